Context: an optimization exercise on an open-source flow, tuned for a short achievable clock period. The choices shown serve that exercise and are no tape-out recipe.
The RTL was checked by simulation tests, not by an equivalence proof against the original design.
The runs stand in the order in which they began. Some may have run side by side, so a run need not build on the results above it, and the first need not be the original design.
Not every run is shown, and edits may drop behaviour that the tests do not exercise.
No driver is modelled on the clock port, so clocking that relies on it looks cheaper here than on a real chip.
Power figures rest on the tool's default switching activity, not on a simulated workload.

**flow/run.sh**
```bash
#!/bin/bash
# synth_recipe.tcl (not shown) runs the flow's synth.tcl, then flattens the netlist and writes it again
# the make line also repeats each setting of config.mk as NAME=value (left out here)
make -C /OpenROAD-flow-scripts/flow DESIGN_CONFIG=/design/flow/config.mk WORK_HOME=/design/flow/orfs CLKGATE_MAP_FILE= SYNTH_SCRIPT=/design/flow/synth_recipe.tcl finish
```
**flow/config.mk**
```make
export PLATFORM = sky130hd
export DESIGN_NAME = Basic_ALU
export DESIGN_NICKNAME = Basic_ALU
export VERILOG_FILES = /design/flow/design.v
export SDC_FILE = /design/flow/constraint.sdc
export NUM_CORES = 4
export LEC_CHECK = 0
export CAP_MARGIN = 20
export CORE_MARGIN = 2
export CORE_UTILIZATION = 40
export SLEW_MARGIN = 20
```
**flow/constraint.sdc**
```tcl
create_clock -name core_clock -period 6.0 [get_ports {clock}]
set_input_delay 1.2000 -clock core_clock [delete_from_list [all_inputs] [get_ports {clock}]]
set_output_delay 1.2000 -clock core_clock [all_outputs]
set_load 0.01 [all_outputs]
```
**flow/design.v**
```verilog
module Basic_ALU 	( 
					clock, 
					reset, 
					enable, 
					aluin1, 
					aluin2, 
                    aluoperation, 
					aluopselect, 
					aluout  );
	parameter   reg_wd    	=  32;
	parameter	[0:3] 
				ADD	= 8'b001,
				SUB	= 8'b010,
				NOT	= 8'b011,
				AND	= 8'b100,
				OR	= 8'b101,
				XOR	= 8'b110;
	parameter   [0:3] ARITH_LOGIC = 3'b001;
    input                   			clock, reset, enable;
    input     		[reg_wd -1:0]   	aluin1, aluin2;
    input   		[2:0]           	aluoperation, aluopselect;
    output   reg   	[reg_wd:0]   		aluout;
	always @ (posedge clock)
    begin
        if (reset)
        begin
            aluout  <=  0;
        end    
        else if (enable)
        begin   
       			case(aluoperation)
       			ADD : 	begin	aluout <= aluin1 + aluin2;	    end
       			SUB: 	begin   aluout <= aluin1 - aluin2;    	end 
       			NOT: 	begin   aluout <= {1'b0, {~aluin2}};    	end 
       			AND: 	begin   aluout <= {1'b0,{aluin1 & aluin2}};    	end
       			OR: 	begin   aluout <= {1'b0,{aluin1 | aluin2}};    	end
       			XOR: 	begin   aluout <= {1'b0,{aluin1 ^ aluin2}};      end
       			endcase
        end   
    end
endmodule 
```
==> impl_results.md, run 1 <==
* Worst hold slack at 0.4872 ns
* GRT Total Usage at 24.61%
* Placeable core area at 13720 um2
* Htree depth at 2
* Actual transition at the worst max-transition pin at 0.9890 ns
* Number of buffers created by CTS at 5
* Clock transition time at the flip-flop clock pins of the worst setup and hold paths at 0.06 ns
* Worst Path Max Fanout at 7
* Busiest grt layer: met2
* Fmax at 0.1795 GHz
* Die footprint at 14830 um2
* Total I/O pin count at 106
* Buffers added on ports at 102
* Routability congestion estimate from global placement at 0.9700
* Die H at 121.8 um
* Die span in x at 121.8 um
* First-pass GRT wire length at 29100 um
* Total detailed-routing wirelength at 18110 um
* Largest registers in the final layout: aluout x33
* Core utilization of the finished layout at 50.22%
* TritonCTS clock tree: done
* First-iteration detailed-routing DRC count at 321
* Max Slew Vio Count at 0
* Met3 global-route usage at 3.418%
* Max FFs per register at 33
* Num Clock Sinks at 33
* Startpoint-to-endpoint class of the critical path: primary input to flop
* Post-synth EDFFs at 0
* Number of fill cells in the layout at 1417
* Avg Cell Area, Syn at 7.140 um2
* RSZ-0062 raised after global routing: false
* Area share of xor/xnor cells in the synthesized design at 8.367%
* Sequential cell area fraction in the yosys report at 11.91%
* Post-CTS Setup Inserts at 0
* Vias in the first global route at 5792
* Net switching power of the design at 0.4551 mW
* Remaining Overflow, GRT at 0
* Post-synthesis simple-gate area fraction at 20.59%
* Largest net degree at the start of global routing at 33
* Quantity of gates resized following cts at 0
* Setup Total Neg Slack at 0 ns
* Post-synthesis adder-cell area fraction at 22.24%
* Hold_buf cts at 0
* Combinational cell fraction of total power at 53.1%
* FF+latch count, synth at 33
* Number of search-and-repair iterations in the first detailed-routing pass at 5
* Relative area change from synthesis to final layout at 24.20%
* Max incr delay on CP at 0.60 ns
* Ant. Diodes at 0
* Clock skew at 0 ns
* Initial core utilization at 40.44%
* Data arrival time at the worst-slack endpoint at 5.75 ns
* Standby leakage power at 3.023 nW
* Number of vias after detailed routing at 6013
* Max-capacitance violation count at 0
* Clock insertion delay at the later pin of the skew report at 0.29 ns
* Summed instance area of the synthesized netlist at 5548 um2
* Clock root cell: sky130_fd_sc_hd__clkbuf_16
* Dominant register cell in the synthesized netlist: sky130_fd_sc_hd__dfxtp_1
* Critical-path cell list: clkdlybuf4s50_1 > or4_4 > or4_4 > nor2_1 > nand3_1 > o21ai_0 > xnor2_1 > ha_1 > a21oi_1 > o21ai_0 > a221o_1 > a21o_1 > a31o_2 > a221oi_4 > a2111oi_0 > a311o_1
* Antenna viol nets, final at 0
* Share of power burned in the clock network at 24.3%
* GR Layer Usage met1 at 32.03%
* Average vias per placed instance at 5.754
* Multiplexer share of the synthesized area at 0.9021%
* Seq pwr share at 22.7%
* Startpoint Class: primary input
* Worst slew margin relative to its limit at 33.88%
* Largest family of logic cells by synthesized area: compound AO/OA/AOI/OAI gates
* Result of the run: timing/DRC/antenna clean
* Total internal power at 0.6791 mW
* Synthesized instance count at 777
* Sum of net half-perimeters after detailed placement at 13470 um
* Category of the worst setup path capture point: flop
* Final period utilization at 92.86%
* FP Rows at 43
* Post-Synthesis Net Count at 948
* Largest reg by FF count: aluout
* Count of endpoints failing setup in the final report at 0
* Worst Path Required at 6.18 ns
* Switching portion of total power at 40.13%
* Endpoints failing hold at 0
* Worst path slowest cell: sky130_fd_sc_hd__or4_4
* Drt drc at 0
* Global-route met2 utilization at 41.72%
* Number of library cell types mapped by synthesis at 64
* Post-layout min period at 5.572 ns
* Fraction of final layout cells with drive strength greater than 1 at 4.971%
* Yosys warning count at 1
* Asr flop ratio synth at 0%
* Maximum buffer depth of the clock tree at 2
* Power density over the cells at 164.6 nW/um2
* Antenna violations before repair at 0
* Post-synthesis compound-gate area fraction at 27.54%
* Number of nets in the final layout at 1036
* Worst vdd rail ir drop at 105.2 uV
* Average routed wire per standard cell at 17.33 um
* Type of the most critical hold path: flop to flop
synthesized netlist by cell type, drive strengths merged (4+ instances only):
| library cell | number | area, um2 |
|---|---|---|
| ha | 97 | 1214 |
| clkbuf | 31 | 117.6 |
| nor2 | 82 | 310.3 |
| o31ai | 5 | 42.54 |
| dfxtp | 33 | 660.6 |
| and3 | 8 | 50.05 |
| nand2 | 59 | 221.5 |
| o22ai | 9 | 56.30 |
| o41ai | 4 | 50.05 |
| a221oi | 5 | 61.31 |
| a31oi | 9 | 56.30 |
| nor2b | 7 | 43.79 |
| xor2 | 5 | 43.79 |
| o2111ai | 13 | 113.9 |
| o21bai | 5 | 37.54 |
| nand2b | 6 | 37.54 |
| and2 | 5 | 31.28 |
| buf | 7 | 60.06 |
| mux2i | 5 | 50.05 |
| a22o | 4 | 35.03 |
| o21ai | 51 | 255.3 |
| xnor2 | 48 | 420.4 |
| a2111oi | 9 | 85.08 |
| nand3 | 17 | 85.08 |
| a21oi | 73 | 365.4 |
| a21o | 13 | 97.59 |
| nand4 | 8 | 56.30 |
| nor3 | 32 | 165.2 |
| a211oi | 4 | 30.03 |
| nand3b | 5 | 37.54 |
| inv | 75 | 281.5 |
through the flow:
| step | cell area [um2] | cells | setup WS (ns) | total power [mW] |
|---|---|---|---|---|
| after global routing | 6890 | 1045 | 0.1509 | 1.215 |
| final | 6890 | 1045 | 0.4282 | 1.134 |
| after global placement | 6748 | 1038 | 0.2254 | 0.8487 |
| after detailed placement | 6748 | 1038 | 0.1760 | 0.8559 |
| after floorplan | 5548 | 777 | 1.053 | 0.6398 |
| after CTS | 6890 | 1045 | 0.4721 | 1.143 |
power groups by stage:
stage / logic (mW) / clock network (mW) / registers [mW]
after floorplan: 0.369 / 0 / 0.271
after global placement: 0.588 / 0 / 0.261
after detailed placement: 0.594 / 0 / 0.262
after CTS: 0.599 / 0.287 / 0.257
after global routing: 0.666 / 0.290 / 0.259
final: 0.602 / 0.275 / 0.257
critical path, delay by kind of cell:
kind            cells  cell delay [ns]
compound gates      9             2.21
simple gates        4             1.41
buf+inv             1             0.46
fa+ha+maj           1             0.33
xor+xnor            1             0.15
cell type report:
type                       count  area (um2)  area share (%)
tap                          180       225.2           3.269
inverter                      75       281.5           4.086
multi-input combinational    630        4424           64.21
clock buffer                   7       142.6           2.070
sequential                    33       660.6           9.588
timing repair buffer         120        1156           16.78
logic make-up (layout without fill, tap and decap cells):
group           Yosys count  count (layout)
mux                       5               5
xor+xnor                 53              53
compound gates          231             231
simple gates            243             243
fa+ha+maj                98              98
buf+inv                 114             202
flops                    33              33
cell usage in the layout, fill, tap and decap left out, drive strengths merged, types with 5 or more instances in the layout:
master	n
o31ai	5
nand3b	5
a21o	13
xnor2	48
nand2b	6
mux2i	5
nor2	82
and2	5
xor2	5
nand4	8
dfxtp	33
nor2b	7
o21ai	51
a221oi	5
buf	18
and3	8
a2111oi	9
nand2	59
o21bai	5
nor3	32
ha	97
clkbuf	7
o22ai	9
inv	75
nand3	17
clkdlybuf4s50	102
a31oi	9
a21oi	73
o2111ai	13
per-layer routing:
metal / up-vias / share of wire, %
met2: 166 / 47
met3: 28 / 4.7
li1: 2946 / -
met5: - / 0
met1: 2873 / 46
met4: 0 / 2.1
final timing paths:
kind | from | endpoint | slack [ns] | cells after the start
worst max-delay path | aluin2[7] | aluout[29]$_SDFFE_PP0P_ | 0.43 | 16
worst min-delay path | aluout[18]$_SDFFE_PP0P_ | aluout[18]$_SDFFE_PP0P_ | 0.49 | 2
worst max register to register | aluout[29]$_SDFFE_PP0P_ | aluout[29]$_SDFFE_PP0P_ | 4.86 | 3
worst min register to register | aluout[18]$_SDFFE_PP0P_ | aluout[18]$_SDFFE_PP0P_ | 0.49 | 2
==> run 2, diff against run 1 <==
--- a/flow/config.mk
+++ b/flow/config.mk
@@ -7,2 +7,3 @@
 export LEC_CHECK = 0
+export ABC_CLOCK_PERIOD_IN_PS = 1000
 export CAP_MARGIN = 20
@@ -10,2 +11,3 @@
 export CORE_UTILIZATION = 40
+export SETUP_SLACK_MARGIN = 4
 export SLEW_MARGIN = 20
==> run 2 against run 1 <==
Compared with the run above:
- hold slack lost 0.00064 ns
- die area is the same
- clock skew is the same
==> impl_results.md, run 2 <==
* Fraction of final layout cells with drive strength greater than 1 at 28.97% (was 4.971%)
* Worst Path Required at 6.19 ns (was 6.18 ns)
* Type of the most critical hold path: flop to flop (unchanged)
* Sum of net half-perimeters after detailed placement at 13860 um (was 13470 um)
* Number of fill cells in the layout at 1259 (was 1417)
* Fmax at 0.2050 GHz (was 0.1795 GHz)
* Final Instance Area at 8053 um2 (was 6890 um2)
* Die footprint at 14830 um2 (unchanged)
* Category of the worst setup path capture point: flop (unchanged)
* Number of search-and-repair iterations in the first detailed-routing pass at 7 (was 5)
* Largest net degree at the start of global routing at 38 (was 33)
* Dominant register cell in the synthesized netlist: sky130_fd_sc_hd__dfxtp_1 (unchanged)
* Num Clock Sinks at 33 (unchanged)
* Max incr delay on CP at 0.55 ns (was 0.60 ns)
* Clock transition time at the flip-flop clock pins of the worst setup and hold paths at 0.06 ns (about the same)
* GRT Total Usage at 28.25% (was 24.61%)
* Most common library cell in the layout ignoring fill and taps: sky130_fd_sc_hd__ha_1 (was sky130_fd_sc_hd__clkdlybuf4s50_1)
* TritonCTS clock tree: done (unchanged)
* Worst vdd rail ir drop at 95.16 uV (was 105.2 uV)
* Worst slew margin relative to its limit at 49.82% (was 33.88%)
* Number of library cell types mapped by synthesis at 64 (unchanged)
* Clock root cell: sky130_fd_sc_hd__clkbuf_16 (unchanged)
* Number of vias after detailed routing at 6431 (was 6013)
* Maximum buffer depth of the clock tree at 2 (unchanged)
* Result of the run: timing/DRC/antenna clean (unchanged)
* Summed instance area of the synthesized netlist at 5548 um2 (unchanged)
* Synthesized instance count at 777 (unchanged)
* Count of endpoints failing setup in the final report at 0 (unchanged)
* Die H at 121.8 um (unchanged)
* Clock skew at 0 ns (unchanged)
* Cell types with the largest area share after synthesis: sky130_fd_sc_hd__ha_1 (22%), sky130_fd_sc_hd__dfxtp_1 (12%), sky130_fd_sc_hd__xnor2_1 (7.6%), sky130_fd_sc_hd__a21oi_1 (6.6%), sky130_fd_sc_hd__nor2_1 (5.5%) (unchanged)
* Power density over the cells at 161.6 nW/um2 (was 164.6 nW/um2)
* Antenna viol nets, final at 0 (unchanged)
* Placeable core area at 13720 um2 (unchanged)
* FF+latch count, synth at 33 (unchanged)
* Avg Cell Area, Syn at 7.140 um2 (unchanged)
* Critical-path cell list: buf_6 > or4_4 > or4_4 > nor2_4 > nand3_4 > o31ai_2 > xnor2_1 > ha_2 > a21oi_2 > o21ai_2 > a221o_1 > a21o_1 > a31o_4 > a221oi_4 > buf_6 > a2111oi_4 > a311o_1 (was clkdlybuf4s50_1 > or4_4 > or4_4 > nor2_1 > nand3_1 > o21ai_0 > xnor2_1 > ha_1 > a21oi_1 > o21ai_0 > a221o_1 > a21o_1 > a31o_2 > a221oi_4 > a2111oi_0 > a311o_1)
* Asr flop ratio synth at 0% (unchanged)
* Average routed wire per standard cell at 18.89 um (was 17.33 um)
* Relative area change from synthesis to final layout at 45.15% (was 24.20%)
* Final period utilization at 81.31% (was 92.86%)
* Vias in the first global route at 6375 (was 5792)
* Max Slew Vio Count at 0 (unchanged)
* Worst path slowest cell: sky130_fd_sc_hd__or4_4 (unchanged)
* Total detailed-routing wirelength at 21010 um (was 18110 um)
* Initial core utilization at 40.44% (unchanged)
* Endpoints failing hold at 0 (unchanged)
* Share of the synthesized area in the top cell type at 21.88% (unchanged)
* Largest area contributor in the netlist: sky130_fd_sc_hd__ha_1 (unchanged)
* Area after DPL at 6874 um2 (was 6748 um2)
* Post-layout min period at 4.879 ns (was 5.572 ns)
* First-iteration detailed-routing DRC count at 395 (was 321)
* Post-Synthesis Net Count at 948 (unchanged)
* Most instantiated library cell after synthesis: sky130_fd_sc_hd__ha_1 (unchanged)
* Routability congestion estimate from global placement at 0.9115 (was 0.9700)
* Setup Total Neg Slack at 0 ns (unchanged)
* Total I/O pin count at 106 (unchanged)
* Post-synth EDFFs at 0 (unchanged)
* Startpoint-to-endpoint class of the critical path: primary input to flop (unchanged)
* Max FFs per register at 33 (unchanged)
* Htree depth at 2 (unchanged)
* Largest reg by FF count: aluout (unchanged)
* Sequential cell area fraction in the yosys report at 11.91% (unchanged)
* Remaining Overflow, GRT at 0 (unchanged)
* Antenna violations before repair at 0 (unchanged)
* FP Rows at 43 (unchanged)
* Most frequent cells in the layout: sky130_fd_sc_hd__ha_1 (83), sky130_fd_sc_hd__inv_1 (72), sky130_fd_sc_hd__nor2_1 (72) (was sky130_fd_sc_hd__clkdlybuf4s50_1 (102), sky130_fd_sc_hd__ha_1 (97), sky130_fd_sc_hd__nor2_1 (79))
* Drt drc at 0 (unchanged)
* Cell count after placement at 1032 (was 1038)
* Actual transition at the worst max-transition pin at 0.7469 ns (was 0.9890 ns)
* Most used standard cells in the synthesized netlist: sky130_fd_sc_hd__ha_1 (97), sky130_fd_sc_hd__nor2_1 (81), sky130_fd_sc_hd__inv_1 (75), sky130_fd_sc_hd__a21oi_1 (73), sky130_fd_sc_hd__nand2_1 (59) (unchanged)
* Die span in x at 121.8 um (unchanged)
* Clock insertion delay at the later pin of the skew report at 0.30 ns (was 0.29 ns)
* Worst hold slack at 0.4866 ns (was 0.4872 ns)
* Number of buffers created by CTS at 5 (unchanged)
* Standby leakage power at 3.581 nW (was 3.023 nW)
* Number of standard cells in the final layout excluding fillers at 1112 (was 1045)
* Max-capacitance violation count at 0 (unchanged)
* Average vias per placed instance at 5.783 (was 5.754)
* RSZ-0062 raised after global routing: true (was false)
* Number of nets in the final layout at 1103 (was 1036)
* Data arrival time at the worst-slack endpoint at 5.07 ns (was 5.75 ns)
* Yosys warning count at 1 (unchanged)
* Ant. Diodes at 0 (unchanged)
* First-pass GRT wire length at 32700 um (was 29100 um)
* Buffers added on ports at 102 (unchanged)
* Worst Path Max Fanout at 6 (was 7)
* Startpoint Class: primary input (unchanged)
* Largest registers in the final layout: aluout x33 (unchanged)
[run 2: layout make-up]
class	instances	area (um2)	area share [%]
clock buffer	7	142.6	1.771
sequential	33	671.9	8.344
tap	180	225.2	2.797
multi-input combinational	634	5149	63.94
inverter	75	289.0	3.589
timing repair buffer	183	1575	19.56
[run 2: worst paths after layout]
path / start / to / slack [ns] / cells after the start
max: aluin2[4] / aluout[29]$_SDFFE_PP0P_ / 1.12 / 17
min reg2reg: aluout[20]$_SDFFE_PP0P_ / aluout[20]$_SDFFE_PP0P_ / 0.49 / 2
min: aluout[20]$_SDFFE_PP0P_ / aluout[20]$_SDFFE_PP0P_ / 0.49 / 2
max reg2reg: aluout[29]$_SDFFE_PP0P_ / aluout[29]$_SDFFE_PP0P_ / 4.68 / 3
[run 2: cells by family after synthesis]
group / Yosys count / synth area share, %
AOI/OAI and AO/OA: 231 / 27.54
and+or+nand+nor: 243 / 20.59
xor gates and xnor gates: 53 / 8.367
muxes: 5 / 0.9022
DFF: 33 / 11.91
adders and majority gates: 98 / 22.24
buffers and inverters: 114 / 8.457
[run 2: repair_timing]
item | 4_1_cts | 5_1_grt
resized for setup | 315 | 39
hold buffers | 0 | 0
endpoints found under the setup margin | 66 | 37
buffers inserted | 59 | 10
pin swaps | 76 | 41
gates cloned | 4 | 0
[run 2: per-layer routing]
metal  part of all wire (%)  global-route usage (%)  vias to the layer above
met5                      0                       0                        -
met4                    2.9                   11.64                        0
met3                    7.0                   4.494                       44
met2                     46                   45.53                      240
met1                     44                   37.47                     3058
li1                       -                       -                     3089
[run 2: power by group]
group / internal [mW] / total (mW) / switching [mW]
combinational: 0.355 / 0.770 / 0.415
sequential: 0.245 / 0.257 / 0.0127
clock: 0.163 / 0.274 / 0.111
total: 0.763 / 1.30 / 0.538
[run 2: worst max-delay path, delay by kind of cell]
family / cells / cell delay (ns)
compound gates: 9 / 1.86
simple gates: 4 / 1.27
fa+ha+maj: 1 / 0.34
buf+inv: 2 / 0.25
xor+xnor: 1 / 0.15
[run 2: metrics by stage]
stage	utilization, %	setup WS [ns]	total power [mW]
6_report	58.70	1.121	1.302
5_1_grt	58.70	0.9770	1.383
4_1_cts	57.05	1.012	1.260
3_5_place_dp	50.10	0.2374	0.8770
3_3_place_gp	50.10	0.2594	0.8667
2_1_floorplan	-	1.150	0.6735
==> run 3, diff against run 2 <==
==> flow/design.v (replaced) <==
module Basic_ALU (
    clock,
    reset,
    enable,
    aluin1,
    aluin2,
    aluoperation,
    aluopselect,
    aluout
);
    input               clock, reset, enable;
    input      [31:0]   aluin1, aluin2;
    input      [2:0]    aluoperation, aluopselect;
    output reg [32:0]   aluout;
    wire [31:0] a = aluin1;
    wire [31:0] b = aluin2;
    wire is_add = (aluoperation == 3'd1);
    wire is_sub = (aluoperation == 3'd2);
    wire is_not = (aluoperation == 3'd3);
    wire is_and = (aluoperation == 3'd4);
    wire is_or  = (aluoperation == 3'd5);
    wire is_xor = (aluoperation == 3'd6);
    wire is_op  = is_add | is_sub | is_not | is_and | is_or | is_xor;
    wire [31:0] ga0 = a & b;
    wire [31:0] ta0 = a | b;
    wire [31:0] gs_raw = a & ~b;
    wire [31:0] ts0 = a | ~b;
    wire [31:0] gs0 = {gs_raw[31:1], ts0[0]};
    wire [31:0] ga1, ta1, ga2, ta2, ga3, ta3, ga4, ta4, ga5;
    wire [31:0] gs1, ts1, gs2, ts2, gs3, ts3, gs4, ts4, gs5;
    genvar i;
    generate
        for (i = 0; i < 32; i = i + 1) begin : ks
            if (i >= 1) begin : l1
                assign ga1[i] = ga0[i] | (ta0[i] & ga0[i-1]);
                assign ta1[i] = ta0[i] & ta0[i-1];
                assign gs1[i] = gs0[i] | (ts0[i] & gs0[i-1]);
                assign ts1[i] = ts0[i] & ts0[i-1];
            end else begin : l1p
                assign ga1[i] = ga0[i];
                assign ta1[i] = ta0[i];
                assign gs1[i] = gs0[i];
                assign ts1[i] = ts0[i];
            end
            if (i >= 2) begin : l2
                assign ga2[i] = ga1[i] | (ta1[i] & ga1[i-2]);
                assign ta2[i] = ta1[i] & ta1[i-2];
                assign gs2[i] = gs1[i] | (ts1[i] & gs1[i-2]);
                assign ts2[i] = ts1[i] & ts1[i-2];
            end else begin : l2p
                assign ga2[i] = ga1[i];
                assign ta2[i] = ta1[i];
                assign gs2[i] = gs1[i];
                assign ts2[i] = ts1[i];
            end
            if (i >= 4) begin : l3
                assign ga3[i] = ga2[i] | (ta2[i] & ga2[i-4]);
                assign ta3[i] = ta2[i] & ta2[i-4];
                assign gs3[i] = gs2[i] | (ts2[i] & gs2[i-4]);
                assign ts3[i] = ts2[i] & ts2[i-4];
            end else begin : l3p
                assign ga3[i] = ga2[i];
                assign ta3[i] = ta2[i];
                assign gs3[i] = gs2[i];
                assign ts3[i] = ts2[i];
            end
            if (i >= 8) begin : l4
                assign ga4[i] = ga3[i] | (ta3[i] & ga3[i-8]);
                assign ta4[i] = ta3[i] & ta3[i-8];
                assign gs4[i] = gs3[i] | (ts3[i] & gs3[i-8]);
                assign ts4[i] = ts3[i] & ts3[i-8];
            end else begin : l4p
                assign ga4[i] = ga3[i];
                assign ta4[i] = ta3[i];
                assign gs4[i] = gs3[i];
                assign ts4[i] = ts3[i];
            end
            if (i >= 16) begin : l5
                assign ga5[i] = ga4[i] | (ta4[i] & ga4[i-16]);
                assign gs5[i] = gs4[i] | (ts4[i] & gs4[i-16]);
            end else begin : l5p
                assign ga5[i] = ga4[i];
                assign gs5[i] = gs4[i];
            end
        end
    endgenerate
    wire [32:0] ca = {ga5, 1'b0};
    wire [32:0] cs = {gs5, 1'b1};
    wire [31:0] px = a ^ b;
    wire load   = ~reset & enable & is_op;
    wire sel_a  = ~reset & enable & is_add;
    wire sel_s  = ~reset & enable & is_sub;
    wire sel_l  = ~reset & enable & (is_not | is_and | is_or | is_xor);
    wire hold   = ~reset & ~load;
    wire [31:0] logic_res = ({32{is_not}} & ~b)
                          | ({32{is_and}} & (a & b))
                          | ({32{is_or}}  & (a | b))
                          | ({32{is_xor}} & px);
    wire [31:0] other = ({32{sel_l}} & logic_res) | ({32{hold}} & aluout[31:0]);
    wire [31:0] add_res = px ^ ca[31:0];
    wire [31:0] sub_res = ~px ^ cs[31:0];
    wire [31:0] nxt_lo = ({32{sel_a}} & add_res) | ({32{sel_s}} & sub_res) | other;
    wire        nxt_hi = (sel_a & ca[32]) | (sel_s & ~cs[32]) | (hold & aluout[32]);
    always @(posedge clock) begin
        aluout <= {nxt_hi, nxt_lo};
    end
endmodule
==> flow/flow/run.sh (new file) <==
#!/bin/bash
# Standard ORFS layout (standard.sh) with a custom synthesis step:
#  - no full/half-adder extraction (ADDER_MAP_FILE empty), so ABC sees the whole adder;
set -euo pipefail
here=$(pwd)
export MY_ABC_SCRIPT=$here/flow/abc.script
bash standard.sh SYNTH_SCRIPT=$here/flow/my_synth.tcl ADDER_MAP_FILE= finish 2>&1 | tee $here/make.log
test -f out/final.def
==> flow/flow/abc.script (new file) <==
strash
dch -f
map -p
topo
buffer -p -c
upsize -c
dnsize -c
stime -c
==> flow/flow/my_synth.tcl (new file) <==
# The standard flow's synthesis script (synth_recipe.tcl) with one change: Yosys's abc call
# uses the ABC script named by MY_ABC_SCRIPT instead of ORFS's speed script.
proc synth {args} { yosys synth -nofsm -noshare {*}$args }
proc abc {args} {
  if {[info exists ::env(MY_ABC_SCRIPT)] && $::env(MY_ABC_SCRIPT) ne ""} {
    set i [lsearch -exact $args -script]
    if {$i >= 0} { set args [lreplace $args $i [expr {$i+1}] -script $::env(MY_ABC_SCRIPT)] }
  }
  puts "MY_ABC: $args"
  yosys abc {*}$args
}
source $::env(SCRIPTS_DIR)/synth.tcl
# left out here: clear keep_hierarchy, flatten, clean up, hide names made inside functions, write 1_2_yosys.v
==> flow/standard.sh (new file) <==
#!/bin/bash
# synth_recipe.tcl (not shown) runs the flow's synth.tcl, then flattens the netlist and writes it again
# the make line also repeats each setting of config.mk as NAME=value (left out here)
make -C /OpenROAD-flow-scripts/flow DESIGN_CONFIG=/design/flow/config.mk WORK_HOME=/design/flow/orfs CLKGATE_MAP_FILE= SYNTH_SCRIPT=/design/flow/synth_recipe.tcl "${@:-finish}"
--- a/flow/config.mk
+++ b/flow/config.mk
@@ -7,3 +7,2 @@
 export LEC_CHECK = 0
-export ABC_CLOCK_PERIOD_IN_PS = 1000
 export CAP_MARGIN = 20
removed: flow/run.sh
==> run 3 against run 2 <==
Compared with the run above:
- setup slack improved by 2.3 ns
- total power rose by 46%
- cell area rose by 80%
- wire length rose to 2.5 times the previous value
- critical endpoint is now aluout[27]$_DFF_P_
==> impl_results.md, run 3 <==
* First-pass GRT wire length at 70840 um (was 32700 um)
* Most frequent cells in the layout: sky130_fd_sc_hd__buf_4 (158), sky130_fd_sc_hd__nand2_1 (98), sky130_fd_sc_hd__nand4_1 (71) (was sky130_fd_sc_hd__ha_1 (83), sky130_fd_sc_hd__inv_1 (72), sky130_fd_sc_hd__nor2_1 (72))
* Max FFs per register at 33 (unchanged)
* Cell type with the highest occurrence count on the critical path: sky130_fd_sc_hd__nand2_1
* Met3 global-route usage at 11.54% (was 4.494%)
* Startpoint-to-endpoint class of the critical path: primary input to flop (unchanged)
* Multiplexer share of the synthesized area at 0.2431% (was 0.9021%)
* Result of the run: timing/DRC/antenna clean (unchanged)
* Count of endpoints failing setup in the final report at 0 (unchanged)
* Maximum buffer depth of the clock tree at 2 (unchanged)
* Sequential cell area fraction in the yosys report at 8.021% (was 11.91%)
* Routability congestion estimate from global placement at 1.056 (was 0.9115)
* Post-Place Setup Slack at 1.924 ns (was 0.2374 ns)
* Clock root cell: sky130_fd_sc_hd__clkbuf_16 (unchanged)
* Endpoints failing hold at 0 (unchanged)
* Busiest grt layer: met2 (unchanged)
* Sum of net half-perimeters after detailed placement at 31660 um (was 13860 um)
* Startpoint Class: primary input (unchanged)
* Setup Total Neg Slack at 0 ns (unchanged)
* Category of the worst setup path capture point: flop (unchanged)
* TritonCTS clock tree: done (unchanged)
* Antenna viol nets, final at 0 (unchanged)
* Dominant register cell in the synthesized netlist: sky130_fd_sc_hd__dfxtp_1 (unchanged)
* Max Slew Vio Count at 0 (unchanged)
* Drt drc at 0 (unchanged)
* Post-layout min period at 2.596 ns (was 4.879 ns)
* Placeable core area at 20230 um2 (was 13720 um2)
* Post-synth EDFFs at 0 (unchanged)
* Actual transition at the worst max-transition pin at 0.7687 ns (was 0.7469 ns)
* Largest net degree at the start of global routing at 27 (was 38)
* Setup WS post-layout at 3.404 ns (was 1.121 ns)
* Avg Cell Area, Syn at 6.430 um2 (was 7.140 um2)
* Reg2reg setup slack at 5.07 ns (was 4.68 ns)
* Remaining Overflow, GRT at 0 (unchanged)
* Post-synthesis compound-gate area fraction at 46.41% (was 27.54%)
* GR Layer Usage met1 at 57.06% (was 37.47%)
* RSZ-0062 raised after global routing: true (unchanged)
* Num Clock Sinks at 33 (unchanged)
* Hold Path Cell Cnt at 1 (was 2)
* Max-capacitance violation count at 0 (unchanged)
* Fraction of final layout cells with drive strength greater than 1 at 52.01% (was 28.97%)
* Post-Synthesis Net Count at 1354 (was 948)
* Antenna violations before repair at 2 (was 0)
* Yosys warning count at 1 (unchanged)
* FP Rows at 52 (was 43)
* Number of nets in the final layout at 1591 (was 1103)
* Initial core utilization at 40.71% (was 40.44%)
* Standby leakage power at 5.797 nW (was 3.581 nW)
* Fmax at 0.3852 GHz (was 0.2050 GHz)
* Worst Path Max Fanout at 8 (was 6)
* Number of search-and-repair iterations in the first detailed-routing pass at 10 (was 7)
* Reg-to-reg critical path startpoint: aluout[15]$_DFF_P_ (was aluout[29]$_SDFFE_PP0P_)
* Power density over the cells at 131.6 nW/um2 (was 161.6 nW/um2)
* Relative area change from synthesis to final layout at 75.83% (was 45.15%)
* Clock skew at 0 ns (unchanged)
* Total I/O pin count at 106 (unchanged)
* WHS Endpoint: aluout[1]$_DFF_P_ (was aluout[20]$_SDFFE_PP0P_)
* Htree depth at 2 (unchanged)
* Max incr delay on CP at 0.27 ns (was 0.55 ns)
* Buffers added on ports at 102 (unchanged)
* Worst hold slack at 0.4575 ns (was 0.4866 ns)
* Number of vias after detailed routing at 12.97k (was 6431)
* First-iteration detailed-routing DRC count at 1925 (was 395)
* Die span in x at 147.5 um (was 121.8 um)
* Clock insertion delay at the later pin of the skew report at 0.31 ns (was 0.30 ns)
* Total power of the final layout at 1.905 mW (was 1.302 mW)
* GRT Total Usage at 43.06% (was 28.25%)
* Worst slew margin relative to its limit at 48.38% (was 49.82%)
* Cell types with the largest area share after synthesis: sky130_fd_sc_hd__dfxtp_1 (8.0%), sky130_fd_sc_hd__nand2_1 (6.7%), sky130_fd_sc_hd__nand4_1 (5.4%), sky130_fd_sc_hd__a21oi_1 (5.3%), sky130_fd_sc_hd__inv_1 (4.5%) (was sky130_fd_sc_hd__ha_1 (22%), sky130_fd_sc_hd__dfxtp_1 (12%), sky130_fd_sc_hd__xnor2_1 (7.6%), sky130_fd_sc_hd__a21oi_1 (6.6%), sky130_fd_sc_hd__nor2_1 (5.5%))
* Post-synthesis simple-gate area fraction at 29.61% (was 20.59%)
* Final period utilization at 43.27% (was 81.31%)
* Critical-path cell list: buf_12 > buf_4 > o22a_4 > nand2_1 > nor2_2 > nand2_1 > a31oi_4 > o21bai_1 > nand3_2 > nand3_1 (was buf_6 > or4_4 > or4_4 > nor2_4 > nand3_4 > o31ai_2 > xnor2_1 > ha_2 > a21oi_2 > o21ai_2 > a221o_1 > a21o_1 > a31o_4 > a221oi_4 > buf_6 > a2111oi_4 > a311o_1)
* Worst path slowest cell: sky130_fd_sc_hd__nand2_1 (was sky130_fd_sc_hd__or4_4)
* Synthesized instance count at 1281 (was 777)
* Share of the synthesized area in the top cell type at 8.021% (was 21.88%)
* Most used standard cells in the synthesized netlist: sky130_fd_sc_hd__nand2_1 (146), sky130_fd_sc_hd__inv_1 (98), sky130_fd_sc_hd__a21oi_1 (87), sky130_fd_sc_hd__nor2_1 (72), sky130_fd_sc_hd__nand4_1 (71) (was sky130_fd_sc_hd__ha_1 (97), sky130_fd_sc_hd__nor2_1 (81), sky130_fd_sc_hd__inv_1 (75), sky130_fd_sc_hd__a21oi_1 (73), sky130_fd_sc_hd__nand2_1 (59))
* Type of the most critical hold path: flop to flop (unchanged)
* Clock transition time at the flip-flop clock pins of the worst setup and hold paths at 0.07 ns (was 0.06 ns)
* Most instantiated library cell after synthesis: sky130_fd_sc_hd__nand2_1 (was sky130_fd_sc_hd__ha_1)
* Average vias per placed instance at 7.246 (was 5.783)
* Largest registers in the final layout: aluout x33 (unchanged)
* Area share of xor/xnor cells in the synthesized design at 4.451% (was 8.367%)
* Die footprint at 21750 um2 (was 14830 um2)
* Core utilization of the finished layout at 71.57% (was 58.70%)
* Vias in the first global route at 11.39k (was 6375)
* Average routed wire per standard cell at 29.46 um (was 18.89 um)
* Largest family of logic cells by synthesized area: compound AO/OA/AOI/OAI gates (unchanged)
* Number of buffers created by CTS at 5 (unchanged)
* Summed instance area of the synthesized netlist at 8237 um2 (was 5548 um2)
* Worst Path Required at 6.19 ns (about the same)
* Hold wc startpoint: aluout[1]$_DFF_P_ (was aluout[20]$_SDFFE_PP0P_)
* Terminus of the critical flop-to-flop path: aluout[15]$_DFF_P_ (was aluout[29]$_SDFFE_PP0P_)
* Depth of the worst register-to-register path at 3 (unchanged)
* Number of library cell types mapped by synthesis at 75 (was 64)
* Worst vdd rail ir drop at 105.9 uV (was 95.16 uV)
* Die H at 147.5 um (was 121.8 um)
* Largest area contributor in the netlist: sky130_fd_sc_hd__dfxtp_1 (was sky130_fd_sc_hd__ha_1)
* Data arrival time at the worst-slack endpoint at 2.79 ns (was 5.07 ns)
* Asr flop ratio synth at 0% (unchanged)
* Total detailed-routing wirelength at 52740 um (was 21010 um)
* Post-synthesis adder-cell area fraction at 0% (was 22.24%)
* Most common library cell in the layout ignoring fill and taps: sky130_fd_sc_hd__buf_4 (was sky130_fd_sc_hd__ha_1)
* FF+latch count, synth at 33 (unchanged)
* Global-route met2 utilization at 62.78% (was 45.53%)
* Largest reg by FF count: aluout (unchanged)
## run 3: cell count changes after synthesis, sizes merged, moves of 29 or more
cell,delta
a22oi,+34
buf,+74
ha,-97
nand2,+88
nand2b,+29
nand3,+49
nand4,+64
nor2b,+37
## run 3: worst max-delay path, delay by kind of cell
kind / cells / cell delay, ns
AOI/OAI and AO/OA: 3 / 0.59
buffers and inverters: 2 / 0.22
and+or+nand+nor: 5 / 0.78
## run 3: metrics by stage
stage	instances	area, um2
finish	1790	14480
global route	1789	14480
CTS	1697	12640
detailed placement	1551	9430
global placement	1551	9430
floorplan	1281	8786
## run 3: worst max path at each step
| stage | startpoint | end | slack [ns] | depth (start not counted) |
|---|---|---|---|---|
| after floorplan | aluoperation[2] | aluout[2]$_DFF_P_ | 3.47 | 7 |
| after global placement | aluoperation[1] | aluout[16]$_DFF_P_ | 1.91 | 7 |
| after detailed placement | aluoperation[1] | aluout[12]$_DFF_P_ | 1.92 | 7 |
| after CTS | aluoperation[2] | aluout[26]$_DFF_P_ | 3.54 | 9 |
| after global routing | aluin1[13] | aluout[27]$_DFF_P_ | 3.37 | 10 |
| final | aluin1[13] | aluout[27]$_DFF_P_ | 3.40 | 10 |
## run 3: layer usage
metal  vias up  part of all wire, %
li1       5409                    -
met1      6017                   36
met2      1135                   40
met3       406                   15
met4         4                  9.1
met5         -                0.064
## run 3: cell type report
cell class	instances	area, um2
Fill cell	1487	5752
Multi-Input combinational cell	1044	9179
Timing Repair inverter	5	46.29
Clock buffer	5	125.1
Clock inverter	3	22.52
Sequential cell	33	698.2
Antenna cell	1	2.502
Timing Repair Buffer	327	3627
Tap cell	270	337.8
Inverter	102	444.2
## run 3: cell families after synthesis
logic type | count (synthesis)
multiplexers | 2
AO/OA/AOI/OAI | 516
flip-flops | 33
buffers and inverters | 211
AND/OR/NAND/NOR | 482
XOR/XNOR | 37
## run 3: timing repair
item                                    in CTS  in global routing
pin swaps                                  114                134
cloned                                      19                  8
hold buffers                                 0                  0
endpoints found under the setup margin      66                 44
gates resized for setup                   1035                236
buffers inserted                           119                 84
## run 3: power by group
| group | total, mW | leakage [nW] | switching [mW] | internal (mW) |
|---|---|---|---|---|
| Sequential | 0.255 | 0.283 | 0.0139 | 0.242 |
| Clock | 0.310 | 0.0621 | 0.155 | 0.155 |
| Combinational | 1.34 | 5.45 | 0.783 | 0.557 |
==> run 4, diff against run 3 <==
--- a/flow/config.mk
+++ b/flow/config.mk
@@ -9,4 +9,4 @@
 export CORE_MARGIN = 2
-export CORE_UTILIZATION = 40
-export SETUP_SLACK_MARGIN = 4
+export CORE_UTILIZATION = 20
+export SETUP_SLACK_MARGIN = 3.6
 export SLEW_MARGIN = 20
==> run 4 against run 3 <==
Compared with the run above:
- first-iteration DRC count down 13%
- hold slack better by 0.039 ns
- non-clock buffer count down 45
- critical endpoint is now aluout[31]$_DFF_P_
- largest cell class unchanged
==> impl_results.md, run 4 <==
* Result of the run: timing/DRC/antenna clean (unchanged)
* Post-layout min period at 2.523 ns (was 2.596 ns)
* Number of library cell types mapped by synthesis at 75 (unchanged)
* Actual transition at the worst max-transition pin at 0.7174 ns (was 0.7687 ns)
* Average vias per placed instance at 6.160 (was 7.246)
* Buffers added on ports at 102 (unchanged)
* Summed instance area of the synthesized netlist at 8237 um2 (unchanged)
* Count of endpoints failing setup in the final report at 0 (unchanged)
* Most instantiated library cell after synthesis: sky130_fd_sc_hd__nand2_1 (unchanged)
* Standby leakage power at 5.445 nW (was 5.797 nW)
* Depth of the worst register-to-register path at 1 (was 3)
* Reg-to-reg critical path startpoint: aluout[4]$_DFF_P_ (was aluout[15]$_DFF_P_)
* Worst Path Max Fanout at 9 (was 8)
* Fraction of final layout cells with drive strength greater than 1 at 42.97% (was 52.01%)
* Num Clock Sinks at 33 (unchanged)
* Most common library cell in the layout ignoring fill and taps: sky130_fd_sc_hd__buf_4 (unchanged)
* Crit. Startpoint: aluin1[15] (was aluin1[13])
* Max-capacitance violation count at 0 (unchanged)
* Worst Path Required at 6.19 ns (about the same)
* Max FFs per register at 33 (unchanged)
* Sequential cell area at 661.9 um2 (was 698.2 um2)
* Asr flop ratio synth at 0% (unchanged)
* Most frequent cells in the layout: sky130_fd_sc_hd__buf_4 (149), sky130_fd_sc_hd__nand2_1 (107), sky130_fd_sc_hd__nand4_1 (71) (was sky130_fd_sc_hd__buf_4 (158), sky130_fd_sc_hd__nand2_1 (98), sky130_fd_sc_hd__nand4_1 (71))
* Startpoint Class: primary input (unchanged)
* Clock skew at 0 ns (unchanged)
* Setup Total Neg Slack at 0 ns (unchanged)
* Number of standard cells in the final layout excluding fillers at 2005 (was 1790)
* Placeable core area at 40740 um2 (was 20230 um2)
* Number of fill cells in the layout at 4239 (was 1487)
* GRT Total Usage at 22.89% (was 43.06%)
* First-pass GRT wire length at 73100 um (was 70840 um)
* Die footprint at 42820 um2 (was 21750 um2)
* Antenna violations before repair at 0 (was 2)
* RSZ-0062 raised after global routing: true (unchanged)
* GR Layer Usage met1 at 29.63% (was 57.06%)
* Clock root cell: sky130_fd_sc_hd__clkbuf_16 (unchanged)
* Drt drc at 0 (unchanged)
* Largest net degree at the start of global routing at 28 (was 27)
* Yosys warning count at 1 (unchanged)
* Synthesized instance count at 1281 (unchanged)
* TritonCTS clock tree: done (unchanged)
* Clock insertion delay at the later pin of the skew report at 0.30 ns (was 0.31 ns)
* Endpoints failing hold at 0 (unchanged)
* Clock transition time at the flip-flop clock pins of the worst setup and hold paths at 0.07 ns (about the same)
* Number of buffers created by CTS at 5 (unchanged)
* First-iteration detailed-routing DRC count at 1683 (was 1925)
* Dominant register cell in the synthesized netlist: sky130_fd_sc_hd__dfxtp_1 (unchanged)
* Largest area contributor in the netlist: sky130_fd_sc_hd__dfxtp_1 (unchanged)
* Final period utilization at 42.05% (was 43.27%)
* Largest registers in the final layout: aluout x33 (unchanged)
* Total detailed-routing wirelength at 52640 um (was 52740 um)
* Htree depth at 2 (unchanged)
* Startpoint-to-endpoint class of the critical path: primary input to flop (unchanged)
* Type of the most critical hold path: flop to flop (unchanged)
* Worst vdd rail ir drop at 85.11 uV (was 105.9 uV)
* FP Rows at 74 (was 52)
* Busiest grt layer: met2 (unchanged)
* Avg Cell Area, Syn at 6.430 um2 (unchanged)
* Routability congestion estimate from global placement at 0.9767 (was 1.056)
* Met3 global-route usage at 3.203% (was 11.54%)
* Fmax at 0.3963 GHz (was 0.3852 GHz)
* Cell types with the largest area share after synthesis: sky130_fd_sc_hd__dfxtp_1 (8.0%), sky130_fd_sc_hd__nand2_1 (6.7%), sky130_fd_sc_hd__nand4_1 (5.4%), sky130_fd_sc_hd__a21oi_1 (5.3%), sky130_fd_sc_hd__inv_1 (4.5%) (unchanged)
* Global-route met2 utilization at 36.42% (was 62.78%)
* Terminus of the critical flop-to-flop path: aluout[4]$_DFF_P_ (was aluout[15]$_DFF_P_)
* Number of nets in the final layout at 1545 (was 1591)
* Ant. Diodes at 0 (was 1)
* Relative area change from synthesis to final layout at 66.91% (was 75.83%)
* Total I/O pin count at 106 (unchanged)
* Die H at 206.9 um (was 147.5 um)
* Reg2reg setup slack at 5.18 ns (was 5.07 ns)
* Antenna viol nets, final at 0 (unchanged)
* Number of search-and-repair iterations in the first detailed-routing pass at 5 (was 10)
* End point of the critical path: aluout[31]$_DFF_P_ (was aluout[27]$_DFF_P_)
* Post-synth EDFFs at 0 (unchanged)
* Post-Synthesis Net Count at 1354 (unchanged)
* Sum of net half-perimeters after detailed placement at 35540 um (was 31660 um)
* Power density over the cells at 129.0 nW/um2 (was 131.6 nW/um2)
* Largest reg by FF count: aluout (unchanged)
* Most used standard cells in the synthesized netlist: sky130_fd_sc_hd__nand2_1 (146), sky130_fd_sc_hd__inv_1 (98), sky130_fd_sc_hd__a21oi_1 (87), sky130_fd_sc_hd__nor2_1 (72), sky130_fd_sc_hd__nand4_1 (71) (unchanged)
* Maximum buffer depth of the clock tree at 2 (unchanged)
* Footprint of the multi-input gates at 8727 um2 (was 9179 um2)
* Category of the worst setup path capture point: flop (unchanged)
* Max Slew Vio Count at 0 (unchanged)
* Total power of the final layout at 1.774 mW (was 1.905 mW)
* FF+latch count, synth at 33 (unchanged)
* Die span in x at 206.9 um (was 147.5 um)
* Number of vias after detailed routing at 12.35k (was 12.97k)
* Initial core utilization at 20.22% (was 40.71%)
* Share of the synthesized area in the top cell type at 8.021% (unchanged)
* Worst slew margin relative to its limit at 51.83% (was 48.38%)
* Cell count after placement at 1811 (was 1551)
* Remaining Overflow, GRT at 0 (unchanged)
* Sequential cell area fraction in the yosys report at 8.021% (unchanged)
* Vias in the first global route at 11.30k (was 11.39k)
* Data arrival time at the worst-slack endpoint at 2.71 ns (was 2.79 ns)
* Average routed wire per standard cell at 26.25 um (was 29.46 um)
run 4: cell counts after synthesis:
Identical to the previous run, type by type.
run 4: final cells by class:
| type | count | area share [%] |
|---|---|---|
| tap | 532 | 4.842 |
| clock inverter | 2 | 0.07281 |
| clock buffer | 6 | 0.9374 |
| inverter | 102 | 3.331 |
| timing repair inverter | 3 | 0.1456 |
| sequential | 33 | 4.814 |
| timing repair buffer | 282 | 22.38 |
| multi-input combinational | 1045 | 63.48 |
run 4: cells by family (layout without fill, tap and decap cells):
family                 count (synthesis)  count (layout)  share of synthesized area [%]
XOR/XNOR                              37              37                          4.451
flip-flops                            33              33                          8.021
AO/OA/AOI/OAI                        516             517                          46.41
buffers and inverters                211             395                          11.27
AND/OR/NAND/NOR                      482             489                          29.61
multiplexers                           2               2                         0.2431
run 4: worst min-delay path by stage:
stage	start	depth (start not counted)	slack (ns)	to
after global placement	aluout[1]$_DFF_P_	1	0.47	aluout[1]$_DFF_P_
after floorplan	aluout[1]$_DFF_P_	1	0.51	aluout[1]$_DFF_P_
after global routing	aluout[1]$_DFF_P_	1	0.51	aluout[1]$_DFF_P_
after CTS	aluout[1]$_DFF_P_	1	0.48	aluout[1]$_DFF_P_
after detailed placement	aluout[1]$_DFF_P_	1	0.46	aluout[1]$_DFF_P_
final	aluout[3]$_DFF_P_	1	0.50	aluout[3]$_DFF_P_
run 4: repair_timing:
item | in CTS | in global routing
gates cloned | 13 | 10
setup buffers | 112 | 51
hold buffers | 0 | 0
pin swaps | 98 | 107
endpoints found under the setup margin | 65 | 33
resized for setup | 820 | 193
run 4: through the flow:
| stage | hold slack (ns) | utilization, % | setup slack [ns] | instance area [um2] |
|---|---|---|---|---|
| 2_1_floorplan | 0.5078 | - | 3.466 | 8783 |
| 3_3_place_gp | 0.4656 | 23.90 | 1.458 | 9736 |
| 3_5_place_dp | 0.4646 | 23.90 | 1.435 | 9736 |
| 4_1_cts | 0.4819 | 30.41 | 3.493 | 12390 |
| 5_1_grt | 0.5094 | 33.75 | 3.447 | 13750 |
| 6_report | 0.4966 | 33.75 | 3.477 | 13750 |
run 4: worst max-delay path, stage by stage:
cell and delay, ns:
sky130_fd_sc_hd__buf_6 0.12, sky130_fd_sc_hd__inv_1 0.10, sky130_fd_sc_hd__o2bb2ai_1 0.22, sky130_fd_sc_hd__nand4_1 0.21
sky130_fd_sc_hd__a21oi_1 0.34, sky130_fd_sc_hd__o21bai_1 0.12, sky130_fd_sc_hd__nand2_1 0.13, sky130_fd_sc_hd__o21bai_1 0.08
sky130_fd_sc_hd__nand3_1 0.11, sky130_fd_sc_hd__nand3_2 0.08
run 4: power by group:
part	leakage (nW)	internal, mW	switching, mW
Clock	0.0706	0.154	0.135
Sequential	0.270	0.238	0.0179
Combinational	5.10	0.505	0.723
run 4: layer usage:
layer | wire (um) | up-vias
met5 | 0 | -
met4 | 3354 | 0
met3 | 5580 | 221
met2 | 23290 | 862
met1 | 20420 | 5971
li1 | - | 5296
==> run 5, diff against run 4 <==
==> flow/design.v (replaced) <==
module Basic_ALU (
    clock,
    reset,
    enable,
    aluin1,
    aluin2,
    aluoperation,
    aluopselect,
    aluout
);
    input               clock, reset, enable;
    input      [31:0]   aluin1, aluin2;
    input      [2:0]    aluoperation, aluopselect;
    output reg [32:0]   aluout;
    wire [31:0] a = aluin1;
    wire [31:0] b = aluin2;
    wire is_add = (aluoperation == 3'd1);
    wire is_sub = (aluoperation == 3'd2);
    wire is_not = (aluoperation == 3'd3);
    wire is_and = (aluoperation == 3'd4);
    wire is_or  = (aluoperation == 3'd5);
    wire is_xor = (aluoperation == 3'd6);
    wire is_op  = is_add | is_sub | is_not | is_and | is_or | is_xor;
    wire [31:0] a_g0 = a & b;
    wire [31:0] a_t0 = a | b;
    wire [31:0] s_graw = a & ~b;
    wire [31:0] s_t0 = a | ~b;
    wire [31:0] s_g0 = {s_graw[31:1], s_t0[0]};
    wire [31:0] a_g1, a_t1;
    assign a_g1[0] = a_g0[0];
    assign a_t1[0] = a_t0[0];
    assign a_g1[1] = a_g0[1] | (a_t0[1] & a_g0[0]);
    assign a_t1[1] = a_t0[1] & a_t0[0];
    assign a_g1[2] = a_g0[2] | (a_t0[2] & a_g0[1]);
    assign a_t1[2] = a_t0[2] & a_t0[1];
    assign a_g1[3] = a_g0[3] | (a_t0[3] & a_g0[2]);
    assign a_t1[3] = a_t0[3] & a_t0[2];
    assign a_g1[4] = a_g0[4] | (a_t0[4] & a_g0[3]);
    assign a_t1[4] = a_t0[4] & a_t0[3];
    assign a_g1[5] = a_g0[5] | (a_t0[5] & a_g0[4]);
    assign a_t1[5] = a_t0[5] & a_t0[4];
    assign a_g1[6] = a_g0[6] | (a_t0[6] & a_g0[5]);
    assign a_t1[6] = a_t0[6] & a_t0[5];
    assign a_g1[7] = a_g0[7] | (a_t0[7] & a_g0[6]);
    assign a_t1[7] = a_t0[7] & a_t0[6];
    assign a_g1[8] = a_g0[8] | (a_t0[8] & a_g0[7]);
    assign a_t1[8] = a_t0[8] & a_t0[7];
    assign a_g1[9] = a_g0[9] | (a_t0[9] & a_g0[8]);
    assign a_t1[9] = a_t0[9] & a_t0[8];
    assign a_g1[10] = a_g0[10] | (a_t0[10] & a_g0[9]);
    assign a_t1[10] = a_t0[10] & a_t0[9];
    assign a_g1[11] = a_g0[11] | (a_t0[11] & a_g0[10]);
    assign a_t1[11] = a_t0[11] & a_t0[10];
    assign a_g1[12] = a_g0[12] | (a_t0[12] & a_g0[11]);
    assign a_t1[12] = a_t0[12] & a_t0[11];
    assign a_g1[13] = a_g0[13] | (a_t0[13] & a_g0[12]);
    assign a_t1[13] = a_t0[13] & a_t0[12];
    assign a_g1[14] = a_g0[14] | (a_t0[14] & a_g0[13]);
    assign a_t1[14] = a_t0[14] & a_t0[13];
    assign a_g1[15] = a_g0[15] | (a_t0[15] & a_g0[14]);
    assign a_t1[15] = a_t0[15] & a_t0[14];
    assign a_g1[16] = a_g0[16] | (a_t0[16] & a_g0[15]);
    assign a_t1[16] = a_t0[16] & a_t0[15];
    assign a_g1[17] = a_g0[17] | (a_t0[17] & a_g0[16]);
    assign a_t1[17] = a_t0[17] & a_t0[16];
    assign a_g1[18] = a_g0[18] | (a_t0[18] & a_g0[17]);
    assign a_t1[18] = a_t0[18] & a_t0[17];
    assign a_g1[19] = a_g0[19] | (a_t0[19] & a_g0[18]);
    assign a_t1[19] = a_t0[19] & a_t0[18];
    assign a_g1[20] = a_g0[20] | (a_t0[20] & a_g0[19]);
    assign a_t1[20] = a_t0[20] & a_t0[19];
    assign a_g1[21] = a_g0[21] | (a_t0[21] & a_g0[20]);
    assign a_t1[21] = a_t0[21] & a_t0[20];
    assign a_g1[22] = a_g0[22] | (a_t0[22] & a_g0[21]);
    assign a_t1[22] = a_t0[22] & a_t0[21];
    assign a_g1[23] = a_g0[23] | (a_t0[23] & a_g0[22]);
    assign a_t1[23] = a_t0[23] & a_t0[22];
    assign a_g1[24] = a_g0[24] | (a_t0[24] & a_g0[23]);
    assign a_t1[24] = a_t0[24] & a_t0[23];
    assign a_g1[25] = a_g0[25] | (a_t0[25] & a_g0[24]);
    assign a_t1[25] = a_t0[25] & a_t0[24];
    assign a_g1[26] = a_g0[26] | (a_t0[26] & a_g0[25]);
    assign a_t1[26] = a_t0[26] & a_t0[25];
    assign a_g1[27] = a_g0[27] | (a_t0[27] & a_g0[26]);
    assign a_t1[27] = a_t0[27] & a_t0[26];
    assign a_g1[28] = a_g0[28] | (a_t0[28] & a_g0[27]);
    assign a_t1[28] = a_t0[28] & a_t0[27];
    assign a_g1[29] = a_g0[29] | (a_t0[29] & a_g0[28]);
    assign a_t1[29] = a_t0[29] & a_t0[28];
    assign a_g1[30] = a_g0[30] | (a_t0[30] & a_g0[29]);
    assign a_t1[30] = a_t0[30] & a_t0[29];
    assign a_g1[31] = a_g0[31] | (a_t0[31] & a_g0[30]);
    assign a_t1[31] = a_t0[31] & a_t0[30];
    wire [31:0] a_g2, a_t2;
    assign a_g2[0] = a_g1[0];
    assign a_t2[0] = a_t1[0];
    assign a_g2[1] = a_g1[1];
    assign a_t2[1] = a_t1[1];
    assign a_g2[2] = a_g1[2] | (a_t1[2] & a_g1[0]);
    assign a_t2[2] = a_t1[2] & a_t1[0];
    assign a_g2[3] = a_g1[3] | (a_t1[3] & a_g1[1]);
    assign a_t2[3] = a_t1[3] & a_t1[1];
    assign a_g2[4] = a_g1[4] | (a_t1[4] & a_g1[2]);
    assign a_t2[4] = a_t1[4] & a_t1[2];
    assign a_g2[5] = a_g1[5] | (a_t1[5] & a_g1[3]);
    assign a_t2[5] = a_t1[5] & a_t1[3];
    assign a_g2[6] = a_g1[6] | (a_t1[6] & a_g1[4]);
    assign a_t2[6] = a_t1[6] & a_t1[4];
    assign a_g2[7] = a_g1[7] | (a_t1[7] & a_g1[5]);
    assign a_t2[7] = a_t1[7] & a_t1[5];
    assign a_g2[8] = a_g1[8] | (a_t1[8] & a_g1[6]);
    assign a_t2[8] = a_t1[8] & a_t1[6];
    assign a_g2[9] = a_g1[9] | (a_t1[9] & a_g1[7]);
    assign a_t2[9] = a_t1[9] & a_t1[7];
    assign a_g2[10] = a_g1[10] | (a_t1[10] & a_g1[8]);
    assign a_t2[10] = a_t1[10] & a_t1[8];
    assign a_g2[11] = a_g1[11] | (a_t1[11] & a_g1[9]);
    assign a_t2[11] = a_t1[11] & a_t1[9];
    assign a_g2[12] = a_g1[12] | (a_t1[12] & a_g1[10]);
    assign a_t2[12] = a_t1[12] & a_t1[10];
    assign a_g2[13] = a_g1[13] | (a_t1[13] & a_g1[11]);
    assign a_t2[13] = a_t1[13] & a_t1[11];
    assign a_g2[14] = a_g1[14] | (a_t1[14] & a_g1[12]);
    assign a_t2[14] = a_t1[14] & a_t1[12];
    assign a_g2[15] = a_g1[15] | (a_t1[15] & a_g1[13]);
    assign a_t2[15] = a_t1[15] & a_t1[13];
    assign a_g2[16] = a_g1[16] | (a_t1[16] & a_g1[14]);
    assign a_t2[16] = a_t1[16] & a_t1[14];
    assign a_g2[17] = a_g1[17] | (a_t1[17] & a_g1[15]);
    assign a_t2[17] = a_t1[17] & a_t1[15];
    assign a_g2[18] = a_g1[18] | (a_t1[18] & a_g1[16]);
    assign a_t2[18] = a_t1[18] & a_t1[16];
    assign a_g2[19] = a_g1[19] | (a_t1[19] & a_g1[17]);
    assign a_t2[19] = a_t1[19] & a_t1[17];
    assign a_g2[20] = a_g1[20] | (a_t1[20] & a_g1[18]);
    assign a_t2[20] = a_t1[20] & a_t1[18];
    assign a_g2[21] = a_g1[21] | (a_t1[21] & a_g1[19]);
    assign a_t2[21] = a_t1[21] & a_t1[19];
    assign a_g2[22] = a_g1[22] | (a_t1[22] & a_g1[20]);
    assign a_t2[22] = a_t1[22] & a_t1[20];
    assign a_g2[23] = a_g1[23] | (a_t1[23] & a_g1[21]);
    assign a_t2[23] = a_t1[23] & a_t1[21];
    assign a_g2[24] = a_g1[24] | (a_t1[24] & a_g1[22]);
    assign a_t2[24] = a_t1[24] & a_t1[22];
    assign a_g2[25] = a_g1[25] | (a_t1[25] & a_g1[23]);
    assign a_t2[25] = a_t1[25] & a_t1[23];
    assign a_g2[26] = a_g1[26] | (a_t1[26] & a_g1[24]);
    assign a_t2[26] = a_t1[26] & a_t1[24];
    assign a_g2[27] = a_g1[27] | (a_t1[27] & a_g1[25]);
    assign a_t2[27] = a_t1[27] & a_t1[25];
    assign a_g2[28] = a_g1[28] | (a_t1[28] & a_g1[26]);
    assign a_t2[28] = a_t1[28] & a_t1[26];
    assign a_g2[29] = a_g1[29] | (a_t1[29] & a_g1[27]);
    assign a_t2[29] = a_t1[29] & a_t1[27];
    assign a_g2[30] = a_g1[30] | (a_t1[30] & a_g1[28]);
    assign a_t2[30] = a_t1[30] & a_t1[28];
    assign a_g2[31] = a_g1[31] | (a_t1[31] & a_g1[29]);
    assign a_t2[31] = a_t1[31] & a_t1[29];
    wire [31:0] a_g3, a_t3;
    assign a_g3[0] = a_g2[0];
    assign a_t3[0] = a_t2[0];
    assign a_g3[1] = a_g2[1];
    assign a_t3[1] = a_t2[1];
    assign a_g3[2] = a_g2[2];
    assign a_t3[2] = a_t2[2];
    assign a_g3[3] = a_g2[3];
    assign a_t3[3] = a_t2[3];
    assign a_g3[4] = a_g2[4] | (a_t2[4] & a_g2[0]);
    assign a_t3[4] = a_t2[4] & a_t2[0];
    assign a_g3[5] = a_g2[5] | (a_t2[5] & a_g2[1]);
    assign a_t3[5] = a_t2[5] & a_t2[1];
    assign a_g3[6] = a_g2[6] | (a_t2[6] & a_g2[2]);
    assign a_t3[6] = a_t2[6] & a_t2[2];
    assign a_g3[7] = a_g2[7] | (a_t2[7] & a_g2[3]);
    assign a_t3[7] = a_t2[7] & a_t2[3];
    assign a_g3[8] = a_g2[8] | (a_t2[8] & a_g2[4]);
    assign a_t3[8] = a_t2[8] & a_t2[4];
    assign a_g3[9] = a_g2[9] | (a_t2[9] & a_g2[5]);
    assign a_t3[9] = a_t2[9] & a_t2[5];
    assign a_g3[10] = a_g2[10] | (a_t2[10] & a_g2[6]);
    assign a_t3[10] = a_t2[10] & a_t2[6];
    assign a_g3[11] = a_g2[11] | (a_t2[11] & a_g2[7]);
    assign a_t3[11] = a_t2[11] & a_t2[7];
    assign a_g3[12] = a_g2[12] | (a_t2[12] & a_g2[8]);
    assign a_t3[12] = a_t2[12] & a_t2[8];
    assign a_g3[13] = a_g2[13] | (a_t2[13] & a_g2[9]);
    assign a_t3[13] = a_t2[13] & a_t2[9];
    assign a_g3[14] = a_g2[14] | (a_t2[14] & a_g2[10]);
    assign a_t3[14] = a_t2[14] & a_t2[10];
    assign a_g3[15] = a_g2[15] | (a_t2[15] & a_g2[11]);
    assign a_t3[15] = a_t2[15] & a_t2[11];
    assign a_g3[16] = a_g2[16] | (a_t2[16] & a_g2[12]);
    assign a_t3[16] = a_t2[16] & a_t2[12];
    assign a_g3[17] = a_g2[17] | (a_t2[17] & a_g2[13]);
    assign a_t3[17] = a_t2[17] & a_t2[13];
    assign a_g3[18] = a_g2[18] | (a_t2[18] & a_g2[14]);
    assign a_t3[18] = a_t2[18] & a_t2[14];
    assign a_g3[19] = a_g2[19] | (a_t2[19] & a_g2[15]);
    assign a_t3[19] = a_t2[19] & a_t2[15];
    assign a_g3[20] = a_g2[20] | (a_t2[20] & a_g2[16]);
    assign a_t3[20] = a_t2[20] & a_t2[16];
    assign a_g3[21] = a_g2[21] | (a_t2[21] & a_g2[17]);
    assign a_t3[21] = a_t2[21] & a_t2[17];
    assign a_g3[22] = a_g2[22] | (a_t2[22] & a_g2[18]);
    assign a_t3[22] = a_t2[22] & a_t2[18];
    assign a_g3[23] = a_g2[23] | (a_t2[23] & a_g2[19]);
    assign a_t3[23] = a_t2[23] & a_t2[19];
    assign a_g3[24] = a_g2[24] | (a_t2[24] & a_g2[20]);
    assign a_t3[24] = a_t2[24] & a_t2[20];
    assign a_g3[25] = a_g2[25] | (a_t2[25] & a_g2[21]);
    assign a_t3[25] = a_t2[25] & a_t2[21];
    assign a_g3[26] = a_g2[26] | (a_t2[26] & a_g2[22]);
    assign a_t3[26] = a_t2[26] & a_t2[22];
    assign a_g3[27] = a_g2[27] | (a_t2[27] & a_g2[23]);
    assign a_t3[27] = a_t2[27] & a_t2[23];
    assign a_g3[28] = a_g2[28] | (a_t2[28] & a_g2[24]);
    assign a_t3[28] = a_t2[28] & a_t2[24];
    assign a_g3[29] = a_g2[29] | (a_t2[29] & a_g2[25]);
    assign a_t3[29] = a_t2[29] & a_t2[25];
    assign a_g3[30] = a_g2[30] | (a_t2[30] & a_g2[26]);
    assign a_t3[30] = a_t2[30] & a_t2[26];
    assign a_g3[31] = a_g2[31] | (a_t2[31] & a_g2[27]);
    assign a_t3[31] = a_t2[31] & a_t2[27];
    wire [31:0] a_g4, a_t4;
    assign a_g4[0] = a_g3[0];
    assign a_t4[0] = a_t3[0];
    assign a_g4[1] = a_g3[1];
    assign a_t4[1] = a_t3[1];
    assign a_g4[2] = a_g3[2];
    assign a_t4[2] = a_t3[2];
    assign a_g4[3] = a_g3[3];
    assign a_t4[3] = a_t3[3];
    assign a_g4[4] = a_g3[4];
    assign a_t4[4] = a_t3[4];
    assign a_g4[5] = a_g3[5];
    assign a_t4[5] = a_t3[5];
    assign a_g4[6] = a_g3[6];
    assign a_t4[6] = a_t3[6];
    assign a_g4[7] = a_g3[7];
    assign a_t4[7] = a_t3[7];
    assign a_g4[8] = a_g3[8] | (a_t3[8] & a_g3[0]);
    assign a_t4[8] = a_t3[8] & a_t3[0];
    assign a_g4[9] = a_g3[9] | (a_t3[9] & a_g3[1]);
    assign a_t4[9] = a_t3[9] & a_t3[1];
    assign a_g4[10] = a_g3[10] | (a_t3[10] & a_g3[2]);
    assign a_t4[10] = a_t3[10] & a_t3[2];
    assign a_g4[11] = a_g3[11] | (a_t3[11] & a_g3[3]);
    assign a_t4[11] = a_t3[11] & a_t3[3];
    assign a_g4[12] = a_g3[12] | (a_t3[12] & a_g3[4]);
    assign a_t4[12] = a_t3[12] & a_t3[4];
    assign a_g4[13] = a_g3[13] | (a_t3[13] & a_g3[5]);
    assign a_t4[13] = a_t3[13] & a_t3[5];
    assign a_g4[14] = a_g3[14] | (a_t3[14] & a_g3[6]);
    assign a_t4[14] = a_t3[14] & a_t3[6];
    assign a_g4[15] = a_g3[15] | (a_t3[15] & a_g3[7]);
    assign a_t4[15] = a_t3[15] & a_t3[7];
    assign a_g4[16] = a_g3[16] | (a_t3[16] & a_g3[8]);
    assign a_t4[16] = a_t3[16] & a_t3[8];
    assign a_g4[17] = a_g3[17] | (a_t3[17] & a_g3[9]);
    assign a_t4[17] = a_t3[17] & a_t3[9];
    assign a_g4[18] = a_g3[18] | (a_t3[18] & a_g3[10]);
    assign a_t4[18] = a_t3[18] & a_t3[10];
    assign a_g4[19] = a_g3[19] | (a_t3[19] & a_g3[11]);
    assign a_t4[19] = a_t3[19] & a_t3[11];
    assign a_g4[20] = a_g3[20] | (a_t3[20] & a_g3[12]);
    assign a_t4[20] = a_t3[20] & a_t3[12];
    assign a_g4[21] = a_g3[21] | (a_t3[21] & a_g3[13]);
    assign a_t4[21] = a_t3[21] & a_t3[13];
    assign a_g4[22] = a_g3[22] | (a_t3[22] & a_g3[14]);
    assign a_t4[22] = a_t3[22] & a_t3[14];
    assign a_g4[23] = a_g3[23] | (a_t3[23] & a_g3[15]);
    assign a_t4[23] = a_t3[23] & a_t3[15];
    assign a_g4[24] = a_g3[24] | (a_t3[24] & a_g3[16]);
    assign a_t4[24] = a_t3[24] & a_t3[16];
    assign a_g4[25] = a_g3[25] | (a_t3[25] & a_g3[17]);
    assign a_t4[25] = a_t3[25] & a_t3[17];
    assign a_g4[26] = a_g3[26] | (a_t3[26] & a_g3[18]);
    assign a_t4[26] = a_t3[26] & a_t3[18];
    assign a_g4[27] = a_g3[27] | (a_t3[27] & a_g3[19]);
    assign a_t4[27] = a_t3[27] & a_t3[19];
    assign a_g4[28] = a_g3[28] | (a_t3[28] & a_g3[20]);
    assign a_t4[28] = a_t3[28] & a_t3[20];
    assign a_g4[29] = a_g3[29] | (a_t3[29] & a_g3[21]);
    assign a_t4[29] = a_t3[29] & a_t3[21];
    assign a_g4[30] = a_g3[30] | (a_t3[30] & a_g3[22]);
    assign a_t4[30] = a_t3[30] & a_t3[22];
    assign a_g4[31] = a_g3[31] | (a_t3[31] & a_g3[23]);
    assign a_t4[31] = a_t3[31] & a_t3[23];
    wire [31:0] a_g5, a_t5;
    assign a_g5[0] = a_g4[0];
    assign a_t5[0] = a_t4[0];
    assign a_g5[1] = a_g4[1];
    assign a_t5[1] = a_t4[1];
    assign a_g5[2] = a_g4[2];
    assign a_t5[2] = a_t4[2];
    assign a_g5[3] = a_g4[3];
    assign a_t5[3] = a_t4[3];
    assign a_g5[4] = a_g4[4];
    assign a_t5[4] = a_t4[4];
    assign a_g5[5] = a_g4[5];
    assign a_t5[5] = a_t4[5];
    assign a_g5[6] = a_g4[6];
    assign a_t5[6] = a_t4[6];
    assign a_g5[7] = a_g4[7];
    assign a_t5[7] = a_t4[7];
    assign a_g5[8] = a_g4[8];
    assign a_t5[8] = a_t4[8];
    assign a_g5[9] = a_g4[9];
    assign a_t5[9] = a_t4[9];
    assign a_g5[10] = a_g4[10];
    assign a_t5[10] = a_t4[10];
    assign a_g5[11] = a_g4[11];
    assign a_t5[11] = a_t4[11];
    assign a_g5[12] = a_g4[12];
    assign a_t5[12] = a_t4[12];
    assign a_g5[13] = a_g4[13];
    assign a_t5[13] = a_t4[13];
    assign a_g5[14] = a_g4[14];
    assign a_t5[14] = a_t4[14];
    assign a_g5[15] = a_g4[15];
    assign a_t5[15] = a_t4[15];
    assign a_g5[16] = a_g4[16] | (a_t4[16] & a_g4[0]);
    assign a_t5[16] = a_t4[16] & a_t4[0];
    assign a_g5[17] = a_g4[17] | (a_t4[17] & a_g4[1]);
    assign a_t5[17] = a_t4[17] & a_t4[1];
    assign a_g5[18] = a_g4[18] | (a_t4[18] & a_g4[2]);
    assign a_t5[18] = a_t4[18] & a_t4[2];
    assign a_g5[19] = a_g4[19] | (a_t4[19] & a_g4[3]);
    assign a_t5[19] = a_t4[19] & a_t4[3];
    assign a_g5[20] = a_g4[20] | (a_t4[20] & a_g4[4]);
    assign a_t5[20] = a_t4[20] & a_t4[4];
    assign a_g5[21] = a_g4[21] | (a_t4[21] & a_g4[5]);
    assign a_t5[21] = a_t4[21] & a_t4[5];
    assign a_g5[22] = a_g4[22] | (a_t4[22] & a_g4[6]);
    assign a_t5[22] = a_t4[22] & a_t4[6];
    assign a_g5[23] = a_g4[23] | (a_t4[23] & a_g4[7]);
    assign a_t5[23] = a_t4[23] & a_t4[7];
    assign a_g5[24] = a_g4[24] | (a_t4[24] & a_g4[8]);
    assign a_t5[24] = a_t4[24] & a_t4[8];
    assign a_g5[25] = a_g4[25] | (a_t4[25] & a_g4[9]);
    assign a_t5[25] = a_t4[25] & a_t4[9];
    assign a_g5[26] = a_g4[26] | (a_t4[26] & a_g4[10]);
    assign a_t5[26] = a_t4[26] & a_t4[10];
    assign a_g5[27] = a_g4[27] | (a_t4[27] & a_g4[11]);
    assign a_t5[27] = a_t4[27] & a_t4[11];
    assign a_g5[28] = a_g4[28] | (a_t4[28] & a_g4[12]);
    assign a_t5[28] = a_t4[28] & a_t4[12];
    assign a_g5[29] = a_g4[29] | (a_t4[29] & a_g4[13]);
    assign a_t5[29] = a_t4[29] & a_t4[13];
    assign a_g5[30] = a_g4[30] | (a_t4[30] & a_g4[14]);
    assign a_t5[30] = a_t4[30] & a_t4[14];
    assign a_g5[31] = a_g4[31] | (a_t4[31] & a_g4[15]);
    assign a_t5[31] = a_t4[31] & a_t4[15];
    wire [31:0] s_g1, s_t1;
    assign s_g1[0] = s_g0[0];
    assign s_t1[0] = s_t0[0];
    assign s_g1[1] = s_g0[1] | (s_t0[1] & s_g0[0]);
    assign s_t1[1] = s_t0[1] & s_t0[0];
    assign s_g1[2] = s_g0[2] | (s_t0[2] & s_g0[1]);
    assign s_t1[2] = s_t0[2] & s_t0[1];
    assign s_g1[3] = s_g0[3] | (s_t0[3] & s_g0[2]);
    assign s_t1[3] = s_t0[3] & s_t0[2];
    assign s_g1[4] = s_g0[4] | (s_t0[4] & s_g0[3]);
    assign s_t1[4] = s_t0[4] & s_t0[3];
    assign s_g1[5] = s_g0[5] | (s_t0[5] & s_g0[4]);
    assign s_t1[5] = s_t0[5] & s_t0[4];
    assign s_g1[6] = s_g0[6] | (s_t0[6] & s_g0[5]);
    assign s_t1[6] = s_t0[6] & s_t0[5];
    assign s_g1[7] = s_g0[7] | (s_t0[7] & s_g0[6]);
    assign s_t1[7] = s_t0[7] & s_t0[6];
    assign s_g1[8] = s_g0[8] | (s_t0[8] & s_g0[7]);
    assign s_t1[8] = s_t0[8] & s_t0[7];
    assign s_g1[9] = s_g0[9] | (s_t0[9] & s_g0[8]);
    assign s_t1[9] = s_t0[9] & s_t0[8];
    assign s_g1[10] = s_g0[10] | (s_t0[10] & s_g0[9]);
    assign s_t1[10] = s_t0[10] & s_t0[9];
    assign s_g1[11] = s_g0[11] | (s_t0[11] & s_g0[10]);
    assign s_t1[11] = s_t0[11] & s_t0[10];
    assign s_g1[12] = s_g0[12] | (s_t0[12] & s_g0[11]);
    assign s_t1[12] = s_t0[12] & s_t0[11];
    assign s_g1[13] = s_g0[13] | (s_t0[13] & s_g0[12]);
    assign s_t1[13] = s_t0[13] & s_t0[12];
    assign s_g1[14] = s_g0[14] | (s_t0[14] & s_g0[13]);
    assign s_t1[14] = s_t0[14] & s_t0[13];
    assign s_g1[15] = s_g0[15] | (s_t0[15] & s_g0[14]);
    assign s_t1[15] = s_t0[15] & s_t0[14];
    assign s_g1[16] = s_g0[16] | (s_t0[16] & s_g0[15]);
    assign s_t1[16] = s_t0[16] & s_t0[15];
    assign s_g1[17] = s_g0[17] | (s_t0[17] & s_g0[16]);
    assign s_t1[17] = s_t0[17] & s_t0[16];
    assign s_g1[18] = s_g0[18] | (s_t0[18] & s_g0[17]);
    assign s_t1[18] = s_t0[18] & s_t0[17];
    assign s_g1[19] = s_g0[19] | (s_t0[19] & s_g0[18]);
    assign s_t1[19] = s_t0[19] & s_t0[18];
    assign s_g1[20] = s_g0[20] | (s_t0[20] & s_g0[19]);
    assign s_t1[20] = s_t0[20] & s_t0[19];
    assign s_g1[21] = s_g0[21] | (s_t0[21] & s_g0[20]);
    assign s_t1[21] = s_t0[21] & s_t0[20];
    assign s_g1[22] = s_g0[22] | (s_t0[22] & s_g0[21]);
    assign s_t1[22] = s_t0[22] & s_t0[21];
    assign s_g1[23] = s_g0[23] | (s_t0[23] & s_g0[22]);
    assign s_t1[23] = s_t0[23] & s_t0[22];
    assign s_g1[24] = s_g0[24] | (s_t0[24] & s_g0[23]);
    assign s_t1[24] = s_t0[24] & s_t0[23];
    assign s_g1[25] = s_g0[25] | (s_t0[25] & s_g0[24]);
    assign s_t1[25] = s_t0[25] & s_t0[24];
    assign s_g1[26] = s_g0[26] | (s_t0[26] & s_g0[25]);
    assign s_t1[26] = s_t0[26] & s_t0[25];
    assign s_g1[27] = s_g0[27] | (s_t0[27] & s_g0[26]);
    assign s_t1[27] = s_t0[27] & s_t0[26];
    assign s_g1[28] = s_g0[28] | (s_t0[28] & s_g0[27]);
    assign s_t1[28] = s_t0[28] & s_t0[27];
    assign s_g1[29] = s_g0[29] | (s_t0[29] & s_g0[28]);
    assign s_t1[29] = s_t0[29] & s_t0[28];
    assign s_g1[30] = s_g0[30] | (s_t0[30] & s_g0[29]);
    assign s_t1[30] = s_t0[30] & s_t0[29];
    assign s_g1[31] = s_g0[31] | (s_t0[31] & s_g0[30]);
    assign s_t1[31] = s_t0[31] & s_t0[30];
    wire [31:0] s_g2, s_t2;
    assign s_g2[0] = s_g1[0];
    assign s_t2[0] = s_t1[0];
    assign s_g2[1] = s_g1[1];
    assign s_t2[1] = s_t1[1];
    assign s_g2[2] = s_g1[2] | (s_t1[2] & s_g1[0]);
    assign s_t2[2] = s_t1[2] & s_t1[0];
    assign s_g2[3] = s_g1[3] | (s_t1[3] & s_g1[1]);
    assign s_t2[3] = s_t1[3] & s_t1[1];
    assign s_g2[4] = s_g1[4] | (s_t1[4] & s_g1[2]);
    assign s_t2[4] = s_t1[4] & s_t1[2];
    assign s_g2[5] = s_g1[5] | (s_t1[5] & s_g1[3]);
    assign s_t2[5] = s_t1[5] & s_t1[3];
    assign s_g2[6] = s_g1[6] | (s_t1[6] & s_g1[4]);
    assign s_t2[6] = s_t1[6] & s_t1[4];
    assign s_g2[7] = s_g1[7] | (s_t1[7] & s_g1[5]);
    assign s_t2[7] = s_t1[7] & s_t1[5];
    assign s_g2[8] = s_g1[8] | (s_t1[8] & s_g1[6]);
    assign s_t2[8] = s_t1[8] & s_t1[6];
    assign s_g2[9] = s_g1[9] | (s_t1[9] & s_g1[7]);
    assign s_t2[9] = s_t1[9] & s_t1[7];
    assign s_g2[10] = s_g1[10] | (s_t1[10] & s_g1[8]);
    assign s_t2[10] = s_t1[10] & s_t1[8];
    assign s_g2[11] = s_g1[11] | (s_t1[11] & s_g1[9]);
    assign s_t2[11] = s_t1[11] & s_t1[9];
    assign s_g2[12] = s_g1[12] | (s_t1[12] & s_g1[10]);
    assign s_t2[12] = s_t1[12] & s_t1[10];
    assign s_g2[13] = s_g1[13] | (s_t1[13] & s_g1[11]);
    assign s_t2[13] = s_t1[13] & s_t1[11];
    assign s_g2[14] = s_g1[14] | (s_t1[14] & s_g1[12]);
    assign s_t2[14] = s_t1[14] & s_t1[12];
    assign s_g2[15] = s_g1[15] | (s_t1[15] & s_g1[13]);
    assign s_t2[15] = s_t1[15] & s_t1[13];
    assign s_g2[16] = s_g1[16] | (s_t1[16] & s_g1[14]);
    assign s_t2[16] = s_t1[16] & s_t1[14];
    assign s_g2[17] = s_g1[17] | (s_t1[17] & s_g1[15]);
    assign s_t2[17] = s_t1[17] & s_t1[15];
    assign s_g2[18] = s_g1[18] | (s_t1[18] & s_g1[16]);
    assign s_t2[18] = s_t1[18] & s_t1[16];
    assign s_g2[19] = s_g1[19] | (s_t1[19] & s_g1[17]);
    assign s_t2[19] = s_t1[19] & s_t1[17];
    assign s_g2[20] = s_g1[20] | (s_t1[20] & s_g1[18]);
    assign s_t2[20] = s_t1[20] & s_t1[18];
    assign s_g2[21] = s_g1[21] | (s_t1[21] & s_g1[19]);
    assign s_t2[21] = s_t1[21] & s_t1[19];
    assign s_g2[22] = s_g1[22] | (s_t1[22] & s_g1[20]);
    assign s_t2[22] = s_t1[22] & s_t1[20];
    assign s_g2[23] = s_g1[23] | (s_t1[23] & s_g1[21]);
    assign s_t2[23] = s_t1[23] & s_t1[21];
    assign s_g2[24] = s_g1[24] | (s_t1[24] & s_g1[22]);
    assign s_t2[24] = s_t1[24] & s_t1[22];
    assign s_g2[25] = s_g1[25] | (s_t1[25] & s_g1[23]);
    assign s_t2[25] = s_t1[25] & s_t1[23];
    assign s_g2[26] = s_g1[26] | (s_t1[26] & s_g1[24]);
    assign s_t2[26] = s_t1[26] & s_t1[24];
    assign s_g2[27] = s_g1[27] | (s_t1[27] & s_g1[25]);
    assign s_t2[27] = s_t1[27] & s_t1[25];
    assign s_g2[28] = s_g1[28] | (s_t1[28] & s_g1[26]);
    assign s_t2[28] = s_t1[28] & s_t1[26];
    assign s_g2[29] = s_g1[29] | (s_t1[29] & s_g1[27]);
    assign s_t2[29] = s_t1[29] & s_t1[27];
    assign s_g2[30] = s_g1[30] | (s_t1[30] & s_g1[28]);
    assign s_t2[30] = s_t1[30] & s_t1[28];
    assign s_g2[31] = s_g1[31] | (s_t1[31] & s_g1[29]);
    assign s_t2[31] = s_t1[31] & s_t1[29];
    wire [31:0] s_g3, s_t3;
    assign s_g3[0] = s_g2[0];
    assign s_t3[0] = s_t2[0];
    assign s_g3[1] = s_g2[1];
    assign s_t3[1] = s_t2[1];
    assign s_g3[2] = s_g2[2];
    assign s_t3[2] = s_t2[2];
    assign s_g3[3] = s_g2[3];
    assign s_t3[3] = s_t2[3];
    assign s_g3[4] = s_g2[4] | (s_t2[4] & s_g2[0]);
    assign s_t3[4] = s_t2[4] & s_t2[0];
    assign s_g3[5] = s_g2[5] | (s_t2[5] & s_g2[1]);
    assign s_t3[5] = s_t2[5] & s_t2[1];
    assign s_g3[6] = s_g2[6] | (s_t2[6] & s_g2[2]);
    assign s_t3[6] = s_t2[6] & s_t2[2];
    assign s_g3[7] = s_g2[7] | (s_t2[7] & s_g2[3]);
    assign s_t3[7] = s_t2[7] & s_t2[3];
    assign s_g3[8] = s_g2[8] | (s_t2[8] & s_g2[4]);
    assign s_t3[8] = s_t2[8] & s_t2[4];
    assign s_g3[9] = s_g2[9] | (s_t2[9] & s_g2[5]);
    assign s_t3[9] = s_t2[9] & s_t2[5];
    assign s_g3[10] = s_g2[10] | (s_t2[10] & s_g2[6]);
    assign s_t3[10] = s_t2[10] & s_t2[6];
    assign s_g3[11] = s_g2[11] | (s_t2[11] & s_g2[7]);
    assign s_t3[11] = s_t2[11] & s_t2[7];
    assign s_g3[12] = s_g2[12] | (s_t2[12] & s_g2[8]);
    assign s_t3[12] = s_t2[12] & s_t2[8];
    assign s_g3[13] = s_g2[13] | (s_t2[13] & s_g2[9]);
    assign s_t3[13] = s_t2[13] & s_t2[9];
    assign s_g3[14] = s_g2[14] | (s_t2[14] & s_g2[10]);
    assign s_t3[14] = s_t2[14] & s_t2[10];
    assign s_g3[15] = s_g2[15] | (s_t2[15] & s_g2[11]);
    assign s_t3[15] = s_t2[15] & s_t2[11];
    assign s_g3[16] = s_g2[16] | (s_t2[16] & s_g2[12]);
    assign s_t3[16] = s_t2[16] & s_t2[12];
    assign s_g3[17] = s_g2[17] | (s_t2[17] & s_g2[13]);
    assign s_t3[17] = s_t2[17] & s_t2[13];
    assign s_g3[18] = s_g2[18] | (s_t2[18] & s_g2[14]);
    assign s_t3[18] = s_t2[18] & s_t2[14];
    assign s_g3[19] = s_g2[19] | (s_t2[19] & s_g2[15]);
    assign s_t3[19] = s_t2[19] & s_t2[15];
    assign s_g3[20] = s_g2[20] | (s_t2[20] & s_g2[16]);
    assign s_t3[20] = s_t2[20] & s_t2[16];
    assign s_g3[21] = s_g2[21] | (s_t2[21] & s_g2[17]);
    assign s_t3[21] = s_t2[21] & s_t2[17];
    assign s_g3[22] = s_g2[22] | (s_t2[22] & s_g2[18]);
    assign s_t3[22] = s_t2[22] & s_t2[18];
    assign s_g3[23] = s_g2[23] | (s_t2[23] & s_g2[19]);
    assign s_t3[23] = s_t2[23] & s_t2[19];
    assign s_g3[24] = s_g2[24] | (s_t2[24] & s_g2[20]);
    assign s_t3[24] = s_t2[24] & s_t2[20];
    assign s_g3[25] = s_g2[25] | (s_t2[25] & s_g2[21]);
    assign s_t3[25] = s_t2[25] & s_t2[21];
    assign s_g3[26] = s_g2[26] | (s_t2[26] & s_g2[22]);
    assign s_t3[26] = s_t2[26] & s_t2[22];
    assign s_g3[27] = s_g2[27] | (s_t2[27] & s_g2[23]);
    assign s_t3[27] = s_t2[27] & s_t2[23];
    assign s_g3[28] = s_g2[28] | (s_t2[28] & s_g2[24]);
    assign s_t3[28] = s_t2[28] & s_t2[24];
    assign s_g3[29] = s_g2[29] | (s_t2[29] & s_g2[25]);
    assign s_t3[29] = s_t2[29] & s_t2[25];
    assign s_g3[30] = s_g2[30] | (s_t2[30] & s_g2[26]);
    assign s_t3[30] = s_t2[30] & s_t2[26];
    assign s_g3[31] = s_g2[31] | (s_t2[31] & s_g2[27]);
    assign s_t3[31] = s_t2[31] & s_t2[27];
    wire [31:0] s_g4, s_t4;
    assign s_g4[0] = s_g3[0];
    assign s_t4[0] = s_t3[0];
    assign s_g4[1] = s_g3[1];
    assign s_t4[1] = s_t3[1];
    assign s_g4[2] = s_g3[2];
    assign s_t4[2] = s_t3[2];
    assign s_g4[3] = s_g3[3];
    assign s_t4[3] = s_t3[3];
    assign s_g4[4] = s_g3[4];
    assign s_t4[4] = s_t3[4];
    assign s_g4[5] = s_g3[5];
    assign s_t4[5] = s_t3[5];
    assign s_g4[6] = s_g3[6];
    assign s_t4[6] = s_t3[6];
    assign s_g4[7] = s_g3[7];
    assign s_t4[7] = s_t3[7];
    assign s_g4[8] = s_g3[8] | (s_t3[8] & s_g3[0]);
    assign s_t4[8] = s_t3[8] & s_t3[0];
    assign s_g4[9] = s_g3[9] | (s_t3[9] & s_g3[1]);
    assign s_t4[9] = s_t3[9] & s_t3[1];
    assign s_g4[10] = s_g3[10] | (s_t3[10] & s_g3[2]);
    assign s_t4[10] = s_t3[10] & s_t3[2];
    assign s_g4[11] = s_g3[11] | (s_t3[11] & s_g3[3]);
    assign s_t4[11] = s_t3[11] & s_t3[3];
    assign s_g4[12] = s_g3[12] | (s_t3[12] & s_g3[4]);
    assign s_t4[12] = s_t3[12] & s_t3[4];
    assign s_g4[13] = s_g3[13] | (s_t3[13] & s_g3[5]);
    assign s_t4[13] = s_t3[13] & s_t3[5];
    assign s_g4[14] = s_g3[14] | (s_t3[14] & s_g3[6]);
    assign s_t4[14] = s_t3[14] & s_t3[6];
    assign s_g4[15] = s_g3[15] | (s_t3[15] & s_g3[7]);
    assign s_t4[15] = s_t3[15] & s_t3[7];
    assign s_g4[16] = s_g3[16] | (s_t3[16] & s_g3[8]);
    assign s_t4[16] = s_t3[16] & s_t3[8];
    assign s_g4[17] = s_g3[17] | (s_t3[17] & s_g3[9]);
    assign s_t4[17] = s_t3[17] & s_t3[9];
    assign s_g4[18] = s_g3[18] | (s_t3[18] & s_g3[10]);
    assign s_t4[18] = s_t3[18] & s_t3[10];
    assign s_g4[19] = s_g3[19] | (s_t3[19] & s_g3[11]);
    assign s_t4[19] = s_t3[19] & s_t3[11];
    assign s_g4[20] = s_g3[20] | (s_t3[20] & s_g3[12]);
    assign s_t4[20] = s_t3[20] & s_t3[12];
    assign s_g4[21] = s_g3[21] | (s_t3[21] & s_g3[13]);
    assign s_t4[21] = s_t3[21] & s_t3[13];
    assign s_g4[22] = s_g3[22] | (s_t3[22] & s_g3[14]);
    assign s_t4[22] = s_t3[22] & s_t3[14];
    assign s_g4[23] = s_g3[23] | (s_t3[23] & s_g3[15]);
    assign s_t4[23] = s_t3[23] & s_t3[15];
    assign s_g4[24] = s_g3[24] | (s_t3[24] & s_g3[16]);
    assign s_t4[24] = s_t3[24] & s_t3[16];
    assign s_g4[25] = s_g3[25] | (s_t3[25] & s_g3[17]);
    assign s_t4[25] = s_t3[25] & s_t3[17];
    assign s_g4[26] = s_g3[26] | (s_t3[26] & s_g3[18]);
    assign s_t4[26] = s_t3[26] & s_t3[18];
    assign s_g4[27] = s_g3[27] | (s_t3[27] & s_g3[19]);
    assign s_t4[27] = s_t3[27] & s_t3[19];
    assign s_g4[28] = s_g3[28] | (s_t3[28] & s_g3[20]);
    assign s_t4[28] = s_t3[28] & s_t3[20];
    assign s_g4[29] = s_g3[29] | (s_t3[29] & s_g3[21]);
    assign s_t4[29] = s_t3[29] & s_t3[21];
    assign s_g4[30] = s_g3[30] | (s_t3[30] & s_g3[22]);
    assign s_t4[30] = s_t3[30] & s_t3[22];
    assign s_g4[31] = s_g3[31] | (s_t3[31] & s_g3[23]);
    assign s_t4[31] = s_t3[31] & s_t3[23];
    wire [31:0] s_g5, s_t5;
    assign s_g5[0] = s_g4[0];
    assign s_t5[0] = s_t4[0];
    assign s_g5[1] = s_g4[1];
    assign s_t5[1] = s_t4[1];
    assign s_g5[2] = s_g4[2];
    assign s_t5[2] = s_t4[2];
    assign s_g5[3] = s_g4[3];
    assign s_t5[3] = s_t4[3];
    assign s_g5[4] = s_g4[4];
    assign s_t5[4] = s_t4[4];
    assign s_g5[5] = s_g4[5];
    assign s_t5[5] = s_t4[5];
    assign s_g5[6] = s_g4[6];
    assign s_t5[6] = s_t4[6];
    assign s_g5[7] = s_g4[7];
    assign s_t5[7] = s_t4[7];
    assign s_g5[8] = s_g4[8];
    assign s_t5[8] = s_t4[8];
    assign s_g5[9] = s_g4[9];
    assign s_t5[9] = s_t4[9];
    assign s_g5[10] = s_g4[10];
    assign s_t5[10] = s_t4[10];
    assign s_g5[11] = s_g4[11];
    assign s_t5[11] = s_t4[11];
    assign s_g5[12] = s_g4[12];
    assign s_t5[12] = s_t4[12];
    assign s_g5[13] = s_g4[13];
    assign s_t5[13] = s_t4[13];
    assign s_g5[14] = s_g4[14];
    assign s_t5[14] = s_t4[14];
    assign s_g5[15] = s_g4[15];
    assign s_t5[15] = s_t4[15];
    assign s_g5[16] = s_g4[16] | (s_t4[16] & s_g4[0]);
    assign s_t5[16] = s_t4[16] & s_t4[0];
    assign s_g5[17] = s_g4[17] | (s_t4[17] & s_g4[1]);
    assign s_t5[17] = s_t4[17] & s_t4[1];
    assign s_g5[18] = s_g4[18] | (s_t4[18] & s_g4[2]);
    assign s_t5[18] = s_t4[18] & s_t4[2];
    assign s_g5[19] = s_g4[19] | (s_t4[19] & s_g4[3]);
    assign s_t5[19] = s_t4[19] & s_t4[3];
    assign s_g5[20] = s_g4[20] | (s_t4[20] & s_g4[4]);
    assign s_t5[20] = s_t4[20] & s_t4[4];
    assign s_g5[21] = s_g4[21] | (s_t4[21] & s_g4[5]);
    assign s_t5[21] = s_t4[21] & s_t4[5];
    assign s_g5[22] = s_g4[22] | (s_t4[22] & s_g4[6]);
    assign s_t5[22] = s_t4[22] & s_t4[6];
    assign s_g5[23] = s_g4[23] | (s_t4[23] & s_g4[7]);
    assign s_t5[23] = s_t4[23] & s_t4[7];
    assign s_g5[24] = s_g4[24] | (s_t4[24] & s_g4[8]);
    assign s_t5[24] = s_t4[24] & s_t4[8];
    assign s_g5[25] = s_g4[25] | (s_t4[25] & s_g4[9]);
    assign s_t5[25] = s_t4[25] & s_t4[9];
    assign s_g5[26] = s_g4[26] | (s_t4[26] & s_g4[10]);
    assign s_t5[26] = s_t4[26] & s_t4[10];
    assign s_g5[27] = s_g4[27] | (s_t4[27] & s_g4[11]);
    assign s_t5[27] = s_t4[27] & s_t4[11];
    assign s_g5[28] = s_g4[28] | (s_t4[28] & s_g4[12]);
    assign s_t5[28] = s_t4[28] & s_t4[12];
    assign s_g5[29] = s_g4[29] | (s_t4[29] & s_g4[13]);
    assign s_t5[29] = s_t4[29] & s_t4[13];
    assign s_g5[30] = s_g4[30] | (s_t4[30] & s_g4[14]);
    assign s_t5[30] = s_t4[30] & s_t4[14];
    assign s_g5[31] = s_g4[31] | (s_t4[31] & s_g4[15]);
    assign s_t5[31] = s_t4[31] & s_t4[15];
    wire [32:0] ca = {a_g5, 1'b0};
    wire [32:0] cs = {s_g5, 1'b1};
    wire [31:0] px = a ^ b;
    wire load  = ~reset & enable & is_op;
    wire sel_a = ~reset & enable & is_add;
    wire sel_s = ~reset & enable & is_sub;
    wire sel_l = ~reset & enable & (is_not | is_and | is_or | is_xor);
    wire hold  = ~reset & ~load;
    wire [31:0] logic_res = ({32{is_not}} & ~b)
                          | ({32{is_and}} & (a & b))
                          | ({32{is_or}}  & (a | b))
                          | ({32{is_xor}} & px);
    wire [31:0] other = ({32{sel_l}} & logic_res) | ({32{hold}} & aluout[31:0]);
    wire [31:0] nxt_lo = ({32{sel_a}} & (px ^ ca[31:0])) | ({32{sel_s}} & (~px ^ cs[31:0])) | other;
    wire        nxt_hi = (sel_a & ca[32]) | (sel_s & ~cs[32]) | (hold & aluout[32]);
    always @(posedge clock) begin
        aluout <= {nxt_hi, nxt_lo};
    end
endmodule
==> flow/flow/run.sh (replaced) <==
#!/bin/bash
# Own layout flow: the standard ORFS flow (standard.sh) with a different synthesis step.
#  - flow/gate_synth.tcl present: the design is the hand-mapped gate netlist flow/alu_gates.v
#    (generated by gen/gen_gates.py; same function and register names as rtl/Basic_ALU.v).
set -euo pipefail
here=$(pwd)
args=()
if [ -f flow/gate_synth.tcl ]; then
  export MY_GATES=$here/flow/alu_gates.v
  args+=(SYNTH_SCRIPT=$here/flow/gate_synth.tcl)
elif [ -f flow/my_synth.tcl ]; then
  export MY_ABC_SCRIPT=$here/flow/abc.script
  if [ -f flow/keep.txt ]; then export MY_ABC_KEEP="$(cat flow/keep.txt)"; fi
  args+=(SYNTH_SCRIPT=$here/flow/my_synth.tcl ADDER_MAP_FILE=)
fi
if [ -f flow/post_cts.tcl ]; then args+=(POST_CTS_TCL=$here/flow/post_cts.tcl); fi
bash standard.sh "${args[@]}" finish > $here/flow_make.log 2>&1 || { tail -50 $here/flow_make.log; exit 1; }
tail -5 $here/flow_make.log
test -f out/final.def
==> flow/flow/keep.txt (new file) <==
inv buf nand2 nand3 nor2 nor3 a21oi o21ai a22oi o22ai xor2 xnor2 mux2i
--- a/flow/flow/my_synth.tcl
+++ b/flow/flow/my_synth.tcl
@@ -1,3 +1,5 @@
-# The standard flow's synthesis script (synth_recipe.tcl) with one change: Yosys's abc call
-# uses the ABC script named by MY_ABC_SCRIPT instead of ORFS's speed script.
+# The standard flow's synthesis script (synth_recipe.tcl) with one change: Yosys's abc call uses
+# the ABC script named by MY_ABC_SCRIPT, and, when MY_ABC_KEEP lists cell families,
+# ABC maps only onto those families (the other combinational cells are dont_use for
+# ABC only; the rest of the flow may still use them).
 proc synth {args} { yosys synth -nofsm -noshare {*}$args }
@@ -8,2 +10,11 @@
   }
+  if {[info exists ::env(MY_ABC_KEEP)] && $::env(MY_ABC_KEEP) ne ""} {
+    set keep $::env(MY_ABC_KEEP)
+    set f [open [lindex $::env(LIB_FILES) 0] r]
+    set text [read $f]
+    close $f
+    foreach {m name base} [regexp -all -inline {cell\s*\(\s*"?(sky130_fd_sc_hd__([a-z0-9_]+?)_[0-9]+)"?\s*\)} $text] {
+      if {[lsearch -exact $keep $base] < 0} { lappend args -dont_use $name }
+    }
+  }
   puts "MY_ABC: $args"
==> run 5 against run 4 <==
Compared with the run above:
- sequential share of layout area grew 0.26 points
- clock skew unchanged
- combinational power about the same
- count of clock-buffer cells in the layout is 1 lower
==> impl_results.md, run 5 <==
* Post-layout min period at 2.521 ns (was 2.523 ns)
* Synthesized instance count at 1556 (was 1281)
* Count of endpoints failing setup in the final report at 0 (unchanged)
* TritonCTS clock tree: done (unchanged)
* Standby leakage power at 5.396 nW (was 5.445 nW)
* Total I/O pin count at 106 (unchanged)
* Number of nets in the final layout at 1779 (was 1545)
* Worst slew margin relative to its limit at 54.77% (was 51.83%)
* Share of the synthesized area in the top cell type at 16.32% (was 8.021%)
* RSZ-0062 raised after global routing: true (unchanged)
* Reg-to-reg critical path startpoint: aluout[15]$_DFF_P_ (was aluout[4]$_DFF_P_)
* Initial core utilization at 20.31% (was 20.22%)
* GRT Total Usage at 21.10% (was 22.89%)
* Sum of net half-perimeters after detailed placement at 34790 um (was 35540 um)
* Max incr delay on CP at 0.28 ns (was 0.34 ns)
* Antenna violations before repair at 0 (unchanged)
* Max-capacitance violation count at 0 (unchanged)
* Average routed wire per standard cell at 21.61 um (was 26.25 um)
* Fmax at 0.3966 GHz (was 0.3963 GHz)
* Worst vdd rail ir drop at 103.6 uV (was 85.11 uV)
* Data arrival time at the worst-slack endpoint at 2.71 ns (about the same)
* Top delay family on crit path: compound AO/OA/AOI/OAI gates (unchanged)
* Number of vias after detailed routing at 12.36k (was 12.35k)
* Num Clock Sinks at 33 (unchanged)
* Number of search-and-repair iterations in the first detailed-routing pass at 6 (was 5)
* Most instantiated library cell after synthesis: sky130_fd_sc_hd__a21oi_1 (was sky130_fd_sc_hd__nand2_1)
* Yosys warning count at 1 (unchanged)
* Core utilization of the finished layout at 32.00% (was 33.75%)
* Die span in x at 207.9 um (was 206.9 um)
* Asr flop ratio synth at 0% (unchanged)
* Drt drc at 0 (unchanged)
* Summed instance area of the synthesized netlist at 8313 um2 (was 8237 um2)
* Setup WS post-layout at 3.479 ns (was 3.477 ns)
* Final period utilization at 42.02% (was 42.05%)
* Clock insertion delay at the later pin of the skew report at 0.31 ns (was 0.30 ns)
* Endpoints failing hold at 0 (unchanged)
* Actual transition at the worst max-transition pin at 0.6736 ns (was 0.7174 ns)
* Average vias per placed instance at 5.522 (was 6.160)
* Post-Place Setup Slack at 1.872 ns (was 1.435 ns)
* Remaining Overflow, GRT at 0 (unchanged)
* Hold wc startpoint: aluout[3]$_DFF_P_ (unchanged)
* Routability congestion estimate from global placement at 0.9690 (was 0.9767)
* Depth of the worst register-to-register path at 2 (was 1)
* WHS Endpoint: aluout[3]$_DFF_P_ (unchanged)
* Worst Path Max Fanout at 10 (was 9)
* Vias in the first global route at 11.73k (was 11.30k)
* Most frequent cells in the layout: sky130_fd_sc_hd__nand2_1 (184), sky130_fd_sc_hd__a21oi_1 (184), sky130_fd_sc_hd__nand3_1 (167) (was sky130_fd_sc_hd__buf_4 (149), sky130_fd_sc_hd__nand2_1 (107), sky130_fd_sc_hd__nand4_1 (71))
* Total detailed-routing wirelength at 48390 um (was 52640 um)
* Type of the most critical hold path: flop to flop (unchanged)
* Largest area contributor in the netlist: sky130_fd_sc_hd__a21oi_1 (was sky130_fd_sc_hd__dfxtp_1)
* Sequential cell area fraction in the yosys report at 7.947% (was 8.021%)
* FF+latch count, synth at 33 (unchanged)
* FP Rows at 74 (unchanged)
* Setup Total Neg Slack at 0 ns (unchanged)
* Largest registers in the final layout: aluout x33 (unchanged)
* Max Slew Vio Count at 0 (unchanged)
* Cell type with the highest occurrence count on the critical path: sky130_fd_sc_hd__nand3_2 (was sky130_fd_sc_hd__o21bai_1)
* First-pass GRT wire length at 70410 um (was 73100 um)
* Post-Synthesis Net Count at 1629 (was 1354)
* Fraction of final layout cells with drive strength greater than 1 at 38.78% (was 42.97%)
* Power density over the cells at 136.4 nW/um2 (was 129.0 nW/um2)
* Category of the worst setup path capture point: flop (unchanged)
* Worst path slowest cell: sky130_fd_sc_hd__a22oi_2 (was sky130_fd_sc_hd__a21oi_1)
* Most used standard cells in the synthesized netlist: sky130_fd_sc_hd__a21oi_1 (271), sky130_fd_sc_hd__nand2_1 (250), sky130_fd_sc_hd__nand3_1 (217), sky130_fd_sc_hd__inv_1 (196), sky130_fd_sc_hd__nor2_1 (134) (was sky130_fd_sc_hd__nand2_1 (146), sky130_fd_sc_hd__inv_1 (98), sky130_fd_sc_hd__a21oi_1 (87), sky130_fd_sc_hd__nor2_1 (72), sky130_fd_sc_hd__nand4_1 (71))
* Worst path bufs/invs at 3 (was 2)
* Critical-path cell list: buf_6 > inv_2 > a22oi_2 > buf_4 > nand2_1 > a21oi_4 > o21ai_2 > a21oi_2 > o21ai_1 > nand3_2 > nand3_2 (was buf_6 > inv_1 > o2bb2ai_1 > nand4_1 > a21oi_1 > o21bai_1 > nand2_1 > o21bai_1 > nand3_1 > nand3_2)
* Worst Path Required at 6.19 ns (about the same)
* Antenna viol nets, final at 0 (unchanged)
* Hold Path Cell Cnt at 2 (was 1)
* Largest net degree at the start of global routing at 33 (was 28)
* Post-synth EDFFs at 0 (unchanged)
* First-iteration detailed-routing DRC count at 1579 (was 1683)
* Startpoint Class: primary input (unchanged)
* Placeable core area at 40920 um2 (was 40740 um2)
* Result of the run: timing/DRC/antenna clean (unchanged)
* Cell types with the largest area share after synthesis: sky130_fd_sc_hd__a21oi_1 (16%), sky130_fd_sc_hd__nand3_1 (13%), sky130_fd_sc_hd__nand2_1 (11%), sky130_fd_sc_hd__inv_1 (8.9%), sky130_fd_sc_hd__dfxtp_1 (7.9%) (was sky130_fd_sc_hd__dfxtp_1 (8.0%), sky130_fd_sc_hd__nand2_1 (6.7%), sky130_fd_sc_hd__nand4_1 (5.4%), sky130_fd_sc_hd__a21oi_1 (5.3%), sky130_fd_sc_hd__inv_1 (4.5%))
* Reg2reg setup slack at 5.25 ns (was 5.18 ns)
* Ant. Diodes at 0 (unchanged)
* Die H at 207.9 um (was 206.9 um)
* Buffers added on ports at 102 (unchanged)
* Number of library cell types mapped by synthesis at 28 (was 75)
* Relative area change from synthesis to final layout at 57.51% (was 66.91%)
* Die footprint at 43210 um2 (was 42820 um2)
* Dominant register cell in the synthesized netlist: sky130_fd_sc_hd__dfxtp_1 (unchanged)
* Clock transition time at the flip-flop clock pins of the worst setup and hold paths at 0.08 ns (was 0.07 ns)
* Terminus of the critical flop-to-flop path: aluout[15]$_DFF_P_ (was aluout[4]$_DFF_P_)
* Avg Cell Area, Syn at 5.343 um2 (was 6.430 um2)
* Startpoint-to-endpoint class of the critical path: primary input to flop (unchanged)
* Clock skew at 0 ns (unchanged)
* Max FFs per register at 33 (unchanged)
* Largest reg by FF count: aluout (unchanged)
==> run 5: cell count changes after synthesis, sizes merged, moves of 30 or more <==
cell,delta
a21oi,+197
inv,+123
nand2,+106
nand2b,-35
nand3,+152
nand4,-72
nor2,+63
nor2b,-44
o21ai,+83
o221ai,-30
o22ai,+74
==> run 5: worst min-delay path: stages, from the launching register on <==
cell	delay, ns
sky130_fd_sc_hd__dfxtp_1	0.33
sky130_fd_sc_hd__a21oi_1	0.06
sky130_fd_sc_hd__nand3_1	0.06
==> run 5: how the worst max path moves through the flow <==
stage                                from            endpoint  slack (ns)  cells past startpoint
after floorplan                 aluin1[5]  aluout[26]$_DFF_P_        3.58                     10
final                           aluin1[5]  aluout[31]$_DFF_P_        3.48                     11
after global placement    aluoperation[0]  aluout[16]$_DFF_P_        1.93                      9
after global routing           aluin1[11]  aluout[29]$_DFF_P_        3.47                     12
after detailed placement  aluoperation[0]  aluout[16]$_DFF_P_        1.87                      9
==> run 5: kinds of logic (layout without fill, tap and decap cells) <==
kind of cell,after synthesis,count (layout),synth area share (%)
and+or+nand+nor,625,627,32.51
AOI/OAI and AO/OA,549,549,38.55
buffers and inverters,308,457,16.68
xor gates and xnor gates,41,41,4.320
DFF,33,33,7.947
==> run 5: layer usage <==
metal / global-route usage, % / part of all wire [%] / vias to the layer above
li1: - / - / 5646
met3: 3.782 / 9.8 / 140
met1: 28.07 / 41 / 5826
met5: 0 / 0 / -
met4: 9.195 / 5.1 / 0
met2: 33.25 / 44 / 752
==> run 5: cell type report <==
| type | count | area [um2] |
|---|---|---|
| Timing Repair Buffer | 224 | 2147 |
| Tap cell | 532 | 665.6 |
| Sequential cell | 33 | 664.4 |
| Timing Repair inverter | 1 | 7.507 |
| Clock inverter | 3 | 17.52 |
| Inverter | 224 | 944.7 |
| Clock buffer | 5 | 125.1 |
| Fill cell | 4409 | 27830 |
| Multi-Input combinational cell | 1217 | 8522 |
==> run 5: report_power, final <==
part / internal, mW / total (mW) / switching (mW)
combinational: 0.437 / 1.23 / 0.796
clock: 0.154 / 0.300 / 0.146
sequential: 0.239 / 0.253 / 0.0143
==> run 5: per-stage QoR <==
step           hold slack, ns  std cells  total power [mW]  area [um2]
5_1_grt                0.5085       2239             1.865       13090
3_5_place_dp           0.4663       2112             1.109        9642
3_3_place_gp           0.4606       2112             1.105        9642
6_report               0.4758       2239             1.786       13090
2_1_floorplan          0.5009       1556            0.8213        8472
==> run 6, diff against run 5 <==
--- a/flow/flow/run.sh
+++ b/flow/flow/run.sh
@@ -2,4 +2,4 @@
 # Own layout flow: the standard ORFS flow (standard.sh) with a different synthesis step.
-#  - flow/gate_synth.tcl present: the design is the hand-mapped gate netlist flow/alu_gates.v
-#    (generated by gen/gen_gates.py; same function and register names as rtl/Basic_ALU.v).
+#  - flow/gate_synth.tcl present: the design is a hand-mapped gate netlist that
+#    flow/gen_gates.py writes to alu_gates.v ( same function and register names as rtl/Basic_ALU.v).
 set -euo pipefail
@@ -8,3 +8,4 @@
 if [ -f flow/gate_synth.tcl ]; then
-  export MY_GATES=$here/flow/alu_gates.v
+  python3 flow/gen_gates.py > $here/alu_gates.v
+  export MY_GATES=$here/alu_gates.v
   args+=(SYNTH_SCRIPT=$here/flow/gate_synth.tcl)
==> flow/flow/gate_synth.tcl (new file) <==
# Synthesis step of this flow: the design is the hand-mapped gate netlist named by
# MY_GATES (flow/alu_gates.v, generated by gen/gen_gates.py). It is read against the
# platform's cells and written out as ORFS's synthesis result, flat, with the
# registers named as the standard synthesis of the RTL names them.
foreach lib $::env(LIB_FILES) { yosys read_liberty -lib $lib }
yosys read_verilog $::env(MY_GATES)
yosys hierarchy -check -top $::env(DESIGN_NAME)
yosys check -assert
yosys stat
# left out here: write 1_2_yosys.v
==> flow/flow/gen_gates.py (new file) <==
#!/usr/bin/env python3
"""Write a hand-mapped sky130hd gate netlist of Basic_ALU (same function as rtl/Basic_ALU.v).

ADD and SUB each get a Kogge-Stone carry tree in alternating-polarity AOI/OAI form
(nand2/nor2 generate-transmit, then o21ai/nor2 and a21oi/nand2 levels). The carry into
each bit drives the select of an inverting mux whose data inputs (the selected result
for carry 0 and carry 1) are ready early; a nand3 per bit merges ADD, SUB and the rest
(logic operations and hold). The 33 registers are named as Yosys names them in the
standard synthesis of the RTL (aluout[i]$_DFF_P_), as sky130_fd_sc_hd__dfxtp_1.

usage: gen_gates.py > alu_gates.v
"""
N = 32
P = "sky130_fd_sc_hd__"


class Net:
    def __init__(self):
        self.lines = []
        self.wires = []
        self.n = 0
        self.inv_cache = {}

    def wire(self, hint):
        self.n += 1
        w = f"n{self.n}_{hint}"
        self.wires.append(w)
        return w

    def cell(self, typ, out_pin, hint, **pins):
        self.n += 1
        o = f"n{self.n}_{hint}"
        self.wires.append(o)
        conns = ", ".join(f".{k}({v})" for k, v in pins.items())
        self.lines.append(f"  {P}{typ}_1 g{self.n} ({conns}, .{out_pin}({o}));")
        return o

    def inv(self, x):
        if x not in self.inv_cache:
            y = self.cell("inv", "Y", "inv", A=x)
            self.inv_cache[x] = y
            self.inv_cache[y] = x
        return self.inv_cache[x]


def main():
    m = Net()
    a = [f"aluin1[{i}]" for i in range(N)]
    b = [f"aluin2[{i}]" for i in range(N)]
    op = [f"aluoperation[{i}]" for i in range(3)]
    q = [f"aluout[{i}]" for i in range(N + 1)]

    # ---- decode (early) ----
    nreset = m.inv("reset")
    nop = [m.inv(o) for o in op]
    en = m.cell("and2", "X", "en", A="enable", B=nreset)          # enable & ~reset
    # one-hot operation selects, already gated by en
    def sel(bits, hint):
        ins = [op[k] if bits[k] else nop[k] for k in range(3)]
        return m.cell("and4", "X", hint, A=en, B=ins[0], C=ins[1], D=ins[2])

    def nsel(bits, hint):
        ins = [op[k] if bits[k] else nop[k] for k in range(3)]
        return m.cell("nand4", "Y", hint, A=en, B=ins[0], C=ins[1], D=ins[2])

    # bits given as (op0, op1, op2)
    nsel_a = nsel((1, 0, 0), "nsela")
    nsel_s = nsel((0, 1, 0), "nsels")
    sel_a = nsel_a and m.cell("and4", "X", "sela", A=en, B=op[0], C=nop[1], D=nop[2])
    sel_s = m.cell("and4", "X", "sels", A=en, B=nop[0], C=op[1], D=nop[2])
    s_not = sel((1, 1, 0), "snot")
    s_and = sel((0, 0, 1), "sand")
    s_or = sel((1, 0, 1), "sor")
    s_xor = sel((0, 1, 1), "sxor")
    # inverted truth table of the selected logic operation, indexed by (a, b):
    # T0 = (0,0), T1 = (0,1), T2 = (1,0), T3 = (1,1); all 0 unless a logic op is selected
    nT0 = m.inv(s_not)
    nT1 = m.cell("nor2", "Y", "nT1", A=s_or, B=s_xor)
    nT2 = m.cell("nor3", "Y", "nT2", A=s_not, B=s_or, C=s_xor)
    nT3 = m.cell("nor2", "Y", "nT3", A=s_and, B=s_or)
    # load = en & op not in {0, 7}; hold = ~reset & ~load
    any1 = m.cell("or3", "X", "any1", A=op[0], B=op[1], C=op[2])
    nall = m.cell("nand3", "Y", "nall", A=op[0], B=op[1], C=op[2])
    load = m.cell("and3", "X", "load", A=en, B=any1, C=nall)
    hold = m.cell("nor2", "Y", "hold", A="reset", B=load)

    # ---- per-bit early signals ----
    px = [m.cell("xor2", "X", f"px{i}", A=a[i], B=b[i]) for i in range(N)]
    pxn = [m.cell("xnor2", "Y", f"pxn{i}", A=a[i], B=b[i]) for i in range(N)]
    bn = [m.inv(b[i]) for i in range(N)]

    # ---- prefix trees ----
    def tree(kind):
        # level-0 nodes in negative polarity: ng = ~g, nt = ~t
        g = [None] * N
        t = [None] * N
        pol = [0] * N  # 0 = negative (signals are ~g/~t), 1 = positive
        done = [False] * N  # node covers [i:0]
        for i in range(N):
            if kind == "a":
                g[i] = m.cell("nand2", "Y", f"ang{i}", A=a[i], B=b[i])     # ~(a&b)
                if i > 0:
                    t[i] = m.cell("nor2", "Y", f"ant{i}", A=a[i], B=b[i])  # ~(a|b)
            else:
                if i == 0:
                    # carry in 1 folded in: g0' = a0 | ~b0 ; ~g0' = ~a0 & b0
                    g[i] = m.cell("nor2", "Y", f"sng{i}", A=a[i], B=bn[i])
                else:
                    g[i] = m.cell("nand2", "Y", f"sng{i}", A=a[i], B=bn[i])  # ~(a&~b)
                    t[i] = m.cell("nor2", "Y", f"snt{i}", A=a[i], B=bn[i])   # ~(a|~b)
        done[0] = True
        d = 1
        lvl = 0
        while d < N:
            lvl += 1
            ng, nt, npol, ndone = list(g), list(t), list(pol), list(done)
            for i in range(d, N):
                j = i - d
                p = pol[i]
                gl = g[j]
                tl = t[j]
                if pol[j] != p:
                    gl = m.inv(gl)
                    if not done[j]:
                        tl = m.inv(tl)
                if p == 0:
                    # inputs negative -> outputs positive
                    ng[i] = m.cell("o21ai", "Y", f"{kind}g{lvl}_{i}", A1=t[i], A2=gl, B1=g[i])
                    if not done[j]:
                        nt[i] = m.cell("nor2", "Y", f"{kind}t{lvl}_{i}", A=t[i], B=tl)
                    else:
                        nt[i] = None
                else:
                    ng[i] = m.cell("a21oi", "Y", f"{kind}g{lvl}_{i}", A1=t[i], A2=gl, B1=g[i])
                    if not done[j]:
                        nt[i] = m.cell("nand2", "Y", f"{kind}t{lvl}_{i}", A=t[i], B=tl)
                    else:
                        nt[i] = None
                npol[i] = 1 - p
                ndone[i] = done[j]
            g, t, pol, done = ng, nt, npol, ndone
            d *= 2
        assert all(done)
        return g, pol

    ga, pa = tree("a")
    gs, ps = tree("s")

    # ---- per-bit result ----
    for i in range(N):
        # ~(selected logic result): two levels of inverting muxes on the truth table
        m0 = m.cell("mux2i", "Y", f"lm0_{i}", A0=nT0, A1=nT1, S=b[i])   # b ? T1 : T0
        m1 = m.cell("mux2i", "Y", f"lm1_{i}", A0=nT2, A1=nT3, S=b[i])   # b ? T3 : T2
        nlog = m.cell("mux2i", "Y", f"nlog{i}", A0=m0, A1=m1, S=a[i])   # ~logic
        nhold = m.cell("nand2", "Y", f"nh{i}", A=hold, B=q[i])
        if i == 0:
            # ADD carry in 0, SUB carry in 1: both give a0 ^ b0
            nta = m.cell("nand2", "Y", f"nta{i}", A=sel_a, B=px[i])
            nts = m.cell("nand2", "Y", f"nts{i}", A=sel_s, B=px[i])
        else:
            # ADD: term = c ? sel_a & ~px : sel_a & px
            xa1 = m.cell("nor2", "Y", f"xa1_{i}", A=nsel_a, B=px[i])
            xa0 = m.cell("nor2", "Y", f"xa0_{i}", A=nsel_a, B=pxn[i])
            c, p = ga[i - 1], pa[i - 1]
            if p == 1:
                nta = m.cell("mux2i", "Y", f"nta{i}", A0=xa0, A1=xa1, S=c)
            else:
                nta = m.cell("mux2i", "Y", f"nta{i}", A0=xa1, A1=xa0, S=c)
            # SUB: term = c ? sel_s & px : sel_s & ~px
            xs1 = m.cell("nor2", "Y", f"xs1_{i}", A=nsel_s, B=pxn[i])
            xs0 = m.cell("nor2", "Y", f"xs0_{i}", A=nsel_s, B=px[i])
            c, p = gs[i - 1], ps[i - 1]
            if p == 1:
                nts = m.cell("mux2i", "Y", f"nts{i}", A0=xs0, A1=xs1, S=c)
            else:
                nts = m.cell("mux2i", "Y", f"nts{i}", A0=xs1, A1=xs0, S=c)
        m.lines.append(f"  {P}nand4_1 d{i} (.A({nta}), .B({nts}), .C({nlog}), .D({nhold}), .Y(nxt{i}));")
        m.wires.append(f"nxt{i}")

    # bit 32: ADD carry out, SUB borrow (= ~carry out)
    c, p = ga[N - 1], pa[N - 1]
    cpos = c if p == 1 else m.inv(c)
    nta = m.cell("nand2", "Y", "nta32", A=sel_a, B=cpos)
    c, p = gs[N - 1], ps[N - 1]
    cneg = c if p == 0 else m.inv(c)
    nts = m.cell("nand2", "Y", "nts32", A=sel_s, B=cneg)
    nother = m.cell("nand2", "Y", "no32", A=hold, B=q[N])
    m.lines.append(f"  {P}nand3_1 d32 (.A({nta}), .B({nts}), .C({nother}), .Y(nxt32));")
    m.wires.append("nxt32")

    for i in range(N + 1):
        m.lines.append(f"  {P}dfxtp_1 \\aluout[{i}]$_DFF_P_  (.CLK(clock), .D(nxt{i}), .Q(aluout[{i}]));")

    # drop cells whose output drives nothing (repeat until stable)
    import re
    while True:
        used = set()
        for ln in m.lines:
            for mm in re.finditer(r"\.(\w+)\(([^()]*)\)", ln):
                pin, net = mm.group(1), mm.group(2)
                if pin not in ("Y", "X", "Q"):
                    used.add(net)
        keep = []
        for ln in m.lines:
            mo = re.search(r"\.(?:Y|X)\((\w+)\)", ln)
            if mo and mo.group(1) not in used and not mo.group(1).startswith("nxt"):
                continue
            keep.append(ln)
        if len(keep) == len(m.lines):
            break
        m.lines = keep
    alive = set()
    for ln in m.lines:
        for mm in re.finditer(r"\((\w+)\)", ln):
            alive.add(mm.group(1))
    m.wires = [w for w in m.wires if w in alive]
    out = []
    out.append("// Generated by gen_gates.py: hand-mapped sky130hd netlist of Basic_ALU.")
    out.append("module Basic_ALU(clock, reset, enable, aluin1, aluin2, aluoperation, aluopselect, aluout);")
    out.append("  input clock;\n  input reset;\n  input enable;\n  input [31:0] aluin1;\n  input [31:0] aluin2;")
    out.append("  input [2:0] aluoperation;\n  input [2:0] aluopselect;\n  output [32:0] aluout;")
    for w in m.wires:
        out.append(f"  wire {w};")
    out += m.lines
    out.append("endmodule")
    print("\n".join(out))


if __name__ == "__main__":
    main()
removed: flow/flow/abc.script
removed: flow/flow/keep.txt
removed: flow/flow/my_synth.tcl
==> run 6 against run 5 <==
Compared with the run above:
- via count is 27% lower
- synthesized cell count is 29% lower
- clock power is 11% higher
- first-iteration DRC count is 58% lower
- setup slack worse by 0.053 ns
- clock skew stayed put
- utilization is 4.1 points higher
- non-clock buffer count is 52 lower
- critical path depth is 2 lower
- synthesized area is 23% lower
==> impl_results.md, run 6 <==
* Terminus of the critical flop-to-flop path: aluout[7]$_DFF_P_ (was aluout[15]$_DFF_P_)
* Placeable core area at 31560 um2 (was 40920 um2)
* Hold Path Cell Cnt at 2 (unchanged)
* Drt drc at 0 (unchanged)
* Fraction of final layout cells with drive strength greater than 1 at 44.85% (was 38.78%)
* RSZ-0062 raised after global routing: true (unchanged)
* Total I/O pin count at 106 (unchanged)
* Antenna viol nets, final at 0 (unchanged)
* Clock transition time at the flip-flop clock pins of the worst setup and hold paths at 0.06 ns (was 0.08 ns)
* Hold wc startpoint: aluout[11]$_DFF_P_ (was aluout[3]$_DFF_P_)
* Endpoints failing hold at 0 (unchanged)
* Largest net degree at the start of global routing at 63 (was 33)
* Worst slew margin relative to its limit at 65.59% (was 54.77%)
* Worst path slowest cell: sky130_fd_sc_hd__o21ai_2 (was sky130_fd_sc_hd__a22oi_2)
* Max-capacitance violation count at 0 (unchanged)
* Initial core utilization at 20.32% (was 20.31%)
* Crit. Startpoint: aluin1[16] (was aluin1[5])
* Count of endpoints failing setup in the final report at 0 (unchanged)
* TritonCTS clock tree: done (unchanged)
* FP Rows at 65 (was 74)
* Synthesized instance count at 1098 (was 1556)
* Data arrival time at the worst-slack endpoint at 2.75 ns (was 2.71 ns)
* Post-Synthesis Net Count at 1171 (was 1629)
* Average vias per placed instance at 5.327 (was 5.522)
* Summed instance area of the synthesized netlist at 6411 um2 (was 8313 um2)
* Max incr delay on CP at 0.29 ns (was 0.28 ns)
* Worst vdd rail ir drop at 96.59 uV (was 103.6 uV)
* Post-layout min period at 2.574 ns (was 2.521 ns)
* Number of fill cells in the layout at 3186 (was 4409)
* Critical-path cell list: buf_4 > nor2_4 > nor2_2 > nand2_2 > nor2_2 > nand2_1 > o21ai_2 > mux2i_1 > nand4_1 (was buf_6 > inv_2 > a22oi_2 > buf_4 > nand2_1 > a21oi_4 > o21ai_2 > a21oi_2 > o21ai_1 > nand3_2 > nand3_2)
* Clock skew at 0 ns (unchanged)
* Cell type with the highest occurrence count on the critical path: sky130_fd_sc_hd__nor2_2 (was sky130_fd_sc_hd__nand3_2)
* Routability congestion estimate from global placement at 0.9730 (was 0.9690)
* Most common library cell in the layout ignoring fill and taps: sky130_fd_sc_hd__mux2i_1
* Die span in x at 183.0 um (was 207.9 um)
* Reg2reg setup slack at 5.36 ns (was 5.25 ns)
* Reg-to-reg critical path startpoint: aluout[7]$_DFF_P_ (was aluout[15]$_DFF_P_)
* Average routed wire per standard cell at 20.70 um (was 21.61 um)
* Largest registers in the final layout: aluout x33 (unchanged)
* Category of the worst setup path capture point: flop (unchanged)
* Max FFs per register at 33 (unchanged)
* Startpoint-to-endpoint class of the critical path: primary input to flop (unchanged)
* Total detailed-routing wirelength at 34860 um (was 48390 um)
* First-pass GRT wire length at 50200 um (was 70410 um)
* Setup WS post-layout at 3.426 ns (was 3.479 ns)
* Num Clock Sinks at 33 (unchanged)
* Worst Path Required at 6.17 ns (was 6.19 ns)
* Depth of the worst register-to-register path at 2 (unchanged)
* Yosys warning count at 1 (unchanged)
* Clock insertion delay at the later pin of the skew report at 0.30 ns (was 0.31 ns)
* Startpoint Class: primary input (unchanged)
* Die footprint at 33500 um2 (was 43210 um2)
* Final period utilization at 42.90% (was 42.02%)
* GRT Total Usage at 19.39% (was 21.10%)
* Type of the most critical hold path: flop to flop (unchanged)
* First-iteration detailed-routing DRC count at 659 (was 1579)
* Setup Total Neg Slack at 0 ns (unchanged)
* Sum of net half-perimeters after detailed placement at 22610 um (was 34790 um)
* Number of vias after detailed routing at 8970 (was 12.36k)
* Relative area change from synthesis to final layout at 77.89% (was 57.51%)
* Post-Place Setup Slack at 2.117 ns (was 1.872 ns)
* Largest reg by FF count: aluout (unchanged)
* Most frequent cells in the layout: sky130_fd_sc_hd__mux2i_1 (157), sky130_fd_sc_hd__nand2_1 (138), sky130_fd_sc_hd__nor2_1 (136) (was sky130_fd_sc_hd__nand2_1 (184), sky130_fd_sc_hd__a21oi_1 (184), sky130_fd_sc_hd__nand3_1 (167))
* Max Slew Vio Count at 0 (unchanged)
* Buffers added on ports at 102 (unchanged)
* Result of the run: timing/DRC/antenna clean (unchanged)
* Worst Path Max Fanout at 7 (was 10)
* Power density over the cells at 140.8 nW/um2 (was 136.4 nW/um2)
* Actual transition at the worst max-transition pin at 0.5162 ns (was 0.6736 ns)
* Die H at 183.0 um (was 207.9 um)
* Number of search-and-repair iterations in the first detailed-routing pass at 5 (was 6)
* Antenna violations before repair at 0 (unchanged)
* Standby leakage power at 4.835 nW (was 5.396 nW)
* Vias in the first global route at 9059 (was 11.73k)
* Ant. Diodes at 0 (unchanged)
* Avg Cell Area, Syn at 5.839 um2 (was 5.343 um2)
* Remaining Overflow, GRT at 0 (unchanged)
* WHS Endpoint: aluout[11]$_DFF_P_ (was aluout[3]$_DFF_P_)
* Fmax at 0.3885 GHz (was 0.3966 GHz)
* Number of nets in the final layout at 1354 (was 1779)
-- run 6: cell count changes in the layout (fill, tap and decap cells not counted), sizes merged, moves of 24 or more --
| cell | change |
|---|---|
| nand4 | +34 |
| inv | -164 |
| a22oi | -29 |
| buf | -53 |
| mux2i | +158 |
| nor2 | +165 |
| a21oi | -181 |
| o22ai | -83 |
| nand2 | -65 |
| xor2 | +24 |
| nand3 | -217 |
-- run 6: metal layers --
metal	GRT usage (%)	share of wire, %	up-vias	wire (um)
li1	-	-	4178	-
met2	34.48	48	364	16790
met5	0	0	-	0
met1	22.92	40	4307	13870
met4	9.632	6.6	0	2291
met3	2.482	5.5	121	1911
-- run 6: worst max-delay path by stage --
stage,slack (ns),end
3_3_place_gp,2.18,aluout[31]$_DFF_P_
3_5_place_dp,2.12,aluout[30]$_DFF_P_
6_report,3.43,aluout[25]$_DFF_P_
5_1_grt,3.43,aluout[27]$_DFF_P_
2_1_floorplan,2.75,aluout[10]$_DFF_P_
-- run 6: per-stage QoR --
step | cells | util [%] | hold WS [ns] | power [mW] | instance area, um2
floorplan | 1098 | - | 0.5042 | 0.6301 | 6470
global placement | 1606 | 25.43 | 0.4687 | 0.9082 | 8024
detailed placement | 1606 | 25.43 | 0.4663 | 0.9125 | 8024
global route | 1684 | 36.14 | 0.4970 | 1.678 | 11400
finish | 1684 | 36.14 | 0.4588 | 1.605 | 11400
-- run 6: critical path: cells and delay by family --
kind / cells / cell delay [ns]
buf+inv: 1 / 0.18
simple gates: 6 / 0.84
compound gates: 1 / 0.29
mux: 1 / 0.23
-- run 6: layout make-up --
| type | count | area [um2] | share of cell area (%) |
|---|---|---|---|
| inverters | 54 | 267.8 | 2.348 |
| clock buffers | 7 | 142.6 | 1.251 |
| clock inverters | 1 | 30.03 | 0.2633 |
| well taps | 402 | 503.0 | 4.410 |
| flip-flops and latches | 33 | 660.6 | 5.793 |
| repair buffers | 172 | 1857 | 16.28 |
| multi-input cells | 1015 | 7944 | 69.65 |
-- run 6: where the power goes --
part,internal (mW),total (mW),switching [mW]
sequential,0.246,0.260,0.0139
clock,0.208,0.332,0.124
combinational,0.393,1.01,0.620
==> run 7, diff against run 6 <==
--- a/flow/flow/run.sh
+++ b/flow/flow/run.sh
@@ -3,3 +3,3 @@
 #  - flow/gate_synth.tcl present: the design is a hand-mapped gate netlist that
-#    flow/gen_gates.py writes to alu_gates.v ( same function and register names as rtl/Basic_ALU.v).
+#    flow/gen_gates.py writes to alu_gates.v (same function and register names as rtl/Basic_ALU.v).
 set -euo pipefail
==> flow/flow/abc.script (new file) <==
strash
dch -f
map -p
topo
buffer -p -c
upsize -c
dnsize -c
stime -c
==> flow/flow/keep.txt (new file) <==
inv buf nand2 nand3 nor2 nor3 a21oi o21ai a22oi o22ai xor2 xnor2 mux2i
==> flow/flow/my_synth.tcl (new file) <==
# The standard flow's synthesis script (synth_recipe.tcl) with one change: Yosys's abc call uses
# the ABC script named by MY_ABC_SCRIPT, and, when MY_ABC_KEEP lists cell families,
# ABC maps only onto those families (the other combinational cells are dont_use for
# ABC only; the rest of the flow may still use them).
proc synth {args} { yosys synth -nofsm -noshare {*}$args }
proc abc {args} {
  if {[info exists ::env(MY_ABC_SCRIPT)] && $::env(MY_ABC_SCRIPT) ne ""} {
    set i [lsearch -exact $args -script]
    if {$i >= 0} { set args [lreplace $args $i [expr {$i+1}] -script $::env(MY_ABC_SCRIPT)] }
  }
  if {[info exists ::env(MY_ABC_KEEP)] && $::env(MY_ABC_KEEP) ne ""} {
    set keep $::env(MY_ABC_KEEP)
    set f [open [lindex $::env(LIB_FILES) 0] r]
    set text [read $f]
    close $f
    foreach {m name base} [regexp -all -inline {cell\s*\(\s*"?(sky130_fd_sc_hd__([a-z0-9_]+?)_[0-9]+)"?\s*\)} $text] {
      if {[lsearch -exact $keep $base] < 0} { lappend args -dont_use $name }
    }
  }
  puts "MY_ABC: $args"
  yosys abc {*}$args
}
source $::env(SCRIPTS_DIR)/synth.tcl
# left out here: clear keep_hierarchy, flatten, clean up, hide names made inside functions, write 1_2_yosys.v
==> flow/flow/post_cts.tcl (new file) <==
# Extra setup repair after CTS (sourced by ORFS's cts.tcl as POST_CTS_TCL):
# a longer repair_timing run, then a greedy sizer that tries every drive strength
# of each cell on the worst path and keeps the one that gives the best worst slack.
log_cmd estimate_parasitics -placement
puts "post_cts: WS before [worst_slack -max]"
set margin [expr {[info exists ::env(SETUP_SLACK_MARGIN)] ? $::env(SETUP_SLACK_MARGIN) : 0}]
log_cmd repair_timing -setup -setup_margin $margin -repair_tns 100 -max_passes 1000 -sequence "sizeup,swap"
puts "post_cts: WS after repair_timing [worst_slack -max]"
estimate_parasitics -placement
puts "post_cts: WS after repair re-estimated [worst_slack -max]"

proc size_family {cell} {
  set name [get_name $cell]
  if {![regexp {^(sky130_fd_sc_hd__[a-z0-9_]+?)_([0-9]+)$} $name -> base sz]} { return {} }
  set res {}
  foreach c [get_lib_cells ${base}_*] {
    set n [get_name $c]
    if {![regexp "^${base}_\[0-9\]+\$" $n]} continue
    set bad 0
    foreach pat $::env(DONT_USE_CELLS) { if {[string match $pat $n]} { set bad 1 } }
    if {!$bad} { lappend res $n }
  }
  return $res
}
proc path_insts {} {
  set pe [lindex [find_timing_paths -path_delay max -group_path_count 1] 0]
  set insts {}
  foreach pin [[$pe path] pins] {
    set pn [get_full_name $pin]
    set k [string last "/" $pn]
    if {$k < 0} continue
    set iname [string range $pn 0 [expr {$k-1}]]
    if {[lsearch -exact $insts $iname] < 0} { lappend insts $iname }
  }
  return $insts
}
set stall 0
for {set it 0} {$it < 80 && $stall < 3} {incr it} {
  set ws_start [worst_slack -max]
  foreach iname [path_insts] {
    set inst [get_cells $iname]
    set cur [get_name [get_lib_cells -of_objects $inst]]
    if {[string match "*__df*" $cur] || [string match "*clkbuf*" $cur]} continue
    set best $cur; set bestws [worst_slack -max]
    foreach c [size_family [get_lib_cells -of_objects $inst]] {
      if {$c eq $cur} continue
      replace_cell $inst $c
      estimate_parasitics -placement
      set ws [worst_slack -max]
      if {$ws > $bestws + 1e-5} { set best $c; set bestws $ws }
    }
    replace_cell $inst $best
    estimate_parasitics -placement
  }
  set ws_end [worst_slack -max]
  if {$ws_end > $ws_start + 1e-4} { set stall 0 } else { incr stall }
}
puts "post_cts: WS after sizer [worst_slack -max]"
estimate_parasitics -placement
puts "post_cts: WS after sizer re-estimated [worst_slack -max]"
set result [catch { detailed_placement } msg]
if { $result != 0 } { error "post_cts: detailed placement failed: $msg" }
check_placement -verbose
log_cmd estimate_parasitics -placement
puts "post_cts: WS after legalization [worst_slack -max]"
removed: flow/flow/gate_synth.tcl
removed: flow/flow/gen_gates.py
==> run 7 against run 6 <==
Compared with the run above:
- sequential cell count is the same
- hold slack gained 0.016 ns
- critical endpoint is now aluout[27]$_DFF_P_
- first-iteration DRC count is 130% higher
- setup slack better by 0.12 ns
- critical path depth up 1
- via count grew 41%
- count of clock-buffer cells in the layout fell by 2
==> impl_results.md, run 7 <==
* Result of the run: timing/DRC/antenna clean (unchanged)
* Number of nets in the final layout at 1800 (was 1354)
* Fmax at 0.4072 GHz (was 0.3885 GHz)
* Avg Cell Area, Syn at 5.343 um2 (was 5.839 um2)
* Post-Synthesis Net Count at 1629 (was 1171)
* Relative area change from synthesis to final layout at 68.35% (was 77.89%)
* Number of search-and-repair iterations in the first detailed-routing pass at 6 (was 5)
* Number of fill cells in the layout at 4276 (was 3186)
* Antenna viol nets, final at 0 (unchanged)
* Most used standard cells in the synthesized netlist: sky130_fd_sc_hd__a21oi_1 (271), sky130_fd_sc_hd__nand2_1 (250), sky130_fd_sc_hd__nand3_1 (217), sky130_fd_sc_hd__inv_1 (196), sky130_fd_sc_hd__nor2_1 (134)
* Startpoint Class: primary input (unchanged)
* Final period utilization at 40.93% (was 42.90%)
* Remaining Overflow, GRT at 0 (unchanged)
* Endpoints failing hold at 0 (unchanged)
* Asr flop ratio synth at 0%
* Routability congestion estimate from global placement at 0.9690 (was 0.9730)
* Worst Path Required at 6.19 ns (was 6.17 ns)
* Average routed wire per standard cell at 22.13 um (was 20.70 um)
* Number of library cell types mapped by synthesis at 28
* Most common library cell in the layout ignoring fill and taps: sky130_fd_sc_hd__a21oi_1 (was sky130_fd_sc_hd__mux2i_1)
* Number of vias after detailed routing at 12.68k (was 8970)
* Most frequent cells in the layout: sky130_fd_sc_hd__a21oi_1 (169), sky130_fd_sc_hd__nand2_1 (166), sky130_fd_sc_hd__inv_1 (152) (was sky130_fd_sc_hd__mux2i_1 (157), sky130_fd_sc_hd__nand2_1 (138), sky130_fd_sc_hd__nor2_1 (136))
* Total I/O pin count at 106 (unchanged)
* Type of the most critical hold path: flop to flop (unchanged)
* Clock transition time at the flip-flop clock pins of the worst setup and hold paths at 0.08 ns (was 0.06 ns)
* Num Clock Sinks at 33 (unchanged)
* FF+latch count, synth at 33
* Power density over the cells at 134.8 nW/um2 (was 140.8 nW/um2)
* Summed instance area of the synthesized netlist at 8313 um2 (was 6411 um2)
* Die H at 207.9 um (was 183.0 um)
* RSZ-0062 raised after global routing: true (unchanged)
* Data arrival time at the worst-slack endpoint at 2.65 ns (was 2.75 ns)
* Max Slew Vio Count at 0 (unchanged)
* Cell types with the largest area share after synthesis: sky130_fd_sc_hd__a21oi_1 (16%), sky130_fd_sc_hd__nand3_1 (13%), sky130_fd_sc_hd__nand2_1 (11%), sky130_fd_sc_hd__inv_1 (8.9%), sky130_fd_sc_hd__dfxtp_1 (7.9%)
* Initial core utilization at 20.31% (was 20.32%)
* Yosys warning count at 1 (unchanged)
* Clock insertion delay at the later pin of the skew report at 0.31 ns (was 0.30 ns)
* Clock skew at 0 ns (unchanged)
* FP Rows at 74 (was 65)
* Sequential cell area at 664.4 um2 (was 660.6 um2)
* TritonCTS clock tree: done (unchanged)
* Buffers added on ports at 102 (unchanged)
* Average vias per placed instance at 5.609 (was 5.327)
* Die span in x at 207.9 um (was 183.0 um)
* Post-layout min period at 2.456 ns (was 2.574 ns)
* Most instantiated library cell after synthesis: sky130_fd_sc_hd__a21oi_1
* Sum of net half-perimeters after detailed placement at 34790 um (was 22610 um)
* Category of the worst setup path capture point: flop (unchanged)
* Dominant register cell in the synthesized netlist: sky130_fd_sc_hd__dfxtp_1
* Largest net degree at the start of global routing at 33 (was 63)
* First-pass GRT wire length at 70680 um (was 50200 um)
* Startpoint-to-endpoint class of the critical path: primary input to flop (unchanged)
* Standby leakage power at 5.667 nW (was 4.835 nW)
* Count of endpoints failing setup in the final report at 0 (unchanged)
* Largest area contributor in the netlist: sky130_fd_sc_hd__a21oi_1
* Worst slew margin relative to its limit at 54.78% (was 65.59%)
* Post-synth EDFFs at 0
* Final Instance Area at 13990 um2 (was 11400 um2)
* Setup Total Neg Slack at 0 ns (unchanged)
* Worst Path Max Fanout at 10 (was 7)
* Fraction of final layout cells with drive strength greater than 1 at 44.39% (was 44.85%)
* First-iteration detailed-routing DRC count at 1520 (was 659)
* Ant. Diodes at 0 (unchanged)
* Max FFs per register at 33 (unchanged)
* GRT Total Usage at 21.17% (was 19.39%)
* Largest reg by FF count: aluout (unchanged)
* Vias in the first global route at 11.78k (was 9059)
* Die footprint at 43210 um2 (was 33500 um2)
* Placeable core area at 40920 um2 (was 31560 um2)
* Worst vdd rail ir drop at 106.9 uV (was 96.59 uV)
* Actual transition at the worst max-transition pin at 0.6735 ns (was 0.5162 ns)
* Drt drc at 0 (unchanged)
* Area after DPL at 9642 um2 (was 8024 um2)
* Max-capacitance violation count at 0 (unchanged)
* Largest registers in the final layout: aluout x33 (unchanged)
* Synthesized instance count at 1556 (was 1098)
* Sequential cell area fraction in the yosys report at 7.947%
* Share of the synthesized area in the top cell type at 16.32%
* Footprint of the multi-input gates at 9075 um2 (was 7944 um2)
* Total detailed-routing wirelength at 50020 um (was 34860 um)
* Antenna violations before repair at 0 (unchanged)
-- run 7: logic make-up (layout without fill, tap and decap cells) --
| kind of cell | after synthesis | after routing | synth area share, % |
|---|---|---|---|
| XOR/XNOR | 41 | 41 | 4.320 |
| flip-flops | 33 | 33 | 7.947 |
| buffers and inverters | 308 | 478 | 16.68 |
| AND/OR/NAND/NOR | 625 | 627 | 32.51 |
| AO/OA/AOI/OAI | 549 | 549 | 38.55 |
-- run 7: per-layer routing --
metal  share of wire (%)  global-route usage [%]  wire length [um]  up-vias
li1                    -                       -                 -     5706
met4                 5.1                   9.318              2543        0
met1                  40                   28.08             20050     5986
met5                   0                       0                 0        -
met3                  10                   4.100              5123      170
met2                  45                   33.21             22300      814
-- run 7: layout make-up --
| class | instances | share of cell area, % |
|---|---|---|
| inverters | 224 | 6.938 |
| repair inverters | 1 | 0.05364 |
| clock buffers | 5 | 0.8941 |
| multi-input cells | 1217 | 64.85 |
| clock inverters | 3 | 0.1252 |
| repair buffers | 245 | 17.64 |
| well taps | 532 | 4.756 |
| flip-flops and latches | 33 | 4.747 |
-- run 7: path summary, 6_finish.rpt --
check	slack [ns]	depth (start not counted)	start	end
setup reg to reg	5.25	2	aluout[15]$_DFF_P_	aluout[15]$_DFF_P_
hold / removal	0.47	2	aluout[3]$_DFF_P_	aluout[3]$_DFF_P_
setup / recovery	3.54	10	aluin2[19]	aluout[27]$_DFF_P_
hold reg to reg	0.47	2	aluout[3]$_DFF_P_	aluout[3]$_DFF_P_
-- run 7: power by group --
part / switching, mW / internal (mW)
registers: 0.0147 / 0.239
logic: 0.848 / 0.481
clock network: 0.149 / 0.154
-- run 7: through the flow --
stage               util [%]  power [mW]  hold WS [ns]  setup WS (ns)  instances
detailed placement     23.56       1.109        0.4663          1.872       2112
finish                 34.20       1.886        0.4743          3.544       2260
floorplan                  -      0.8213        0.5009          3.582       1556
global route           34.20       1.957        0.5079          3.481       2260
global placement       23.56       1.105        0.4606          1.928       2112
-- run 7: critical path, stage by stage --
cell	delay [ns]
sky130_fd_sc_hd__buf_4	0.21
sky130_fd_sc_hd__nand2_1	0.15
sky130_fd_sc_hd__o21ai_1	0.32
sky130_fd_sc_hd__a21oi_2	0.13
sky130_fd_sc_hd__o21ai_1	0.24
sky130_fd_sc_hd__inv_1	0.07
sky130_fd_sc_hd__nand2_1	0.08
sky130_fd_sc_hd__o22ai_1	0.08
sky130_fd_sc_hd__nand3_1	0.09
sky130_fd_sc_hd__nand3_1	0.08
==> run 8, diff against run 7 <==
==> flow/flow/gate_synth.tcl (new file) <==
# Synthesis step of this flow: the design is the hand-mapped gate netlist named by
# MY_GATES (alu_gates.v, written by flow/gen_gates.py). It is read against the
# platform's cells and written out as ORFS's synthesis result, flat, with the
# registers named as the standard synthesis of the RTL names them.
foreach lib $::env(LIB_FILES) { yosys read_liberty -lib $lib }
yosys read_verilog $::env(MY_GATES)
yosys hierarchy -check -top $::env(DESIGN_NAME)
yosys check -assert
yosys stat
# left out here: write 1_2_yosys.v
==> flow/flow/gen_gates.py (new file) <==
#!/usr/bin/env python3
"""Write a hand-mapped sky130hd gate netlist of Basic_ALU (same function as rtl/Basic_ALU.v).

ADD and SUB each get a Kogge-Stone carry tree in alternating-polarity AOI/OAI form
(nand2/nor2 generate-transmit, then o21ai/nor2 and a21oi/nand2 levels). The carry into
each bit drives the select of an inverting mux whose data inputs (the selected result
for carry 0 and carry 1) are ready early; a nand3 per bit merges ADD, SUB and the rest
(logic operations and hold). The 33 registers are named as Yosys names them in the
standard synthesis of the RTL (aluout[i]$_DFF_P_), as sky130_fd_sc_hd__dfxtp_1.

usage: gen_gates.py > alu_gates.v
"""
N = 32
P = "sky130_fd_sc_hd__"
# initial drive strengths of the cells on the carry paths (the layout flow resizes them)
import os
SIZES = {"a21oi": 1, "o21ai": 1, "nand2": 1, "nor2": 1, "a22oi": 1, "o22ai": 1,
         "mux2i": 1, "nand4": 1, "nand3": 1, "inv": 1}
LOGIC_STYLE = os.environ.get("LOGIC_STYLE", "aoi")
if os.environ.get("GATE_SIZES"):
    SIZES.update({k: int(v) for k, v in (kv.split("=") for kv in os.environ["GATE_SIZES"].split(","))})


class Net:
    def __init__(self):
        self.lines = []
        self.wires = []
        self.n = 0
        self.inv_cache = {}

    def wire(self, hint):
        self.n += 1
        w = f"n{self.n}_{hint}"
        self.wires.append(w)
        return w

    def cell(self, typ, out_pin, hint, crit=False, **pins):
        self.n += 1
        o = f"n{self.n}_{hint}"
        self.wires.append(o)
        conns = ", ".join(f".{k}({v})" for k, v in pins.items())
        size = SIZES.get(typ, 1) if crit else 1
        self.lines.append(f"  {P}{typ}_{size} g{self.n} ({conns}, .{out_pin}({o}));")
        return o

    def inv(self, x):
        if x not in self.inv_cache:
            y = self.cell("inv", "Y", "inv", crit=True, A=x)
            self.inv_cache[x] = y
            self.inv_cache[y] = x
        return self.inv_cache[x]


def main():
    m = Net()
    a = [f"aluin1[{i}]" for i in range(N)]
    b = [f"aluin2[{i}]" for i in range(N)]
    op = [f"aluoperation[{i}]" for i in range(3)]
    q = [f"aluout[{i}]" for i in range(N + 1)]

    # ---- decode (early) ----
    nreset = m.inv("reset")
    nop = [m.inv(o) for o in op]
    en = m.cell("and2", "X", "en", A="enable", B=nreset)          # enable & ~reset
    # one-hot operation selects, already gated by en
    def sel(bits, hint):
        ins = [op[k] if bits[k] else nop[k] for k in range(3)]
        return m.cell("and4", "X", hint, A=en, B=ins[0], C=ins[1], D=ins[2])

    def nsel(bits, hint):
        ins = [op[k] if bits[k] else nop[k] for k in range(3)]
        return m.cell("nand4", "Y", hint, A=en, B=ins[0], C=ins[1], D=ins[2])

    # bits given as (op0, op1, op2)
    nsel_a = nsel((1, 0, 0), "nsela")
    nsel_s = nsel((0, 1, 0), "nsels")
    sel_a = nsel_a and m.cell("and4", "X", "sela", A=en, B=op[0], C=nop[1], D=nop[2])
    sel_s = m.cell("and4", "X", "sels", A=en, B=nop[0], C=op[1], D=nop[2])
    s_not = sel((1, 1, 0), "snot")
    s_and = sel((0, 0, 1), "sand")
    s_or = sel((1, 0, 1), "sor")
    s_xor = sel((0, 1, 1), "sxor")
    # inverted truth table of the selected logic operation, indexed by (a, b):
    # T0 = (0,0), T1 = (0,1), T2 = (1,0), T3 = (1,1); all 0 unless a logic op is selected
    nT0 = m.inv(s_not)
    nT1 = m.cell("nor2", "Y", "nT1", A=s_or, B=s_xor)
    nT2 = m.cell("nor3", "Y", "nT2", A=s_not, B=s_or, C=s_xor)
    nT3 = m.cell("nor2", "Y", "nT3", A=s_and, B=s_or)
    # load = en & op not in {0, 7}; hold = ~reset & ~load
    any1 = m.cell("or3", "X", "any1", A=op[0], B=op[1], C=op[2])
    nall = m.cell("nand3", "Y", "nall", A=op[0], B=op[1], C=op[2])
    load = m.cell("and3", "X", "load", A=en, B=any1, C=nall)
    hold = m.cell("nor2", "Y", "hold", A="reset", B=load)

    # ---- per-bit early signals ----
    px = [m.cell("xor2", "X", f"px{i}", A=a[i], B=b[i]) for i in range(N)]
    pxn = [m.cell("xnor2", "Y", f"pxn{i}", A=a[i], B=b[i]) for i in range(N)]
    bn = [m.inv(b[i]) for i in range(N)]

    # ---- prefix trees ----
    def tree(kind):
        # level-0 nodes in negative polarity: ng = ~g, nt = ~t
        g = [None] * N
        t = [None] * N
        pol = [0] * N  # 0 = negative (signals are ~g/~t), 1 = positive
        done = [False] * N  # node covers [i:0]
        for i in range(N):
            if kind == "a":
                g[i] = m.cell("nand2", "Y", f"ang{i}", A=a[i], B=b[i])     # ~(a&b)
                if i > 0:
                    t[i] = m.cell("nor2", "Y", f"ant{i}", A=a[i], B=b[i])  # ~(a|b)
            else:
                if i == 0:
                    # carry in 1 folded in: g0' = a0 | ~b0 ; ~g0' = ~a0 & b0
                    g[i] = m.cell("nor2", "Y", f"sng{i}", A=a[i], B=bn[i])
                else:
                    g[i] = m.cell("nand2", "Y", f"sng{i}", A=a[i], B=bn[i])  # ~(a&~b)
                    t[i] = m.cell("nor2", "Y", f"snt{i}", A=a[i], B=bn[i])   # ~(a|~b)
        done[0] = True
        d = 1
        lvl = 0
        while d < N:
            lvl += 1
            ng, nt, npol, ndone = list(g), list(t), list(pol), list(done)
            for i in range(d, N):
                j = i - d
                p = pol[i]
                gl = g[j]
                tl = t[j]
                if pol[j] != p:
                    gl = m.inv(gl)
                    if not done[j]:
                        tl = m.inv(tl)
                if p == 0:
                    # inputs negative -> outputs positive
                    ng[i] = m.cell("o21ai", "Y", f"{kind}g{lvl}_{i}", crit=True, A1=t[i], A2=gl, B1=g[i])
                    if not done[j]:
                        nt[i] = m.cell("nor2", "Y", f"{kind}t{lvl}_{i}", crit=True, A=t[i], B=tl)
                    else:
                        nt[i] = None
                else:
                    ng[i] = m.cell("a21oi", "Y", f"{kind}g{lvl}_{i}", crit=True, A1=t[i], A2=gl, B1=g[i])
                    if not done[j]:
                        nt[i] = m.cell("nand2", "Y", f"{kind}t{lvl}_{i}", crit=True, A=t[i], B=tl)
                    else:
                        nt[i] = None
                npol[i] = 1 - p
                ndone[i] = done[j]
            g, t, pol, done = ng, nt, npol, ndone
            d *= 2
        assert all(done)
        return g, pol

    ga, pa = tree("a")
    gs, ps = tree("s")

    # ---- per-bit result ----
    for i in range(N):
        # ~(selected logic result): two levels of inverting muxes on the truth table
        if LOGIC_STYLE == "tt":
            m0 = m.cell("mux2i", "Y", f"lm0_{i}", A0=nT0, A1=nT1, S=b[i])   # b ? T1 : T0
            m1 = m.cell("mux2i", "Y", f"lm1_{i}", A0=nT2, A1=nT3, S=b[i])   # b ? T3 : T2
            nlog = m.cell("mux2i", "Y", f"nlog{i}", A0=m0, A1=m1, S=a[i])   # ~logic
            nhold = m.cell("nand2", "Y", f"nh{i}", A=hold, B=q[i])
        else:
            # ~(selected logic result | hold & q) in and-or-invert form
            ab = m.cell("and2", "X", f"ab{i}", A=a[i], B=b[i])
            aob = m.cell("or2", "X", f"aob{i}", A=a[i], B=b[i])
            l1 = m.cell("a22oi", "Y", f"l1_{i}", A1=s_not, A2=bn[i], B1=s_and, B2=ab)
            l2 = m.cell("a22oi", "Y", f"l2_{i}", A1=s_or, A2=aob, B1=s_xor, B2=px[i])
            lg = m.cell("nand2", "Y", f"lg{i}", A=l1, B=l2)
            nother = m.cell("a21oi", "Y", f"no{i}", A1=hold, A2=q[i], B1=lg)
        if i == 0:
            # ADD carry in 0, SUB carry in 1: both give a0 ^ b0
            nta = m.cell("nand2", "Y", f"nta{i}", A=sel_a, B=px[i])
            nts = m.cell("nand2", "Y", f"nts{i}", A=sel_s, B=px[i])
        else:
            # ADD: term = c ? sel_a & ~px : sel_a & px
            xa1 = m.cell("nor2", "Y", f"xa1_{i}", A=nsel_a, B=px[i])
            xa0 = m.cell("nor2", "Y", f"xa0_{i}", A=nsel_a, B=pxn[i])
            c, p = ga[i - 1], pa[i - 1]
            if p == 1:
                nta = m.cell("mux2i", "Y", f"nta{i}", crit=True, A0=xa0, A1=xa1, S=c)
            else:
                nta = m.cell("mux2i", "Y", f"nta{i}", crit=True, A0=xa1, A1=xa0, S=c)
            # SUB: term = c ? sel_s & px : sel_s & ~px
            xs1 = m.cell("nor2", "Y", f"xs1_{i}", A=nsel_s, B=pxn[i])
            xs0 = m.cell("nor2", "Y", f"xs0_{i}", A=nsel_s, B=px[i])
            c, p = gs[i - 1], ps[i - 1]
            if p == 1:
                nts = m.cell("mux2i", "Y", f"nts{i}", crit=True, A0=xs0, A1=xs1, S=c)
            else:
                nts = m.cell("mux2i", "Y", f"nts{i}", crit=True, A0=xs1, A1=xs0, S=c)
        if LOGIC_STYLE == "tt":
            m.lines.append(f"  {P}nand4_{SIZES['nand4']} d{i} (.A({nta}), .B({nts}), .C({nlog}), .D({nhold}), .Y(nxt{i}));")
        else:
            m.lines.append(f"  {P}nand3_{SIZES['nand3']} d{i} (.A({nta}), .B({nts}), .C({nother}), .Y(nxt{i}));")
        m.wires.append(f"nxt{i}")

    # bit 32: ADD carry out, SUB borrow (= ~carry out)
    c, p = ga[N - 1], pa[N - 1]
    cpos = c if p == 1 else m.inv(c)
    nta = m.cell("nand2", "Y", "nta32", A=sel_a, B=cpos)
    c, p = gs[N - 1], ps[N - 1]
    cneg = c if p == 0 else m.inv(c)
    nts = m.cell("nand2", "Y", "nts32", A=sel_s, B=cneg)
    nother = m.cell("nand2", "Y", "no32", A=hold, B=q[N])
    m.lines.append(f"  {P}nand3_{SIZES['nand3']} d32 (.A({nta}), .B({nts}), .C({nother}), .Y(nxt32));")
    m.wires.append("nxt32")

    for i in range(N + 1):
        m.lines.append(f"  {P}dfxtp_1 \\aluout[{i}]$_DFF_P_  (.CLK(clock), .D(nxt{i}), .Q(aluout[{i}]));")

    # drop cells whose output drives nothing (repeat until stable)
    import re
    while True:
        used = set()
        for ln in m.lines:
            for mm in re.finditer(r"\.(\w+)\(([^()]*)\)", ln):
                pin, net = mm.group(1), mm.group(2)
                if pin not in ("Y", "X", "Q"):
                    used.add(net)
        keep = []
        for ln in m.lines:
            mo = re.search(r"\.(?:Y|X)\((\w+)\)", ln)
            if mo and mo.group(1) not in used and not mo.group(1).startswith("nxt"):
                continue
            keep.append(ln)
        if len(keep) == len(m.lines):
            break
        m.lines = keep
    alive = set()
    for ln in m.lines:
        for mm in re.finditer(r"\((\w+)\)", ln):
            alive.add(mm.group(1))
    m.wires = [w for w in m.wires if w in alive]
    out = []
    out.append("// Generated by gen_gates.py: hand-mapped sky130hd netlist of Basic_ALU.")
    out.append("module Basic_ALU(clock, reset, enable, aluin1, aluin2, aluoperation, aluopselect, aluout);")
    out.append("  input clock;\n  input reset;\n  input enable;\n  input [31:0] aluin1;\n  input [31:0] aluin2;")
    out.append("  input [2:0] aluoperation;\n  input [2:0] aluopselect;\n  output [32:0] aluout;")
    for w in m.wires:
        out.append(f"  wire {w};")
    out += m.lines
    out.append("endmodule")
    print("\n".join(out))


if __name__ == "__main__":
    main()
removed: flow/flow/abc.script
removed: flow/flow/keep.txt
removed: flow/flow/my_synth.tcl
removed: flow/flow/post_cts.tcl
==> run 8 against run 7 <==
Compared with the run above:
- highest routed layer unchanged
- cell area decreased by 19%
- first-iteration DRC count down 45%
- largest cell class unchanged
- sequential share of layout area up 1.1 points
- combinational power fell by 25%
- via count fell by 25%
- fmax fell by 1.9%
==> impl_results.md, run 8 <==
* Clock skew at 0 ns (unchanged)
* Actual transition at the worst max-transition pin at 0.3553 ns (was 0.6735 ns)
* Number of search-and-repair iterations in the first detailed-routing pass at 5 (was 6)
* Number of fill cells in the layout at 3235 (was 4276)
* Count of endpoints failing setup in the final report at 0 (unchanged)
* Worst slew margin relative to its limit at 76.31% (was 54.78%)
* Startpoint-to-endpoint class of the critical path: primary input to flop (unchanged)
* Buffers added on ports at 102 (unchanged)
* Antenna violations before repair at 0 (unchanged)
* Final period utilization at 41.72% (was 40.93%)
* RSZ-0062 raised after global routing: true (unchanged)
* End point of the critical path: aluout[29]$_DFF_P_ (was aluout[27]$_DFF_P_)
* Average vias per placed instance at 5.414 (was 5.609)
* Terminus of the critical flop-to-flop path: aluout[10]$_DFF_P_ (was aluout[15]$_DFF_P_)
* Worst vdd rail ir drop at 134.6 uV (was 106.9 uV)
* Type of the most critical hold path: flop to flop (unchanged)
* Num Clock Sinks at 33 (unchanged)
* First-pass GRT wire length at 53200 um (was 70680 um)
* Max Slew Vio Count at 0 (unchanged)
* Placeable core area at 31640 um2 (was 40920 um2)
* Summed instance area of the synthesized netlist at 6435 um2 (was 8313 um2)
* Category of the worst setup path capture point: flop (unchanged)
* Max incr delay on CP at 0.23 ns (was 0.32 ns)
* Clock insertion delay at the later pin of the skew report at 0.31 ns (about the same)
* Post-layout min period at 2.503 ns (was 2.456 ns)
* Fmax at 0.3995 GHz (was 0.4072 GHz)
* Initial core utilization at 20.34% (was 20.31%)
* Number of nets in the final layout at 1419 (was 1800)
* Die H at 183.4 um (was 207.9 um)
* Antenna viol nets, final at 0 (unchanged)
* Drt drc at 0 (unchanged)
* Remaining Overflow, GRT at 0 (unchanged)
* Vias in the first global route at 9233 (was 11.78k)
* Clock transition time at the flip-flop clock pins of the worst setup and hold paths at 0.06 ns (was 0.08 ns)
* Yosys warning count at 1 (unchanged)
* Routability congestion estimate from global placement at 0.9412 (was 0.9690)
* Average routed wire per standard cell at 21.29 um (was 22.13 um)
* Worst path slowest cell: sky130_fd_sc_hd__o21ai_2 (was sky130_fd_sc_hd__o21ai_1)
* Total power of the final layout at 1.593 mW (was 1.886 mW)
* Largest reg by FF count: aluout (unchanged)
* Startpoint Class: primary input (unchanged)
* TritonCTS clock tree: done (unchanged)
* Worst hold slack at 0.4804 ns (was 0.4743 ns)
* Worst Path Max Fanout at 8 (was 10)
* FP Rows at 65 (was 74)
* Ant. Diodes at 0 (unchanged)
* Post-Synthesis Net Count at 1231 (was 1629)
* Largest net degree at the start of global routing at 63 (was 33)
* Cell type with the highest occurrence count on the critical path: sky130_fd_sc_hd__o21ai_2
* Worst Path Required at 6.19 ns (about the same)
* Max FFs per register at 33 (unchanged)
* Logic depth of the worst setup path including buffers at 9 (was 10)
* Critical-path cell list: buf_4 > nand2_1 > o21ai_2 > a21oi_2 > o21ai_2 > a21oi_4 > o21ai_4 > mux2i_1 > nand3_1 (was buf_4 > nand2_1 > o21ai_1 > a21oi_2 > o21ai_1 > inv_1 > nand2_1 > o22ai_1 > nand3_1 > nand3_1)
* Standby leakage power at 4.602 nW (was 5.667 nW)
* Setup Total Neg Slack at 0 ns (unchanged)
* Die span in x at 183.4 um (was 207.9 um)
* Setup WS post-layout at 3.497 ns (was 3.544 ns)
* Reg-to-reg critical path startpoint: aluout[10]$_DFF_P_ (was aluout[15]$_DFF_P_)
* Area after DPL at 8010 um2 (was 9642 um2)
* Sum of net half-perimeters after detailed placement at 23950 um (was 34790 um)
* Synthesized instance count at 1158 (was 1556)
* Result of the run: timing/DRC/antenna clean (unchanged)
* Max-capacitance violation count at 0 (unchanged)
* Top delay family on crit path: compound AO/OA/AOI/OAI gates (unchanged)
* Relative area change from synthesis to final layout at 75.69% (was 68.35%)
* Largest registers in the final layout: aluout x33 (unchanged)
* Die footprint at 33620 um2 (was 43210 um2)
* Fraction of final layout cells with drive strength greater than 1 at 42.84% (was 44.39%)
* Number of standard cells in the final layout excluding fillers at 1749 (was 2260)
* Reg2reg setup slack at 5.28 ns (was 5.25 ns)
* Final Instance Area at 11310 um2 (was 13990 um2)
* Cell count after placement at 1664 (was 2112)
* Endpoints failing hold at 0 (unchanged)
* Worst path bufs/invs at 1 (was 2)
* Power density over the cells at 140.9 nW/um2 (was 134.8 nW/um2)
* Total I/O pin count at 106 (unchanged)
* First-iteration detailed-routing DRC count at 836 (was 1520)
* Number of vias after detailed routing at 9469 (was 12.68k)
* Avg Cell Area, Syn at 5.557 um2 (was 5.343 um2)
* Depth of the worst register-to-register path at 2 (unchanged)
* Crit. Startpoint: aluin1[5] (was aluin2[19])
* Core utilization of the finished layout at 35.74% (was 34.20%)
* Post-Place Setup Slack at 2.108 ns (was 1.872 ns)
* Most frequent cells in the layout: sky130_fd_sc_hd__nand2_1 (140), sky130_fd_sc_hd__nor2_1 (139), sky130_fd_sc_hd__nor2_4 (109) (was sky130_fd_sc_hd__a21oi_1 (169), sky130_fd_sc_hd__nand2_1 (166), sky130_fd_sc_hd__inv_1 (152))
* GRT Total Usage at 20.89% (was 21.17%)
* Total detailed-routing wirelength at 37240 um (was 50020 um)
* Most common library cell in the layout ignoring fill and taps: sky130_fd_sc_hd__nand2_1 (was sky130_fd_sc_hd__a21oi_1)
* Data arrival time at the worst-slack endpoint at 2.69 ns (was 2.65 ns)
run 8: cell count changes in the layout (fill, tap and decap cells not counted), moves of 48 or more:
cell	previous run	this run
sky130_fd_sc_hd__a22oi_1	4	64
sky130_fd_sc_hd__o22ai_1	54	0
sky130_fd_sc_hd__inv_1	152	13
sky130_fd_sc_hd__buf_4	118	70
sky130_fd_sc_hd__a21oi_1	169	64
sky130_fd_sc_hd__nor2_1	76	139
sky130_fd_sc_hd__nand3_1	149	34
sky130_fd_sc_hd__mux2i_1	0	61
sky130_fd_sc_hd__nor2_4	31	109
run 8: worst min-delay path, cell delays in order (launching register included):
cell and delay, ns:
sky130_fd_sc_hd__dfxtp_1 0.33, sky130_fd_sc_hd__a21oi_1 0.06, sky130_fd_sc_hd__nand3_1 0.06
run 8: layout make-up:
| type | instances | area (um2) | share of cell area (%) |
|---|---|---|---|
| multi-input combinational | 1079 | 7955 | 70.36 |
| clock buffer | 7 | 142.6 | 1.262 |
| timing repair buffer | 174 | 1749 | 15.47 |
| inverter | 53 | 265.3 | 2.346 |
| tap | 402 | 503.0 | 4.449 |
| clock inverter | 1 | 30.03 | 0.2656 |
| sequential | 33 | 660.6 | 5.843 |
run 8: worst min path at each step:
stage | start | to | slack, ns | cells after the start
floorplan | aluout[32]$_DFF_P_ | aluout[32]$_DFF_P_ | 0.50 | 2
finish | aluout[0]$_DFF_P_ | aluout[0]$_DFF_P_ | 0.48 | 2
detailed placement | aluout[1]$_DFF_P_ | aluout[1]$_DFF_P_ | 0.47 | 2
global placement | aluout[5]$_DFF_P_ | aluout[5]$_DFF_P_ | 0.47 | 2
global route | aluout[29]$_DFF_P_ | aluout[29]$_DFF_P_ | 0.50 | 2
run 8: per-layer routing:
metal  part of all wire [%]  track usage, %
met1                     41           25.09
met2                     46           35.62
met3                    6.9           3.852
met4                    6.4           10.59
met5                      0               0
run 8: report_power, final:
group | total [mW] | internal [mW] | switching [mW] | leakage, nW
clock network | 0.335 | 0.208 | 0.126 | 0.0841
registers | 0.259 | 0.244 | 0.0145 | 0.272
logic | 0.999 | 0.374 | 0.625 | 4.25
==> run 9, diff against run 8 <==
==> flow/flow/abc.script (new file) <==
strash
dch -f
map -p
topo
buffer -p -c
upsize -c
dnsize -c
stime -c
==> flow/flow/keep.txt (new file) <==
inv buf nand2 nand3 nor2 nor3 a21oi o21ai a22oi o22ai xor2 xnor2 mux2i
==> flow/flow/my_synth.tcl (new file) <==
# The standard flow's synthesis script (synth_recipe.tcl) with one change: Yosys's abc call uses
# the ABC script named by MY_ABC_SCRIPT, and, when MY_ABC_KEEP lists cell families,
# ABC maps only onto those families (the other combinational cells are dont_use for
# ABC only; the rest of the flow may still use them).
proc synth {args} { yosys synth -nofsm -noshare {*}$args }
proc abc {args} {
  if {[info exists ::env(MY_ABC_SCRIPT)] && $::env(MY_ABC_SCRIPT) ne ""} {
    set i [lsearch -exact $args -script]
    if {$i >= 0} { set args [lreplace $args $i [expr {$i+1}] -script $::env(MY_ABC_SCRIPT)] }
  }
  if {[info exists ::env(MY_ABC_KEEP)] && $::env(MY_ABC_KEEP) ne ""} {
    set keep $::env(MY_ABC_KEEP)
    set f [open [lindex $::env(LIB_FILES) 0] r]
    set text [read $f]
    close $f
    foreach {m name base} [regexp -all -inline {cell\s*\(\s*"?(sky130_fd_sc_hd__([a-z0-9_]+?)_[0-9]+)"?\s*\)} $text] {
      if {[lsearch -exact $keep $base] < 0} { lappend args -dont_use $name }
    }
  }
  puts "MY_ABC: $args"
  yosys abc {*}$args
}
source $::env(SCRIPTS_DIR)/synth.tcl
# left out here: clear keep_hierarchy, flatten, clean up, hide names made inside functions, write 1_2_yosys.v
==> flow/flow/post_cts.tcl: back to that of run 7 <==
--- a/flow/config.mk
+++ b/flow/config.mk
@@ -10,3 +10,3 @@
 export CORE_UTILIZATION = 20
-export SETUP_SLACK_MARGIN = 3.6
+export SETUP_SLACK_MARGIN = 5
 export SLEW_MARGIN = 20
removed: flow/flow/gate_synth.tcl
removed: flow/flow/gen_gates.py
==> run 9 against run 8 <==
Compared with the run above:
- die area up 29%
- sequential cell count unchanged
- cell count up 33%
- register-to-register slack worse by 0.10 ns
- fmax up 1.7%
==> impl_results.md, run 9 <==
* Number of nets in the final layout at 1861 (was 1419)
* Worst Path Max Fanout at 4 (was 8)
* Post-layout min period at 2.462 ns (was 2.503 ns)
* Post-Synthesis Net Count at 1629 (was 1231)
* Standby leakage power at 6.286 nW (was 4.602 nW)
* Max Slew Vio Count at 0 (unchanged)
* Worst Path Required at 6.19 ns (about the same)
* Placeable core area at 40920 um2 (was 31640 um2)
* Most used standard cells in the synthesized netlist: sky130_fd_sc_hd__a21oi_1 (271), sky130_fd_sc_hd__nand2_1 (250), sky130_fd_sc_hd__nand3_1 (217), sky130_fd_sc_hd__inv_1 (196), sky130_fd_sc_hd__nor2_1 (134)
* Number of search-and-repair iterations in the first detailed-routing pass at 5 (unchanged)
* Clock insertion delay at the later pin of the skew report at 0.32 ns (was 0.31 ns)
* Remaining Overflow, GRT at 0 (unchanged)
* Initial core utilization at 20.31% (was 20.34%)
* Number of vias after detailed routing at 12.96k (was 9469)
* Routability congestion estimate from global placement at 0.9948 (was 0.9412)
* Asr flop ratio synth at 0%
* Average routed wire per standard cell at 22.77 um (was 21.29 um)
* Post-synthesis adder-cell area fraction at 0%
* Most instantiated library cell after synthesis: sky130_fd_sc_hd__a21oi_1
* Fmax at 0.4062 GHz (was 0.3995 GHz)
* Avg Cell Area, Syn at 5.343 um2 (was 5.557 um2)
* Antenna violations before repair at 1 (was 0)
* Total power of the final layout at 2.087 mW (was 1.593 mW)
* Area share of xor/xnor cells in the synthesized design at 4.320%
* Average vias per placed instance at 5.584 (was 5.414)
* Post-synth EDFFs at 0
* FP Rows at 74 (was 65)
* Summed instance area of the synthesized netlist at 8313 um2 (was 6435 um2)
* Area after DPL at 10390 um2 (was 8010 um2)
* Depth of the worst register-to-register path at 3 (was 2)
* WHS Endpoint: aluout[1]$_DFF_P_ (was aluout[0]$_DFF_P_)
* Dominant register cell in the synthesized netlist: sky130_fd_sc_hd__dfxtp_1
* Post-synthesis compound-gate area fraction at 38.55%
* First-iteration detailed-routing DRC count at 1560 (was 836)
* Die H at 207.9 um (was 183.4 um)
* Max-capacitance violation count at 0 (unchanged)
* Post-synthesis simple-gate area fraction at 32.51%
* Clock skew at 0 ns (unchanged)
* Data arrival time at the worst-slack endpoint at 2.65 ns (was 2.69 ns)
* Drt drc at 0 (unchanged)
* Hold wc startpoint: aluout[1]$_DFF_P_ (was aluout[0]$_DFF_P_)
* Vias in the first global route at 12.64k (was 9233)
* Worst slew margin relative to its limit at 58.42% (was 76.31%)
* TritonCTS clock tree: done (unchanged)
* Endpoints failing hold at 0 (unchanged)
* Die footprint at 43210 um2 (was 33620 um2)
* Multiplexer share of the synthesized area at 0%
* Max FFs per register at 33 (unchanged)
* Hold Path Cell Cnt at 2 (unchanged)
* Total I/O pin count at 106 (unchanged)
* Count of endpoints failing setup in the final report at 0 (unchanged)
* Num Clock Sinks at 33 (unchanged)
* Startpoint-to-endpoint class of the critical path: primary input to flop (unchanged)
* Buffers added on ports at 102 (unchanged)
* Largest reg by FF count: aluout (unchanged)
* Terminus of the critical flop-to-flop path: aluout[2]$_DFF_P_ (was aluout[10]$_DFF_P_)
* Final period utilization at 41.03% (was 41.72%)
* Largest area contributor in the netlist: sky130_fd_sc_hd__a21oi_1
* Yosys warning count at 1 (unchanged)
* GRT Total Usage at 23.39% (was 20.89%)
* Antenna viol nets, final at 0 (unchanged)
* Relative area change from synthesis to final layout at 89.48% (was 75.69%)
* Fraction of final layout cells with drive strength greater than 1 at 55.26% (was 42.84%)
* Synthesized instance count at 1556 (was 1158)
* Power density over the cells at 132.5 nW/um2 (was 140.9 nW/um2)
* Worst path slowest cell: sky130_fd_sc_hd__a22oi_4 (was sky130_fd_sc_hd__o21ai_2)
* Startpoint Class: primary input (unchanged)
* Largest family of logic cells by synthesized area: compound AO/OA/AOI/OAI gates
* Core utilization of the finished layout at 38.49% (was 35.74%)
* Category of the worst setup path capture point: flop (unchanged)
* Cell types with the largest area share after synthesis: sky130_fd_sc_hd__a21oi_1 (16%), sky130_fd_sc_hd__nand3_1 (13%), sky130_fd_sc_hd__nand2_1 (11%), sky130_fd_sc_hd__inv_1 (8.9%), sky130_fd_sc_hd__dfxtp_1 (7.9%)
* Largest net degree at the start of global routing at 30 (was 63)
* Number of standard cells in the final layout excluding fillers at 2321 (was 1749)
* Type of the most critical hold path: flop to flop (unchanged)
* Cell count after placement at 2112 (was 1664)
* Die span in x at 207.9 um (was 183.4 um)
* Most frequent cells in the layout: sky130_fd_sc_hd__a21oi_1 (156), sky130_fd_sc_hd__buf_4 (152), sky130_fd_sc_hd__nand2_1 (149) (was sky130_fd_sc_hd__nand2_1 (140), sky130_fd_sc_hd__nor2_1 (139), sky130_fd_sc_hd__nor2_4 (109))
* FF+latch count, synth at 33
* Number of library cell types mapped by synthesis at 28
* Reg2reg setup slack at 5.18 ns (was 5.28 ns)
* Sequential cell area fraction in the yosys report at 7.947%
* Total detailed-routing wirelength at 52840 um (was 37240 um)
* Final Instance Area at 15750 um2 (was 11310 um2)
* Worst vdd rail ir drop at 107.3 uV (was 134.6 uV)
* Critical-path cell list: buf_12 > clkinvlp_4 > a22oi_4 > buf_4 > nand3_2 > nand3_4 > a21oi_4 > nand2_2 > nor2_2 > o21ai_2 > nand3_1 (was buf_4 > nand2_1 > o21ai_2 > a21oi_2 > o21ai_2 > a21oi_4 > o21ai_4 > mux2i_1 > nand3_1)
* RSZ-0062 raised after global routing: true (unchanged)
* Share of the synthesized area in the top cell type at 16.32%
* Number of fill cells in the layout at 4170 (was 3235)
* Largest registers in the final layout: aluout x33 (unchanged)
* Actual transition at the worst max-transition pin at 0.6193 ns (was 0.3553 ns)
* Setup Total Neg Slack at 0 ns (unchanged)
* First-pass GRT wire length at 77900 um (was 53200 um)
* Result of the run: timing/DRC/antenna clean (unchanged)
* Most common library cell in the layout ignoring fill and taps: sky130_fd_sc_hd__a21oi_1 (was sky130_fd_sc_hd__nand2_1)
* Sum of net half-perimeters after detailed placement at 36300 um (was 23950 um)
* Clock transition time at the flip-flop clock pins of the worst setup and hold paths at 0.07 ns (was 0.06 ns)
* Max incr delay on CP at 0.28 ns (was 0.23 ns)
* Reg-to-reg critical path startpoint: aluout[2]$_DFF_P_ (was aluout[10]$_DFF_P_)
## run 9: report_power, final
| part | total, mW | internal, mW | switching [mW] |
|---|---|---|---|
| clock | 0.311 | 0.165 | 0.146 |
| combinational | 1.52 | 0.592 | 0.924 |
| sequential | 0.260 | 0.242 | 0.0185 |
## run 9: final cells by class
class	instances	area, um2	area share (%)
Sequential cell	33	716.9	4.552
Antenna cell	1	2.502	0.01589
Timing Repair Buffer	308	3448	21.89
Tap cell	532	665.6	4.226
Inverter	224	1050	6.665
Timing Repair inverter	1	11.26	0.07149
Multi-Input combinational cell	1215	9714	61.67
Clock buffer	7	142.6	0.9056
## run 9: layer usage
layer	vias to the layer above	wire, um	GRT usage (%)
li1	5836	-	-
met1	6198	21630	30.41
met2	734	23650	36.98
met3	192	4568	4.236
met4	0	2995	11.81
met5	-	0	0
## run 9: worst max path at each step
stage / from / endpoint / slack (ns) / depth (start not counted)
floorplan: aluin1[30] / aluout[31]$_DFF_P_ / 3.60 / 10
global placement: aluin2[17] / aluout[28]$_DFF_P_ / 1.97 / 10
detailed placement: aluin2[17] / aluout[28]$_DFF_P_ / 2.03 / 10
global route: aluin1[11] / aluout[30]$_DFF_P_ / 3.50 / 11
finish: aluin1[11] / aluout[16]$_DFF_P_ / 3.54 / 11
## run 9: cells by family after synthesis
group                  after synthesis
buffers and inverters              308
flip-flops                          33
XOR/XNOR                            41
AO/OA/AOI/OAI                      549
AND/OR/NAND/NOR                    625
## run 9: metrics by stage
stage,worst slack (ns),hold slack [ns]
after floorplan,3.601,0.4728
after global placement,1.969,0.4496
after detailed placement,2.025,0.4529
after global routing,3.504,0.5112
final,3.538,0.4867
## run 9: critical path, delay by kind of cell
kind                   cells  cell delay, ns
AO/OA/AOI/OAI              3            0.61
buffers and inverters      3            0.37
AND/OR/NAND/NOR            5            0.46
==> run 10, diff against run 9 <==
--- a/flow/flow/run.sh
+++ b/flow/flow/run.sh
@@ -17,2 +17,3 @@
 if [ -f flow/post_cts.tcl ]; then args+=(POST_CTS_TCL=$here/flow/post_cts.tcl); fi
+if [ -f flow/post_grt.tcl ]; then args+=(POST_GLOBAL_ROUTE_TCL=$here/flow/post_grt.tcl); fi
 bash standard.sh "${args[@]}" finish > $here/flow_make.log 2>&1 || { tail -50 $here/flow_make.log; exit 1; }
==> flow/flow/post_grt.tcl (new file) <==
# Extra setup repair after global routing (sourced by ORFS's global_route.tcl as
# POST_GLOBAL_ROUTE_TCL): a longer repair_timing run on global-route parasitics,
# then legalization, incremental re-route of the changed nets and new route guides.
log_cmd estimate_parasitics -global_routing
puts "post_grt: WS before [worst_slack -max]"
set margin [expr {[info exists ::env(SETUP_SLACK_MARGIN)] ? $::env(SETUP_SLACK_MARGIN) : 0}]
log_cmd global_route -start_incremental
log_cmd repair_timing -setup -setup_margin $margin -repair_tns 100 -max_passes 1000 -sequence "sizeup,swap"
log_cmd detailed_placement
log_cmd global_route -end_incremental
log_cmd estimate_parasitics -global_routing
puts "post_grt: WS after [worst_slack -max]"
check_placement -verbose
write_guides $::env(RESULTS_DIR)/route.guide
==> run 10 against run 9 <==
Compared with the run above:
- critical path depth stayed put
- utilization is 0.72 points higher
- largest cell class unchanged
- global-route usage stayed put
- first-iteration DRC count is 2.4% higher
- total power is 1.6% higher
- wire length is 1.0% higher
- synthesized area stayed put
- combinational power hardly changed
- sequential power hardly changed
- sequential share of layout area is 0.083 points lower
- sequential cell count stayed put
==> impl_results.md, run 10 <==
* Category of the worst setup path capture point: flop (unchanged)
* Avg Cell Area, Syn at 5.343 um2 (unchanged)
* Setup Total Neg Slack at 0 ns (unchanged)
* Final period utilization at 41.02% (was 41.03%)
* Number of search-and-repair iterations in the first detailed-routing pass at 6 (was 5)
* GR Layer Usage met1 at 30.41% (unchanged)
* Most frequent cells in the layout: sky130_fd_sc_hd__a21oi_1 (149), sky130_fd_sc_hd__buf_4 (147), sky130_fd_sc_hd__nand2_1 (144) (was sky130_fd_sc_hd__a21oi_1 (156), sky130_fd_sc_hd__buf_4 (152), sky130_fd_sc_hd__nand2_1 (149))
* Dominant register cell in the synthesized netlist: sky130_fd_sc_hd__dfxtp_1 (unchanged)
* Clock skew at 0 ns (unchanged)
* Die span in x at 207.9 um (unchanged)
* Average routed wire per standard cell at 23.00 um (was 22.77 um)
* Worst hold slack at 0.4895 ns (was 0.4867 ns)
* Total detailed-routing wirelength at 53380 um (was 52840 um)
* Max FFs per register at 33 (unchanged)
* Placeable core area at 40920 um2 (unchanged)
* Average vias per placed instance at 5.537 (was 5.584)
* Startpoint Class: primary input (unchanged)
* Met3 global-route usage at 4.236% (unchanged)
* Actual transition at the worst max-transition pin at 0.6420 ns (was 0.6193 ns)
* Crit. Startpoint: aluin1[11] (unchanged)
* Terminus of the critical flop-to-flop path: aluout[2]$_DFF_P_ (unchanged)
* First-pass GRT wire length at 77900 um (unchanged)
* Busiest grt layer: met2 (unchanged)
* Critical-path cell list: buf_12 > clkinvlp_4 > a22oi_4 > buf_4 > nand3_2 > nand3_4 > a21oi_4 > nand2_2 > nor2_2 > o21ai_2 > nand3_1 (unchanged)
* Asr flop ratio synth at 0% (unchanged)
* Sum of net half-perimeters after detailed placement at 36300 um (unchanged)
* Result of the run: timing/DRC/antenna clean (unchanged)
* Number of library cell types mapped by synthesis at 28 (unchanged)
* Post-Place Setup Slack at 2.025 ns (unchanged)
* Summed instance area of the synthesized netlist at 8313 um2 (unchanged)
* Reg2reg setup slack at 5.18 ns (about the same)
* Most common library cell in the layout ignoring fill and taps: sky130_fd_sc_hd__a21oi_1 (unchanged)
* Power density over the cells at 132.2 nW/um2 (was 132.5 nW/um2)
* End point of the critical path: aluout[16]$_DFF_P_ (unchanged)
* Cell types with the largest area share after synthesis: sky130_fd_sc_hd__a21oi_1 (16%), sky130_fd_sc_hd__nand3_1 (13%), sky130_fd_sc_hd__nand2_1 (11%), sky130_fd_sc_hd__inv_1 (8.9%), sky130_fd_sc_hd__dfxtp_1 (7.9%) (unchanged)
* Max incr delay on CP at 0.27 ns (was 0.28 ns)
* Fraction of final layout cells with drive strength greater than 1 at 57.38% (was 55.26%)
* Data arrival time at the worst-slack endpoint at 2.66 ns (was 2.65 ns)
* Reg-to-reg critical path startpoint: aluout[2]$_DFF_P_ (unchanged)
* Max Slew Vio Count at 0 (unchanged)
* Fmax at 0.4063 GHz (was 0.4062 GHz)
* Max-capacitance violation count at 0 (unchanged)
* Antenna viol nets, final at 0 (unchanged)
* Largest net degree at the start of global routing at 30 (unchanged)
* Endpoints failing hold at 0 (unchanged)
* Standby leakage power at 6.363 nW (was 6.286 nW)
* Most used standard cells in the synthesized netlist: sky130_fd_sc_hd__a21oi_1 (271), sky130_fd_sc_hd__nand2_1 (250), sky130_fd_sc_hd__nand3_1 (217), sky130_fd_sc_hd__inv_1 (196), sky130_fd_sc_hd__nor2_1 (134) (unchanged)
* Remaining Overflow, GRT at 0 (unchanged)
* Most instantiated library cell after synthesis: sky130_fd_sc_hd__a21oi_1 (unchanged)
* Die H at 207.9 um (unchanged)
* Largest reg by FF count: aluout (unchanged)
* FF+latch count, synth at 33 (unchanged)
* Initial core utilization at 20.31% (unchanged)
* Vias in the first global route at 12.64k (unchanged)
* Num Clock Sinks at 33 (unchanged)
* Post-synth EDFFs at 0 (unchanged)
* Count of endpoints failing setup in the final report at 0 (unchanged)
* Global-route met2 utilization at 36.98% (unchanged)
* FP Rows at 74 (unchanged)
* Buffers added on ports at 102 (unchanged)
* TritonCTS clock tree: done (unchanged)
* Type of the most critical hold path: flop to flop (unchanged)
* Synthesized instance count at 1556 (unchanged)
* Depth of the worst register-to-register path at 3 (unchanged)
* First-iteration detailed-routing DRC count at 1598 (was 1560)
* GRT Total Usage at 23.39% (unchanged)
* Setup WS post-layout at 3.539 ns (was 3.538 ns)
* Total I/O pin count at 106 (unchanged)
* Worst Path Max Fanout at 4 (unchanged)
* Sequential cell area fraction in the yosys report at 7.947% (unchanged)
* Relative area change from synthesis to final layout at 93.02% (was 89.48%)
* Startpoint-to-endpoint class of the critical path: primary input to flop (unchanged)
* Number of vias after detailed routing at 12.85k (was 12.96k)
* Post-layout min period at 2.461 ns (was 2.462 ns)
* Antenna violations before repair at 1 (unchanged)
* Worst path slowest cell: sky130_fd_sc_hd__a22oi_4 (unchanged)
* Clock transition time at the flip-flop clock pins of the worst setup and hold paths at 0.07 ns (about the same)
* Worst slew margin relative to its limit at 56.89% (was 58.42%)
* Share of the synthesized area in the top cell type at 16.32% (unchanged)
* Routability congestion estimate from global placement at 0.9948 (unchanged)
* Post-Synthesis Net Count at 1629 (unchanged)
* Number of nets in the final layout at 1861 (unchanged)
* Clock insertion delay at the later pin of the skew report at 0.32 ns (about the same)
* Largest area contributor in the netlist: sky130_fd_sc_hd__a21oi_1 (unchanged)
* Worst vdd rail ir drop at 107.2 uV (was 107.3 uV)
* Worst Path Required at 6.19 ns (about the same)
* Largest registers in the final layout: aluout x33 (unchanged)
* Drt drc at 0 (unchanged)
* Die footprint at 43210 um2 (unchanged)
* Yosys warning count at 1 (unchanged)
-- run 10: cell counts after synthesis --
No cell type changed its count.
-- run 10: power breakdown --
part           internal, mW  switching, mW
Clock                 0.165          0.148
Combinational         0.605          0.943
Sequential            0.242         0.0189
-- run 10: worst max-delay path: cells and delay by family --
kind / cells / cell delay [ns]
compound gates: 3 / 0.60
buf+inv: 3 / 0.38
simple gates: 5 / 0.48
-- run 10: worst min path at each step --
stage / depth (start not counted) / end / slack, ns / start
3_3_place_gp: 2 / aluout[0]$_DFF_P_ / 0.45 / aluout[0]$_DFF_P_
2_1_floorplan: 2 / aluout[0]$_DFF_P_ / 0.47 / aluout[0]$_DFF_P_
6_report: 2 / aluout[1]$_DFF_P_ / 0.49 / aluout[1]$_DFF_P_
3_5_place_dp: 2 / aluout[1]$_DFF_P_ / 0.45 / aluout[1]$_DFF_P_
-- run 10: final cells by class --
cell class	count	area, um2
Antenna cell	1	2.502
Inverter	224	1060
Multi-Input combinational cell	1215	9951
Clock buffer	7	142.6
Timing Repair inverter	1	11.26
Fill cell	4119	24880
Timing Repair Buffer	308	3496
Tap cell	532	665.6
Sequential cell	33	716.9
-- run 10: per-layer routing --
metal	vias to the layer above	share of wire [%]
li1	5836	-
met1	6107	40
met2	707	45
met3	202	8.7
met4	0	6.2
met5	-	0
-- run 10: kinds of logic (layout without fill, tap and decap cells) --
logic type | after synthesis | count (layout) | synth area share, %
DFF | 33 | 33 | 7.947
other | 0 | 1 | 0
AOI/OAI and AO/OA | 549 | 549 | 38.55
xor gates and xnor gates | 41 | 41 | 4.320
and+or+nand+nor | 625 | 625 | 32.51
buffers and inverters | 308 | 540 | 16.68
-- run 10: metrics by stage --
stage               util, %  power [mW]  area (um2)  instances
floorplan                 -      0.9123        9515       1556
global placement      25.39       1.192       10390       2112
detailed placement    25.39       1.195       10390       2112
finish                39.21       2.121       16050       2321
==> run 11, diff against run 10 <==
==> flow/flow/abc.script (replaced) <==
strash
dch -f
map -p
mfs2
strash
dch -f
map -p
topo
buffer -p -c
upsize -c
dnsize -c
stime -c
==> run 11 against run 10 <==
Compared with the run above:
- wire length decreased by 11%
- first-iteration DRC count is 18% lower
- fmax is 2.4% higher
- sequential share of layout area rose by 0.47 points
- utilization increased by 0.99 points
- total power shrank 11%
- largest power group unchanged
- cell area fell by 8.5%
- clock skew did not move
- critical path type unchanged
- still clean on timing, DRC and antenna
==> impl_results.md, run 11 <==
* Number of fill cells in the layout at 3636 (was 4119)
* Buffers added on ports at 102 (unchanged)
* Data arrival time at the worst-slack endpoint at 2.59 ns (was 2.66 ns)
* Max-capacitance violation count at 0 (unchanged)
* Dominant register cell in the synthesized netlist: sky130_fd_sc_hd__dfxtp_1 (unchanged)
* FP Rows at 70 (was 74)
* Sequential cell area fraction in the yosys report at 8.949% (was 7.947%)
* Clock transition time at the flip-flop clock pins of the worst setup and hold paths at 0.09 ns (was 0.07 ns)
* Number of search-and-repair iterations in the first detailed-routing pass at 7 (was 6)
* Post-layout min period at 2.403 ns (was 2.461 ns)
* Number of vias after detailed routing at 11.88k (was 12.85k)
* Setup Total Neg Slack at 0 ns (unchanged)
* Num Clock Sinks at 33 (unchanged)
* Antenna violations before repair at 1 (unchanged)
* Max Slew Vio Count at 0 (unchanged)
* Largest area contributor in the netlist: sky130_fd_sc_hd__a21oi_1 (unchanged)
* Sum of net half-perimeters after detailed placement at 32210 um (was 36300 um)
* Total I/O pin count at 106 (unchanged)
* Remaining Overflow, GRT at 0 (unchanged)
* Standby leakage power at 6.038 nW (was 6.363 nW)
* Met3 global-route usage at 4.676% (was 4.236%)
* Total power of the final layout at 1.898 mW (was 2.121 mW)
* Actual transition at the worst max-transition pin at 0.5876 ns (was 0.6420 ns)
* Drt drc at 0 (unchanged)
* Worst Path Required at 6.18 ns (was 6.19 ns)
* Vias in the first global route at 11.45k (was 12.64k)
* Average vias per placed instance at 5.581 (was 5.537)
* Logic depth of the worst setup path including buffers at 9 (was 11)
* Fmax at 0.4162 GHz (was 0.4063 GHz)
* Hold Path Cell Cnt at 2 (unchanged)
* Startpoint-to-endpoint class of the critical path: primary input to flop (unchanged)
* Post-Synthesis Net Count at 1500 (was 1629)
* Max FFs per register at 33 (unchanged)
* Worst slew margin relative to its limit at 60.68% (was 56.89%)
* Ant. Diodes at 0 (was 1)
* Critical-path cell list: buf_8 > nor2_4 > buf_4 > nor3_4 > nand3_2 > a21oi_2 > o22ai_1 > nand3_1 > nand3_1 (was buf_12 > clkinvlp_4 > a22oi_4 > buf_4 > nand3_2 > nand3_4 > a21oi_4 > nand2_2 > nor2_2 > o21ai_2 > nand3_1)
* Synthesized instance count at 1427 (was 1556)
* Clock skew at 0 ns (unchanged)
* Die footprint at 38460 um2 (was 43210 um2)
* Relative area change from synthesis to final layout at 98.90% (was 93.02%)
* Largest registers in the final layout: aluout x33 (unchanged)
* Total detailed-routing wirelength at 47360 um (was 53380 um)
* Share of the synthesized area in the top cell type at 16.27% (was 16.32%)
* Cell type with the highest occurrence count on the critical path: sky130_fd_sc_hd__nand3_1
* Routability congestion estimate from global placement at 1.019 (was 0.9948)
* Avg Cell Area, Syn at 5.173 um2 (was 5.343 um2)
* Max incr delay on CP at 0.30 ns (was 0.27 ns)
* Yosys warning count at 1 (unchanged)
* Number of library cell types mapped by synthesis at 29 (was 28)
* First-pass GRT wire length at 68710 um (was 77900 um)
* Busiest grt layer: met2 (unchanged)
* Top delay family on crit path: simple AND/OR/NAND/NOR gates (was compound AO/OA/AOI/OAI gates)
* Final period utilization at 40.04% (was 41.02%)
* Post-synth EDFFs at 0 (unchanged)
* Worst Path Max Fanout at 10 (was 4)
* Number of nets in the final layout at 1733 (was 1861)
* Largest net degree at the start of global routing at 34 (was 30)
* GRT Total Usage at 23.53% (was 23.39%)
* Depth of the worst register-to-register path at 3 (unchanged)
* Worst vdd rail ir drop at 107.6 uV (was 107.2 uV)
* GR Layer Usage met1 at 30.16% (was 30.41%)
* Average routed wire per standard cell at 22.25 um (was 23.00 um)
* Most frequent cells in the layout: sky130_fd_sc_hd__inv_1 (159), sky130_fd_sc_hd__nand2_1 (133), sky130_fd_sc_hd__a21oi_1 (116) (was sky130_fd_sc_hd__a21oi_1 (149), sky130_fd_sc_hd__buf_4 (147), sky130_fd_sc_hd__nand2_1 (144))
* Die H at 196.1 um (was 207.9 um)
* Count of endpoints failing setup in the final report at 0 (unchanged)
* Placeable core area at 36520 um2 (was 40920 um2)
* Largest reg by FF count: aluout (unchanged)
* FF+latch count, synth at 33 (unchanged)
* Worst path bufs/invs at 2 (was 3)
* Startpoint Class: primary input (unchanged)
* Category of the worst setup path capture point: flop (unchanged)
* Antenna viol nets, final at 0 (unchanged)
* First-iteration detailed-routing DRC count at 1306 (was 1598)
* Result of the run: timing/DRC/antenna clean (unchanged)
* Initial core utilization at 20.21% (was 20.31%)
* TritonCTS clock tree: done (unchanged)
* Die span in x at 196.1 um (was 207.9 um)
* Endpoints failing hold at 0 (unchanged)
* Cell types with the largest area share after synthesis: sky130_fd_sc_hd__a21oi_1 (16%), sky130_fd_sc_hd__inv_1 (12%), sky130_fd_sc_hd__nand2_1 (12%), sky130_fd_sc_hd__nand3_1 (11%), sky130_fd_sc_hd__dfxtp_1 (8.9%) (was sky130_fd_sc_hd__a21oi_1 (16%), sky130_fd_sc_hd__nand3_1 (13%), sky130_fd_sc_hd__nand2_1 (11%), sky130_fd_sc_hd__inv_1 (8.9%), sky130_fd_sc_hd__dfxtp_1 (7.9%))
* Most instantiated library cell after synthesis: sky130_fd_sc_hd__a21oi_1 (unchanged)
* Type of the most critical hold path: flop to flop (unchanged)
* Global-route met2 utilization at 38.10% (was 36.98%)
* Worst path slowest cell: sky130_fd_sc_hd__nor3_4 (was sky130_fd_sc_hd__a22oi_4)
* Clock insertion delay at the later pin of the skew report at 0.32 ns (about the same)
* Most used standard cells in the synthesized netlist: sky130_fd_sc_hd__a21oi_1 (240), sky130_fd_sc_hd__inv_1 (238), sky130_fd_sc_hd__nand2_1 (233), sky130_fd_sc_hd__nand3_1 (158), sky130_fd_sc_hd__nor2_1 (135) (was sky130_fd_sc_hd__a21oi_1 (271), sky130_fd_sc_hd__nand2_1 (250), sky130_fd_sc_hd__nand3_1 (217), sky130_fd_sc_hd__inv_1 (196), sky130_fd_sc_hd__nor2_1 (134))
* Asr flop ratio synth at 0% (unchanged)
* Summed instance area of the synthesized netlist at 7382 um2 (was 8313 um2)
* Power density over the cells at 129.2 nW/um2 (was 132.2 nW/um2)
* Fraction of final layout cells with drive strength greater than 1 at 56.11% (was 57.38%)
* Most common library cell in the layout ignoring fill and taps: sky130_fd_sc_hd__inv_1 (was sky130_fd_sc_hd__a21oi_1)
## run 11: cell count changes after synthesis, sizes merged, moves of 28 or more
cell	before	now
a21oi	289	252
a22oi	29	68
buf	84	47
inv	224	262
nand3	218	161
xnor2	33	5
## run 11: routing by layer
metal	vias to the layer above	share of wire, %
met3	177	10
li1	5373	-
met1	5586	39
met5	-	0.038
met2	745	45
met4	2	5.5
## run 11: final timing paths
path,to,from,slack (ns)
max,aluout[28]$_DFF_P_,aluin2[11],3.60
max reg2reg,aluout[4]$_DFF_P_,aluout[4]$_DFF_P_,5.19
min,aluout[2]$_DFF_P_,aluout[2]$_DFF_P_,0.48
min reg2reg,aluout[2]$_DFF_P_,aluout[2]$_DFF_P_,0.48
## run 11: worst register-to-register path, cell delays in order, from the launching register on
cell	delay, ns
sky130_fd_sc_hd__dfxtp_4	0.37
sky130_fd_sc_hd__buf_4	0.13
sky130_fd_sc_hd__a21oi_2	0.12
sky130_fd_sc_hd__nand3_1	0.08
## run 11: logic make-up (layout without fill, tap and decap cells)
family | count (synthesis) | count (layout) | share of synthesized area, %
xor+xnor | 9 | 9 | 1.068
flops | 33 | 33 | 8.949
simple gates | 562 | 562 | 32.86
mux | 1 | 1 | 0.1356
buf+inv | 309 | 543 | 16.59
compound gates | 513 | 513 | 40.39
## run 11: power by group
group | leakage [nW] | internal [mW] | total [mW] | switching, mW
clock | 0.0621 | 0.155 | 0.309 | 0.154
combinational | 5.69 | 0.519 | 1.33 | 0.816
sequential | 0.286 | 0.237 | 0.254 | 0.0165
## run 11: cell type report
type / count / area [um2] / area share (%)
multi-input cells: 1085 / 8773 / 59.75
repair buffers: 272 / 3236 / 22.04
inverters: 262 / 1207 / 8.223
flip-flops and latches: 33 / 724.4 / 4.934
well taps: 468 / 585.6 / 3.988
clock buffers: 5 / 125.1 / 0.8522
clock inverters: 3 / 22.52 / 0.1534
repair inverters: 1 / 8.758 / 0.05965
## run 11: through the flow
stage          area (um2)  std cells  hold WS (ns)  setup slack [ns]  utilization [%]
2_1_floorplan        8509       1427        0.4671             3.615                -
3_3_place_gp         9663       1958        0.4551             1.989            26.46
3_5_place_dp         9663       1958        0.4428             1.985            26.46
6_report            14680       2129        0.4771             3.597            40.20
==> run 12, diff against run 11 <==
==> flow/flow/abc.script (replaced) <==
strash
dch -f
map -p
mfs2 -a
strash
dch -f
map -p
topo
buffer -p -c
upsize -c
dnsize -c
stime -c
==> run 12 against run 11 <==
Compared with the run above:
- combinational power grew 4%
- utilization grew 0.33 points
- count of clock-buffer cells in the layout grew 2
- cell count increased by 3.9%
- synthesized area grew 2.6%
- hold slack improved by 0.0035 ns
- clock skew did not move
- sequential power hardly changed
- non-clock buffer count grew 23
==> impl_results.md, run 12 <==
* Result of the run: timing/DRC/antenna clean (unchanged)
* Count of endpoints failing setup in the final report at 0 (unchanged)
* Average routed wire per standard cell at 21.64 um (was 22.25 um)
* Standby leakage power at 6.254 nW (was 6.038 nW)
* Initial core utilization at 20.20% (was 20.21%)
* FF+latch count, synth at 33 (unchanged)
* Most instantiated library cell after synthesis: sky130_fd_sc_hd__a21oi_1 (unchanged)
* Sequential cell area fraction in the yosys report at 8.724% (was 8.949%)
* Antenna violations before repair at 1 (unchanged)
* Clock skew at 0 ns (unchanged)
* Total length of routed met2 wires at 21550 um (was 21350 um)
* Seq pwr share at 12.7% (was 13.4%)
* Antenna viol nets, final at 0 (unchanged)
* Largest net degree at the start of global routing at 34 (unchanged)
* Worst vdd rail ir drop at 107.5 uV (was 107.6 uV)
* Drt drc at 0 (unchanged)
* Total power of the final layout at 1.998 mW (was 1.898 mW)
* Net switching power of the design at 1.008 mW (was 0.9860 mW)
* Clock insertion delay at the later pin of the skew report at 0.31 ns (was 0.32 ns)
* Met1 layer wirelength in the final routing at 18530 um (was 18600 um)
* Worst hold slack at 0.4806 ns (was 0.4771 ns)
* Most used standard cells in the synthesized netlist: sky130_fd_sc_hd__a21oi_1 (251), sky130_fd_sc_hd__inv_1 (243), sky130_fd_sc_hd__nand2_1 (216), sky130_fd_sc_hd__nand3_1 (167), sky130_fd_sc_hd__nor2_1 (132) (was sky130_fd_sc_hd__a21oi_1 (240), sky130_fd_sc_hd__inv_1 (238), sky130_fd_sc_hd__nand2_1 (233), sky130_fd_sc_hd__nand3_1 (158), sky130_fd_sc_hd__nor2_1 (135))
* Switching portion of total power at 50.46% (was 51.96%)
* Yosys warning count at 1 (unchanged)
* Largest area contributor in the netlist: sky130_fd_sc_hd__a21oi_1 (unchanged)
* Sequential cell area at 726.9 um2 (was 724.4 um2)
* First-pass GRT wire length at 69950 um (was 68710 um)
* Ant. Diodes at 0 (unchanged)
* Sum of net half-perimeters after detailed placement at 33320 um (was 32210 um)
* Fraction of final layout cells with drive strength greater than 1 at 56.82% (was 56.11%)
* Startpoint Class: primary input (unchanged)
* First-iteration detailed-routing DRC count at 1275 (was 1306)
* Worst Path Max Fanout at 6 (was 10)
* Number of vias after detailed routing at 12.01k (was 11.88k)
* Core utilization of the finished layout at 40.53% (was 40.20%)
* Combinational cell fraction of total power at 69.2% (was 70.3%)
* GRT Total Usage at 23.72% (was 23.53%)
* Routability congestion estimate from global placement at 0.9909 (was 1.019)
* Dominant register cell in the synthesized netlist: sky130_fd_sc_hd__dfxtp_1 (unchanged)
* Actual transition at the worst max-transition pin at 0.5349 ns (was 0.5876 ns)
* Summed instance area of the synthesized netlist at 7572 um2 (was 7382 um2)
* Placeable core area at 37490 um2 (was 36520 um2)
* Type of the most critical hold path: flop to flop (unchanged)
* Number of library cell types mapped by synthesis at 32 (was 29)
* Remaining Overflow, GRT at 0 (unchanged)
* Power density over the cells at 131.5 nW/um2 (was 129.2 nW/um2)
* Largest registers in the final layout: aluout x33 (unchanged)
* Clock transition time at the flip-flop clock pins of the worst setup and hold paths at 0.08 ns (was 0.09 ns)
* Die span in x at 198.6 um (was 196.1 um)
* Vias in the first global route at 11.63k (was 11.45k)
* Asr flop ratio synth at 0% (unchanged)
* Most frequent cells in the layout: sky130_fd_sc_hd__inv_1 (165), sky130_fd_sc_hd__buf_4 (139), sky130_fd_sc_hd__a21oi_1 (125) (was sky130_fd_sc_hd__inv_1 (159), sky130_fd_sc_hd__nand2_1 (133), sky130_fd_sc_hd__a21oi_1 (116))
* Synthesized instance count at 1445 (was 1427)
* Area after DPL at 9853 um2 (was 9663 um2)
* Share of the synthesized area in the top cell type at 16.59% (was 16.27%)
* Startpoint-to-endpoint class of the critical path: primary input to flop (unchanged)
* Post-synth EDFFs at 0 (unchanged)
* Final period utilization at 40.35% (was 40.04%)
* Setup Total Neg Slack at 0 ns (unchanged)
* Largest reg by FF count: aluout (unchanged)
* Buffers added on ports at 102 (unchanged)
* Final Instance Area at 15200 um2 (was 14680 um2)
* Top Metal Used: met4 (was met5)
* Share of power burned in the clock network at 18.1% (was 16.3%)
* TritonCTS clock tree: done (unchanged)
* Fmax at 0.4131 GHz (was 0.4162 GHz)
* Endpoints failing hold at 0 (unchanged)
* Relative area change from synthesis to final layout at 100.7% (was 98.90%)
* Max FFs per register at 33 (unchanged)
* Number of nets in the final layout at 1774 (was 1733)
* Avg Cell Area, Syn at 5.240 um2 (was 5.173 um2)
* Die H at 198.6 um (was 196.1 um)
* Average vias per placed instance at 5.425 (was 5.581)
* Num Clock Sinks at 33 (unchanged)
* Data arrival time at the worst-slack endpoint at 2.63 ns (was 2.59 ns)
* Total internal power at 0.9896 mW (was 0.9116 mW)
* Max Slew Vio Count at 0 (unchanged)
* Post-layout min period at 2.421 ns (was 2.403 ns)
* Footprint of the multi-input gates at 9087 um2 (was 8773 um2)
* Category of the worst setup path capture point: flop (unchanged)
* Post-Synthesis Net Count at 1518 (was 1500)
* FP Rows at 71 (was 70)
* Number of search-and-repair iterations in the first detailed-routing pass at 5 (was 7)
* Cell types with the largest area share after synthesis: sky130_fd_sc_hd__a21oi_1 (17%), sky130_fd_sc_hd__inv_1 (12%), sky130_fd_sc_hd__nand3_1 (11%), sky130_fd_sc_hd__nand2_1 (11%), sky130_fd_sc_hd__dfxtp_1 (8.7%) (was sky130_fd_sc_hd__a21oi_1 (16%), sky130_fd_sc_hd__inv_1 (12%), sky130_fd_sc_hd__nand2_1 (12%), sky130_fd_sc_hd__nand3_1 (11%), sky130_fd_sc_hd__dfxtp_1 (8.9%))
* Met3 Wirelength at 4908 um (was 4772 um)
* Most common library cell in the layout ignoring fill and taps: sky130_fd_sc_hd__inv_1 (unchanged)
* Total I/O pin count at 106 (unchanged)
* Number of fill cells in the layout at 3820 (was 3636)
* Worst Path Required at 6.21 ns (was 6.18 ns)
* Total detailed-routing wirelength at 47890 um (was 47360 um)
* Max-capacitance violation count at 0 (unchanged)
* Die footprint at 39430 um2 (was 38460 um2)
* Worst slew margin relative to its limit at 64.26% (was 60.68%)
-- run 12: cell count changes in the layout (fill, tap and decap cells not counted), sizes merged, moves of 3 or more --
| cell | previous run | this run |
|---|---|---|
| nor3 | 24 | 32 |
| o21ai | 133 | 149 |
| clkbuf | 5 | 8 |
| bufbuf | 3 | 0 |
| o22ai | 60 | 63 |
| buf | 266 | 292 |
| nand3 | 161 | 171 |
| clkinv | 5 | 2 |
| a22oi | 68 | 58 |
| a21oi | 252 | 263 |
| nand2 | 235 | 221 |
-- run 12: worst max-delay path, stage by stage --
cell and delay, ns:
sky130_fd_sc_hd__buf_12 0.09, sky130_fd_sc_hd__clkinvlp_4 0.20, sky130_fd_sc_hd__a21oi_4 0.26, sky130_fd_sc_hd__nand2_2 0.13, sky130_fd_sc_hd__o21ai_4 0.28, sky130_fd_sc_hd__nand3_4 0.19, sky130_fd_sc_hd__nand2_2 0.11, sky130_fd_sc_hd__nand2_2 0.05
sky130_fd_sc_hd__nand3_2 0.07, sky130_fd_sc_hd__nand3_2 0.05
-- run 12: cell families (layout without fill, tap and decap cells) --
family          count (synthesis)  count (layout)  synth area share (%)
compound gates                533             533                 41.03
xor+xnor                        7               7                0.8097
simple gates                  565             566                 32.96
buf+inv                       306             562                 16.34
mux                             1               1                0.1322
flops                          33              33                 8.724
-- run 12: per-layer routing --
metal / up-vias / track usage, %
met5: - / 0
met4: 0 / 11.80
met3: 161 / 4.120
met2: 727 / 38.55
met1: 5612 / 30.17
li1: 5505 / -
-- run 12: per-stage QoR --
step / cells / worst slack (ns)
after detailed placement: 2018 / 1.955
after floorplan: 1445 / 3.602
final: 2213 / 3.579
after global placement: 2018 / 1.963
-- run 12: power by group through the flow --
stage | Sequential (mW) | Combinational (mW) | Clock (mW)
floorplan | 0.259 | 0.554 | 0
global placement | 0.258 | 0.825 | 0
detailed placement | 0.257 | 0.828 | 0
finish | 0.254 | 1.38 | 0.361
-- run 12: area by class of cell --
class	count	area share, %
Clock inverter	1	0.1976
Tap cell	511	4.207
Inverter	259	7.987
Sequential cell	33	4.784
Timing Repair Buffer	295	22.08
Clock buffer	7	0.9387
Multi-Input combinational cell	1107	59.80
-- run 12: final timing paths --
check	start	to	slack, ns	depth (start not counted)
max	aluin2[4]	aluout[24]$_DFF_P_	3.58	10
min	aluout[32]$_DFF_P_	aluout[32]$_DFF_P_	0.48	2
max reg2reg	aluout[25]$_DFF_P_	aluout[25]$_DFF_P_	5.17	3
min reg2reg	aluout[32]$_DFF_P_	aluout[32]$_DFF_P_	0.48	2
==> run 13, diff against run 12 <==
==> flow/flow/abc.script (replaced) <==
strash
dch -f
map -p
mfs2
strash
dch -f
map -p
topo
buffer -p -c
upsize -c
dnsize -c
stime -c
--- a/flow/config.mk
+++ b/flow/config.mk
@@ -9,3 +9,3 @@
 export CORE_MARGIN = 2
-export CORE_UTILIZATION = 20
+export CORE_UTILIZATION = 30
 export SETUP_SLACK_MARGIN = 5
==> run 13 against run 12 <==
Compared with the run above:
- setup slack improved by 0.0088 ns
- wire length down 0.80%
- largest power group unchanged
- critical endpoint is now aluout[30]$_DFF_P_
- global-route usage rose by 9.3 points
==> impl_results.md, run 13 <==
* Fraction of final layout cells with drive strength greater than 1 at 58.71% (was 56.82%)
* Depth of the worst register-to-register path at 3 (unchanged)
* Total I/O pin count at 106 (unchanged)
* Most used standard cells in the synthesized netlist: sky130_fd_sc_hd__a21oi_1 (240), sky130_fd_sc_hd__inv_1 (238), sky130_fd_sc_hd__nand2_1 (233), sky130_fd_sc_hd__nand3_1 (158), sky130_fd_sc_hd__nor2_1 (135) (was sky130_fd_sc_hd__a21oi_1 (251), sky130_fd_sc_hd__inv_1 (243), sky130_fd_sc_hd__nand2_1 (216), sky130_fd_sc_hd__nand3_1 (167), sky130_fd_sc_hd__nor2_1 (132))
* Worst slew margin relative to its limit at 61.50% (was 64.26%)
* Ant. Diodes at 0 (unchanged)
* Largest registers in the final layout: aluout x33 (unchanged)
* Buffers added on ports at 102 (unchanged)
* Die span in x at 160.9 um (was 198.6 um)
* Type of the most critical hold path: flop to flop (unchanged)
* Fmax at 0.4146 GHz (was 0.4131 GHz)
* TritonCTS clock tree: done (unchanged)
* Average routed wire per standard cell at 23.75 um (was 21.64 um)
* Setup Total Neg Slack at 0 ns (unchanged)
* Clock insertion delay at the later pin of the skew report at 0.31 ns (about the same)
* GRT Total Usage at 33.06% (was 23.72%)
* Max-capacitance violation count at 0 (unchanged)
* Worst Path Max Fanout at 8 (was 6)
* Category of the worst setup path capture point: flop (unchanged)
* Clock transition time at the flip-flop clock pins of the worst setup and hold paths at 0.08 ns (about the same)
* Largest net degree at the start of global routing at 26 (was 34)
* Final period utilization at 40.20% (was 40.35%)
* Power density over the cells at 133.3 nW/um2 (was 131.5 nW/um2)
* Number of fill cells in the layout at 2072 (was 3820)
* Largest reg by FF count: aluout (unchanged)
* Post-Synthesis Net Count at 1500 (was 1518)
* Die H at 160.9 um (was 198.6 um)
* Most instantiated library cell after synthesis: sky130_fd_sc_hd__a21oi_1 (unchanged)
* Initial core utilization at 30.44% (was 20.20%)
* Avg Cell Area, Syn at 5.173 um2 (was 5.240 um2)
* Number of vias after detailed routing at 12.06k (was 12.01k)
* Vias in the first global route at 10.89k (was 11.63k)
* Count of endpoints failing setup in the final report at 0 (unchanged)
* Most frequent cells in the layout: sky130_fd_sc_hd__inv_1 (165), sky130_fd_sc_hd__nand2_1 (132), sky130_fd_sc_hd__buf_4 (122) (was sky130_fd_sc_hd__inv_1 (165), sky130_fd_sc_hd__buf_4 (139), sky130_fd_sc_hd__a21oi_1 (125))
* Clock skew at 0 ns (unchanged)
* Synthesized instance count at 1427 (was 1445)
* FF+latch count, synth at 33 (unchanged)
* Post-layout min period at 2.412 ns (was 2.421 ns)
* Number of library cell types mapped by synthesis at 29 (was 32)
* Routability congestion estimate from global placement at 0.9908 (was 0.9909)
* Relative area change from synthesis to final layout at 103.5% (was 100.7%)
* Share of the synthesized area in the top cell type at 16.27% (was 16.59%)
* First-iteration detailed-routing DRC count at 1458 (was 1275)
* Largest area contributor in the netlist: sky130_fd_sc_hd__a21oi_1 (unchanged)
* Standby leakage power at 6.296 nW (was 6.254 nW)
* Placeable core area at 24250 um2 (was 37490 um2)
* Data arrival time at the worst-slack endpoint at 2.61 ns (was 2.63 ns)
* End point of the critical path: aluout[30]$_DFF_P_ (was aluout[24]$_DFF_P_)
* First-pass GRT wire length at 64740 um (was 69950 um)
* Startpoint-to-endpoint class of the critical path: primary input to flop (unchanged)
* Summed instance area of the synthesized netlist at 7382 um2 (was 7572 um2)
* Asr flop ratio synth at 0% (unchanged)
* Endpoints failing hold at 0 (unchanged)
* Startpoint Class: primary input (unchanged)
* Number of search-and-repair iterations in the first detailed-routing pass at 6 (was 5)
* Die footprint at 25880 um2 (was 39430 um2)
* FP Rows at 57 (was 71)
* Worst vdd rail ir drop at 102.2 uV (was 107.5 uV)
* Reg2reg setup slack at 5.19 ns (was 5.17 ns)
* Sequential cell area fraction in the yosys report at 8.949% (was 8.724%)
* Remaining Overflow, GRT at 0 (unchanged)
* Num Clock Sinks at 33 (unchanged)
* Result of the run: timing/DRC/antenna clean (unchanged)
* Worst Path Required at 6.20 ns (was 6.21 ns)
* Post-synth EDFFs at 0 (unchanged)
* Crit. Startpoint: aluin2[12] (was aluin2[4])
* Antenna viol nets, final at 0 (unchanged)
* Most common library cell in the layout ignoring fill and taps: sky130_fd_sc_hd__inv_1 (unchanged)
* Average vias per placed instance at 6.031 (was 5.425)
* Terminus of the critical flop-to-flop path: aluout[6]$_DFF_P_ (was aluout[25]$_DFF_P_)
* Reg-to-reg critical path startpoint: aluout[6]$_DFF_P_ (was aluout[25]$_DFF_P_)
* Dominant register cell in the synthesized netlist: sky130_fd_sc_hd__dfxtp_1 (unchanged)
* Max FFs per register at 33 (unchanged)
* Yosys warning count at 1 (unchanged)
* Drt drc at 0 (unchanged)
* Cell types with the largest area share after synthesis: sky130_fd_sc_hd__a21oi_1 (16%), sky130_fd_sc_hd__inv_1 (12%), sky130_fd_sc_hd__nand2_1 (12%), sky130_fd_sc_hd__nand3_1 (11%), sky130_fd_sc_hd__dfxtp_1 (8.9%) (was sky130_fd_sc_hd__a21oi_1 (17%), sky130_fd_sc_hd__inv_1 (12%), sky130_fd_sc_hd__nand3_1 (11%), sky130_fd_sc_hd__nand2_1 (11%), sky130_fd_sc_hd__dfxtp_1 (8.7%))
* Antenna violations before repair at 0 (was 1)
* Number of nets in the final layout at 1748 (was 1774)
* Sum of net half-perimeters after detailed placement at 30590 um (was 33320 um)
* Actual transition at the worst max-transition pin at 0.5754 ns (was 0.5349 ns)
* Max Slew Vio Count at 0 (unchanged)
* Setup WS post-layout at 3.588 ns (was 3.579 ns)
* Total detailed-routing wirelength at 47510 um (was 47890 um)
* Post-Place Setup Slack at 2.060 ns (was 1.955 ns)
## run 13: logic make-up after synthesis
family                    count (synthesis)  synth area share, %
DFF                                      33                8.949
and+or+nand+nor                         562                32.86
buffers and inverters                   309                16.59
muxes                                     1               0.1356
xor gates and xnor gates                  9                1.068
AOI/OAI and AO/OA                       513                40.39
## run 13: how the worst min path moves through the flow
stage                       from                end  slack [ns]  cells past startpoint
2_1_floorplan  aluout[2]$_DFF_P_  aluout[2]$_DFF_P_        0.47                      2
3_3_place_gp   aluout[2]$_DFF_P_  aluout[2]$_DFF_P_        0.45                      2
3_5_place_dp   aluout[2]$_DFF_P_  aluout[2]$_DFF_P_        0.44                      2
6_report       aluout[2]$_DFF_P_  aluout[2]$_DFF_P_        0.48                      2
## run 13: cell type report
cell class | instances | area [um2] | share of cell area, %
sequential | 33 | 711.9 | 4.738
timing repair buffer | 287 | 3432 | 22.84
clock buffer | 5 | 125.1 | 0.8327
multi-input combinational | 1086 | 9099 | 60.55
clock inverter | 3 | 46.29 | 0.3081
inverter | 262 | 1206 | 8.027
tap | 324 | 405.4 | 2.698
## run 13: routing by layer
layer  wire length (um)  up-vias  track usage [%]
met1              18500     5673            44.01
met3               5120      193            6.715
li1                   -     5401                -
met4               2749        0            14.85
met2              21130      794            51.48
met5                  0        -                0
## run 13: metrics by stage
step	total power, mW	utilization (%)	hold slack [ns]	cells	instance area [um2]
6_report	2.002	61.97	0.4785	2000	15030
3_3_place_gp	1.065	39.11	0.4477	1814	9483
2_1_floorplan	0.8002	-	0.4671	1427	8509
3_5_place_dp	1.067	39.11	0.4443	1814	9483
## run 13: worst max-delay path: stages
cell                      delay, ns
sky130_fd_sc_hd__buf_12        0.13
sky130_fd_sc_hd__nor2_4        0.22
sky130_fd_sc_hd__a21oi_4       0.09
sky130_fd_sc_hd__a21oi_2       0.19
sky130_fd_sc_hd__inv_2         0.07
sky130_fd_sc_hd__a21oi_4       0.24
sky130_fd_sc_hd__nand2_4       0.12
sky130_fd_sc_hd__nand3_2       0.09
sky130_fd_sc_hd__nand3_2       0.07
sky130_fd_sc_hd__nand3_2       0.11
sky130_fd_sc_hd__nand3_2       0.08
## run 13: report_power, final
group | leakage (nW) | total (mW) | internal, mW | switching (mW)
Clock | 0.0800 | 0.350 | 0.198 | 0.152
Sequential | 0.285 | 0.253 | 0.238 | 0.0147
Combinational | 5.93 | 1.40 | 0.546 | 0.854
Total | 6.30 | 2.00 | 0.982 | 1.02

## separate check: timing with driven ports
Ports are ideal in the flow. The routed layouts listed here were re-timed in OpenROAD. Step 1, drivers: a clkbuf_16 drives clock and a buf_2 each remaining input, both assumed. Step 2 moves the port delays by t, midway between the first and last clock arrival at a register: inputs arrive t later, outputs are due t later. That takes back most of the time a late clock gives input paths. Slacks: ideal / step 1 / step 2; pairs: ideal / step 1.
run	shift t [ns]	setup WS [ns]	worst setup path after step 2
run 1	0.333	0.428 / 0.448 / 0.115	input to register
run 2	0.335	1.121 / 1.121 / 0.786	input to register
run 3	0.361	3.404 / 3.384 / 3.022	input to register
run 4	0.357	3.477 / 3.408 / 3.050	input to register
run 5	0.354	3.479 / 3.471 / 3.116	input to register
run 6	0.344	3.426 / 3.449 / 3.105	input to register
run 7	0.353	3.544 / 3.504 / 3.151	input to register
run 8	0.355	3.497 / 3.501 / 3.145	input to register
run 9	0.368	3.538 / 3.465 / 3.097	input to register
run 10	0.369	3.539 / 3.468 / 3.099	input to register
run 11	0.352	3.597 / 3.568 / 3.217	input to register
run 12	0.358	3.579 / 3.552 / 3.194	input to register
run 13	0.356	3.588 / 3.580 / 3.224	input to register
After both steps setup and hold are still met in every run listed. The setup slack of run 9, which loses most, moves by -0.073 ns with the drivers and by -0.441 ns with both steps.
